What follows belongs to an exercise in optimizing a design on an open flow for small area; a production flow would make more cautious choices.
Only simulation tests tie the RTL to the original design; equivalence was not proved.
The runs stand in the order in which they began. Some may have run side by side, so a run need not build on the results above it, and the first need not be the original design.
Some runs may be left out. An edit can pass the tests and still lose a function that they never use.
The clock port is modelled as an ideal driver; clocking choices that lean on that would not hold on a real chip.

### flow/run.sh
#!/bin/bash
# synth_recipe.tcl (not shown) runs the flow's synth.tcl, then flattens the netlist and writes it again
# the make line also repeats each setting of config.mk as NAME=value (left out here)
make -C /OpenROAD-flow-scripts/flow DESIGN_CONFIG=/design/flow/config.mk WORK_HOME=/design/flow/orfs CLKGATE_MAP_FILE= SYNTH_SCRIPT=/design/flow/synth_recipe.tcl finish
### flow/design.v
module walker( 
   va_rdy_o, pa_o, pa_vld_o, pa_fault_o, pw_c_va_o, pw_c_vld_o,
   l1_va_o, l1_cancel_o, l1_va_vld_o, ch_va_o, ch_va_vld_o, stall_o,
   clk_i, resetn_i, va_i, va_vld_i, pw_c_pa_i, l1_pa_i, l1_pa_vld_i,
   ch_fault_i, stall_i
   );
   input logic clk_i;   
   input logic resetn_i;
   input logic [31:0] va_i;
   input logic        va_vld_i;
   output logic       va_rdy_o;
   output logic[27:0] pa_o;
   output logic       pa_vld_o;
   output logic       pa_fault_o;
   output logic [31:0] pw_c_va_o;
   output logic        pw_c_vld_o;
   input logic [15:0]  pw_c_pa_i;
   output logic[27:0] l1_va_o;
   output logic       l1_cancel_o;
   output logic       l1_va_vld_o;
   input logic [31:0] l1_pa_i;
   input logic        l1_pa_vld_i;
   output logic[27:0] ch_va_o;
   output logic       ch_va_vld_o;
   input logic        ch_fault_i;
   output logic       stall_o;
   input logic        stall_i;
   logic [31:0] va_reg;
   logic [3:0]  pw00_03_va_vld_reg;
   logic        ld05_va_vld_reg;
   logic        cancel_fault_reg;
   logic [27:0] ld_va_reg;
   logic        va_rdy_reg;
   assign pw_c_va_o = va_reg;
   assign pw_c_vld_o = pw00_03_va_vld_reg[0];
   always_ff@(posedge clk_i)
   begin
      if (!resetn_i)
      begin
	 va_reg <= 32'h0;
	 pw00_03_va_vld_reg <= 4'h0;
	 ld_va_reg <= 28'h0;
      end
      else
      begin
	 if (!stall_o && !stall_i)
	 begin
	    if (va_vld_i && va_rdy_o) 
	    begin
	       va_reg <= va_i;
	    end
	    pw00_03_va_vld_reg[3:0] <= {pw00_03_va_vld_reg[2:0], va_vld_i && va_rdy_o};
	    ld_va_reg <= {pw_c_pa_i, va_reg[11:0]};	    
	 end
      end
   end
   assign va_rdy_o = va_rdy_reg || (pw00_03_va_vld_reg[3] && !stall_o && !stall_i);
   always @(posedge clk_i)
   begin
      if (!resetn_i)		 
	va_rdy_reg <= 1'b1;
      else
	begin	    
	   if (va_vld_i && (va_rdy_reg || va_rdy_o)) 
	     va_rdy_reg <= 1'b0;
	   else if (!va_rdy_reg && va_rdy_o)
	     va_rdy_reg <= 1'b1;
	end
   end
   assign l1_va_o     = ld_va_reg;
   assign l1_va_vld_o = pw00_03_va_vld_reg[2] && !stall_i;
   assign ch_va_o = ld_va_reg;
   assign ch_va_vld_o = pw00_03_va_vld_reg[2] && !stall_i;
   assign l1_cancel_o = ch_fault_i && !cancel_fault_reg && pw00_03_va_vld_reg[3];
   always@(posedge clk_i)
   begin
      if (!resetn_i)
      begin
	 cancel_fault_reg <= 1'b0;	 
	 ld05_va_vld_reg <= 1'b0;
      end
      else
      begin
	 if (!stall_o && !stall_i) 
	 begin	 
	    ld05_va_vld_reg <= pw00_03_va_vld_reg[3];
	 end
	 if (pw00_03_va_vld_reg[3])
	   cancel_fault_reg <= l1_cancel_o;
	 else if (cancel_fault_reg && l1_pa_vld_i && !stall_i)
	   cancel_fault_reg <= 1'b0;
      end
   end
   assign stall_o = !ch_fault_i && !l1_pa_vld_i && pw00_03_va_vld_reg[3]; 
   assign pa_o = {va_reg[31:16],l1_pa_i[11:0]};
   assign pa_vld_o = (l1_pa_vld_i || cancel_fault_reg) && pw00_03_va_vld_reg[3];
   assign pa_fault_o = cancel_fault_reg;
endmodule
module PWU 
( 
   va_rdy_o, pa_o, pa_vld_o, pa_fault_o, pw_c_va_o, pw_c_vld_o,
   l1_va_o, l1_cancel_o, l1_va_vld_o, ch_va_o, ch_va_vld_o,
   clk_i, resetn_i, va_i, va_vld_i, pa_rdy_i, pw_c_pa_i, l1_pa_i,
   l1_pa_vld_i, ch_fault_i
   );
   input logic clk_i;   
   input logic resetn_i;
   input logic [31:0] va_i;
   input logic        va_vld_i;
   output logic       va_rdy_o;
   output logic[27:0] pa_o;
   output logic       pa_vld_o;
   output logic       pa_fault_o;
   input logic        pa_rdy_i;
   output logic [31:0] pw_c_va_o;
   output logic        pw_c_vld_o;
   input logic [15:0]  pw_c_pa_i;
   output logic[27:0] l1_va_o;
   output logic       l1_cancel_o;
   output logic       l1_va_vld_o;
   input logic [31:0] l1_pa_i;
   input logic        l1_pa_vld_i;
   output logic[27:0] ch_va_o;
   output logic       ch_va_vld_o;
   input logic        ch_fault_i;
   logic [1:0]      walk_sel_reg;
   logic [3:0][1:0] walk_sel_pw00_03_reg;
   logic walkers_ready_s;
   logic walkers_stall_s;
   logic [3:0]       va_rdy_s;
   logic [3:0][27:0] pa_s;
   logic [3:0]       pa_vld_s;
   logic [3:0]       pa_fault_s;
   logic [3:0][31:0] pw_c_va_s;
   logic [3:0]       pw_c_vld_s;
   logic [3:0][27:0] l1_va_s;
   logic [3:0]       l1_cancel_s;
   logic [3:0]       l1_va_vld_s;
   logic [3:0][27:0] ch_va_s;
   logic [3:0]       ch_va_vld_s;
   logic [3:0]       stall_s;
   logic [3:0]       va_vld_s;
   always_ff@(posedge clk_i)
   begin
      if (!resetn_i)
      begin
	walk_sel_reg <= 2'h0;
	 for (int i=0; i<4;i++)
	   walk_sel_pw00_03_reg[i] <= 2'h0;
      end
      else
      begin
	 if (walkers_ready_s && va_vld_i && !walkers_stall_s)
	 begin
	    walk_sel_reg <= walk_sel_reg + 1; 
	 end
	 if (!walkers_stall_s)
	 begin
	    walk_sel_pw00_03_reg <= {walk_sel_pw00_03_reg[2:0], walk_sel_reg}; 
	 end
      end      
   end
   assign walkers_ready_s = va_rdy_s != 0;
   assign va_rdy_o = walkers_ready_s;
   always_comb
   begin
      va_vld_s = 4'h1;
      for (int i=0; i<4; i++)
	if (walk_sel_reg == i[1:0])
	begin
	   va_vld_s[i] = 1'b1;
	end
   end
   assign pw_c_vld_o = pw_c_vld_s[walk_sel_pw00_03_reg[0]];
   assign pw_c_va_o  = pw_c_va_s[walk_sel_pw00_03_reg[0]];
   assign l1_va_o     = l1_va_s[walk_sel_pw00_03_reg[2]];
   assign l1_va_vld_o = l1_va_vld_s[walk_sel_pw00_03_reg[2]];
   assign ch_va_o = ch_va_s[walk_sel_pw00_03_reg[2]];
   assign ch_va_vld_o = ch_va_vld_s[walk_sel_pw00_03_reg[2]];
   assign l1_cancel_o = l1_cancel_s[walk_sel_pw00_03_reg[3]];
   assign walkers_stall_s = stall_s != 0 || (pa_vld_o && !pa_rdy_i);
   generate
      for (genvar i=0; i<4; i++)
      begin
	 walker walker_inst( 
			    .va_rdy_o		(va_rdy_s[i]),	  
			    .pa_o		(pa_s[i]),	  
			    .pa_vld_o		(pa_vld_s[i]),	  
			    .pa_fault_o		(pa_fault_s[i]),  
			    .pw_c_va_o		(pw_c_va_s[i]),	  
			    .pw_c_vld_o		(pw_c_vld_s[i]),  
			    .l1_va_o		(l1_va_s[i]),	  
			    .l1_cancel_o	(l1_cancel_s[i]),  
			    .l1_va_vld_o	(l1_va_vld_s[i]),  
			    .ch_va_o		(ch_va_s[i]),	  
			    .ch_va_vld_o	(ch_va_vld_s[i]),  
			    .stall_o		(stall_s[i]),	  
			    .clk_i		(clk_i),
			    .resetn_i		(resetn_i),
			    .va_i		(va_i[31:0]),
			    .va_vld_i		(va_vld_s[i]),	  
			    .pw_c_pa_i		(pw_c_pa_i[15:0]),
			    .l1_pa_i		(l1_pa_i[31:0]),
			    .l1_pa_vld_i	(l1_pa_vld_i),
			    .ch_fault_i		(ch_fault_i),
			    .stall_i		(walkers_stall_s));  
      end
   endgenerate
   always_ff@(posedge clk_i)
   begin
      if (!resetn_i)
      begin
	 pa_o       <= 28'h0;
	 pa_vld_o   <= 1'b0;
	 pa_fault_o <= 1'b0;
      end
      else
      begin
	 if (pa_rdy_i || (!pa_rdy_i && !pa_vld_o))
	 begin
	    pa_o       <= pa_s[walk_sel_pw00_03_reg[3]];
	    pa_vld_o   <= pa_vld_s[walk_sel_pw00_03_reg[3]];
	    pa_fault_o <= pa_fault_s[walk_sel_pw00_03_reg[3]] || l1_pa_i[31:12] != 0; 
	 end
      end
   end
endmodule
### flow/constraint.sdc
create_clock -name core_clock -period 4.0 [get_ports {clk_i}]
set_input_delay 0.8000 -clock core_clock [delete_from_list [all_inputs] [get_ports {clk_i}]]
set_output_delay 0.8000 -clock core_clock [all_outputs]
set_load 0.01 [all_outputs]
### flow/config.mk
export PLATFORM = sky130hd
export DESIGN_NAME = PWU
export DESIGN_NICKNAME = PWU
export VERILOG_FILES = /design/flow/design.v
export SDC_FILE = /design/flow/constraint.sdc
export NUM_CORES = 4
export LEC_CHECK = 0
export CAP_MARGIN = 20
export CORE_MARGIN = 2
export CORE_UTILIZATION = 40
export SLEW_MARGIN = 20
==> parameters.txt, run 1 <==
Parameter                              Value

Layout
  Fraction of final layout cells sized beyond drive strength 1 ... a little under an eighth
  Leading cell types in the layout, fill and taps excluded ... 441 x sky130_fd_sc_hd__nand2_1, 300 x sky130_fd_sc_hd__dfxtp_1, 207 x sky130_fd_sc_hd__clkdlybuf4s50_1
  Number of inserted filler cells in the final layout ... 2922
  Synthesis-to-finish area growth ... 25.9%
  Commonest non-fill, non-tap cell in the layout ... sky130_fd_sc_hd__nand2_1
  Net total in the final layout ... 1542
  Max reg flops ... roughly 130

Timing
  Least-Margin Pin Slew ... approximately 1.0 ns
  Final cycle utilization of the critical path ... around 86%
  Final setup vio count ... 0
  RSZ-0062 raised after global routing ... false
  Count of pins over their slew limit ... 0
  Max-slew headroom ... a little under a third
  Setup tns final ... 0 ns
  Endpoints failing hold ... 0
  Fin crit period ... approximately 3.4 ns
  Worst clock skew ... a little under 0.01 ns
  Maximum frequency from static timing analysis ... 292 MHz

Synthesis
  Cell taking the most area after synthesis ... sky130_fd_sc_hd__dfxtp_1
  Number of standard cells after synthesis ... about 1300
  Post-synth EDFFs ... 0
  Sequential fraction of the synthesis area ... a little under half
  Avg Synthesized Cell Area ... 9.73 sq um
  Dominant synthesized flop cell ... sky130_fd_sc_hd__dfxtp_1
  Synth warnings ... 2
  Yosys top cell area share ... around 47%
  Post-Synthesis Cell Area ... between 10000 and 15000 sq um
  Async set-reset flop share out of synthesis ... 0%
  Yosys reg bits ... just over 300
  Biggest area contributors in the synthesized netlist ... sky130_fd_sc_hd__dfxtp_1 47%, sky130_fd_sc_hd__mux4_2 14%, sky130_fd_sc_hd__nand2_1 13%
  Number of distinct library cell variants in the gate-level netlist after synthesis ... 34
  Number of nets produced by synthesis ... 1408

Setup path
  Crit path required time ... approximately 3.2 ns
  Startpoint Class ... input port
  CP endpoint kind ... output pin
  Cells along the critical path ... clkdlybuf4s50_1 -> or2_1 -> o21a_4 -> and2_1 -> clkdlybuf4s50_1
  Worst path max stage delay ... approximately 0.56 ns
  Crit-path max FO ... 10
  Path type of the worst setup path ... in -> out
  Master of the slowest instance on the critical path ... sky130_fd_sc_hd__clkdlybuf4s50_1
  Data arrival time at the worst-slack endpoint ... around 2.6 ns
  Most prevalent standard cell on the critical path ... sky130_fd_sc_hd__clkdlybuf4s50_1

Clocking
  Post-cts repair resize count ... 0
  Count of clock tree sinks ... roughly 300
  Maximum buffer depth of the clock tree ... 3
  Worst-Skew Late Latency ... ~0.50 ns
  Post-CTS setup buffer count ... 0
  TritonCTS Buffers ... 35
  CTS H-tree lvls ... 2
  Clock Pin Slew Worst Setup and Hold Paths ... 0.06 ns
  Number of buffers added to fix hold violations after cts ... 0
  Clk root buf ... sky130_fd_sc_hd__clkbuf_16
  CTS tree ... built

Global route
  Grt total ovfl ... 0
  Maximum number of pins on one net before global-route repair ... about 100
  Vias in the first global route ... approximately 9500
  Combined global-route utilization of all metal layers ... between 10% and 20%
  Antenna violations before repair ... 1
  Wire length of the first global-routing pass ... ~50000 microns

Floorplanning
  Die Ht ... between 150 and 200 microns
  Placeable Area ... approximately 32000 sq um
  Number of placement rows ... 65
  Overall die area ... around 34000 sq um
  Effective utilization at floorplan ... between 40% and 50%
  Total I/O pin count ... between 200 and 250
  Die W ... ~180 microns

Placed design
  Final estimated routing congestion in global placement ... 0.736
  Estimated wirelength of the detail-placed design ... a little under 20000 microns
  Port bufs ... 208

Min path
  Min-delay worst type ... reg -> reg

Routing
  Wire length the detailed router placed on met1 ... 14700 microns
  Top layer used by detailed routing ... met4
  Via count normalized by instance count ... between 5 and 6
  Routed wl met3 ... 1460 microns
  Detailed-route via count ... 9661
  Number of routed nets with antenna violations ... 0
  Total detailed-routing wirelength ... approximately 32000 microns
  Total met2 wirelength after detailed routing ... 14900 microns
  Routed wire per std cell ... roughly 17 microns
  Detailed-route DRC error count ... 0
  Pre-antenna DRT Iters ... 5
  Starting DRT DRC Count ... ~520

Run status
  Status ... complete, no violations

Run
  Max cap viols ... 0
-- critical path, delay by kind of cell --
family	cells	cell delay (ns)
AND/OR/NAND/NOR	2	0.55
AO/OA/AOI/OAI	1	0.23
buffers and inverters	2	1.04
-- area by class of cell --
class	instances	area (sq um)	share of cell area [%]
flip-flops and latches	304	6090	37.7
multi-input cells	878	6040	37.4
repair buffers	230	2310	14.3
clock buffers	55	1100	6.83
well taps	402	503	3.11
clock inverters	8	92.6	0.573
inverters	4	17.5	0.108
diodes	1	2.50	0.0155
-- kinds of logic (layout without fill, tap and decap cells) --
kind of cell / count (synthesis) / count (layout) / synth area share [%]
AND/OR/NAND/NOR: 475 / 475 / 14.6
flip-flops: 304 / 304 / 47.4
multiplexers: 209 / 209 / 24.1
AO/OA/AOI/OAI: 191 / 191 / 7.81
buffers and inverters: 137 / 297 / 5.79
adder cells (fa/ha/maj): 3 / 3 / 0.292
other: 0 / 1 / 0
-- final timing paths --
check / startpoint / endpoint / slack (ns) / depth (start not counted)
worst max-delay path: l1_pa_vld_i / ch_va_vld_o / 0.58 / 5
worst max register to register: genblk1[0].walker_inst.pw00_03_va_vld_reg[3] / walk_sel_reg[1] / 1.67 / 5
worst min-delay path: walk_sel_pw00_03_reg[3] / walk_sel_pw00_03_reg[5] / 0.45 / 2
worst min register to register: walk_sel_pw00_03_reg[3] / walk_sel_pw00_03_reg[5] / 0.45 / 2
-- layer usage --
layer	vias up	global-route usage, %
li1	4756	-
met1	4673	25.1
met2	199	31.3
met3	33	3.34
met4	0	4.22
met5	-	0
-- per-stage QoR --
| stage | utilization [%] | hold slack (ns) | std cells | setup WS [ns] | cell area [sq um] |
|---|---|---|---|---|---|
| after floorplan | - | 0.432 | 1319 | 0.970 | 12800 |
| after global placement | 47.4 | 0.433 | 1818 | 0.603 | 15000 |
| after detailed placement | 47.4 | 0.437 | 1818 | 0.598 | 15000 |
| after CTS | 51.2 | 0.447 | 1881 | 0.515 | 16200 |
| after global routing | 51.2 | 0.463 | 1881 | 0.468 | 16200 |
| final | 51.2 | 0.445 | 1882 | 0.575 | 16200 |
-- synth_stat cells (4+ instances only) --
master                     number
sky130_fd_sc_hd__mux4_2        80
sky130_fd_sc_hd__nor2_1         7
sky130_fd_sc_hd__nor3b_1        4
sky130_fd_sc_hd__o21a_1         5
sky130_fd_sc_hd__buf_4         45
sky130_fd_sc_hd__dfxtp_1      304
sky130_fd_sc_hd__nand2_1      441
sky130_fd_sc_hd__mux2i_1      129
sky130_fd_sc_hd__a21oi_1      169
sky130_fd_sc_hd__buf_2         30
sky130_fd_sc_hd__a31oi_1        4
sky130_fd_sc_hd__o21ai_0        8
sky130_fd_sc_hd__inv_1          4
sky130_fd_sc_hd__and2_1         5
sky130_fd_sc_hd__nor4_1         6
sky130_fd_sc_hd__clkbuf_1      53
Power of run 1 is not shown: the default activity estimate is doubtful for this run.
==> run 2: changes to the inputs <==
==> flow/design.v (replaced) <==
module walker
  (
   input  logic clk_i,
   input  logic resetn_i,
   input  logic va_vld_i,
   input  logic vld3_i,
   input  logic stall_i,
   input  logic ch_fault_i,
   input  logic l1_pa_vld_i,
   output logic va_rdy_o,
   output logic rdy_reg_o,
   output logic cfr_o
   );
   logic rdy_reg;
   logic cfr;
   assign va_rdy_o  = rdy_reg || (vld3_i && !stall_i);
   assign rdy_reg_o = rdy_reg;
   assign cfr_o     = cfr;
   always_ff @(posedge clk_i)
   begin
      if (!resetn_i)
      begin
         rdy_reg <= 1'b1;
         cfr     <= 1'b0;
      end
      else
      begin
         rdy_reg <= !va_vld_i && va_rdy_o;
         if (vld3_i)
           cfr <= ch_fault_i && !cfr;
         else if (cfr && l1_pa_vld_i && !stall_i)
           cfr <= 1'b0;
      end
   end
endmodule
module PWU
  (
   input  logic        clk_i,
   input  logic        resetn_i,
   input  logic [31:0] va_i,
   input  logic        va_vld_i,
   output logic        va_rdy_o,
   output logic [27:0] pa_o,
   output logic        pa_vld_o,
   output logic        pa_fault_o,
   input  logic        pa_rdy_i,
   output logic [31:0] pw_c_va_o,
   output logic        pw_c_vld_o,
   input  logic [15:0] pw_c_pa_i,
   output logic [27:0] l1_va_o,
   output logic        l1_cancel_o,
   output logic        l1_va_vld_o,
   input  logic [31:0] l1_pa_i,
   input  logic        l1_pa_vld_i,
   output logic [27:0] ch_va_o,
   output logic        ch_va_vld_o,
   input  logic        ch_fault_i
   );
   logic [1:0]      walk_sel_reg;
   logic [3:0][1:0] sel_reg;    
   logic [3:0]      act_reg;    
   logic [1:0]      ph0_reg;    
   logic [31:0]     va0_reg;    
   logic [27:0]     va1_reg;    
   logic [27:0]     va2_reg;    
   logic [15:0]     va3_reg;    
   logic [15:0]     pwc_reg;    
   logic [3:0]      va_vld_s;
   logic [3:0]      vld3_s;
   logic [3:0]      va_rdy_s;
   logic [3:0]      rdy_reg_s;
   logic [3:0]      cfr_s;
   logic            any_vld3_s;
   logic            stall_s;
   logic            cfr3_s;
   assign vld3_s[0] = !rdy_reg_s[0] && ph0_reg == 2'd3;
   for (genvar i = 1; i < 4; i++)
     assign vld3_s[i] = act_reg[3] && sel_reg[3] == i;
   assign any_vld3_s = act_reg[3] || vld3_s[0];
   assign stall_s    = (any_vld3_s && !ch_fault_i && !l1_pa_vld_i) || (pa_vld_o && !pa_rdy_i);
   assign va_rdy_o   = va_rdy_s != 0;
   always_comb
   begin
      va_vld_s = 4'h1;
      va_vld_s[walk_sel_reg] = 1'b1;
   end
   for (genvar i = 0; i < 4; i++)
   begin : g_walker
      walker walker_inst
        (
         .clk_i       (clk_i),
         .resetn_i    (resetn_i),
         .va_vld_i    (va_vld_s[i]),
         .vld3_i      (vld3_s[i]),
         .stall_i     (stall_s),
         .ch_fault_i  (ch_fault_i),
         .l1_pa_vld_i (l1_pa_vld_i),
         .va_rdy_o    (va_rdy_s[i]),
         .rdy_reg_o   (rdy_reg_s[i]),
         .cfr_o       (cfr_s[i])
         );
   end
   assign cfr3_s = cfr_s[sel_reg[3]];
   always_ff @(posedge clk_i)
   begin
      if (!resetn_i)
      begin
         walk_sel_reg <= 2'h0;
         sel_reg      <= '0;
         act_reg      <= 4'h0;
         ph0_reg      <= 2'd3;
      end
      else if (!stall_s)
      begin
         if (va_rdy_o && va_vld_i)
           walk_sel_reg <= walk_sel_reg + 2'd1;
         sel_reg <= {sel_reg[2:0], walk_sel_reg};
         act_reg <= {act_reg[2:0], va_rdy_s[walk_sel_reg]};
         ph0_reg <= ph0_reg + 2'd1;
      end
   end
   always_ff @(posedge clk_i)
   begin
      if (!stall_s)
      begin
         va0_reg <= va_i;
         va1_reg <= {va0_reg[31:16], va0_reg[11:0]};
         va2_reg <= va1_reg;
         va3_reg <= va2_reg[27:12];
         pwc_reg <= pw_c_pa_i;
      end
   end
   assign pw_c_va_o   = va0_reg;
   assign pw_c_vld_o  = act_reg[0];
   assign l1_va_o     = {pwc_reg, va2_reg[11:0]};
   assign ch_va_o     = {pwc_reg, va2_reg[11:0]};
   assign l1_va_vld_o = act_reg[2] && !stall_s;
   assign ch_va_vld_o = act_reg[2] && !stall_s;
   assign l1_cancel_o = ch_fault_i && !cfr3_s && act_reg[3];
   always_ff @(posedge clk_i)
   begin
      if (!resetn_i)
        pa_vld_o <= 1'b0;
      else if (pa_rdy_i || !pa_vld_o)
        pa_vld_o <= (l1_pa_vld_i || cfr3_s) && act_reg[3];
   end
   always_ff @(posedge clk_i)
   begin
      if (pa_rdy_i || !pa_vld_o)
      begin
         pa_o       <= {va3_reg, l1_pa_i[11:0]};
         pa_fault_o <= cfr3_s || l1_pa_i[31:12] != 0;
      end
   end
endmodule
==> parameters.txt, run 2 <==
Parameter                              Value

Clocking
  Count of clock tree sinks ... 174 (was 304)
  Worst-Skew Late Latency ... 0.42 ns (was 0.50 ns)
  TritonCTS Buffers ... 17 (was 35)
  CTS tree ... built (unchanged)
  Number of buffers added to fix hold violations after cts ... 0 (unchanged)
  CTS H-tree lvls ... 4 (was 2)
  Clk root buf ... sky130_fd_sc_hd__clkbuf_16 (unchanged)
  Clock Pin Slew Worst Setup and Hold Paths ... 0.06 ns (about the same)
  Post-cts repair resize count ... 0 (unchanged)
  Maximum buffer depth of the clock tree ... 2 (was 3)
  Post-CTS setup buffer count ... 0 (unchanged)

Setup path
  CP endpoint kind ... output pin (unchanged)
  Crit-path max FO ... 15 (was 10)
  Crit path required time ... 3.20 ns (about the same)
  Path type of the worst setup path ... in -> out (unchanged)
  Startpoint Class ... input port (unchanged)
  Data arrival time at the worst-slack endpoint ... 2.80 ns (was 2.62 ns)
  Cell depth of the worst flop-to-flop path ... 5 (unchanged)

Global route
  Vias in the first global route ... 3431 (was 9479)
  Combined global-route utilization of all metal layers ... 14.2% (was 18.6%)
  Grt total ovfl ... 0 (unchanged)
  Wire length of the first global-routing pass ... 17200 microns (was 50300 microns)
  Maximum number of pins on one net before global-route repair ... 80 (was 104)
  Antenna violations before repair ... 0 (was 1)

Routing
  Detailed-route DRC error count ... 0 (unchanged)
  Total met2 wirelength after detailed routing ... 5880 microns (was 14900 microns)
  Detailed-route via count ... 3349 (was 9661)
  Starting DRT DRC Count ... 200 (was 519)
  Wire length the detailed router placed on met1 ... 4080 microns (was 14700 microns)
  Routed wl met3 ... 1120 microns (was 1460 microns)
  Routed wire per std cell ... 15.7 microns (was 16.8 microns)
  Via count normalized by instance count ... 4.67 (was 5.13)
  Pre-antenna DRT Iters ... 4 (was 5)
  Total detailed-routing wirelength ... 11200 microns (was 31500 microns)
  Top layer used by detailed routing ... met4 (unchanged)
  Number of routed nets with antenna violations ... 0 (unchanged)

Timing
  Max-slew headroom ... 62.3% (was 31.1%)
  Maximum frequency from static timing analysis ... 278 MHz (was 292 MHz)
  Setup tns final ... 0 ns (unchanged)
  Fin crit period ... 3.60 ns (was 3.42 ns)
  Worst clock skew ... 0.00954 ns (was 0.00978 ns)
  Count of pins over their slew limit ... 0 (unchanged)
  Hold slack ... 0.416 ns (was 0.445 ns)
  Endpoints failing hold ... 0 (unchanged)
  Final setup vio count ... 0 (unchanged)
  Least-Margin Pin Slew ... 0.565 ns (was 1.03 ns)
  Final cycle utilization of the critical path ... 90.0% (was 85.6%)
  RSZ-0062 raised after global routing ... false (unchanged)

Layout
  Commonest non-fill, non-tap cell in the layout ... sky130_fd_sc_hd__clkdlybuf4s50_1 (was sky130_fd_sc_hd__nand2_1)
  Final core utilization ... 59.0% (was 51.2%)
  Net total in the final layout ... 610 (was 1542)
  Fraction of final layout cells sized beyond drive strength 1 ... 7.32% (was 11.7%)
  Antenna fix cells ... 0 (was 1)
  Synthesis-to-finish area growth ... 43.3% (was 25.9%)
  Number of inserted filler cells in the final layout ... 1107 (was 2922)
  Max reg flops ... 32 (was 128)
  Leading cell types in the layout, fill and taps excluded ... 208 x sky130_fd_sc_hd__clkdlybuf4s50_1, 149 x sky130_fd_sc_hd__edfxtp_1, 25 x sky130_fd_sc_hd__dfxtp_1 (was 441 x sky130_fd_sc_hd__nand2_1, 300 x sky130_fd_sc_hd__dfxtp_1, 207 x sky130_fd_sc_hd__clkdlybuf4s50_1)

Synthesis
  Number of standard cells after synthesis ... 338 (was 1319)
  Number of nets produced by synthesis ... 428 (was 1408)
  Biggest area contributors in the synthesized netlist ... sky130_fd_sc_hd__edfxtp_1 75%, sky130_fd_sc_hd__dfxtp_1 8.3%, sky130_fd_sc_hd__buf_4 5.1% (was sky130_fd_sc_hd__dfxtp_1 47%, sky130_fd_sc_hd__mux4_2 14%, sky130_fd_sc_hd__nand2_1 13%)
  Post-Synthesis Cell Area ... 6000 sq um (was 12800 sq um)
  Yosys reg bits ... 174 (was 304)
  Avg Synthesized Cell Area ... 17.8 sq um (was 9.73 sq um)
  Dominant synthesized flop cell ... sky130_fd_sc_hd__edfxtp_1 (was sky130_fd_sc_hd__dfxtp_1)
  Sequential fraction of the synthesis area ... 82.9% (was 47.4%)
  Cell taking the most area after synthesis ... sky130_fd_sc_hd__edfxtp_1 (was sky130_fd_sc_hd__dfxtp_1)
  Yosys top cell area share ... 74.5% (was 47.4%)
  Post-synth EDFFs ... 149 (was 0)
  Synth warnings ... 2 (unchanged)
  Number of distinct library cell variants in the gate-level netlist after synthesis ... 35 (was 34)
  Async set-reset flop share out of synthesis ... 0% (unchanged)
  Synth top cells by count ... 149 x sky130_fd_sc_hd__edfxtp_1, 41 x sky130_fd_sc_hd__buf_4, 25 x sky130_fd_sc_hd__dfxtp_1 (was 441 x sky130_fd_sc_hd__nand2_1, 304 x sky130_fd_sc_hd__dfxtp_1, 169 x sky130_fd_sc_hd__a21oi_1)
  Most frequent cell after synthesis ... sky130_fd_sc_hd__edfxtp_1 (was sky130_fd_sc_hd__nand2_1)

Floorplanning
  Overall die area ... 16000 sq um (was 33500 sq um)
  Die W ... 126 microns (was 183 microns)
  Total I/O pin count ... 209 (unchanged)
  Number of placement rows ... 44 (was 65)
  Die Ht ... 126 microns (was 183 microns)
  Placeable Area ... 14600 sq um (was 31600 sq um)
  Effective utilization at floorplan ... 41.1% (was 40.7%)

Min path
  Min-delay worst type ... reg -> reg (unchanged)
  Count of cells along the worst hold path ... 0 (was 2)

Run status
  Status ... complete, no violations (unchanged)

Placed design
  Estimated wirelength of the detail-placed design ... 7690 microns (was 19400 microns)
  Port bufs ... 208 (unchanged)
  Final estimated routing congestion in global placement ... 0.764 (was 0.736)

Run
  Max cap viols ... 0 (unchanged)
[run 2: area by class of cell]
| class | instances | area, sq um | share of cell area [%] |
|---|---|---|---|
| well taps | 184 | 230 | 2.68 |
| clock buffers | 20 | 437 | 5.08 |
| inverters | 7 | 26.3 | 0.305 |
| multi-input cells | 108 | 667 | 7.75 |
| clock inverters | 12 | 144 | 1.67 |
| repair buffers | 212 | 2120 | 24.7 |
| flip-flops and latches | 174 | 4970 | 57.8 |
[run 2: stage by stage]
step | instances | instance area (sq um) | setup WS (ns)
2_1_floorplan | 338 | 6010 | 0.640
3_3_place_gp | 685 | 8020 | 0.508
3_5_place_dp | 685 | 8020 | 0.445
4_1_cts | 717 | 8600 | 0.424
5_1_grt | 717 | 8600 | 0.264
6_report | 717 | 8600 | 0.398
[run 2: per-layer routing]
metal | track usage (%) | up-vias
li1 | - | 1601
met1 | 15.0 | 1591
met2 | 24.1 | 146
met3 | 6.66 | 11
met4 | 6.40 | 0
met5 | 0 | -
[run 2: worst max-delay path, cell delays in order]
cell and delay, ns:
sky130_fd_sc_hd__clkdlybuf4s50_1 0.51, sky130_fd_sc_hd__nor2_2 0.32, sky130_fd_sc_hd__o21a_1 0.49, sky130_fd_sc_hd__o31ai_1 0.16
sky130_fd_sc_hd__clkdlybuf4s50_1 0.50
[run 2: kinds of logic after synthesis]
group                    synth area share [%]
buffers and inverters                    6.13
adder cells (fa/ha/maj)                 0.834
flip-flops                               82.9
multiplexers                            0.709
AND/OR/NAND/NOR                          5.42
AO/OA/AOI/OAI                            4.02
[run 2: path summary, 6_finish.rpt]
path | start | end | slack (ns)
hold reg to reg | va1_reg[27] | va2_reg[27] | 0.42
setup / recovery | ch_fault_i | va_rdy_o | 0.40
hold / removal | va1_reg[27] | va2_reg[27] | 0.42
setup reg to reg | ph0_reg[0] | va2_reg[25] | 1.82
Power of run 2 is not shown: the default activity estimate is doubtful for this run.
==> run 3: changes to the inputs <==
==> flow/flow/run.sh (new file) <==
#!/bin/bash
# Standard ORFS layout (standard.sh, standard synthesis unchanged); the only
# difference is that the port buffers that global placement inserts on every input
# and output port use the smallest buffer cell instead of the tool's default choice.
set -euo pipefail
export BUFFER_PORTS_ARGS="-buffer_cell sky130_fd_sc_hd__buf_1"
bash standard.sh finish > standard_flow.log 2>&1
==> flow/standard.sh (new file) <==
#!/bin/bash
# synth_recipe.tcl (not shown) runs the flow's synth.tcl, then flattens the netlist and writes it again
# the make line also repeats each setting of config.mk as NAME=value (left out here)
make -C /OpenROAD-flow-scripts/flow DESIGN_CONFIG=/design/flow/config.mk WORK_HOME=/design/flow/orfs CLKGATE_MAP_FILE= SYNTH_SCRIPT=/design/flow/synth_recipe.tcl "${@:-finish}"
removed: flow/run.sh
==> parameters.txt, run 3 <==
Parameter                              Value

Routing
  Routed wl met3 ... 780 microns (was 1120 microns)
  Routed wire per std cell ... 14.5 microns (was 15.7 microns)
  Top layer used by detailed routing ... met4 (unchanged)
  Total met2 wirelength after detailed routing ... 5340 microns (was 5880 microns)
  Starting DRT DRC Count ... 180 (was 200)
  Wire length the detailed router placed on met1 ... 4150 microns (was 4080 microns)
  Via count normalized by instance count ... 4.68 (was 4.67)
  Number of routed nets with antenna violations ... 0 (unchanged)
  Detailed-route DRC error count ... 0 (unchanged)
  Detailed-route via count ... 3366 (was 3349)
  Pre-antenna DRT Iters ... 6 (was 4)
  Total detailed-routing wirelength ... 10500 microns (was 11200 microns)

Timing
  Max-slew headroom ... 50.8% (was 62.3%)
  Worst clock skew ... 0.00415 ns (was 0.00954 ns)
  RSZ-0062 raised after global routing ... false (unchanged)
  Fin crit period ... 2.92 ns (was 3.60 ns)
  Final cycle utilization of the critical path ... 72.9% (was 90.0%)
  Least-Margin Pin Slew ... 0.736 ns (was 0.565 ns)
  Final setup vio count ... 0 (unchanged)
  Setup tns final ... 0 ns (unchanged)
  Endpoints failing hold ... 0 (unchanged)
  Count of pins over their slew limit ... 0 (unchanged)
  Maximum frequency from static timing analysis ... 343 MHz (was 278 MHz)

Layout
  Fraction of final layout cells sized beyond drive strength 1 ... 7.84% (was 7.32%)
  Leading cell types in the layout, fill and taps excluded ... 208 x sky130_fd_sc_hd__buf_1, 149 x sky130_fd_sc_hd__edfxtp_1, 25 x sky130_fd_sc_hd__dfxtp_1 (was 208 x sky130_fd_sc_hd__clkdlybuf4s50_1, 149 x sky130_fd_sc_hd__edfxtp_1, 25 x sky130_fd_sc_hd__dfxtp_1)
  Synthesis-to-finish area growth ... 21.9% (was 43.3%)
  Commonest non-fill, non-tap cell in the layout ... sky130_fd_sc_hd__buf_1 (was sky130_fd_sc_hd__clkdlybuf4s50_1)
  Net total in the final layout ... 613 (was 610)
  Antenna fix cells ... 0 (unchanged)
  Max reg flops ... 32 (unchanged)

Setup path
  Crit path required time ... 3.20 ns (about the same)
  Cells along the critical path ... ha_1 -> and2b_2 -> o21ai_2 -> nand3_1 -> inv_1 -> buf_1 (was clkdlybuf4s50_1 -> nor2_2 -> o21a_1 -> o31ai_1 -> clkdlybuf4s50_1)
  Cell depth of the worst flop-to-flop path ... 5 (unchanged)
  Destination of the critical timing path ... ch_va_vld_o (was va_rdy_o)
  Critical path startpoint ... ph0_reg[0] (was ch_fault_i)
  Worst path max stage delay ... 0.47 ns (was 0.51 ns)
  CP endpoint kind ... output pin (unchanged)
  Worst reg2reg path endpoint ... va3_reg[5] (was va2_reg[25])
  Register-to-Register Setup Slack ... 1.58 ns (was 1.82 ns)
  Master of the slowest instance on the critical path ... sky130_fd_sc_hd__o21ai_2 (was sky130_fd_sc_hd__clkdlybuf4s50_1)
  Crit-path max FO ... 14 (was 15)
  Path type of the worst setup path ... reg -> out (was in -> out)
  Source of the worst register-to-register timing path ... ph0_reg[0] (unchanged)
  Data arrival time at the worst-slack endpoint ... 2.12 ns (was 2.80 ns)
  Startpoint Class ... flop (was input port)

Synthesis
  Most frequent cell after synthesis ... sky130_fd_sc_hd__edfxtp_1 (unchanged)
  Avg Synthesized Cell Area ... 17.8 sq um (unchanged)
  Number of distinct library cell variants in the gate-level netlist after synthesis ... 35 (unchanged)
  Biggest area contributors in the synthesized netlist ... sky130_fd_sc_hd__edfxtp_1 75%, sky130_fd_sc_hd__dfxtp_1 8.3%, sky130_fd_sc_hd__buf_4 5.1% (unchanged)
  Yosys reg bits ... 174 (unchanged)
  Dominant synthesized flop cell ... sky130_fd_sc_hd__edfxtp_1 (unchanged)
  Post-Synthesis Cell Area ... 6000 sq um (unchanged)
  Number of nets produced by synthesis ... 428 (unchanged)
  Synth warnings ... 2 (unchanged)
  Async set-reset flop share out of synthesis ... 0% (unchanged)
  Post-synth EDFFs ... 149 (unchanged)
  Synth top cells by count ... 149 x sky130_fd_sc_hd__edfxtp_1, 41 x sky130_fd_sc_hd__buf_4, 25 x sky130_fd_sc_hd__dfxtp_1 (unchanged)
  Yosys top cell area share ... 74.5% (unchanged)
  Number of standard cells after synthesis ... 338 (unchanged)
  Cell taking the most area after synthesis ... sky130_fd_sc_hd__edfxtp_1 (unchanged)
  Sequential fraction of the synthesis area ... 82.9% (unchanged)

Floorplanning
  Number of placement rows ... 44 (unchanged)
  Effective utilization at floorplan ... 41.1% (unchanged)
  Placeable Area ... 14600 sq um (unchanged)
  Die W ... 126 microns (unchanged)
  Overall die area ... 16000 sq um (unchanged)
  Die Ht ... 126 microns (unchanged)
  Total I/O pin count ... 209 (unchanged)

Placed design
  Port bufs ... 208 (unchanged)
  Estimated wirelength of the detail-placed design ... 7360 microns (was 7690 microns)
  Final estimated routing congestion in global placement ... 0.772 (was 0.764)

Clocking
  CTS H-tree lvls ... 4 (unchanged)
  CTS tree ... built (unchanged)
  Clock Pin Slew Worst Setup and Hold Paths ... 0.06 ns (about the same)
  Clk root buf ... sky130_fd_sc_hd__clkbuf_16 (unchanged)
  Post-CTS setup buffer count ... 0 (unchanged)
  Number of buffers added to fix hold violations after cts ... 0 (unchanged)
  Post-cts repair resize count ... 0 (unchanged)
  Maximum buffer depth of the clock tree ... 2 (unchanged)
  Count of clock tree sinks ... 174 (unchanged)
  TritonCTS Buffers ... 17 (unchanged)
  Worst-Skew Late Latency ... 0.41 ns (was 0.42 ns)

Global route
  Maximum number of pins on one net before global-route repair ... 46 (was 80)
  Vias in the first global route ... 3321 (was 3431)
  Combined global-route utilization of all metal layers ... 13.2% (was 14.2%)
  Wire length of the first global-routing pass ... 16100 microns (was 17200 microns)
  Grt total ovfl ... 0 (unchanged)
  Antenna violations before repair ... 0 (unchanged)

Min path
  Min-delay worst type ... reg -> reg (unchanged)

Run
  Max cap viols ... 0 (unchanged)

Run status
  Status ... complete, no violations (unchanged)
## run 3: cell types whose count changed in the layout (fill, tap and decap cells not counted), moves of 2 or more
cell | before | now
sky130_fd_sc_hd__buf_1 | 0 | 208
sky130_fd_sc_hd__clkdlybuf4s50_1 | 208 | 0
sky130_fd_sc_hd__buf_12 | 1 | 3
sky130_fd_sc_hd__bufinv_16 | 3 | 1
sky130_fd_sc_hd__clkinv_2 | 5 | 3
sky130_fd_sc_hd__clkinvlp_4 | 1 | 3
sky130_fd_sc_hd__inv_6 | 1 | 3
## run 3: worst min path at each step
| stage | end | from | cells after the start | slack (ns) |
|---|---|---|---|---|
| final | pa_o[23] | va3_reg[11] | 0 | 0.41 |
| after global routing | pa_o[24] | va3_reg[12] | 0 | 0.42 |
| after CTS | pa_o[23] | va3_reg[11] | 0 | 0.42 |
| after detailed placement | pa_o[23] | va3_reg[11] | 0 | 0.40 |
| after global placement | va3_reg[0] | va2_reg[12] | 0 | 0.40 |
| after floorplan | pa_o[12] | va3_reg[0] | 0 | 0.40 |
## run 3: kinds of logic after synthesis
logic type | synth area share [%]
flops | 82.9
compound gates | 4.02
simple gates | 5.42
mux | 0.709
fa+ha+maj | 0.834
buf+inv | 6.13
## run 3: worst max-delay path, delay by kind of cell (launching register included)
kind / cells / cell delay, ns
AOI/OAI and AO/OA: 1 / 0.47
adders and majority gates: 1 / 0.23
buffers and inverters: 2 / 0.26
DFF: 1 / 0.32
and+or+nand+nor: 2 / 0.41
## run 3: final cells by class
type,count,area (sq um)
sequential,174,4970
timing repair buffer,215,871
clock buffer,19,433
fill,1262,7270
tap,184,230
multi-input combinational,108,667
clock inverter,13,113
inverter,7,26.3
## run 3: per-layer routing
metal  up-vias  GRT usage, %
met2       159          21.8
met4         0          5.62
met3        14          4.51
met1      1585          15.7
met5         -             0
li1       1608             -
## run 3: per-stage QoR
stage                     util (%)  cell area (sq um)  std cells  hold slack, ns  worst slack, ns
after floorplan                  -               6010        338           0.400            0.640
after global placement        46.4               6770        688           0.400             1.23
after detailed placement      46.4               6770        688           0.405             1.19
after CTS                     50.1               7310        720           0.415             1.04
after global routing          50.1               7310        720           0.423            0.881
final                         50.1               7310        720           0.414             1.08
Power of run 3 is not shown: the default activity estimate is doubtful for this run.
==> run 4: changes to the inputs <==
--- a/flow/design.v
+++ b/flow/design.v
@@ -56,15 +56,17 @@
    output logic        ch_va_vld_o,
    input  logic        ch_fault_i
    );
-   logic [1:0]      walk_sel_reg;
-   logic [3:0][1:0] sel_reg;    
-   logic [3:0]      act_reg;    
-   logic [1:0]      ph0_reg;    
+   logic [1:0]      walk_sel_reg;   
+   logic [3:0][1:0] sel_reg;        
+   logic [3:0]      act_reg;        
+   logic [1:0]      ph0_reg;        
    logic [31:0]     va0_reg;    
    logic [27:0]     va1_reg;    
    logic [27:0]     va2_reg;    
    logic [15:0]     va3_reg;    
    logic [15:0]     pwc_reg;    
+   localparam logic [1:0] GRAY0 = 2'b00;
+   localparam logic [1:0] GRAY3 = 2'b10;
    logic [3:0]      va_vld_s;
    logic [3:0]      vld3_s;
    logic [3:0]      va_rdy_s;
@@ -73,17 +75,16 @@
    logic            any_vld3_s;
    logic            stall_s;
    logic            cfr3_s;
-   assign vld3_s[0] = !rdy_reg_s[0] && ph0_reg == 2'd3;
+   logic            act0_s;
+   assign vld3_s[0] = !rdy_reg_s[0] && ph0_reg == GRAY3;
    for (genvar i = 1; i < 4; i++)
-     assign vld3_s[i] = act_reg[3] && sel_reg[3] == i;
+     assign vld3_s[i] = act_reg[3] && sel_reg[3] == 2'(i ^ (i >> 1));
    assign any_vld3_s = act_reg[3] || vld3_s[0];
    assign stall_s    = (any_vld3_s && !ch_fault_i && !l1_pa_vld_i) || (pa_vld_o && !pa_rdy_i);
    assign va_rdy_o   = va_rdy_s != 0;
-   always_comb
-   begin
-      va_vld_s = 4'h1;
-      va_vld_s[walk_sel_reg] = 1'b1;
-   end
+   assign va_vld_s[0] = 1'b1;
+   for (genvar i = 1; i < 4; i++)
+     assign va_vld_s[i] = walk_sel_reg == 2'(i ^ (i >> 1));
    for (genvar i = 0; i < 4; i++)
    begin : g_walker
       walker walker_inst
@@ -100,24 +101,38 @@
          .cfr_o       (cfr_s[i])
          );
    end
-   assign cfr3_s = cfr_s[sel_reg[3]];
+   always_comb
+   begin
+      cfr3_s = cfr_s[0];
+      act0_s = va_rdy_s[0];
+      for (int i = 1; i < 4; i++)
+      begin
+         if (sel_reg[3] == 2'(i ^ (i >> 1)))
+           cfr3_s = cfr_s[i];
+         if (walk_sel_reg == 2'(i ^ (i >> 1)))
+           act0_s = va_rdy_s[i];
+      end
+   end
    always_ff @(posedge clk_i)
    begin
       if (!resetn_i)
       begin
-         walk_sel_reg <= 2'h0;
-         sel_reg      <= '0;
+         walk_sel_reg <= GRAY0;
          act_reg      <= 4'h0;
-         ph0_reg      <= 2'd3;
+         ph0_reg      <= GRAY3;
       end
       else if (!stall_s)
       begin
          if (va_rdy_o && va_vld_i)
-           walk_sel_reg <= walk_sel_reg + 2'd1;
-         sel_reg <= {sel_reg[2:0], walk_sel_reg};
-         act_reg <= {act_reg[2:0], va_rdy_s[walk_sel_reg]};
-         ph0_reg <= ph0_reg + 2'd1;
+           walk_sel_reg <= {walk_sel_reg[0], !walk_sel_reg[1]};
+         act_reg <= {act_reg[2:0], act0_s};
+         ph0_reg <= {ph0_reg[0], !ph0_reg[1]};
       end
+   end
+   always_ff @(posedge clk_i)
+   begin
+      if (!stall_s)
+        sel_reg <= {sel_reg[2:0], walk_sel_reg};
    end
    always_ff @(posedge clk_i)
    begin
--- a/flow/config.mk
+++ b/flow/config.mk
@@ -8,4 +8,5 @@
 export CAP_MARGIN = 20
 export CORE_MARGIN = 2
 export CORE_UTILIZATION = 40
+export CTS_BUF_LIST = sky130_fd_sc_hd__clkbuf_4 sky130_fd_sc_hd__clkbuf_8
 export SLEW_MARGIN = 20
==> parameters.txt, run 4 <==
Parameter                              Value

Layout
  Fraction of final layout cells sized beyond drive strength 1 ... 8.12% (was 7.84%)
  Leading cell types in the layout, fill and taps excluded ... 208 x sky130_fd_sc_hd__buf_1, 157 x sky130_fd_sc_hd__edfxtp_1, 17 x sky130_fd_sc_hd__dfxtp_1, 17 x sky130_fd_sc_hd__clkbuf_8, 10 x sky130_fd_sc_hd__nand2_1 (was 208 x sky130_fd_sc_hd__buf_1, 149 x sky130_fd_sc_hd__edfxtp_1, 25 x sky130_fd_sc_hd__dfxtp_1)
  Antenna fix cells ... 0 (unchanged)
  Net total in the final layout ... 578 (was 613)
  Final core utilization ... 48.4% (was 50.1%)
  Commonest non-fill, non-tap cell in the layout ... sky130_fd_sc_hd__buf_1 (unchanged)
  Max reg flops ... 32 (unchanged)
  Synthesis-to-finish area growth ... 18.2% (was 21.9%)

Timing
  Maximum frequency from static timing analysis ... 362 MHz (was 343 MHz)
  Max-slew headroom ... 33.4% (was 50.8%)
  Count of pins over their slew limit ... 0 (unchanged)
  Endpoints failing hold ... 0 (unchanged)
  Worst setup margin ... 1.23 ns (was 1.08 ns)
  Fin crit period ... 2.77 ns (was 2.92 ns)
  Final setup vio count ... 0 (unchanged)
  Final cycle utilization of the critical path ... 69.2% (was 72.9%)
  Least-Margin Pin Slew ... 0.999 ns (was 0.736 ns)
  Setup tns final ... 0 ns (unchanged)
  Worst clock skew ... 0.0164 ns (was 0.00415 ns)
  RSZ-0062 raised after global routing ... false (unchanged)

Routing
  Wire length the detailed router placed on met1 ... 4020 microns (was 4150 microns)
  Starting DRT DRC Count ... 237 (was 180)
  Routed wire per std cell ... 14.5 microns (about the same)
  Routed wl met3 ... 816 microns (was 780 microns)
  Top layer used by detailed routing ... met5 (was met4)
  Pre-antenna DRT Iters ... 4 (was 6)
  Total detailed-routing wirelength ... 9970 microns (was 10500 microns)
  Detailed-route via count ... 3169 (was 3366)
  Number of routed nets with antenna violations ... 0 (unchanged)
  Total met2 wirelength after detailed routing ... 4920 microns (was 5340 microns)
  Via count normalized by instance count ... 4.60 (was 4.68)
  Detailed-route DRC error count ... 0 (unchanged)

Run status
  Status ... complete, no violations (unchanged)

Synthesis
  Synth warnings ... 2 (unchanged)
  Most frequent cell after synthesis ... sky130_fd_sc_hd__edfxtp_1 (unchanged)
  Dominant synthesized flop cell ... sky130_fd_sc_hd__edfxtp_1 (unchanged)
  Post-synth EDFFs ... 157 (was 149)
  Cell taking the most area after synthesis ... sky130_fd_sc_hd__edfxtp_1 (unchanged)
  Yosys reg bits ... 174 (unchanged)
  Yosys top cell area share ... 79.2% (was 74.5%)
  Sequential fraction of the synthesis area ... 85.0% (was 82.9%)
  Number of distinct library cell variants in the gate-level netlist after synthesis ... 41 (was 35)
  Post-Synthesis Cell Area ... 5950 sq um (was 6000 sq um)
  Synth top cells by count ... 157 x sky130_fd_sc_hd__edfxtp_1, 41 x sky130_fd_sc_hd__buf_4, 17 x sky130_fd_sc_hd__dfxtp_1 (was 149 x sky130_fd_sc_hd__edfxtp_1, 41 x sky130_fd_sc_hd__buf_4, 25 x sky130_fd_sc_hd__dfxtp_1)
  Biggest area contributors in the synthesized netlist ... sky130_fd_sc_hd__edfxtp_1 79%, sky130_fd_sc_hd__dfxtp_1 5.7%, sky130_fd_sc_hd__buf_4 5.2% (was sky130_fd_sc_hd__edfxtp_1 75%, sky130_fd_sc_hd__dfxtp_1 8.3%, sky130_fd_sc_hd__buf_4 5.1%)
  Number of standard cells after synthesis ... 308 (was 338)
  Avg Synthesized Cell Area ... 19.3 sq um (was 17.8 sq um)
  Number of nets produced by synthesis ... 394 (was 428)
  Async set-reset flop share out of synthesis ... 0% (unchanged)

Min path
  Count of cells along the worst hold path ... 0 (unchanged)
  Min-delay worst type ... reg -> reg (unchanged)

Global route
  Maximum number of pins on one net before global-route repair ... 131 (was 46)
  Grt total ovfl ... 0 (unchanged)
  Combined global-route utilization of all metal layers ... 12.5% (was 13.2%)
  Vias in the first global route ... 2994 (was 3321)
  Wire length of the first global-routing pass ... 14900 microns (was 16100 microns)
  Antenna violations before repair ... 1 (was 0)

Placed design
  Port bufs ... 208 (unchanged)
  Post-Place Worst Slack ... 1.24 ns (was 1.19 ns)
  Estimated wirelength of the detail-placed design ... 6690 microns (was 7360 microns)
  Final estimated routing congestion in global placement ... 0.833 (was 0.772)

Clocking
  Number of buffers added to fix hold violations after cts ... 0 (unchanged)
  Maximum buffer depth of the clock tree ... 2 (unchanged)
  CTS tree ... built (unchanged)
  Post-CTS setup buffer count ... 0 (unchanged)
  TritonCTS Buffers ... 17 (unchanged)
  Clk root buf ... sky130_fd_sc_hd__clkbuf_8 (was sky130_fd_sc_hd__clkbuf_16)
  Post-cts repair resize count ... 0 (unchanged)
  Worst-Skew Late Latency ... 0.45 ns (was 0.41 ns)
  Clock Pin Slew Worst Setup and Hold Paths ... 0.08 ns (was 0.06 ns)
  Count of clock tree sinks ... 174 (unchanged)
  CTS H-tree lvls ... 4 (unchanged)

Setup path
  Path type of the worst setup path ... in -> out (was reg -> out)
  Cell depth of the worst flop-to-flop path ... 4 (was 5)
  Cell class contributing the biggest share of worst-path delay ... buffers and inverters (was compound AO/OA/AOI/OAI gates)
  Buf/Inv on CP ... 3 (was 2)
  Master of the slowest instance on the critical path ... sky130_fd_sc_hd__nor2_1 (was sky130_fd_sc_hd__o21ai_2)
  Data arrival time at the worst-slack endpoint ... 1.97 ns (was 2.12 ns)
  Startpoint Class ... input port (was flop)
  Worst path max stage delay ... 0.33 ns (was 0.47 ns)
  Crit-path max FO ... 7 (was 14)
  CP endpoint kind ... output pin (unchanged)
  Most prevalent standard cell on the critical path ... sky130_fd_sc_hd__buf_1
  Number of cells on the critical path ... 6 (unchanged)
  Cells along the critical path ... buf_1 -> nor2_2 -> nor2_1 -> o21ai_0 -> inv_1 -> buf_1 (was ha_1 -> and2b_2 -> o21ai_2 -> nand3_1 -> inv_1 -> buf_1)
  Crit path required time ... 3.20 ns (about the same)

Floorplanning
  Number of placement rows ... 44 (unchanged)
  Die Ht ... 126 microns (about the same)
  Effective utilization at floorplan ... 40.9% (was 41.1%)
  Total I/O pin count ... 209 (unchanged)
  Placeable Area ... 14500 sq um (was 14600 sq um)
  Overall die area ... 15900 sq um (was 16000 sq um)
  Die W ... 126 microns (about the same)

Run
  Max cap viols ... 0 (unchanged)
run 4: cell count changes in the layout (fill, tap and decap cells not counted), sizes merged, moves of 6 or more:
cell    change
buf         -6
dfxtp       -8
o21ai       -8
nand3      -10
a21oi       -7
edfxtp      +8
run 4: worst paths after layout:
kind,endpoint,slack (ns),start
max,ch_va_vld_o,1.23,ch_fault_i
min,sel_reg[7],0.41,sel_reg[5]
max reg2reg,va1_reg[1],1.74,pa_vld_o
min reg2reg,sel_reg[7],0.41,sel_reg[5]
run 4: per-stage QoR:
step                std cells  instance area [sq um]  hold WS [ns]
finish                    689                   7030         0.414
global route              689                   7030         0.426
CTS                       689                   7030         0.417
detailed placement        657                   6650         0.405
global placement          657                   6650         0.401
floorplan                 308                   5950         0.400
run 4: area by class of cell:
cell class / instances / area (sq um)
multi-input combinational: 85 / 562
tap: 184 / 230
clock buffer: 17 / 234
inverter: 5 / 18.8
fill: 1294 / 7500
timing repair buffer: 209 / 788
sequential: 174 / 5050
clock inverter: 15 / 145
run 4: logic make-up after synthesis:
group	count (synthesis)	share of synthesized area, %
AO/OA/AOI/OAI	29	3.26
buffers and inverters	49	5.83
flip-flops	174	85.0
multiplexers	3	0.715
AND/OR/NAND/NOR	53	5.24
run 4: layer usage:
| metal | vias to the layer above | global-route usage [%] |
|---|---|---|
| met2 | 157 | 18.9 |
| li1 | 1507 | - |
| met4 | 2 | 6.33 |
| met5 | - | 0 |
| met3 | 21 | 4.84 |
| met1 | 1482 | 15.6 |
Power of run 4 is not shown: the default activity estimate is doubtful for this run.
==> run 5: changes to the inputs <==
--- a/flow/config.mk
+++ b/flow/config.mk
@@ -8,5 +8,5 @@
 export CAP_MARGIN = 20
 export CORE_MARGIN = 2
 export CORE_UTILIZATION = 40
-export CTS_BUF_LIST = sky130_fd_sc_hd__clkbuf_4 sky130_fd_sc_hd__clkbuf_8
+export CTS_BUF_LIST = sky130_fd_sc_hd__clkbuf_8
 export SLEW_MARGIN = 20
==> parameters.txt, run 5 <==
Parameter                              Value

Timing
  Fin crit period ... 2.77 ns (unchanged)
  Least-Margin Pin Slew ... 0.999 ns (unchanged)
  Setup tns final ... 0 ns (unchanged)
  Count of pins over their slew limit ... 0 (unchanged)
  Final setup vio count ... 0 (unchanged)
  Worst clock skew ... 0.0164 ns (unchanged)
  Max-slew headroom ... 33.4% (unchanged)
  RSZ-0062 raised after global routing ... false (unchanged)
  Maximum frequency from static timing analysis ... 362 MHz (unchanged)
  Endpoints failing hold ... 0 (unchanged)
  Final cycle utilization of the critical path ... 69.2% (unchanged)

Layout
  Max reg flops ... 32 (unchanged)
  Leading cell types in the layout, fill and taps excluded ... 208 x sky130_fd_sc_hd__buf_1, 157 x sky130_fd_sc_hd__edfxtp_1, 17 x sky130_fd_sc_hd__dfxtp_1, 17 x sky130_fd_sc_hd__clkbuf_8, 10 x sky130_fd_sc_hd__nand2_1 (unchanged)
  Number of inserted filler cells in the final layout ... 1294 (unchanged)
  Net total in the final layout ... 578 (unchanged)
  Fraction of final layout cells sized beyond drive strength 1 ... 8.12% (unchanged)
  Synthesis-to-finish area growth ... 18.2% (unchanged)
  Antenna fix cells ... 0 (unchanged)
  Commonest non-fill, non-tap cell in the layout ... sky130_fd_sc_hd__buf_1 (unchanged)

Placed design
  Port bufs ... 208 (unchanged)
  Estimated wirelength of the detail-placed design ... 6690 microns (unchanged)
  Final estimated routing congestion in global placement ... 0.833 (unchanged)

Global route
  Wire length of the first global-routing pass ... 14900 microns (unchanged)
  Combined global-route utilization of all metal layers ... 12.5% (unchanged)
  Maximum number of pins on one net before global-route repair ... 131 (unchanged)
  Vias in the first global route ... 2994 (unchanged)
  Antenna violations before repair ... 1 (unchanged)
  Grt total ovfl ... 0 (unchanged)

Clocking
  Clock Pin Slew Worst Setup and Hold Paths ... 0.08 ns (about the same)
  Count of clock tree sinks ... 174 (unchanged)
  Clk root buf ... sky130_fd_sc_hd__clkbuf_8 (unchanged)
  CTS tree ... built (unchanged)
  Maximum buffer depth of the clock tree ... 2 (unchanged)
  Worst-Skew Late Latency ... 0.45 ns (about the same)
  Post-CTS setup buffer count ... 0 (unchanged)
  TritonCTS Buffers ... 17 (unchanged)
  CTS H-tree lvls ... 4 (unchanged)
  Post-cts repair resize count ... 0 (unchanged)
  Number of buffers added to fix hold violations after cts ... 0 (unchanged)

Routing
  Detailed-route via count ... 3169 (unchanged)
  Detailed-route DRC error count ... 0 (unchanged)
  Starting DRT DRC Count ... 237 (unchanged)
  Pre-antenna DRT Iters ... 4 (unchanged)
  Total detailed-routing wirelength ... 9970 microns (unchanged)
  Number of routed nets with antenna violations ... 0 (unchanged)
  Via count normalized by instance count ... 4.60 (unchanged)
  Routed wire per std cell ... 14.5 microns (unchanged)

Setup path
  Crit-path max FO ... 7 (unchanged)
  CP endpoint kind ... output pin (unchanged)
  Crit path required time ... 3.20 ns (about the same)
  Data arrival time at the worst-slack endpoint ... 1.97 ns (about the same)
  Startpoint Class ... input port (unchanged)
  Path type of the worst setup path ... in -> out (unchanged)

Synthesis
  Post-Synthesis Cell Area ... 5950 sq um (unchanged)
  Async set-reset flop share out of synthesis ... 0% (unchanged)
  Number of nets produced by synthesis ... 394 (unchanged)
  Cell taking the most area after synthesis ... sky130_fd_sc_hd__edfxtp_1 (unchanged)
  Post-synth EDFFs ... 157 (unchanged)
  Dominant synthesized flop cell ... sky130_fd_sc_hd__edfxtp_1 (unchanged)
  Most frequent cell after synthesis ... sky130_fd_sc_hd__edfxtp_1 (unchanged)
  Number of distinct library cell variants in the gate-level netlist after synthesis ... 41 (unchanged)
  Avg Synthesized Cell Area ... 19.3 sq um (unchanged)
  Sequential fraction of the synthesis area ... 85.0% (unchanged)
  Yosys top cell area share ... 79.2% (unchanged)
  Biggest area contributors in the synthesized netlist ... sky130_fd_sc_hd__edfxtp_1 79%, sky130_fd_sc_hd__dfxtp_1 5.7%, sky130_fd_sc_hd__buf_4 5.2% (unchanged)
  Number of standard cells after synthesis ... 308 (unchanged)
  Yosys reg bits ... 174 (unchanged)
  Synth warnings ... 2 (unchanged)
  Synth top cells by count ... 157 x sky130_fd_sc_hd__edfxtp_1, 41 x sky130_fd_sc_hd__buf_4, 17 x sky130_fd_sc_hd__dfxtp_1 (unchanged)

Floorplanning
  Total I/O pin count ... 209 (unchanged)
  Number of placement rows ... 44 (unchanged)
  Overall die area ... 15900 sq um (unchanged)
  Die W ... 126 microns (unchanged)
  Effective utilization at floorplan ... 40.9% (unchanged)
  Die Ht ... 126 microns (unchanged)
  Placeable Area ... 14500 sq um (unchanged)

Run
  Max cap viols ... 0 (unchanged)

Min path
  Min-delay worst type ... reg -> reg (unchanged)

Run status
  Status ... complete, no violations (unchanged)
-- run 5: cell counts after synthesis --
No cell type changed its count.
-- run 5: area by class of cell --
cell class | instances | area [sq um] | area share, %
repair buffers | 209 | 788 | 11.2
well taps | 184 | 230 | 3.27
clock buffers | 17 | 234 | 3.33
flip-flops and latches | 174 | 5050 | 71.9
multi-input cells | 85 | 562 | 7.99
inverters | 5 | 18.8 | 0.267
clock inverters | 15 | 145 | 2.06
-- run 5: cells by family (layout without fill, tap and decap cells) --
group | after synthesis | after routing | synth area share [%]
AOI/OAI and AO/OA | 29 | 29 | 3.26
muxes | 3 | 3 | 0.715
and+or+nand+nor | 53 | 53 | 5.24
DFF | 174 | 174 | 85.0
buffers and inverters | 49 | 246 | 5.83
-- run 5: worst max-delay path: stages --
cell and delay (ns):
sky130_fd_sc_hd__buf_1 0.26, sky130_fd_sc_hd__nor2_2 0.14, sky130_fd_sc_hd__nor2_1 0.33, sky130_fd_sc_hd__o21ai_0 0.19, sky130_fd_sc_hd__inv_1 0.10, sky130_fd_sc_hd__buf_1 0.15
-- run 5: final timing paths --
path	start	slack, ns	endpoint	cells past startpoint
max	ch_fault_i	1.23	ch_va_vld_o	6
min	sel_reg[5]	0.41	sel_reg[7]	0
max reg2reg	pa_vld_o	1.74	va1_reg[1]	4
min reg2reg	sel_reg[5]	0.41	sel_reg[7]	0
-- run 5: layer usage --
metal	up-vias	track usage, %	part of all wire [%]
met2	157	18.9	49
met3	21	4.84	8.2
met5	-	0	0.11
met4	2	6.33	2.1
met1	1482	15.6	40
li1	1507	-	-
-- run 5: through the flow --
step / util [%] / hold WS [ns] / cells / setup WS [ns] / cell area, sq um
detailed placement: 45.8 / 0.405 / 657 / 1.24 / 6650
floorplan: - / 0.400 / 308 / 0.132 / 5950
finish: 48.4 / 0.414 / 689 / 1.23 / 7030
global route: 48.4 / 0.426 / 689 / 1.04 / 7030
global placement: 45.8 / 0.401 / 657 / 1.28 / 6650
CTS: 48.4 / 0.417 / 689 / 1.25 / 7030
Power of run 5 is not shown: the default activity estimate is doubtful for this run.
==> run 6: changes to the inputs <==
==> flow/flow/run.sh (replaced) <==
#!/bin/bash
# Standard ORFS layout (standard.sh, standard synthesis unchanged), with the
# port buffers on the smallest buffer cell and the clock tree built from small buffers.
set -euo pipefail
export BUFFER_PORTS_ARGS="-buffer_cell sky130_fd_sc_hd__buf_1"
export CTS_ARGS="-sink_clustering_enable -repair_clock_nets -buf_list sky130_fd_sc_hd__clkbuf_8 -dont_use_dummy_load"
bash standard.sh finish > standard_flow.log 2>&1
--- a/flow/config.mk
+++ b/flow/config.mk
@@ -8,5 +8,4 @@
 export CAP_MARGIN = 20
 export CORE_MARGIN = 2
 export CORE_UTILIZATION = 40
-export CTS_BUF_LIST = sky130_fd_sc_hd__clkbuf_8
 export SLEW_MARGIN = 20
==> parameters.txt, run 6 <==
Parameter                              Value

Run status
  Status ... complete, no violations (unchanged)

Layout
  Commonest non-fill, non-tap cell in the layout ... sky130_fd_sc_hd__buf_1 (unchanged)
  Leading cell types in the layout, fill and taps excluded ... 208 x sky130_fd_sc_hd__buf_1, 157 x sky130_fd_sc_hd__edfxtp_1, 17 x sky130_fd_sc_hd__dfxtp_1, 17 x sky130_fd_sc_hd__clkbuf_8, 10 x sky130_fd_sc_hd__nand2_1 (unchanged)
  Synthesis-to-finish area growth ... 15.8% (was 18.2%)
  Flip-flop and latch area ... 5050 sq um (unchanged)
  Finished Cell Area ... 6890 sq um (was 7030 sq um)
  Max reg flops ... 32 (unchanged)
  Antenna fix cells ... 0 (unchanged)
  Number of inserted filler cells in the final layout ... 1304 (was 1294)
  Fraction of final layout cells sized beyond drive strength 1 ... 6.12% (was 8.12%)
  Net total in the final layout ... 578 (unchanged)
  Area occupied by multi-input gates ... 562 sq um (unchanged)

Setup path
  Cell depth of the worst flop-to-flop path ... 4 (unchanged)
  Path type of the worst setup path ... in -> out (unchanged)
  Startpoint Class ... input port (unchanged)
  Crit-path max FO ... 7 (unchanged)
  Crit path required time ... 3.20 ns (about the same)
  CP endpoint kind ... output pin (unchanged)
  Data arrival time at the worst-slack endpoint ... 1.96 ns (was 1.97 ns)

Clocking
  Number of buffers added to fix hold violations after cts ... 0 (unchanged)
  CTS tree ... built (unchanged)
  Count of clock tree sinks ... 174 (unchanged)
  Clk root buf ... sky130_fd_sc_hd__clkbuf_8 (unchanged)
  Post-CTS setup buffer count ... 0 (unchanged)
  Clock Pin Slew Worst Setup and Hold Paths ... 0.06 ns (was 0.08 ns)
  CTS H-tree lvls ... 4 (unchanged)
  Post-cts repair resize count ... 0 (unchanged)
  Worst-Skew Late Latency ... 0.43 ns (was 0.45 ns)
  TritonCTS Buffers ... 17 (unchanged)
  Maximum buffer depth of the clock tree ... 2 (unchanged)

Routing
  Via count normalized by instance count ... 4.66 (was 4.60)
  Starting DRT DRC Count ... 236 (was 237)
  Routed wire per std cell ... 14.7 microns (was 14.5 microns)
  Number of routed nets with antenna violations ... 0 (unchanged)
  Total detailed-routing wirelength ... 9940 microns (was 9970 microns)
  Detailed-route DRC error count ... 0 (unchanged)
  Detailed-route via count ... 3139 (was 3169)
  Pre-antenna DRT Iters ... 4 (unchanged)

Synthesis
  Sequential fraction of the synthesis area ... 85.0% (unchanged)
  Yosys reg bits ... 174 (unchanged)
  Cell taking the most area after synthesis ... sky130_fd_sc_hd__edfxtp_1 (unchanged)
  Synth warnings ... 2 (unchanged)
  Async set-reset flop share out of synthesis ... 0% (unchanged)
  Most frequent cell after synthesis ... sky130_fd_sc_hd__edfxtp_1 (unchanged)
  Number of standard cells after synthesis ... 308 (unchanged)
  Post-Synthesis Cell Area ... 5950 sq um (unchanged)
  Biggest area contributors in the synthesized netlist ... sky130_fd_sc_hd__edfxtp_1 79%, sky130_fd_sc_hd__dfxtp_1 5.7%, sky130_fd_sc_hd__buf_4 5.2% (unchanged)
  Number of nets produced by synthesis ... 394 (unchanged)
  Number of distinct library cell variants in the gate-level netlist after synthesis ... 41 (unchanged)
  Yosys top cell area share ... 79.2% (unchanged)
  Dominant synthesized flop cell ... sky130_fd_sc_hd__edfxtp_1 (unchanged)
  Post-synth EDFFs ... 157 (unchanged)
  Avg Synthesized Cell Area ... 19.3 sq um (unchanged)
  Synth top cells by count ... 157 x sky130_fd_sc_hd__edfxtp_1, 41 x sky130_fd_sc_hd__buf_4, 17 x sky130_fd_sc_hd__dfxtp_1 (unchanged)

Placed design
  Estimated wirelength of the detail-placed design ... 6690 microns (unchanged)
  Final estimated routing congestion in global placement ... 0.833 (unchanged)
  Post-place instance area ... 6650 sq um (unchanged)
  Port bufs ... 208 (unchanged)

Timing
  RSZ-0062 raised after global routing ... false (unchanged)
  Worst clock skew ... 0.0196 ns (was 0.0164 ns)
  Least-Margin Pin Slew ... 1.03 ns (was 0.999 ns)
  Setup tns final ... 0 ns (unchanged)
  Final cycle utilization of the critical path ... 69.0% (was 69.2%)
  Count of pins over their slew limit ... 0 (unchanged)
  Endpoints failing hold ... 0 (unchanged)
  Maximum frequency from static timing analysis ... 362 MHz (about the same)
  Max-slew headroom ... 31.1% (was 33.4%)
  Final setup vio count ... 0 (unchanged)
  Fin crit period ... 2.76 ns (was 2.77 ns)

Floorplanning
  Number of placement rows ... 44 (unchanged)
  Total I/O pin count ... 209 (unchanged)
  Die W ... 126 microns (unchanged)
  Die Ht ... 126 microns (unchanged)
  Overall die area ... 15900 sq um (unchanged)
  Effective utilization at floorplan ... 40.9% (unchanged)
  Placeable Area ... 14500 sq um (unchanged)

Global route
  Antenna violations before repair ... 1 (unchanged)
  Vias in the first global route ... 2965 (was 2994)
  Maximum number of pins on one net before global-route repair ... 131 (unchanged)
  Wire length of the first global-routing pass ... 14800 microns (was 14900 microns)
  Grt total ovfl ... 0 (unchanged)
  Combined global-route utilization of all metal layers ... 12.4% (was 12.5%)

Min path
  Count of cells along the worst hold path ... 0 (unchanged)
  Min-delay worst type ... reg -> reg (unchanged)

Run
  Max cap viols ... 0 (unchanged)
## run 6: changes by cell type in the layout (fill, tap and decap cells not counted)
cell	before	now
sky130_fd_sc_hd__bufinv_16	2	0
sky130_fd_sc_hd__clkinv_1	4	0
sky130_fd_sc_hd__clkinv_2	1	0
sky130_fd_sc_hd__clkinv_4	2	0
sky130_fd_sc_hd__clkinvlp_4	4	0
sky130_fd_sc_hd__inv_6	2	0
## run 6: path summary, 6_finish.rpt
check | slack (ns) | start | end
worst max-delay path | 1.24 | ch_fault_i | ch_va_vld_o
worst min-delay path | 0.41 | sel_reg[5] | sel_reg[7]
worst max register to register | 1.72 | pa_vld_o | va3_reg[6]
worst min register to register | 0.41 | sel_reg[5] | sel_reg[7]
## run 6: critical path, cell delays in order
cell,delay (ns)
sky130_fd_sc_hd__buf_1,0.26
sky130_fd_sc_hd__nor2_2,0.14
sky130_fd_sc_hd__nor2_1,0.32
sky130_fd_sc_hd__o21ai_0,0.19
sky130_fd_sc_hd__inv_1,0.10
sky130_fd_sc_hd__buf_1,0.15
## run 6: cell type report
type	count	share of cell area, %
Multi-Input combinational cell	85	8.16
Timing Repair Buffer	209	11.4
Sequential cell	174	73.4
Inverter	5	0.272
Clock buffer	17	3.40
Tap cell	184	3.34
## run 6: cell families (layout without fill, tap and decap cells)
| kind of cell | after synthesis | after routing | share of synthesized area, % |
|---|---|---|---|
| flops | 174 | 174 | 85.0 |
| simple gates | 53 | 53 | 5.24 |
| buf+inv | 49 | 231 | 5.83 |
| compound gates | 29 | 29 | 3.26 |
| mux | 3 | 3 | 0.715 |
## run 6: metal layers
metal / wire length, microns / track usage [%]
met1: 4000 / 15.4
met2: 4900 / 18.9
met3: 835 / 4.84
met4: 190 / 6.33
met5: 11 / 0
## run 6: through the flow
| step | worst slack (ns) | std cells | util [%] | hold WS [ns] |
|---|---|---|---|---|
| global placement | 1.28 | 657 | 45.8 | 0.401 |
| CTS | 1.25 | 674 | 47.4 | 0.411 |
| global route | 1.04 | 674 | 47.4 | 0.419 |
| floorplan | 0.132 | 308 | - | 0.400 |
| finish | 1.24 | 674 | 47.4 | 0.411 |
| detailed placement | 1.24 | 657 | 45.8 | 0.405 |
Power of run 6 is not shown: the default activity estimate is doubtful for this run.
==> run 7: changes to the inputs <==
==> flow/flow/run.sh (replaced) <==
#!/bin/bash
# Standard ORFS layout (standard.sh, standard synthesis unchanged), except:
# - the port buffers that global placement puts on every input and output use the
#   smallest buffer cell;
# - the clock tree is built from clkbuf_4 cells under a clkbuf_8 root, without dummy
#   loads, and leaf buffers that drive many flip-flops are then upsized to clkbuf_8.
set -euo pipefail
export BUFFER_PORTS_ARGS="-buffer_cell sky130_fd_sc_hd__buf_1"
export CTS_ARGS="-sink_clustering_enable -repair_clock_nets -root_buf sky130_fd_sc_hd__clkbuf_8 -buf_list sky130_fd_sc_hd__clkbuf_4 -dont_use_dummy_load"
export POST_CTS_TCL="$PWD/flow/post_cts.tcl"
bash standard.sh finish > standard_flow.log 2>&1
==> flow/flow/post_cts.tcl (new file) <==
set block [ord::get_db_block]
set changed 0
foreach inst [$block getInsts] {
  if {[[$inst getMaster] getName] ne "sky130_fd_sc_hd__clkbuf_4"} { continue }
  set net [[$inst findITerm X] getNet]
  if {$net eq "NULL"} { continue }
  set n [expr {[llength [$net getITerms]] - 1}]
  if {$n >= 13} {
    replace_cell [$inst getName] sky130_fd_sc_hd__clkbuf_8
    incr changed
  }
}
puts "post_cts: upsized $changed clock buffers"
if {$changed > 0} {
  detailed_placement
  check_placement -verbose
}
==> parameters.txt, run 7 <==
Parameter                              Value

Setup path
  Startpoint Class ... input port (unchanged)
  Worst path max stage delay ... 0.32 ns (about the same)
  Worst reg2reg path endpoint ... va2_reg[4] (was va3_reg[6])
  CP endpoint kind ... output pin (unchanged)
  Path type of the worst setup path ... in -> out (unchanged)
  Cell depth of the worst flop-to-flop path ... 4 (unchanged)
  Cells along the critical path ... buf_1 -> nor2_2 -> nor2_1 -> o21ai_0 -> inv_1 -> buf_1 (unchanged)
  Crit-path max FO ... 7 (unchanged)
  Cell class contributing the biggest share of worst-path delay ... buffers and inverters (unchanged)
  Data arrival time at the worst-slack endpoint ... 1.95 ns (was 1.96 ns)
  Crit path required time ... 3.20 ns (about the same)
  Critical path startpoint ... ch_fault_i (unchanged)
  Buf/Inv on CP ... 3 (unchanged)
  Master of the slowest instance on the critical path ... sky130_fd_sc_hd__nor2_1 (unchanged)
  Most prevalent standard cell on the critical path ... sky130_fd_sc_hd__buf_1 (unchanged)
  Register-to-Register Setup Slack ... 1.68 ns (was 1.72 ns)
  Source of the worst register-to-register timing path ... pa_vld_o (unchanged)

Synthesis
  Biggest area contributors in the synthesized netlist ... sky130_fd_sc_hd__edfxtp_1 79%, sky130_fd_sc_hd__dfxtp_1 5.7%, sky130_fd_sc_hd__buf_4 5.2% (unchanged)
  Post-synth EDFFs ... 157 (unchanged)
  Sequential fraction of the synthesis area ... 85.0% (unchanged)
  Synth top cells by count ... 157 x sky130_fd_sc_hd__edfxtp_1, 41 x sky130_fd_sc_hd__buf_4, 17 x sky130_fd_sc_hd__dfxtp_1 (unchanged)
  Cell taking the most area after synthesis ... sky130_fd_sc_hd__edfxtp_1 (unchanged)
  Async set-reset flop share out of synthesis ... 0% (unchanged)
  Dominant synthesized flop cell ... sky130_fd_sc_hd__edfxtp_1 (unchanged)
  Synth warnings ... 2 (unchanged)
  Avg Synthesized Cell Area ... 19.3 sq um (unchanged)
  Post-Synthesis Cell Area ... 5950 sq um (unchanged)
  Number of standard cells after synthesis ... 308 (unchanged)
  Yosys top cell area share ... 79.2% (unchanged)
  Most frequent cell after synthesis ... sky130_fd_sc_hd__edfxtp_1 (unchanged)
  Number of nets produced by synthesis ... 394 (unchanged)
  Yosys reg bits ... 174 (unchanged)
  Number of distinct library cell variants in the gate-level netlist after synthesis ... 41 (unchanged)

Timing
  RSZ-0062 raised after global routing ... false (unchanged)
  Worst clock skew ... 0.0391 ns (was 0.0196 ns)
  Endpoints failing hold ... 0 (unchanged)
  Setup tns final ... 0 ns (unchanged)
  Final cycle utilization of the critical path ... 68.7% (was 69.0%)
  Fin crit period ... 2.75 ns (was 2.76 ns)
  Least-Margin Pin Slew ... 1.03 ns (about the same)
  Final setup vio count ... 0 (unchanged)
  Worst setup margin ... 1.25 ns (was 1.24 ns)
  Maximum frequency from static timing analysis ... 364 MHz (was 362 MHz)
  Max-slew headroom ... 31.1% (about the same)
  Count of pins over their slew limit ... 0 (unchanged)

Layout
  Leading cell types in the layout, fill and taps excluded ... 208 x sky130_fd_sc_hd__buf_1, 157 x sky130_fd_sc_hd__edfxtp_1, 17 x sky130_fd_sc_hd__dfxtp_1 (was 208 x sky130_fd_sc_hd__buf_1, 157 x sky130_fd_sc_hd__edfxtp_1, 17 x sky130_fd_sc_hd__dfxtp_1, 17 x sky130_fd_sc_hd__clkbuf_8, 10 x sky130_fd_sc_hd__nand2_1)
  Max reg flops ... 32 (unchanged)
  Final Instance Count excl. Fillers ... 675 (was 674)
  Commonest non-fill, non-tap cell in the layout ... sky130_fd_sc_hd__buf_1 (unchanged)
  Number of inserted filler cells in the final layout ... 1313 (was 1304)
  Net total in the final layout ... 578 (unchanged)
  Flip-flop and latch area ... 5050 sq um (unchanged)
  Synthesis-to-finish area growth ... 14.7% (was 15.8%)
  Final core utilization ... 46.9% (was 47.4%)
  Fraction of final layout cells sized beyond drive strength 1 ... 6.12% (unchanged)
  Area occupied by multi-input gates ... 562 sq um (unchanged)

Global route
  Combined global-route utilization of all metal layers ... 12.4% (about the same)
  Vias in the first global route ... 2961 (was 2965)
  Antenna violations before repair ... 1 (unchanged)
  Grt total ovfl ... 0 (unchanged)
  Maximum number of pins on one net before global-route repair ... 131 (unchanged)
  Busiest grt layer ... met2 (unchanged)
  Met3 usage in global routing ... 4.84% (unchanged)
  Met1 capacity usage during global routing ... 15.3% (was 15.4%)
  GR met2 Demand/Resource ... 19.0% (was 18.9%)
  Wire length of the first global-routing pass ... 14800 microns (about the same)

Clocking
  Worst-Skew Late Latency ... 0.44 ns (was 0.43 ns)
  Count of clock tree sinks ... 174 (unchanged)
  CTS tree ... built (unchanged)
  Clock Pin Slew Worst Setup and Hold Paths ... 0.11 ns (was 0.06 ns)

Placed design
  Estimated wirelength of the detail-placed design ... 6690 microns (unchanged)
  Post-Place Worst Slack ... 1.24 ns (unchanged)
  Final estimated routing congestion in global placement ... 0.833 (unchanged)
  Placed Instances ... 657 (unchanged)
  Port bufs ... 208 (unchanged)

Floorplanning
  Die Ht ... 126 microns (unchanged)
  Total I/O pin count ... 209 (unchanged)
  Number of placement rows ... 44 (unchanged)
  Effective utilization at floorplan ... 40.9% (unchanged)
  Die W ... 126 microns (unchanged)
  Placeable Area ... 14500 sq um (unchanged)
  Overall die area ... 15900 sq um (unchanged)

Run status
  Status ... complete, no violations (unchanged)

Routing
  Pre-antenna DRT Iters ... 5 (was 4)
  Number of routed nets with antenna violations ... 0 (unchanged)
  Routed wire per std cell ... 14.7 microns (about the same)
  Via count normalized by instance count ... 4.64 (was 4.66)
  Detailed-route via count ... 3132 (was 3139)
  Detailed-route DRC error count ... 0 (unchanged)
  Starting DRT DRC Count ... 216 (was 236)
  Total detailed-routing wirelength ... 9930 microns (was 9940 microns)

Run
  Max cap viols ... 0 (unchanged)

Min path
  End of the worst hold path ... va2_reg[24] (was sel_reg[7])
  Count of cells along the worst hold path ... 0 (unchanged)
  Min-delay worst type ... reg -> reg (unchanged)
  Worst hold start ... va1_reg[24] (was sel_reg[5])
run 7: layout make-up:
cell class | instances | share of cell area [%]
Antenna cell | 1 | 0.0367
Clock buffer | 17 | 2.42
Inverter | 5 | 0.275
Multi-Input combinational cell | 85 | 8.24
Sequential cell | 174 | 74.1
Tap cell | 184 | 3.37
Timing Repair Buffer | 209 | 11.6
run 7: worst max-delay path by stage:
stage / depth (start not counted) / to / slack, ns
6_report: 6 / ch_va_vld_o / 1.25
3_5_place_dp: 5 / va0_reg[14] / 1.24
2_1_floorplan: 5 / pwc_reg[0] / 0.13
3_3_place_gp: 6 / l1_va_vld_o / 1.28
5_1_grt: 5 / l1_va_vld_o / 1.03
run 7: logic make-up (layout without fill, tap and decap cells):
group | count (synthesis) | count (layout) | share of synthesized area (%)
mux | 3 | 3 | 0.715
simple gates | 53 | 53 | 5.24
flops | 174 | 174 | 85.0
compound gates | 29 | 29 | 3.26
other cells | 0 | 1 | 0
buf+inv | 49 | 231 | 5.83
run 7: metrics by stage:
step           area [sq um]  hold WS, ns
2_1_floorplan          5950        0.400
6_report               6820        0.397
3_3_place_gp           6650        0.401
5_1_grt                6820        0.402
3_5_place_dp           6650        0.405
run 7: per-layer routing:
| metal | wire, microns | vias to the layer above | part of all wire (%) |
|---|---|---|---|
| li1 | - | 1496 | - |
| met1 | 3980 | 1470 | 40 |
| met2 | 4930 | 149 | 50 |
| met3 | 809 | 17 | 8.1 |
| met4 | 210 | 0 | 2.1 |
| met5 | 0 | - | 0 |
Power of run 7 is not shown: the default activity estimate is doubtful for this run.
==> run 8: changes to the inputs <==
--- a/flow/design.v
+++ b/flow/design.v
@@ -57,7 +57,8 @@
    input  logic        ch_fault_i
    );
    logic [1:0]      walk_sel_reg;   
-   logic [3:0][1:0] sel_reg;        
+   logic [3:0]      inc_reg;        
+   logic [1:0]      sel3_reg;       
    logic [3:0]      act_reg;        
    logic [1:0]      ph0_reg;        
    logic [31:0]     va0_reg;    
@@ -78,7 +79,7 @@
    logic            act0_s;
    assign vld3_s[0] = !rdy_reg_s[0] && ph0_reg == GRAY3;
    for (genvar i = 1; i < 4; i++)
-     assign vld3_s[i] = act_reg[3] && sel_reg[3] == 2'(i ^ (i >> 1));
+     assign vld3_s[i] = act_reg[3] && sel3_reg == 2'(i ^ (i >> 1));
    assign any_vld3_s = act_reg[3] || vld3_s[0];
    assign stall_s    = (any_vld3_s && !ch_fault_i && !l1_pa_vld_i) || (pa_vld_o && !pa_rdy_i);
    assign va_rdy_o   = va_rdy_s != 0;
@@ -104,13 +105,13 @@
    always_comb
    begin
       cfr3_s = cfr_s[0];
-      act0_s = va_rdy_s[0];
+      act0_s = rdy_reg_s[0] || vld3_s[0];
       for (int i = 1; i < 4; i++)
       begin
-         if (sel_reg[3] == 2'(i ^ (i >> 1)))
+         if (sel3_reg == 2'(i ^ (i >> 1)))
            cfr3_s = cfr_s[i];
          if (walk_sel_reg == 2'(i ^ (i >> 1)))
-           act0_s = va_rdy_s[i];
+           act0_s = rdy_reg_s[i] || vld3_s[i];
       end
    end
    always_ff @(posedge clk_i)
@@ -118,6 +119,8 @@
       if (!resetn_i)
       begin
          walk_sel_reg <= GRAY0;
+         sel3_reg     <= GRAY0;
+         inc_reg      <= 4'h0;
          act_reg      <= 4'h0;
          ph0_reg      <= GRAY3;
       end
@@ -126,13 +129,11 @@
          if (va_rdy_o && va_vld_i)
            walk_sel_reg <= {walk_sel_reg[0], !walk_sel_reg[1]};
          act_reg <= {act_reg[2:0], act0_s};
+         inc_reg <= {inc_reg[2:0], va_rdy_o && va_vld_i};
+         if (inc_reg[3])
+           sel3_reg <= {sel3_reg[0], !sel3_reg[1]};
          ph0_reg <= {ph0_reg[0], !ph0_reg[1]};
       end
-   end
-   always_ff @(posedge clk_i)
-   begin
-      if (!stall_s)
-        sel_reg <= {sel_reg[2:0], walk_sel_reg};
    end
    always_ff @(posedge clk_i)
    begin
--- a/flow/flow/post_cts.tcl
+++ b/flow/flow/post_cts.tcl
@@ -5,7 +5,7 @@
   set net [[$inst findITerm X] getNet]
   if {$net eq "NULL"} { continue }
   set n [expr {[llength [$net getITerms]] - 1}]
-  if {$n >= 13} {
+  if {$n >= 12} {
     replace_cell [$inst getName] sky130_fd_sc_hd__clkbuf_8
     incr changed
   }
==> parameters.txt, run 8 <==
Parameter                              Value

Run status
  Status ... complete, no violations (unchanged)

Layout
  Max reg flops ... 32 (unchanged)
  Flip-flop and latch area ... 4930 sq um (was 5050 sq um)
  Area occupied by multi-input gates ... 593 sq um (was 562 sq um)
  Synthesis-to-finish area growth ... 14.9% (was 14.7%)
  Antenna fix cells ... 0 (was 1)
  Net total in the final layout ... 591 (was 578)
  Commonest non-fill, non-tap cell in the layout ... sky130_fd_sc_hd__buf_1 (unchanged)
  Leading cell types in the layout, fill and taps excluded ... 208 x sky130_fd_sc_hd__buf_1, 149 x sky130_fd_sc_hd__edfxtp_1, 23 x sky130_fd_sc_hd__dfxtp_1 (was 208 x sky130_fd_sc_hd__buf_1, 157 x sky130_fd_sc_hd__edfxtp_1, 17 x sky130_fd_sc_hd__dfxtp_1)
  Fraction of final layout cells sized beyond drive strength 1 ... 4.77% (was 6.12%)
  Number of inserted filler cells in the final layout ... 1315 (was 1313)

Routing
  Starting DRT DRC Count ... 140 (was 216)
  Detailed-route DRC error count ... 0 (unchanged)
  Via count normalized by instance count ... 4.62 (was 4.64)
  Pre-antenna DRT Iters ... 4 (was 5)
  Total detailed-routing wirelength ... 9580 microns (was 9930 microns)
  Detailed-route via count ... 3173 (was 3132)
  Number of routed nets with antenna violations ... 0 (unchanged)
  Routed wire per std cell ... 13.9 microns (was 14.7 microns)

Timing
  Worst setup margin ... 1.06 ns (was 1.25 ns)
  Fin crit period ... 2.94 ns (was 2.75 ns)
  Final cycle utilization of the critical path ... 73.5% (was 68.7%)
  Max-slew headroom ... 36.9% (was 31.1%)
  Setup tns final ... 0 ns (unchanged)
  Hold slack ... 0.392 ns (was 0.397 ns)
  RSZ-0062 raised after global routing ... false (unchanged)
  Least-Margin Pin Slew ... 0.946 ns (was 1.03 ns)
  Worst clock skew ... 0.0328 ns (was 0.0391 ns)
  Final setup vio count ... 0 (unchanged)
  Maximum frequency from static timing analysis ... 340 MHz (was 364 MHz)
  Endpoints failing hold ... 0 (unchanged)
  Count of pins over their slew limit ... 0 (unchanged)

Global route
  Wire length of the first global-routing pass ... 14700 microns (was 14800 microns)
  Combined global-route utilization of all metal layers ... 12.2% (was 12.4%)
  Antenna violations before repair ... 0 (was 1)
  Vias in the first global route ... 2972 (was 2961)
  Maximum number of pins on one net before global-route repair ... 123 (was 131)
  Grt total ovfl ... 0 (unchanged)

Placed design
  Estimated wirelength of the detail-placed design ... 6510 microns (was 6690 microns)
  Post-Place Worst Slack ... 1.08 ns (was 1.24 ns)
  Port bufs ... 208 (unchanged)
  Final estimated routing congestion in global placement ... 0.800 (was 0.833)

Setup path
  Crit-path max FO ... 13 (was 7)
  Register-to-Register Setup Slack ... 1.68 ns (about the same)
  Cell depth of the worst flop-to-flop path ... 3 (was 4)
  Startpoint Class ... input port (unchanged)
  Source of the worst register-to-register timing path ... ph0_reg[1] (was pa_vld_o)
  Worst path max stage delay ... 0.57 ns (was 0.32 ns)
  Worst reg2reg path endpoint ... va3_reg[2] (was va2_reg[4])
  Crit path required time ... 3.20 ns (about the same)
  Path type of the worst setup path ... in -> out (unchanged)
  Cells along the critical path ... buf_1 -> nor2_1 -> nor2_1 -> o21ai_0 -> inv_1 -> buf_1 (was buf_1 -> nor2_2 -> nor2_1 -> o21ai_0 -> inv_1 -> buf_1)
  Master of the slowest instance on the critical path ... sky130_fd_sc_hd__nor2_1 (unchanged)
  Data arrival time at the worst-slack endpoint ... 2.14 ns (was 1.95 ns)
  CP endpoint kind ... output pin (unchanged)

Synthesis
  Dominant synthesized flop cell ... sky130_fd_sc_hd__edfxtp_1 (unchanged)
  Yosys top cell area share ... 76.1% (was 79.2%)
  Async set-reset flop share out of synthesis ... 0% (unchanged)
  Most frequent cell after synthesis ... sky130_fd_sc_hd__edfxtp_1 (unchanged)
  Yosys reg bits ... 172 (was 174)
  Number of standard cells after synthesis ... 324 (was 308)
  Sequential fraction of the synthesis area ... 83.9% (was 85.0%)
  Number of nets produced by synthesis ... 410 (was 394)
  Synth warnings ... 2 (unchanged)
  Biggest area contributors in the synthesized netlist ... sky130_fd_sc_hd__edfxtp_1 76%, sky130_fd_sc_hd__dfxtp_1 7.8%, sky130_fd_sc_hd__buf_4 5.6% (was sky130_fd_sc_hd__edfxtp_1 79%, sky130_fd_sc_hd__dfxtp_1 5.7%, sky130_fd_sc_hd__buf_4 5.2%)
  Number of distinct library cell variants in the gate-level netlist after synthesis ... 32 (was 41)
  Cell taking the most area after synthesis ... sky130_fd_sc_hd__edfxtp_1 (unchanged)
  Synth top cells by count ... 149 x sky130_fd_sc_hd__edfxtp_1, 44 x sky130_fd_sc_hd__buf_4, 23 x sky130_fd_sc_hd__dfxtp_1 (was 157 x sky130_fd_sc_hd__edfxtp_1, 41 x sky130_fd_sc_hd__buf_4, 17 x sky130_fd_sc_hd__dfxtp_1)
  Post-Synthesis Cell Area ... 5880 sq um (was 5950 sq um)
  Avg Synthesized Cell Area ... 18.2 sq um (was 19.3 sq um)
  Post-synth EDFFs ... 149 (was 157)

Floorplanning
  Effective utilization at floorplan ... 40.8% (was 40.9%)
  Number of placement rows ... 44 (unchanged)
  Placeable Area ... 14400 sq um (was 14500 sq um)
  Total I/O pin count ... 209 (unchanged)
  Die Ht ... 125 microns (was 126 microns)
  Overall die area ... 15700 sq um (was 15900 sq um)
  Die W ... 125 microns (was 126 microns)

Clocking
  CTS tree ... built (unchanged)
  Count of clock tree sinks ... 172 (was 174)
  Clock Pin Slew Worst Setup and Hold Paths ... 0.11 ns (about the same)
  Worst-Skew Late Latency ... 0.44 ns (about the same)

Min path
  End of the worst hold path ... va2_reg[2] (was va2_reg[24])
  Worst hold start ... va1_reg[2] (was va1_reg[24])
  Min-delay worst type ... reg -> reg (unchanged)
  Count of cells along the worst hold path ... 0 (unchanged)

Run
  Max cap viols ... 0 (unchanged)
==> run 8: worst max-delay path, delay by kind of cell <==
kind                   cells  cell delay (ns)
AND/OR/NAND/NOR            2             0.65
buffers and inverters      3             0.47
AO/OA/AOI/OAI              1             0.22
==> run 8: area by class of cell <==
type                       count  share of cell area (%)
tap                          184                    3.41
inverter                       5                   0.278
clock buffer                  17                    2.63
timing repair buffer         211                    11.9
sequential                   172                    73.0
multi-input combinational     98                    8.78
==> run 8: per-layer routing <==
| metal | part of all wire [%] | wire [microns] | track usage, % | vias up |
|---|---|---|---|---|
| li1 | - | - | - | 1530 |
| met1 | 42 | 3990 | 14.9 | 1473 |
| met2 | 48 | 4590 | 18.8 | 154 |
| met3 | 8.0 | 769 | 4.45 | 16 |
| met4 | 2.4 | 227 | 7.06 | 0 |
| met5 | 0 | 0 | 0 | - |
==> run 8: worst max-delay path by stage <==
stage	startpoint	end	slack [ns]	cells past startpoint
2_1_floorplan	pa_rdy_i	pwc_reg[0]	0.19	5
6_report	ch_fault_i	ch_va_vld_o	1.06	6
5_1_grt	ch_fault_i	ch_va_vld_o	0.92	6
3_5_place_dp	ch_fault_i	ch_va_vld_o	1.08	6
3_3_place_gp	ch_fault_i	ch_va_vld_o	1.15	6
==> run 8: kinds of logic (layout without fill, tap and decap cells) <==
| kind of cell | Yosys count | count (layout) | share of synthesized area, % |
|---|---|---|---|
| DFF | 172 | 172 | 83.9 |
| muxes | 5 | 5 | 1.06 |
| AOI/OAI and AO/OA | 35 | 35 | 3.47 |
| and+or+nand+nor | 58 | 58 | 5.28 |
| buffers and inverters | 54 | 233 | 6.30 |
==> run 8: through the flow <==
stage | instances | instance area (sq um) | utilization (%)
3_3_place_gp | 670 | 6580 | 45.6
3_5_place_dp | 670 | 6580 | 45.6
5_1_grt | 687 | 6760 | 46.9
6_report | 687 | 6760 | 46.9
2_1_floorplan | 324 | 5880 | -
Power of run 8 is not shown: the default activity estimate is doubtful for this run.
==> run 9: changes to the inputs <==
--- a/flow/flow/run.sh
+++ b/flow/flow/run.sh
@@ -6,6 +6,6 @@
 #   loads, and leaf buffers that drive many flip-flops are then upsized to clkbuf_8.
 set -euo pipefail
 export BUFFER_PORTS_ARGS="-buffer_cell sky130_fd_sc_hd__buf_1"
-export CTS_ARGS="-sink_clustering_enable -repair_clock_nets -root_buf sky130_fd_sc_hd__clkbuf_8 -buf_list sky130_fd_sc_hd__clkbuf_4 -dont_use_dummy_load"
+export CTS_ARGS="-sink_clustering_enable -repair_clock_nets -root_buf sky130_fd_sc_hd__clkbuf_8 -buf_list sky130_fd_sc_hd__clkbuf_4 -dont_use_dummy_load -sink_clustering_size 10 -sink_clustering_max_diameter 60 -sink_clustering_levels 1 -balance_levels"
 export POST_CTS_TCL="$PWD/flow/post_cts.tcl"
 bash standard.sh finish > standard_flow.log 2>&1
==> parameters.txt, run 9 <==
Parameter                              Value

Global route
  Vias in the first global route ... 2972 (unchanged)
  Combined global-route utilization of all metal layers ... 12.2% (unchanged)
  Grt total ovfl ... 0 (unchanged)
  Maximum number of pins on one net before global-route repair ... 123 (unchanged)
  Wire length of the first global-routing pass ... 14700 microns (unchanged)
  Antenna violations before repair ... 0 (unchanged)

Timing
  Worst setup margin ... 1.06 ns (unchanged)
  Fin crit period ... 2.94 ns (unchanged)
  Count of pins over their slew limit ... 0 (unchanged)
  Final setup vio count ... 0 (unchanged)
  Worst clock skew ... 0.0328 ns (unchanged)
  Hold slack ... 0.392 ns (unchanged)
  Final cycle utilization of the critical path ... 73.5% (unchanged)
  Setup tns final ... 0 ns (unchanged)
  Max-slew headroom ... 36.9% (unchanged)
  Endpoints failing hold ... 0 (unchanged)
  Maximum frequency from static timing analysis ... 340 MHz (unchanged)
  Least-Margin Pin Slew ... 0.946 ns (unchanged)
  RSZ-0062 raised after global routing ... false (unchanged)

Placed design
  Final estimated routing congestion in global placement ... 0.800 (unchanged)
  Port bufs ... 208 (unchanged)
  Estimated wirelength of the detail-placed design ... 6510 microns (unchanged)
  Placed Instances ... 670 (unchanged)
  Post-Place Worst Slack ... 1.08 ns (unchanged)

Floorplanning
  Overall die area ... 15700 sq um (unchanged)
  Die Ht ... 125 microns (unchanged)
  Total I/O pin count ... 209 (unchanged)
  Die W ... 125 microns (unchanged)
  Effective utilization at floorplan ... 40.8% (unchanged)
  Number of placement rows ... 44 (unchanged)
  Placeable Area ... 14400 sq um (unchanged)

Synthesis
  Yosys top cell area share ... 76.1% (unchanged)
  Number of standard cells after synthesis ... 324 (unchanged)
  Most frequent cell after synthesis ... sky130_fd_sc_hd__edfxtp_1 (unchanged)
  Number of distinct library cell variants in the gate-level netlist after synthesis ... 32 (unchanged)
  Yosys reg bits ... 172 (unchanged)
  Number of nets produced by synthesis ... 410 (unchanged)
  Cell taking the most area after synthesis ... sky130_fd_sc_hd__edfxtp_1 (unchanged)
  Post-synth EDFFs ... 149 (unchanged)
  Synth warnings ... 2 (unchanged)
  Post-Synthesis Cell Area ... 5880 sq um (unchanged)
  Synth top cells by count ... 149 x sky130_fd_sc_hd__edfxtp_1, 44 x sky130_fd_sc_hd__buf_4, 23 x sky130_fd_sc_hd__dfxtp_1 (unchanged)
  Sequential fraction of the synthesis area ... 83.9% (unchanged)
  Async set-reset flop share out of synthesis ... 0% (unchanged)
  Dominant synthesized flop cell ... sky130_fd_sc_hd__edfxtp_1 (unchanged)
  Biggest area contributors in the synthesized netlist ... sky130_fd_sc_hd__edfxtp_1 76%, sky130_fd_sc_hd__dfxtp_1 7.8%, sky130_fd_sc_hd__buf_4 5.6% (unchanged)
  Avg Synthesized Cell Area ... 18.2 sq um (unchanged)

Setup path
  CP endpoint kind ... output pin (unchanged)
  Crit path required time ... 3.20 ns (about the same)
  Cell class contributing the biggest share of worst-path delay ... simple AND/OR/NAND/NOR gates (unchanged)
  Worst path max stage delay ... 0.57 ns (about the same)
  Master of the slowest instance on the critical path ... sky130_fd_sc_hd__nor2_1 (unchanged)
  Path type of the worst setup path ... in -> out (unchanged)
  Crit-path max FO ... 13 (unchanged)
  Buf/Inv on CP ... 3 (unchanged)
  Startpoint Class ... input port (unchanged)
  Data arrival time at the worst-slack endpoint ... 2.14 ns (about the same)
  Cells along the critical path ... buf_1 -> nor2_1 -> nor2_1 -> o21ai_0 -> inv_1 -> buf_1 (unchanged)

Clocking
  Clock Pin Slew Worst Setup and Hold Paths ... 0.11 ns (about the same)
  Worst-Skew Late Latency ... 0.44 ns (about the same)
  Count of clock tree sinks ... 172 (unchanged)
  CTS tree ... built (unchanged)

Layout
  Net total in the final layout ... 591 (unchanged)
  Leading cell types in the layout, fill and taps excluded ... 208 x sky130_fd_sc_hd__buf_1, 149 x sky130_fd_sc_hd__edfxtp_1, 23 x sky130_fd_sc_hd__dfxtp_1 (unchanged)
  Final Instance Count excl. Fillers ... 687 (unchanged)
  Max reg flops ... 32 (unchanged)
  Antenna fix cells ... 0 (unchanged)
  Commonest non-fill, non-tap cell in the layout ... sky130_fd_sc_hd__buf_1 (unchanged)
  Synthesis-to-finish area growth ... 14.9% (unchanged)
  Number of inserted filler cells in the final layout ... 1315 (unchanged)
  Fraction of final layout cells sized beyond drive strength 1 ... 4.77% (unchanged)

Routing
  Via count normalized by instance count ... 4.62 (unchanged)
  Detailed-route DRC error count ... 0 (unchanged)
  Detailed-route via count ... 3173 (unchanged)
  Starting DRT DRC Count ... 140 (unchanged)
  Routed wire per std cell ... 13.9 microns (unchanged)
  Number of routed nets with antenna violations ... 0 (unchanged)
  Total detailed-routing wirelength ... 9580 microns (unchanged)
  Pre-antenna DRT Iters ... 4 (unchanged)

Min path
  Min-delay worst type ... reg -> reg (unchanged)

Run
  Max cap viols ... 0 (unchanged)

Run status
  Status ... complete, no violations (unchanged)
-- run 9: cell counts after synthesis --
Identical to the previous run, type by type.
-- run 9: cells by family (layout without fill, tap and decap cells) --
family / Yosys count / count (layout) / synth area share (%)
AOI/OAI and AO/OA: 35 / 35 / 3.47
buffers and inverters: 54 / 233 / 6.30
DFF: 172 / 172 / 83.9
muxes: 5 / 5 / 1.06
and+or+nand+nor: 58 / 58 / 5.28
-- run 9: final timing paths --
path | startpoint | end | slack (ns) | cells after the start
setup / recovery | ch_fault_i | ch_va_vld_o | 1.06 | 6
hold / removal | va1_reg[2] | va2_reg[2] | 0.39 | 0
setup reg to reg | ph0_reg[1] | va3_reg[2] | 1.68 | 3
hold reg to reg | va1_reg[2] | va2_reg[2] | 0.39 | 0
-- run 9: area by class of cell --
class                      instances  area [sq um]  area share [%]
sequential                       172          4930            73.0
timing repair buffer             211           803            11.9
multi-input combinational         98           593            8.78
tap                              184           230            3.41
clock buffer                      17           178            2.63
inverter                           5          18.8           0.278
-- run 9: layer usage --
layer  GRT usage (%)  part of all wire (%)
met1            14.9                    42
met2            18.8                    48
met3            4.45                   8.0
met4            7.06                   2.4
met5               0                     0
-- run 9: stage by stage --
| stage | util (%) | area [sq um] |
|---|---|---|
| after global placement | 45.6 | 6580 |
| after global routing | 46.9 | 6760 |
| after floorplan | - | 5880 |
| after detailed placement | 45.6 | 6580 |
| final | 46.9 | 6760 |
Power of run 9 is not shown: the default activity estimate is doubtful for this run.
==> run 10: changes to the inputs <==
==> flow/flow/run.sh (replaced) <==
#!/bin/bash
# Standard ORFS layout (standard.sh, standard synthesis unchanged), except:
# - the port buffers that global placement puts on every input and output use the
#   smallest buffer cell;
# - the clock tree is built from clkbuf_4 cells under a clkbuf_8 root, without dummy
#   loads, and leaf buffers that drive many flip-flops are then upsized to clkbuf_8.
set -euo pipefail
export BUFFER_PORTS_ARGS="-buffer_cell sky130_fd_sc_hd__buf_1"
export CTS_ARGS="-sink_clustering_enable -repair_clock_nets -root_buf sky130_fd_sc_hd__clkbuf_8 -buf_list sky130_fd_sc_hd__clkbuf_4 -dont_use_dummy_load"
export PRE_CTS_TCL="$PWD/flow/pre_cts.tcl"
export POST_CTS_TCL="$PWD/flow/post_cts.tcl"
bash standard.sh finish > standard_flow.log 2>&1
--- a/flow/flow/post_cts.tcl
+++ b/flow/flow/post_cts.tcl
@@ -1,3 +1,4 @@
+set_max_fanout 1000 [current_design]
 set block [ord::get_db_block]
 set changed 0
 foreach inst [$block getInsts] {
==> flow/flow/pre_cts.tcl (new file) <==
set_max_fanout 10 [current_design]
==> parameters.txt, run 10 <==
Parameter                              Value

Layout
  Fraction of final layout cells sized beyond drive strength 1 ... 10.5% (was 4.77%)
  Leading cell types in the layout, fill and taps excluded ... 208 x sky130_fd_sc_hd__buf_1, 149 x sky130_fd_sc_hd__edfxtp_1, 33 x sky130_fd_sc_hd__clkbuf_8 (was 208 x sky130_fd_sc_hd__buf_1, 149 x sky130_fd_sc_hd__edfxtp_1, 23 x sky130_fd_sc_hd__dfxtp_1)
  Antenna fix cells ... 0 (unchanged)
  Area occupied by multi-input gates ... 593 sq um (unchanged)
  Synthesis-to-finish area growth ... 21.6% (was 14.9%)
  Final Instance Count excl. Fillers ... 719 (was 687)
  Number of inserted filler cells in the final layout ... 1295 (was 1315)
  Finished Cell Area ... 7150 sq um (was 6760 sq um)
  Final core utilization ... 49.6% (was 46.9%)
  Max reg flops ... 32 (unchanged)
  Commonest non-fill, non-tap cell in the layout ... sky130_fd_sc_hd__buf_1 (unchanged)
  Flip-flop and latch area ... 4930 sq um (unchanged)
  Net total in the final layout ... 623 (was 591)

Synthesis
  Cell taking the most area after synthesis ... sky130_fd_sc_hd__edfxtp_1 (unchanged)
  Synth warnings ... 2 (unchanged)
  Number of nets produced by synthesis ... 410 (unchanged)
  Biggest area contributors in the synthesized netlist ... sky130_fd_sc_hd__edfxtp_1 76%, sky130_fd_sc_hd__dfxtp_1 7.8%, sky130_fd_sc_hd__buf_4 5.6% (unchanged)
  Most frequent cell after synthesis ... sky130_fd_sc_hd__edfxtp_1 (unchanged)
  Synth top cells by count ... 149 x sky130_fd_sc_hd__edfxtp_1, 44 x sky130_fd_sc_hd__buf_4, 23 x sky130_fd_sc_hd__dfxtp_1 (unchanged)
  Post-Synthesis Cell Area ... 5880 sq um (unchanged)
  Dominant synthesized flop cell ... sky130_fd_sc_hd__edfxtp_1 (unchanged)
  Number of standard cells after synthesis ... 324 (unchanged)
  Yosys top cell area share ... 76.1% (unchanged)
  Async set-reset flop share out of synthesis ... 0% (unchanged)
  Number of distinct library cell variants in the gate-level netlist after synthesis ... 32 (unchanged)
  Post-synth EDFFs ... 149 (unchanged)
  Sequential fraction of the synthesis area ... 83.9% (unchanged)
  Avg Synthesized Cell Area ... 18.2 sq um (unchanged)
  Yosys reg bits ... 172 (unchanged)

Global route
  Vias in the first global route ... 3313 (was 2972)
  Grt total ovfl ... 0 (unchanged)
  Wire length of the first global-routing pass ... 15600 microns (was 14700 microns)
  Maximum number of pins on one net before global-route repair ... 123 (unchanged)
  Antenna violations before repair ... 0 (unchanged)
  Combined global-route utilization of all metal layers ... 13.0% (was 12.2%)

Timing
  Worst clock skew ... 0.0161 ns (was 0.0328 ns)
  Count of pins over their slew limit ... 0 (unchanged)
  Final setup vio count ... 0 (unchanged)
  Maximum frequency from static timing analysis ... 340 MHz (about the same)
  Fin crit period ... 2.94 ns (about the same)
  Least-Margin Pin Slew ... 0.944 ns (was 0.946 ns)
  RSZ-0062 raised after global routing ... false (unchanged)
  Setup tns final ... 0 ns (unchanged)
  Endpoints failing hold ... 0 (unchanged)
  Max-slew headroom ... 37.1% (was 36.9%)
  Final cycle utilization of the critical path ... 73.6% (was 73.5%)

Routing
  Detailed-route DRC error count ... 0 (unchanged)
  Via count normalized by instance count ... 4.66 (was 4.62)
  Detailed-route via count ... 3353 (was 3173)
  Pre-antenna DRT Iters ... 6 (was 4)
  Starting DRT DRC Count ... 161 (was 140)
  Routed wire per std cell ... 14.1 microns (was 13.9 microns)
  Number of routed nets with antenna violations ... 0 (unchanged)
  Total detailed-routing wirelength ... 10100 microns (was 9580 microns)

Clocking
  Worst-Skew Late Latency ... 0.50 ns (was 0.44 ns)
  Clock Pin Slew Worst Setup and Hold Paths ... 0.04 ns (was 0.11 ns)
  Count of clock tree sinks ... 172 (unchanged)
  CTS tree ... built (unchanged)

Floorplanning
  Placeable Area ... 14400 sq um (unchanged)
  Effective utilization at floorplan ... 40.8% (unchanged)
  Total I/O pin count ... 209 (unchanged)
  Die Ht ... 125 microns (unchanged)
  Die W ... 125 microns (unchanged)
  Overall die area ... 15700 sq um (unchanged)
  Number of placement rows ... 44 (unchanged)

Placed design
  Final estimated routing congestion in global placement ... 0.800 (unchanged)
  Post-place instance area ... 6580 sq um (unchanged)
  Estimated wirelength of the detail-placed design ... 6510 microns (unchanged)
  Port bufs ... 208 (unchanged)
  Placed Instances ... 670 (unchanged)

Setup path
  Path type of the worst setup path ... in -> out (unchanged)
  Startpoint Class ... input port (unchanged)
  Data arrival time at the worst-slack endpoint ... 2.14 ns (about the same)
  CP endpoint kind ... output pin (unchanged)
  Master of the slowest instance on the critical path ... sky130_fd_sc_hd__nor2_1 (unchanged)
  Cells along the critical path ... buf_1 -> nor2_1 -> nor2_1 -> o21ai_0 -> inv_1 -> buf_1 (unchanged)
  Crit path required time ... 3.20 ns (about the same)
  Worst path max stage delay ... 0.57 ns (about the same)
  Crit-path max FO ... 13 (unchanged)

Run
  Max cap viols ... 0 (unchanged)

Run status
  Status ... complete, no violations (unchanged)

Min path
  Min-delay worst type ... reg -> reg (unchanged)
## run 10: cell types whose count changed in the layout (fill, tap and decap cells not counted), sizes merged
cell,before,now
clkbuf,17,49
## run 10: area by class of cell
type,instances,area share (%)
multi-input combinational,98,8.29
sequential,172,69.0
clock buffer,49,8.03
tap,184,3.22
inverter,5,0.262
timing repair buffer,211,11.2
## run 10: critical path: cells and delay by family
| family | cells | cell delay (ns) |
|---|---|---|
| simple gates | 2 | 0.65 |
| buf+inv | 3 | 0.47 |
| compound gates | 1 | 0.22 |
## run 10: cells by family (layout without fill, tap and decap cells)
logic type | after synthesis | count (layout) | synth area share, %
buffers and inverters | 54 | 265 | 6.30
multiplexers | 5 | 5 | 1.06
AO/OA/AOI/OAI | 35 | 35 | 3.47
AND/OR/NAND/NOR | 58 | 58 | 5.28
flip-flops | 172 | 172 | 83.9
## run 10: metrics by stage
step / setup slack, ns / hold slack [ns]
6_report: 1.06 / 0.409
5_1_grt: 0.919 / 0.409
3_5_place_dp: 1.08 / 0.405
3_3_place_gp: 1.15 / 0.401
2_1_floorplan: 0.187 / 0.400
## run 10: routing by layer
layer	vias up	part of all wire (%)	global-route usage (%)
met2	169	48	19.1
met5	-	0	0
li1	1595	-	-
met3	23	8.3	5.91
met4	0	2.9	9.02
met1	1566	41	15.2
## run 10: final timing paths
kind	endpoint	cells past startpoint	start	slack [ns]
worst min-delay path	pa_o[14]	0	va3_reg[2]	0.41
worst max-delay path	ch_va_vld_o	6	ch_fault_i	1.06
worst max register to register	va2_reg[1]	3	ph0_reg[1]	1.69
worst min register to register	pa_o[14]	0	va3_reg[2]	0.41
Power of run 10 is not shown: the default activity estimate is doubtful for this run.
==> run 11: changes to the inputs <==
--- a/flow/flow/run.sh
+++ b/flow/flow/run.sh
@@ -7,6 +7,5 @@
 set -euo pipefail
 export BUFFER_PORTS_ARGS="-buffer_cell sky130_fd_sc_hd__buf_1"
 export CTS_ARGS="-sink_clustering_enable -repair_clock_nets -root_buf sky130_fd_sc_hd__clkbuf_8 -buf_list sky130_fd_sc_hd__clkbuf_4 -dont_use_dummy_load"
-export PRE_CTS_TCL="$PWD/flow/pre_cts.tcl"
 export POST_CTS_TCL="$PWD/flow/post_cts.tcl"
 bash standard.sh finish > standard_flow.log 2>&1
--- a/flow/flow/post_cts.tcl
+++ b/flow/flow/post_cts.tcl
@@ -1,4 +1,3 @@
-set_max_fanout 1000 [current_design]
 set block [ord::get_db_block]
 set changed 0
 foreach inst [$block getInsts] {
==> flow/config.mk (replaced) <==
export PLATFORM = sky130hd
export DESIGN_NAME = PWU
export DESIGN_NICKNAME = PWU
export VERILOG_FILES = /design/flow/design.v
export SDC_FILE = /design/flow/constraint.sdc
export NUM_CORES = 4
export LEC_CHECK = 0
export CAP_MARGIN = 0
export CORE_MARGIN = 2
export CORE_UTILIZATION = 70
export SLEW_MARGIN = 0
removed: flow/flow/pre_cts.tcl
==> parameters.txt, run 11 <==
Parameter                              Value

Synthesis
  Yosys top cell area share ... 76.1% (unchanged)
  Sequential fraction of the synthesis area ... 83.9% (unchanged)
  Post-synth EDFFs ... 149 (unchanged)
  Avg Synthesized Cell Area ... 18.2 sq um (unchanged)
  Number of standard cells after synthesis ... 324 (unchanged)
  Cell taking the most area after synthesis ... sky130_fd_sc_hd__edfxtp_1 (unchanged)
  Synth warnings ... 2 (unchanged)
  Dominant synthesized flop cell ... sky130_fd_sc_hd__edfxtp_1 (unchanged)
  Synth top cells by count ... 149 x sky130_fd_sc_hd__edfxtp_1, 44 x sky130_fd_sc_hd__buf_4, 23 x sky130_fd_sc_hd__dfxtp_1 (unchanged)
  Number of nets produced by synthesis ... 410 (unchanged)
  Async set-reset flop share out of synthesis ... 0% (unchanged)
  Number of distinct library cell variants in the gate-level netlist after synthesis ... 32 (unchanged)
  Post-Synthesis Cell Area ... 5880 sq um (unchanged)
  Biggest area contributors in the synthesized netlist ... sky130_fd_sc_hd__edfxtp_1 76%, sky130_fd_sc_hd__dfxtp_1 7.8%, sky130_fd_sc_hd__buf_4 5.6% (unchanged)
  Yosys reg bits ... 172 (unchanged)
  Most frequent cell after synthesis ... sky130_fd_sc_hd__edfxtp_1 (unchanged)

Routing
  Via count normalized by instance count ... 5.41 (was 4.66)
  Routed wire per std cell ... 17.1 microns (was 14.1 microns)
  Number of routed nets with antenna violations ... 0 (unchanged)
  Detailed-route via count ... 3312 (was 3353)
  Total detailed-routing wirelength ... 10500 microns (was 10100 microns)
  Pre-antenna DRT Iters ... 4 (was 6)
  Detailed-route DRC error count ... 0 (unchanged)
  Starting DRT DRC Count ... 147 (was 161)

Layout
  Number of inserted filler cells in the final layout ... 460 (was 1295)
  Fraction of final layout cells sized beyond drive strength 1 ... 5.52% (was 10.5%)
  Flip-flop and latch area ... 4930 sq um (unchanged)
  Net total in the final layout ... 595 (was 623)
  Antenna fix cells ... 0 (unchanged)
  Commonest non-fill, non-tap cell in the layout ... sky130_fd_sc_hd__buf_1 (unchanged)
  Final Instance Count excl. Fillers ... 612 (was 719)
  Finished Cell Area ... 6690 sq um (was 7150 sq um)
  Leading cell types in the layout, fill and taps excluded ... 208 x sky130_fd_sc_hd__buf_1, 149 x sky130_fd_sc_hd__edfxtp_1, 23 x sky130_fd_sc_hd__dfxtp_1 (was 208 x sky130_fd_sc_hd__buf_1, 149 x sky130_fd_sc_hd__edfxtp_1, 33 x sky130_fd_sc_hd__clkbuf_8)
  Synthesis-to-finish area growth ... 13.7% (was 21.6%)
  Max reg flops ... 32 (unchanged)
  Area occupied by multi-input gates ... 584 sq um (was 593 sq um)

Min path
  Min-delay worst type ... reg -> reg (unchanged)
  Count of cells along the worst hold path ... 0 (unchanged)
  End of the worst hold path ... pa_o[23] (was pa_o[14])
  Worst hold start ... va3_reg[11] (was va3_reg[2])

Timing
  Final setup vio count ... 0 (unchanged)
  Final cycle utilization of the critical path ... 73.8% (was 73.6%)
  Max-slew headroom ... 54.2% (was 37.1%)
  RSZ-0062 raised after global routing ... false (unchanged)
  Worst clock skew ... 0.0403 ns (was 0.0161 ns)
  Endpoints failing hold ... 0 (unchanged)
  Least-Margin Pin Slew ... 0.684 ns (was 0.944 ns)
  Maximum frequency from static timing analysis ... 339 MHz (was 340 MHz)
  Setup tns final ... 0 ns (unchanged)
  Count of pins over their slew limit ... 0 (unchanged)
  Fin crit period ... 2.95 ns (was 2.94 ns)

Placed design
  Final estimated routing congestion in global placement ... 0.818 (was 0.800)
  Estimated wirelength of the detail-placed design ... 7590 microns (was 6510 microns)
  Placed Instances ... 595 (was 670)
  Post-place instance area ... 6520 sq um (was 6580 sq um)
  Port bufs ... 208 (unchanged)

Setup path
  Crit path required time ... 3.20 ns (about the same)
  Startpoint Class ... input port (unchanged)
  Source of the worst register-to-register timing path ... pa_vld_o (was ph0_reg[1])
  Path type of the worst setup path ... in -> out (unchanged)
  Cell depth of the worst flop-to-flop path ... 4 (was 3)
  Register-to-Register Setup Slack ... 1.63 ns (was 1.69 ns)
  Crit-path max FO ... 13 (unchanged)
  Worst reg2reg path endpoint ... va1_reg[13] (was va2_reg[1])
  CP endpoint kind ... output pin (unchanged)
  Data arrival time at the worst-slack endpoint ... 2.15 ns (was 2.14 ns)

Global route
  Grt total ovfl ... 0 (unchanged)
  Vias in the first global route ... 3122 (was 3313)
  Antenna violations before repair ... 0 (unchanged)
  Maximum number of pins on one net before global-route repair ... 53 (was 123)
  Combined global-route utilization of all metal layers ... 22.7% (was 13.0%)
  Wire length of the first global-routing pass ... 14700 microns (was 15600 microns)

Floorplanning
  Die Ht ... 95.7 microns (was 125 microns)
  Placeable Area ... 8180 sq um (was 14400 sq um)
  Number of placement rows ... 33 (was 44)
  Effective utilization at floorplan ... 71.9% (was 40.8%)
  Overall die area ... 9150 sq um (was 15700 sq um)
  Die W ... 95.7 microns (was 125 microns)
  Total I/O pin count ... 209 (unchanged)

Run
  Max cap viols ... 0 (unchanged)

Clocking
  Worst-Skew Late Latency ... 0.42 ns (was 0.50 ns)
  Count of clock tree sinks ... 172 (unchanged)
  CTS tree ... built (unchanged)
  Clock Pin Slew Worst Setup and Hold Paths ... 0.09 ns (was 0.04 ns)

Run status
  Status ... complete, no violations (unchanged)
==> run 11: kinds of logic after synthesis <==
group                  share of synthesized area [%]
and+or+nand+nor                                 5.28
muxes                                           1.06
buffers and inverters                           6.30
AOI/OAI and AO/OA                               3.47
DFF                                             83.9
==> run 11: how the worst max path moves through the flow <==
stage	start	end	slack, ns	depth (start not counted)
2_1_floorplan	pa_rdy_i	pwc_reg[0]	0.19	5
3_3_place_gp	ch_fault_i	ch_va_vld_o	1.15	6
3_5_place_dp	ch_fault_i	ch_va_vld_o	1.08	6
5_1_grt	ch_fault_i	l1_va_vld_o	0.82	6
6_report	ch_fault_i	ch_va_vld_o	1.05	6
==> run 11: stage by stage <==
step           util [%]  hold slack, ns  setup slack [ns]
2_1_floorplan         -           0.400             0.187
3_3_place_gp       79.7           0.400              1.15
3_5_place_dp       79.7           0.405              1.08
5_1_grt            81.8           0.408             0.825
6_report           81.8           0.397              1.05
==> run 11: cell type report <==
type / count / area share, %
inverters: 5 / 0.281
clock buffers: 17 / 2.56
repair buffers: 215 / 12.6
well taps: 105 / 1.96
flip-flops and latches: 172 / 73.8
multi-input cells: 98 / 8.74
==> run 11: per-layer routing <==
| layer | global-route usage [%] | vias to the layer above | wire [microns] |
|---|---|---|---|
| met1 | 23.9 | 1557 | 3500 |
| met5 | 0 | - | 0 |
| met3 | 7.19 | 16 | 903 |
| met4 | 9.40 | 0 | 195 |
| li1 | - | 1543 | - |
| met2 | 41.6 | 196 | 5860 |
==> run 11: critical path, stage by stage <==
cell and delay, ns:
sky130_fd_sc_hd__buf_1 0.22, sky130_fd_sc_hd__nor2_1 0.08, sky130_fd_sc_hd__nor2_1 0.53, sky130_fd_sc_hd__o21ai_0 0.24, sky130_fd_sc_hd__inv_1 0.12, sky130_fd_sc_hd__buf_1 0.16
Power of run 11 is not shown: the default activity estimate is doubtful for this run.
==> run 12: changes to the inputs <==
--- a/flow/flow/run.sh
+++ b/flow/flow/run.sh
@@ -6,6 +6,6 @@
 #   loads, and leaf buffers that drive many flip-flops are then upsized to clkbuf_8.
 set -euo pipefail
 export BUFFER_PORTS_ARGS="-buffer_cell sky130_fd_sc_hd__buf_1"
-export CTS_ARGS="-sink_clustering_enable -repair_clock_nets -root_buf sky130_fd_sc_hd__clkbuf_8 -buf_list sky130_fd_sc_hd__clkbuf_4 -dont_use_dummy_load"
+export CTS_ARGS="-sink_clustering_enable -repair_clock_nets -root_buf sky130_fd_sc_hd__clkbuf_16 -buf_list sky130_fd_sc_hd__clkbuf_4 -dont_use_dummy_load"
 export POST_CTS_TCL="$PWD/flow/post_cts.tcl"
 bash standard.sh finish > standard_flow.log 2>&1
--- a/flow/flow/post_cts.tcl
+++ b/flow/flow/post_cts.tcl
@@ -5,7 +5,7 @@
   set net [[$inst findITerm X] getNet]
   if {$net eq "NULL"} { continue }
   set n [expr {[llength [$net getITerms]] - 1}]
-  if {$n >= 12} {
+  if {$n >= 14} {
     replace_cell [$inst getName] sky130_fd_sc_hd__clkbuf_8
     incr changed
   }
==> flow/config.mk (replaced) <==
export PLATFORM = sky130hd
export DESIGN_NAME = PWU
export DESIGN_NICKNAME = PWU
export VERILOG_FILES = /design/flow/design.v
export SDC_FILE = /design/flow/constraint.sdc
export NUM_CORES = 4
export LEC_CHECK = 0
export CAP_MARGIN = 20
export CORE_MARGIN = 2
export CORE_UTILIZATION = 40
export SLEW_MARGIN = 20
==> parameters.txt, run 12 <==
Parameter                              Value

Run status
  Status ... complete, no violations (unchanged)

Synthesis
  Biggest area contributors in the synthesized netlist ... sky130_fd_sc_hd__edfxtp_1 76%, sky130_fd_sc_hd__dfxtp_1 7.8%, sky130_fd_sc_hd__buf_4 5.6% (unchanged)
  Cell taking the most area after synthesis ... sky130_fd_sc_hd__edfxtp_1 (unchanged)
  Share of synthesized cell area in full adder, half adder and majority cells ... 0% (unchanged)
  Most frequent cell after synthesis ... sky130_fd_sc_hd__edfxtp_1 (unchanged)
  Post-Synthesis Cell Area ... 5880 sq um (unchanged)
  Largest family of logic cells by synthesized area ... buffers and inverters (unchanged)
  Multiplexer fraction of the synthesized cell area ... 1.06% (unchanged)
  Async set-reset flop share out of synthesis ... 0% (unchanged)
  Post-synth EDFFs ... 149 (unchanged)
  Yosys top cell area share ... 76.1% (unchanged)
  Yosys reg bits ... 172 (unchanged)
  Area fraction in and, or, nand and nor cells after synthesis ... 5.28% (unchanged)
  Avg Synthesized Cell Area ... 18.2 sq um (unchanged)
  Compound-Gate Fraction of Synth Area ... 3.47% (unchanged)
  Dominant synthesized flop cell ... sky130_fd_sc_hd__edfxtp_1 (unchanged)
  Number of standard cells after synthesis ... 324 (unchanged)
  Number of distinct library cell variants in the gate-level netlist after synthesis ... 32 (unchanged)
  Post-synthesis share of cell area spent on xor and xnor gates ... 0% (unchanged)
  Sequential fraction of the synthesis area ... 83.9% (unchanged)
  Synth top cells by count ... 149 x sky130_fd_sc_hd__edfxtp_1, 44 x sky130_fd_sc_hd__buf_4, 23 x sky130_fd_sc_hd__dfxtp_1 (unchanged)
  Number of nets produced by synthesis ... 410 (unchanged)
  Synth warnings ... 2 (unchanged)

Floorplanning
  Effective utilization at floorplan ... 40.8% (was 71.9%)
  Overall die area ... 15700 sq um (was 9150 sq um)
  Number of placement rows ... 44 (was 33)
  Total I/O pin count ... 209 (unchanged)
  Placeable Area ... 14400 sq um (was 8180 sq um)
  Die Ht ... 125 microns (was 95.7 microns)
  Die W ... 125 microns (was 95.7 microns)

Placed design
  Estimated wirelength of the detail-placed design ... 6510 microns (was 7590 microns)
  Post-place instance area ... 6580 sq um (was 6520 sq um)
  Final estimated routing congestion in global placement ... 0.800 (was 0.818)
  Port bufs ... 208 (unchanged)

Timing
  Setup tns final ... 0 ns (unchanged)
  Final setup vio count ... 0 (unchanged)
  RSZ-0062 raised after global routing ... false (unchanged)
  Fin crit period ... 2.93 ns (was 2.95 ns)
  Max-slew headroom ... 37.1% (was 54.2%)
  Endpoints failing hold ... 0 (unchanged)
  Worst clock skew ... 0.0298 ns (was 0.0403 ns)
  Maximum frequency from static timing analysis ... 341 MHz (was 339 MHz)
  Least-Margin Pin Slew ... 0.943 ns (was 0.684 ns)
  Count of pins over their slew limit ... 0 (unchanged)
  Final cycle utilization of the critical path ... 73.3% (was 73.8%)

Global route
  Maximum number of pins on one net before global-route repair ... 123 (was 53)
  Grt total ovfl ... 0 (unchanged)
  Wire length of the first global-routing pass ... 14700 microns (about the same)
  Vias in the first global route ... 2967 (was 3122)
  Combined global-route utilization of all metal layers ... 12.2% (was 22.7%)
  Antenna violations before repair ... 0 (unchanged)

Setup path
  Startpoint Class ... input port (unchanged)
  Critical path startpoint ... ch_fault_i (unchanged)
  Path type of the worst setup path ... in -> out (unchanged)
  Worst reg2reg path endpoint ... va3_reg[10] (was va1_reg[13])
  Crit path required time ... 3.20 ns (about the same)
  Source of the worst register-to-register timing path ... ph0_reg[1] (was pa_vld_o)
  CP endpoint kind ... output pin (unchanged)
  Data arrival time at the worst-slack endpoint ... 2.13 ns (was 2.15 ns)
  Destination of the critical timing path ... ch_va_vld_o (unchanged)
  Register-to-Register Setup Slack ... 1.68 ns (was 1.63 ns)
  Cell depth of the worst flop-to-flop path ... 3 (was 4)
  Crit-path max FO ... 13 (unchanged)

Routing
  Routed wire per std cell ... 13.9 microns (was 17.1 microns)
  Number of routed nets with antenna violations ... 0 (unchanged)
  Starting DRT DRC Count ... 120 (was 147)
  Detailed-route DRC error count ... 0 (unchanged)
  Detailed-route via count ... 3151 (was 3312)
  Via count normalized by instance count ... 4.59 (was 5.41)
  Total detailed-routing wirelength ... 9570 microns (was 10500 microns)
  Pre-antenna DRT Iters ... 4 (unchanged)

Layout
  Synthesis-to-finish area growth ... 14.7% (was 13.7%)
  Antenna fix cells ... 0 (unchanged)
  Net total in the final layout ... 591 (was 595)
  Max reg flops ... 32 (unchanged)
  Finished Cell Area ... 6740 sq um (was 6690 sq um)
  Commonest non-fill, non-tap cell in the layout ... sky130_fd_sc_hd__buf_1 (unchanged)
  Fraction of final layout cells sized beyond drive strength 1 ... 4.77% (was 5.52%)
  Leading cell types in the layout, fill and taps excluded ... 208 x sky130_fd_sc_hd__buf_1, 149 x sky130_fd_sc_hd__edfxtp_1, 23 x sky130_fd_sc_hd__dfxtp_1 (unchanged)

Clocking
  CTS tree ... built (unchanged)
  Count of clock tree sinks ... 172 (unchanged)
  Worst-Skew Late Latency ... 0.37 ns (was 0.42 ns)
  Clock Pin Slew Worst Setup and Hold Paths ... 0.11 ns (was 0.09 ns)

Run
  Max cap viols ... 0 (unchanged)

Min path
  Min-delay worst type ... reg -> reg (unchanged)
## run 12: cell counts after synthesis
Identical to the previous run, type by type.
## run 12: worst min path at each step
stage,slack (ns),end,cells past startpoint,start
global placement,0.40,va2_reg[2],0,va1_reg[2]
detailed placement,0.40,pa_o[25],0,va3_reg[13]
global route,0.40,va2_reg[2],0,va1_reg[2]
floorplan,0.40,pa_o[12],0,va3_reg[0]
finish,0.39,va2_reg[2],0,va1_reg[2]
## run 12: area by class of cell
type	count	area [sq um]
well taps	184	230
repair buffers	211	803
inverters	5	18.8
multi-input cells	98	593
clock buffers	17	164
flip-flops and latches	172	4930
fillers	1313	7680
## run 12: critical path: stages
cell,delay (ns)
sky130_fd_sc_hd__buf_1,0.21
sky130_fd_sc_hd__nor2_1,0.08
sky130_fd_sc_hd__nor2_1,0.56
sky130_fd_sc_hd__o21ai_0,0.22
sky130_fd_sc_hd__inv_1,0.11
sky130_fd_sc_hd__buf_1,0.15
## run 12: routing by layer
metal  track usage, %  share of wire, %  up-vias
met5                0                 0        -
met4             6.86               2.4        0
met3             4.45               8.0       15
met2             18.9                48      148
met1             14.9                42     1458
li1                 -                 -     1530
## run 12: kinds of logic after synthesis
logic type | Yosys count
AO/OA/AOI/OAI | 35
multiplexers | 5
buffers and inverters | 54
flip-flops | 172
AND/OR/NAND/NOR | 58
## run 12: through the flow
| step | util [%] | std cells | worst slack (ns) | hold slack, ns |
|---|---|---|---|---|
| finish | 46.8 | 687 | 1.07 | 0.394 |
| detailed placement | 45.6 | 670 | 1.08 | 0.405 |
| global route | 46.8 | 687 | 0.919 | 0.398 |
| floorplan | - | 324 | 0.187 | 0.400 |
| global placement | 45.6 | 670 | 1.15 | 0.401 |
Power of run 12 is not shown: the default activity estimate is doubtful for this run.
==> run 13: changes to the inputs <==
--- a/flow/flow/run.sh
+++ b/flow/flow/run.sh
@@ -2,7 +2,7 @@
 # Standard ORFS layout (standard.sh, standard synthesis unchanged), except:
 # - the port buffers that global placement puts on every input and output use the
 #   smallest buffer cell;
-# - the clock tree is built from clkbuf_4 cells under a clkbuf_8 root, without dummy
+# - the clock tree is built from clkbuf_4 cells under a clkbuf_16 root, without dummy
 #   loads, and leaf buffers that drive many flip-flops are then upsized to clkbuf_8.
 set -euo pipefail
 export BUFFER_PORTS_ARGS="-buffer_cell sky130_fd_sc_hd__buf_1"
--- a/flow/flow/post_cts.tcl
+++ b/flow/flow/post_cts.tcl
@@ -5,7 +5,7 @@
   set net [[$inst findITerm X] getNet]
   if {$net eq "NULL"} { continue }
   set n [expr {[llength [$net getITerms]] - 1}]
-  if {$n >= 14} {
+  if {$n >= 13} {
     replace_cell [$inst getName] sky130_fd_sc_hd__clkbuf_8
     incr changed
   }
==> parameters.txt, run 13 <==
Parameter                              Value

Run status
  Status ... complete, no violations (unchanged)

Floorplanning
  Overall die area ... 15700 sq um (unchanged)
  Placeable Area ... 14400 sq um (unchanged)
  Total I/O pin count ... 209 (unchanged)
  Die Ht ... 125 microns (unchanged)
  Effective utilization at floorplan ... 40.8% (unchanged)
  Number of placement rows ... 44 (unchanged)
  Die W ... 125 microns (unchanged)

Synthesis
  Number of standard cells after synthesis ... 324 (unchanged)
  Most frequent cell after synthesis ... sky130_fd_sc_hd__edfxtp_1 (unchanged)
  Cell taking the most area after synthesis ... sky130_fd_sc_hd__edfxtp_1 (unchanged)
  Avg Synthesized Cell Area ... 18.2 sq um (unchanged)
  Sequential fraction of the synthesis area ... 83.9% (unchanged)
  Synth warnings ... 2 (unchanged)
  Yosys reg bits ... 172 (unchanged)
  Post-Synthesis Cell Area ... 5880 sq um (unchanged)
  Biggest area contributors in the synthesized netlist ... sky130_fd_sc_hd__edfxtp_1 76%, sky130_fd_sc_hd__dfxtp_1 7.8%, sky130_fd_sc_hd__buf_4 5.6% (unchanged)
  Synth top cells by count ... 149 x sky130_fd_sc_hd__edfxtp_1, 44 x sky130_fd_sc_hd__buf_4, 23 x sky130_fd_sc_hd__dfxtp_1 (unchanged)
  Number of distinct library cell variants in the gate-level netlist after synthesis ... 32 (unchanged)
  Yosys top cell area share ... 76.1% (unchanged)
  Post-synth EDFFs ... 149 (unchanged)
  Number of nets produced by synthesis ... 410 (unchanged)
  Async set-reset flop share out of synthesis ... 0% (unchanged)
  Dominant synthesized flop cell ... sky130_fd_sc_hd__edfxtp_1 (unchanged)

Setup path
  Destination of the critical timing path ... ch_va_vld_o (unchanged)
  Cells along the critical path ... buf_1 -> nor2_1 -> nor2_1 -> o21ai_0 -> inv_1 -> buf_1 (unchanged)
  Cell depth of the worst flop-to-flop path ... 3 (unchanged)
  Register-to-Register Setup Slack ... 1.68 ns (about the same)
  Worst path max stage delay ... 0.56 ns (about the same)
  Path type of the worst setup path ... in -> out (unchanged)
  Crit-path max FO ... 13 (unchanged)
  Worst reg2reg path endpoint ... va2_reg[6] (was va3_reg[10])
  Data arrival time at the worst-slack endpoint ... 2.13 ns (about the same)
  Master of the slowest instance on the critical path ... sky130_fd_sc_hd__nor2_1 (unchanged)
  CP endpoint kind ... output pin (unchanged)
  Crit path required time ... 3.20 ns (about the same)
  Critical path startpoint ... ch_fault_i (unchanged)
  Startpoint Class ... input port (unchanged)
  Source of the worst register-to-register timing path ... ph0_reg[1] (unchanged)

Timing
  Final setup vio count ... 0 (unchanged)
  Endpoints failing hold ... 0 (unchanged)
  Fin crit period ... 2.93 ns (about the same)
  Setup tns final ... 0 ns (unchanged)
  Least-Margin Pin Slew ... 0.944 ns (was 0.943 ns)
  Count of pins over their slew limit ... 0 (unchanged)
  Max-slew headroom ... 37.1% (about the same)
  Worst clock skew ... 0.0318 ns (was 0.0298 ns)
  RSZ-0062 raised after global routing ... false (unchanged)
  Maximum frequency from static timing analysis ... 341 MHz (about the same)
  Worst setup margin ... 1.07 ns (about the same)
  Final cycle utilization of the critical path ... 73.3% (about the same)

Global route
  Grt total ovfl ... 0 (unchanged)
  Vias in the first global route ... 2974 (was 2967)
  Combined global-route utilization of all metal layers ... 12.2% (about the same)
  Antenna violations before repair ... 0 (unchanged)
  Maximum number of pins on one net before global-route repair ... 123 (unchanged)
  Wire length of the first global-routing pass ... 14700 microns (about the same)

Layout
  Leading cell types in the layout, fill and taps excluded ... 208 x sky130_fd_sc_hd__buf_1, 149 x sky130_fd_sc_hd__edfxtp_1, 23 x sky130_fd_sc_hd__dfxtp_1 (unchanged)
  Fraction of final layout cells sized beyond drive strength 1 ... 4.77% (unchanged)
  Synthesis-to-finish area growth ... 14.8% (was 14.7%)
  Antenna fix cells ... 0 (unchanged)
  Net total in the final layout ... 591 (unchanged)
  Area occupied by multi-input gates ... 593 sq um (unchanged)
  Final core utilization ... 46.8% (about the same)
  Commonest non-fill, non-tap cell in the layout ... sky130_fd_sc_hd__buf_1 (unchanged)
  Flip-flop and latch area ... 4930 sq um (unchanged)
  Finished Cell Area ... 6750 sq um (was 6740 sq um)
  Number of inserted filler cells in the final layout ... 1314 (was 1313)
  Max reg flops ... 32 (unchanged)

Min path
  Min-delay worst type ... reg -> reg (unchanged)
  Count of cells along the worst hold path ... 0 (unchanged)

Clocking
  Worst-Skew Late Latency ... 0.37 ns (about the same)
  Count of clock tree sinks ... 172 (unchanged)
  Clock Pin Slew Worst Setup and Hold Paths ... 0.11 ns (about the same)
  CTS tree ... built (unchanged)

Routing
  Number of routed nets with antenna violations ... 0 (unchanged)
  Via count normalized by instance count ... 4.61 (was 4.59)
  Starting DRT DRC Count ... 157 (was 120)
  Pre-antenna DRT Iters ... 4 (unchanged)
  Routed wire per std cell ... 13.9 microns (about the same)
  Detailed-route via count ... 3165 (was 3151)
  Detailed-route DRC error count ... 0 (unchanged)
  Total detailed-routing wirelength ... 9580 microns (was 9570 microns)

Placed design
  Post-Place Worst Slack ... 1.08 ns (unchanged)
  Estimated wirelength of the detail-placed design ... 6510 microns (unchanged)
  Port bufs ... 208 (unchanged)
  Final estimated routing congestion in global placement ... 0.800 (unchanged)
  Post-place instance area ... 6580 sq um (unchanged)

Run
  Max cap viols ... 0 (unchanged)
## run 13: changes by cell type in the layout (fill, tap and decap cells not counted)
cell	delta
sky130_fd_sc_hd__clkbuf_4	-1
sky130_fd_sc_hd__clkbuf_8	+1
## run 13: layout make-up
cell class	count	area share, %
Sequential cell	172	73.1
Clock buffer	17	2.52
Tap cell	184	3.41
Inverter	5	0.278
Multi-Input combinational cell	98	8.79
Timing Repair Buffer	211	11.9
## run 13: worst min path at each step
stage / from / to
2_1_floorplan: va3_reg[0] / pa_o[12]
5_1_grt: va1_reg[2] / va2_reg[2]
6_report: va1_reg[2] / va2_reg[2]
3_3_place_gp: va1_reg[2] / va2_reg[2]
3_5_place_dp: va3_reg[13] / pa_o[25]
## run 13: metrics by stage
| stage | std cells | hold WS [ns] |
|---|---|---|
| after floorplan | 324 | 0.400 |
| after global placement | 670 | 0.401 |
| after detailed placement | 670 | 0.405 |
| after global routing | 687 | 0.398 |
| final | 687 | 0.393 |
## run 13: worst max-delay path, delay by kind of cell
kind	cells	cell delay (ns)
buffers and inverters	3	0.47
AOI/OAI and AO/OA	1	0.22
and+or+nand+nor	2	0.64
## run 13: per-layer routing
layer  wire length, microns  track usage, %  up-vias
li1                       -               -     1531
met1                   4020            14.9     1467
met2                   4580            18.8      152
met3                    767            4.58       15
met4                    216            7.06        0
met5                      0               0        -
## run 13: cells by family (layout without fill, tap and decap cells)
group,Yosys count,after routing,share of synthesized area [%]
muxes,5,5,1.06
DFF,172,172,83.9
buffers and inverters,54,233,6.30
and+or+nand+nor,58,58,5.28
AOI/OAI and AO/OA,35,35,3.47
Power of run 13 is not shown: the default activity estimate is doubtful for this run.
==> run 14: changes to the inputs <==
==> flow/run.sh (new file) <==
#!/bin/bash
# synth_recipe.tcl (not shown) runs the flow's synth.tcl, then flattens the netlist and writes it again
# the make line also repeats each setting of config.mk as NAME=value (left out here)
make -C /OpenROAD-flow-scripts/flow DESIGN_CONFIG=/design/flow/config.mk WORK_HOME=/design/flow/orfs CLKGATE_MAP_FILE= SYNTH_SCRIPT=/design/flow/synth_recipe.tcl finish
--- a/flow/config.mk
+++ b/flow/config.mk
@@ -8,4 +8,5 @@
 export CAP_MARGIN = 20
 export CORE_MARGIN = 2
 export CORE_UTILIZATION = 40
+export CTS_BUF_LIST = sky130_fd_sc_hd__clkbuf_8
 export SLEW_MARGIN = 20
removed: flow/flow/run.sh
removed: flow/flow/post_cts.tcl
removed: flow/standard.sh
==> parameters.txt, run 14 <==
Parameter                              Value

Synthesis
  Synth top cells by count ... 149 x sky130_fd_sc_hd__edfxtp_1, 44 x sky130_fd_sc_hd__buf_4, 23 x sky130_fd_sc_hd__dfxtp_1 (unchanged)
  Cell taking the most area after synthesis ... sky130_fd_sc_hd__edfxtp_1 (unchanged)
  Sequential fraction of the synthesis area ... 83.9% (unchanged)
  Post-Synthesis Cell Area ... 5880 sq um (unchanged)
  Number of standard cells after synthesis ... 324 (unchanged)
  Yosys top cell area share ... 76.1% (unchanged)
  Most frequent cell after synthesis ... sky130_fd_sc_hd__edfxtp_1 (unchanged)
  Number of distinct library cell variants in the gate-level netlist after synthesis ... 32 (unchanged)
  Biggest area contributors in the synthesized netlist ... sky130_fd_sc_hd__edfxtp_1 76%, sky130_fd_sc_hd__dfxtp_1 7.8%, sky130_fd_sc_hd__buf_4 5.6% (unchanged)
  Avg Synthesized Cell Area ... 18.2 sq um (unchanged)
  Dominant synthesized flop cell ... sky130_fd_sc_hd__edfxtp_1 (unchanged)
  Async set-reset flop share out of synthesis ... 0% (unchanged)
  Synth warnings ... 2 (unchanged)
  Post-synth EDFFs ... 149 (unchanged)
  Number of nets produced by synthesis ... 410 (unchanged)
  Yosys reg bits ... 172 (unchanged)

Timing
  Endpoints failing hold ... 0 (unchanged)
  Final cycle utilization of the critical path ... 81.8% (was 73.3%)
  RSZ-0062 raised after global routing ... false (unchanged)
  Count of pins over their slew limit ... 0 (unchanged)
  Fin crit period ... 3.27 ns (was 2.93 ns)
  Least-Margin Pin Slew ... 0.730 ns (was 0.944 ns)
  Worst clock skew ... 0.00883 ns (was 0.0318 ns)
  Final setup vio count ... 0 (unchanged)
  Maximum frequency from static timing analysis ... 306 MHz (was 341 MHz)
  Max-slew headroom ... 50.8% (was 37.1%)
  Setup tns final ... 0 ns (unchanged)

Floorplanning
  Die W ... 125 microns (unchanged)
  Effective utilization at floorplan ... 40.8% (unchanged)
  Number of placement rows ... 44 (unchanged)
  Total I/O pin count ... 209 (unchanged)
  Placeable Area ... 14400 sq um (unchanged)
  Overall die area ... 15700 sq um (unchanged)
  Die Ht ... 125 microns (unchanged)

Setup path
  Data arrival time at the worst-slack endpoint ... 2.47 ns (was 2.13 ns)
  Source of the worst register-to-register timing path ... ph0_reg[1] (unchanged)
  CP endpoint kind ... output pin (unchanged)
  Crit-path max FO ... 13 (unchanged)
  Critical path startpoint ... ch_fault_i (unchanged)
  Crit path required time ... 3.20 ns (about the same)
  Startpoint Class ... input port (unchanged)
  Path type of the worst setup path ... in -> out (unchanged)

Clocking
  CTS tree ... built (unchanged)
  Maximum buffer depth of the clock tree ... 2
  Clk root buf ... sky130_fd_sc_hd__clkbuf_8
  Post-CTS setup buffer count ... 0
  Count of clock tree sinks ... 172 (unchanged)
  Number of buffers added to fix hold violations after cts ... 0
  TritonCTS Buffers ... 17
  Clock Pin Slew Worst Setup and Hold Paths ... 0.08 ns (was 0.11 ns)
  Worst-Skew Late Latency ... 0.44 ns (was 0.37 ns)
  CTS H-tree lvls ... 4
  Post-cts repair resize count ... 0

Global route
  Antenna violations before repair ... 1 (was 0)
  Maximum number of pins on one net before global-route repair ... 68 (was 123)
  Grt total ovfl ... 0 (unchanged)
  Combined global-route utilization of all metal layers ... 13.5% (was 12.2%)
  Wire length of the first global-routing pass ... 16200 microns (was 14700 microns)
  Vias in the first global route ... 3226 (was 2974)

Placed design
  Final estimated routing congestion in global placement ... 0.792 (was 0.800)
  Estimated wirelength of the detail-placed design ... 7310 microns (was 6510 microns)
  Port bufs ... 208 (unchanged)

Run
  Max cap viols ... 0 (unchanged)

Layout
  Synthesis-to-finish area growth ... 41.3% (was 14.8%)
  Commonest non-fill, non-tap cell in the layout ... sky130_fd_sc_hd__clkdlybuf4s50_1 (was sky130_fd_sc_hd__buf_1)
  Fraction of final layout cells sized beyond drive strength 1 ... 7.10% (was 4.77%)
  Antenna fix cells ... 0 (unchanged)
  Leading cell types in the layout, fill and taps excluded ... 208 x sky130_fd_sc_hd__clkdlybuf4s50_1, 149 x sky130_fd_sc_hd__edfxtp_1, 23 x sky130_fd_sc_hd__dfxtp_1 (was 208 x sky130_fd_sc_hd__buf_1, 149 x sky130_fd_sc_hd__edfxtp_1, 23 x sky130_fd_sc_hd__dfxtp_1)
  Net total in the final layout ... 595 (was 591)
  Max reg flops ... 32 (unchanged)

Routing
  Detailed-route via count ... 3209 (was 3165)
  Routed wire per std cell ... 14.9 microns (was 13.9 microns)
  Total detailed-routing wirelength ... 10500 microns (was 9580 microns)
  Via count normalized by instance count ... 4.55 (was 4.61)
  Detailed-route DRC error count ... 0 (unchanged)
  Pre-antenna DRT Iters ... 4 (unchanged)
  Starting DRT DRC Count ... 149 (was 157)
  Number of routed nets with antenna violations ... 0 (unchanged)

Run status
  Status ... complete, no violations (unchanged)

Min path
  Worst hold start ... va1_reg[4] (was va1_reg[2])
  Min-delay worst type ... reg -> reg (unchanged)
run 14: changes by cell type in the layout (fill, tap and decap cells not counted), sizes merged:
| cell | delta |
|---|---|
| clkdlybuf4s50 | +208 |
| clkinv | +4 |
| clkinvlp | +2 |
| buf | -204 |
| bufinv | +3 |
| inv | +5 |
run 14: worst max-delay path: stages:
cell and delay, ns:
sky130_fd_sc_hd__clkdlybuf4s50_1 0.58, sky130_fd_sc_hd__nor2_1 0.08, sky130_fd_sc_hd__nor2_1 0.09, sky130_fd_sc_hd__buf_4 0.19, sky130_fd_sc_hd__o21ai_0 0.12, sky130_fd_sc_hd__inv_1 0.09, sky130_fd_sc_hd__clkdlybuf4s50_1 0.53
run 14: worst paths after layout:
kind | endpoint | slack [ns] | cells past startpoint
min | va2_reg[4] | 0.42 | 0
max reg2reg | va2_reg[8] | 1.78 | 4
min reg2reg | va2_reg[4] | 0.42 | 0
max | ch_va_vld_o | 0.73 | 7
run 14: area by class of cell:
| class | count | area, sq um |
|---|---|---|
| multi-input cells | 98 | 593 |
| repair buffers | 215 | 2150 |
| well taps | 184 | 230 |
| flip-flops and latches | 172 | 4930 |
| inverters | 5 | 18.8 |
| clock inverters | 14 | 155 |
| clock buffers | 17 | 234 |
| fillers | 1152 | 6110 |
run 14: metrics by stage:
step | util (%) | cells | instance area [sq um] | setup WS (ns) | hold WS, ns
finish | 57.6 | 705 | 8310 | 0.728 | 0.418
global route | 57.6 | 705 | 8310 | 0.588 | 0.426
CTS | 57.6 | 705 | 8310 | 0.735 | 0.420
detailed placement | 54.9 | 674 | 7920 | 0.742 | 0.405
global placement | 54.9 | 674 | 7920 | 0.728 | 0.400
floorplan | - | 324 | 5880 | 0.187 | 0.400
run 14: routing by layer:
metal | GRT usage [%] | vias up | wire length [microns]
li1 | - | 1552 | -
met1 | 15.6 | 1505 | 4210
met2 | 21.7 | 131 | 5150
met3 | 6.38 | 19 | 924
met4 | 5.75 | 2 | 189
met5 | 0 | - | 11
run 14: logic make-up after synthesis:
logic type	Yosys count	synth area share (%)
flip-flops	172	83.9
buffers and inverters	54	6.30
AO/OA/AOI/OAI	35	3.47
AND/OR/NAND/NOR	58	5.28
multiplexers	5	1.06
Power of run 14 is not shown: the default activity estimate is doubtful for this run.
==> run 15: changes to the inputs <==
==> flow/flow/run.sh (new file) <==
#!/bin/bash
# Standard ORFS layout (standard.sh, standard synthesis unchanged), except:
# - the port buffers that global placement puts on every input and output use the
#   smallest buffer cell;
# - the clock tree is built from clkbuf_4 cells under a clkbuf_16 root, without dummy
#   loads, and leaf buffers that drive many flip-flops are then upsized to clkbuf_8.
set -euo pipefail
export BUFFER_PORTS_ARGS="-buffer_cell sky130_fd_sc_hd__buf_1"
export CTS_ARGS="-sink_clustering_enable -repair_clock_nets -root_buf sky130_fd_sc_hd__clkbuf_16 -buf_list sky130_fd_sc_hd__clkbuf_4 -dont_use_dummy_load"
export POST_CTS_TCL="$PWD/flow/post_cts.tcl"
bash standard.sh finish > standard_flow.log 2>&1
==> flow/flow/post_cts.tcl (new file) <==
set block [ord::get_db_block]
set changed 0
foreach inst [$block getInsts] {
  if {[[$inst getMaster] getName] ne "sky130_fd_sc_hd__clkbuf_4"} { continue }
  set net [[$inst findITerm X] getNet]
  if {$net eq "NULL"} { continue }
  set n [expr {[llength [$net getITerms]] - 1}]
  if {$n >= 13} {
    replace_cell [$inst getName] sky130_fd_sc_hd__clkbuf_8
    incr changed
  }
}
puts "post_cts: upsized $changed clock buffers"
if {$changed > 0} {
  detailed_placement
  check_placement -verbose
}
==> flow/standard.sh (new file) <==
#!/bin/bash
# synth_recipe.tcl (not shown) runs the flow's synth.tcl, then flattens the netlist and writes it again
# the make line also repeats each setting of config.mk as NAME=value (left out here)
make -C /OpenROAD-flow-scripts/flow DESIGN_CONFIG=/design/flow/config.mk WORK_HOME=/design/flow/orfs CLKGATE_MAP_FILE= SYNTH_SCRIPT=/design/flow/synth_recipe.tcl "${@:-finish}"
--- a/flow/config.mk
+++ b/flow/config.mk
@@ -7,6 +7,6 @@
 export LEC_CHECK = 0
 export CAP_MARGIN = 20
 export CORE_MARGIN = 2
-export CORE_UTILIZATION = 40
-export CTS_BUF_LIST = sky130_fd_sc_hd__clkbuf_8
+export CORE_UTILIZATION = 55
+export PLACE_DENSITY = 0.7
 export SLEW_MARGIN = 20
removed: flow/run.sh
==> parameters.txt, run 15 <==
Parameter                              Value

Setup path
  Data arrival time at the worst-slack endpoint ... 2.13 ns (was 2.47 ns)
  Startpoint Class ... input port (unchanged)
  Source of the worst register-to-register timing path ... ph0_reg[1] (unchanged)
  Crit-path max FO ... 13 (unchanged)
  Cell depth of the worst flop-to-flop path ... 4 (unchanged)
  Destination of the critical timing path ... ch_va_vld_o (unchanged)
  Register-to-Register Setup Slack ... 1.70 ns (was 1.78 ns)
  Worst reg2reg path endpoint ... va1_reg[0] (was va2_reg[8])
  Path type of the worst setup path ... in -> out (unchanged)
  Critical path startpoint ... ch_fault_i (unchanged)
  CP endpoint kind ... output pin (unchanged)
  Crit path required time ... 3.20 ns (about the same)

Routing
  Detailed-route DRC error count ... 0 (unchanged)
  Starting DRT DRC Count ... 136 (was 149)
  Detailed-route via count ... 3202 (was 3209)
  Number of routed nets with antenna violations ... 0 (unchanged)
  Pre-antenna DRT Iters ... 6 (was 4)
  Total detailed-routing wirelength ... 9290 microns (was 10500 microns)
  Via count normalized by instance count ... 5.00 (was 4.55)
  Routed wire per std cell ... 14.5 microns (was 14.9 microns)

Clocking
  Worst-Skew Late Latency ... 0.35 ns (was 0.44 ns)
  CTS tree ... built (unchanged)
  Clock Pin Slew Worst Setup and Hold Paths ... 0.11 ns (was 0.08 ns)
  Count of clock tree sinks ... 172 (unchanged)

Layout
  Final core utilization ... 64.7% (was 57.6%)
  Net total in the final layout ... 593 (was 595)
  Antenna fix cells ... 0 (unchanged)
  Max reg flops ... 32 (unchanged)
  Commonest non-fill, non-tap cell in the layout ... sky130_fd_sc_hd__buf_1 (was sky130_fd_sc_hd__clkdlybuf4s50_1)
  Fraction of final layout cells sized beyond drive strength 1 ... 5.15% (was 7.10%)
  Leading cell types in the layout, fill and taps excluded ... 208 x sky130_fd_sc_hd__buf_1, 149 x sky130_fd_sc_hd__edfxtp_1, 23 x sky130_fd_sc_hd__dfxtp_1 (was 208 x sky130_fd_sc_hd__clkdlybuf4s50_1, 149 x sky130_fd_sc_hd__edfxtp_1, 23 x sky130_fd_sc_hd__dfxtp_1)
  Synthesis-to-finish area growth ... 14.1% (was 41.3%)

Timing
  Fin crit period ... 2.93 ns (was 3.27 ns)
  Max-slew headroom ... 52.9% (was 50.8%)
  Final setup vio count ... 0 (unchanged)
  Maximum frequency from static timing analysis ... 342 MHz (was 306 MHz)
  RSZ-0062 raised after global routing ... false (unchanged)
  Endpoints failing hold ... 0 (unchanged)
  Count of pins over their slew limit ... 0 (unchanged)
  Least-Margin Pin Slew ... 0.703 ns (was 0.730 ns)
  Worst clock skew ... 0.0291 ns (was 0.00883 ns)
  Setup tns final ... 0 ns (unchanged)
  Final cycle utilization of the critical path ... 73.2% (was 81.8%)

Synthesis
  Number of nets produced by synthesis ... 410 (unchanged)
  Synth top cells by count ... 149 x sky130_fd_sc_hd__edfxtp_1, 44 x sky130_fd_sc_hd__buf_4, 23 x sky130_fd_sc_hd__dfxtp_1 (unchanged)
  Post-synth EDFFs ... 149 (unchanged)
  Cell taking the most area after synthesis ... sky130_fd_sc_hd__edfxtp_1 (unchanged)
  Biggest area contributors in the synthesized netlist ... sky130_fd_sc_hd__edfxtp_1 76%, sky130_fd_sc_hd__dfxtp_1 7.8%, sky130_fd_sc_hd__buf_4 5.6% (unchanged)
  Synth warnings ... 2 (unchanged)
  Dominant synthesized flop cell ... sky130_fd_sc_hd__edfxtp_1 (unchanged)
  Post-Synthesis Cell Area ... 5880 sq um (unchanged)
  Yosys top cell area share ... 76.1% (unchanged)
  Most frequent cell after synthesis ... sky130_fd_sc_hd__edfxtp_1 (unchanged)
  Async set-reset flop share out of synthesis ... 0% (unchanged)
  Sequential fraction of the synthesis area ... 83.9% (unchanged)
  Number of standard cells after synthesis ... 324 (unchanged)
  Yosys reg bits ... 172 (unchanged)
  Number of distinct library cell variants in the gate-level netlist after synthesis ... 32 (unchanged)
  Avg Synthesized Cell Area ... 18.2 sq um (unchanged)

Placed design
  Estimated wirelength of the detail-placed design ... 6570 microns (was 7310 microns)
  Port bufs ... 208 (unchanged)
  Final estimated routing congestion in global placement ... 0.812 (was 0.792)

Floorplanning
  Effective utilization at floorplan ... 56.7% (was 40.8%)
  Number of placement rows ... 37 (was 44)
  Overall die area ... 11500 sq um (was 15700 sq um)
  Die W ... 107 microns (was 125 microns)
  Placeable Area ... 10400 sq um (was 14400 sq um)
  Total I/O pin count ... 209 (unchanged)
  Die Ht ... 107 microns (was 125 microns)

Global route
  Vias in the first global route ... 3086 (was 3226)
  Antenna violations before repair ... 0 (was 1)
  Grt total ovfl ... 0 (unchanged)
  Combined global-route utilization of all metal layers ... 16.4% (was 13.5%)
  Wire length of the first global-routing pass ... 14100 microns (was 16200 microns)
  Maximum number of pins on one net before global-route repair ... 53 (was 68)

Min path
  Min-delay worst type ... reg -> reg (unchanged)
  Worst hold start ... va3_reg[8] (was va1_reg[4])

Run
  Max cap viols ... 0 (unchanged)

Run status
  Status ... complete, no violations (unchanged)
-- run 15: cell counts after synthesis --
Identical to the previous run, type by type.
-- run 15: worst min-delay path by stage --
stage                  end  slack (ns)  cells past startpoint
2_1_floorplan     pa_o[12]        0.40                      0
3_3_place_gp   va2_reg[14]        0.40                      0
3_5_place_dp      pa_o[14]        0.40                      0
5_1_grt         va2_reg[6]        0.41                      0
6_report          pa_o[20]        0.41                      0
-- run 15: stage by stage --
stage               hold WS (ns)  std cells  setup slack [ns]  cell area, sq um
finish                     0.406        641              1.07              6710
detailed placement         0.405        624              1.07              6540
floorplan                  0.400        324             0.187              5880
global route               0.407        641             0.895              6710
global placement           0.401        624              1.20              6540
-- run 15: kinds of logic after synthesis --
family / after synthesis / synth area share (%)
compound gates: 35 / 3.47
buf+inv: 54 / 6.30
flops: 172 / 83.9
mux: 5 / 1.06
simple gates: 58 / 5.28
-- run 15: per-layer routing --
layer	GRT usage, %	routed length [microns]	vias to the layer above
met2	27.0	4660	182
met3	7.38	922	10
met5	0	0	-
li1	-	-	1539
met1	18.8	3560	1471
met4	6.78	151	0
-- run 15: cell type report --
type	count	area, sq um
flip-flops and latches	172	4930
fillers	784	3660
repair buffers	213	831
multi-input cells	98	584
clock buffers	17	170
well taps	136	170
inverters	5	18.8
-- run 15: critical path, stage by stage --
cell and delay (ns):
sky130_fd_sc_hd__buf_1 0.22, sky130_fd_sc_hd__nor2_1 0.08, sky130_fd_sc_hd__nor2_1 0.55, sky130_fd_sc_hd__o21ai_0 0.22, sky130_fd_sc_hd__inv_1 0.10, sky130_fd_sc_hd__buf_1 0.15
Power of run 15 is not shown: the default activity estimate is doubtful for this run.
==> run 16: changes to the inputs <==
==> flow/config.mk (replaced) <==
export PLATFORM = sky130hd
export DESIGN_NAME = PWU
export DESIGN_NICKNAME = PWU
export VERILOG_FILES = /design/flow/design.v
export SDC_FILE = /design/flow/constraint.sdc
export NUM_CORES = 4
export LEC_CHECK = 0
export CAP_MARGIN = 0
export CORE_MARGIN = 2
export CORE_UTILIZATION = 40
export SLEW_MARGIN = 0
==> parameters.txt, run 16 <==
Parameter                              Value

Run status
  Status ... complete, no violations (unchanged)

Floorplanning
  Overall die area ... 15700 sq um (was 11500 sq um)
  Die Ht ... 125 microns (was 107 microns)
  Effective utilization at floorplan ... 40.8% (was 56.7%)
  Placeable Area ... 14400 sq um (was 10400 sq um)
  Total I/O pin count ... 209 (unchanged)
  Die W ... 125 microns (was 107 microns)
  Number of placement rows ... 44 (was 37)

Layout
  Final Instance Count excl. Fillers ... 687 (was 641)
  Flip-flop and latch area ... 4930 sq um (unchanged)
  Final core utilization ... 46.8% (was 64.7%)
  Max reg flops ... 32 (unchanged)
  Antenna fix cells ... 0 (unchanged)
  Fraction of final layout cells sized beyond drive strength 1 ... 4.77% (was 5.15%)
  Net total in the final layout ... 591 (was 593)
  Area occupied by multi-input gates ... 593 sq um (was 584 sq um)
  Leading cell types in the layout, fill and taps excluded ... 208 x sky130_fd_sc_hd__buf_1, 149 x sky130_fd_sc_hd__edfxtp_1, 23 x sky130_fd_sc_hd__dfxtp_1 (unchanged)
  Synthesis-to-finish area growth ... 14.8% (was 14.1%)
  Number of inserted filler cells in the final layout ... 1314 (was 784)
  Commonest non-fill, non-tap cell in the layout ... sky130_fd_sc_hd__buf_1 (unchanged)

Placed design
  Final estimated routing congestion in global placement ... 0.800 (was 0.812)
  Placed Instances ... 670 (was 624)
  Estimated wirelength of the detail-placed design ... 6510 microns (was 6570 microns)
  Port bufs ... 208 (unchanged)

Global route
  Antenna violations before repair ... 0 (unchanged)
  Maximum number of pins on one net before global-route repair ... 123 (was 53)
  Met3 usage in global routing ... 4.58% (was 7.38%)
  Met1 capacity usage during global routing ... 14.9% (was 18.8%)
  Wire length of the first global-routing pass ... 14700 microns (was 14100 microns)
  GR met2 Demand/Resource ... 18.8% (was 27.0%)
  Grt total ovfl ... 0 (unchanged)
  Vias in the first global route ... 2974 (was 3086)
  Combined global-route utilization of all metal layers ... 12.2% (was 16.4%)
  Busiest grt layer ... met2 (unchanged)

Synthesis
  Synth warnings ... 2 (unchanged)
  Number of standard cells after synthesis ... 324 (unchanged)
  Async set-reset flop share out of synthesis ... 0% (unchanged)
  Post-Synthesis Cell Area ... 5880 sq um (unchanged)
  Yosys top cell area share ... 76.1% (unchanged)
  Dominant synthesized flop cell ... sky130_fd_sc_hd__edfxtp_1 (unchanged)
  Yosys reg bits ... 172 (unchanged)
  Sequential fraction of the synthesis area ... 83.9% (unchanged)
  Number of nets produced by synthesis ... 410 (unchanged)
  Number of distinct library cell variants in the gate-level netlist after synthesis ... 32 (unchanged)
  Cell taking the most area after synthesis ... sky130_fd_sc_hd__edfxtp_1 (unchanged)
  Post-synth EDFFs ... 149 (unchanged)
  Avg Synthesized Cell Area ... 18.2 sq um (unchanged)
  Synth top cells by count ... 149 x sky130_fd_sc_hd__edfxtp_1, 44 x sky130_fd_sc_hd__buf_4, 23 x sky130_fd_sc_hd__dfxtp_1 (unchanged)
  Biggest area contributors in the synthesized netlist ... sky130_fd_sc_hd__edfxtp_1 76%, sky130_fd_sc_hd__dfxtp_1 7.8%, sky130_fd_sc_hd__buf_4 5.6% (unchanged)
  Most frequent cell after synthesis ... sky130_fd_sc_hd__edfxtp_1 (unchanged)

Timing
  Setup tns final ... 0 ns (unchanged)
  Final cycle utilization of the critical path ... 73.3% (was 73.2%)
  Maximum frequency from static timing analysis ... 341 MHz (was 342 MHz)
  Final setup vio count ... 0 (unchanged)
  Worst clock skew ... 0.0318 ns (was 0.0291 ns)
  Hold slack ... 0.393 ns (was 0.406 ns)
  Max-slew headroom ... 37.1% (was 52.9%)
  Endpoints failing hold ... 0 (unchanged)
  Least-Margin Pin Slew ... 0.944 ns (was 0.703 ns)
  Fin crit period ... 2.93 ns (about the same)
  Count of pins over their slew limit ... 0 (unchanged)
  RSZ-0062 raised after global routing ... false (unchanged)

Setup path
  Crit-path max FO ... 13 (unchanged)
  Path type of the worst setup path ... in -> out (unchanged)
  Crit path required time ... 3.20 ns (about the same)
  CP endpoint kind ... output pin (unchanged)
  Data arrival time at the worst-slack endpoint ... 2.13 ns (about the same)
  Startpoint Class ... input port (unchanged)

Routing
  Routed wire per std cell ... 13.9 microns (was 14.5 microns)
  Detailed-route DRC error count ... 0 (unchanged)
  Number of routed nets with antenna violations ... 0 (unchanged)
  Total detailed-routing wirelength ... 9580 microns (was 9290 microns)
  Detailed-route via count ... 3165 (was 3202)
  Starting DRT DRC Count ... 157 (was 136)
  Via count normalized by instance count ... 4.61 (was 5.00)
  Pre-antenna DRT Iters ... 4 (was 6)

Clocking
  Clock Pin Slew Worst Setup and Hold Paths ... 0.11 ns (about the same)
  Count of clock tree sinks ... 172 (unchanged)
  Worst-Skew Late Latency ... 0.37 ns (was 0.35 ns)
  CTS tree ... built (unchanged)

Run
  Max cap viols ... 0 (unchanged)

Min path
  Min-delay worst type ... reg -> reg (unchanged)
==> run 16: cell counts after synthesis <==
No cell type changed its count.
==> run 16: cell families (layout without fill, tap and decap cells) <==
| kind of cell | count (synthesis) | in the layout | share of synthesized area (%) |
|---|---|---|---|
| compound gates | 35 | 35 | 3.47 |
| buf+inv | 54 | 233 | 6.30 |
| flops | 172 | 172 | 83.9 |
| mux | 5 | 5 | 1.06 |
| simple gates | 58 | 58 | 5.28 |
==> run 16: metal layers <==
metal  up-vias  part of all wire (%)  wire [microns]
met1      1467                    42            4020
met5         -                     0               0
met2       152                    48            4580
li1       1531                     -               -
met4         0                   2.3             216
met3        15                   8.0             767
==> run 16: layout make-up <==
type | count | area share (%)
well taps | 184 | 3.41
flip-flops and latches | 172 | 73.1
inverters | 5 | 0.278
multi-input cells | 98 | 8.79
repair buffers | 211 | 11.9
clock buffers | 17 | 2.52
==> run 16: critical path: stages <==
cell and delay (ns):
sky130_fd_sc_hd__buf_1 0.21, sky130_fd_sc_hd__nor2_1 0.08, sky130_fd_sc_hd__nor2_1 0.56, sky130_fd_sc_hd__o21ai_0 0.22, sky130_fd_sc_hd__inv_1 0.11, sky130_fd_sc_hd__buf_1 0.15
==> run 16: final timing paths <==
check	to	start	slack [ns]	cells after the start
setup / recovery	ch_va_vld_o	ch_fault_i	1.07	6
hold / removal	va2_reg[2]	va1_reg[2]	0.39	0
setup reg to reg	va2_reg[6]	ph0_reg[1]	1.68	3
hold reg to reg	va2_reg[2]	va1_reg[2]	0.39	0
==> run 16: per-stage QoR <==
stage	instance area (sq um)	setup WS, ns
after floorplan	5880	0.187
after global placement	6580	1.15
after detailed placement	6580	1.08
after global routing	6750	0.919
final	6750	1.07
Power of run 16 is not shown: the default activity estimate is doubtful for this run.

-- port drivers added, routing unchanged --
No port has a modelled driver above. Below, the same layouts with a new extraction and two added sets of constraints.
Step 1 (the two cells are an assumption about what drives the block):
set clk [get_ports {clk_i}]
set_driving_cell -lib_cell sky130_fd_sc_hd__clkbuf_16 $clk
set_driving_cell -lib_cell sky130_fd_sc_hd__buf_2 [delete_from_list [all_inputs] $clk]
Step 2 moves the port delays by t, midway between the first and last clock arrival at a register: inputs arrive t later, outputs are due t later. That takes back most of the time a late clock gives input paths.
Three values: ideal ports, drivers, drivers and shift; two values: the first two.
run	t (ns)	setup WS [ns]	worst setup path after step 2	latest minus earliest clock arrival (ns)	worst slew at a driven data input, ns
run 1	0.546	0.575 / 0.542 / 0.542	input to output	0.011 / 0.011	0.10
run 2	0.450	0.398 / 0.375 / 0.375	input to output	0.011 / 0.010	0.05
run 3	0.450	1.085 / 1.046 / 1.162	input to output	0.007 / 0.006	0.05
run 4	0.475	1.234 / 1.208 / 1.208	input to output	0.017 / 0.016	0.06
run 5	0.475	1.234 / 1.208 / 1.208	input to output	0.017 / 0.016	0.06
run 6	0.461	1.241 / 1.214 / 1.176	input to register	0.029 / 0.029	0.06
run 7	0.452	1.251 / 1.225 / 1.162	input to register	0.040 / 0.041	0.06
run 8	0.450	1.060 / 1.033 / 1.033	input to output	0.040 / 0.039	0.04
run 9	0.450	1.060 / 1.033 / 1.033	input to output	0.040 / 0.039	0.04
run 10	0.528	1.058 / 1.031 / 1.031	input to output	0.017 / 0.018	0.04
run 11	0.423	1.049 / 1.024 / 1.024	input to output	0.040 / 0.040	0.05
run 12	0.391	1.067 / 1.041 / 1.041	input to output	0.035 / 0.034	0.04
run 13	0.394	1.068 / 1.041 / 1.041	input to output	0.036 / 0.035	0.04
run 14	0.470	0.728 / 0.696 / 0.696	input to output	0.009 / 0.009	0.06
run 15	0.382	1.073 / 1.050 / 1.050	input to output	0.044 / 0.044	0.04
run 16	0.394	1.068 / 1.041 / 1.041	input to output	0.036 / 0.035	0.04
After both steps every run listed still meets setup and hold. For run 7, which loses most, drivers alone change the setup slack by -0.026 ns; drivers and shift together by -0.089 ns.
